Context: an optimization exercise on an open-source flow, tuned for small area, a short achievable clock period and few clock cycles. The choices shown serve that exercise and are no tape-out recipe. The RTL was checked by simulation tests, not by an equivalence proof against the original design. Runs are listed by start time; runs that overlapped did not see each other's results, and the first one shown may already differ from the original design. Some runs may be left out. An edit can pass the tests and still lose a function that they never use. Power is estimated from default activity; no workload was simulated.

### design.v
module ALU(clk, resetn, srcA, srcB, ALUControl, Zero, ALUResult);
input clk, resetn;
input [31:0] srcA, srcB;
input [9:0] ALUControl;
output reg Zero;
output reg [31:0] ALUResult;
localparam ADD               = 10'b0000000000;
localparam SUB               = 10'b0100000000;
localparam SLL               = 10'b0000000001;
localparam SLT               = 10'b0000000010;
localparam SLTU              = 10'b0000000011;
localparam XOR               = 10'b0000000100;
localparam SRL               = 10'b0000000101;
localparam SRA               = 10'b0100000101;
localparam OR                = 10'b0000000110;
localparam AND               = 10'b0000000111;
localparam BEQ               = 10'b0000001000;
localparam BNE               = 10'b0000001001;
localparam BLT               = 10'b0000001010;
localparam BGE               = 10'b0000001011;
localparam BLTU              = 10'b0000001100;
localparam BGEU              = 10'b0000001101;
localparam LUI               = 10'b0000001110;
always @ (*)
begin
	case(ALUControl)
		ADD : ALUResult = srcA + srcB;
		SUB : ALUResult = srcA - srcB;
		SLL : ALUResult = srcA << srcB[4:0];
		SLT : ALUResult = ($signed(srcA) < $signed(srcB))?32'b1:32'b0;
		SLTU: ALUResult = (srcA < srcB)?32'b1:32'b0;
		XOR : ALUResult = srcA ^ srcB;
		SRL : ALUResult = srcA >> srcB[4:0];
		SRA : ALUResult = $signed(srcA) >>> srcB[4:0];
		OR  : ALUResult = srcA | srcB;
		AND : ALUResult = srcA & srcB;
		BEQ :begin
			ALUResult = srcA - srcB;
		end
		BNE :begin
			ALUResult = srcA - srcB;
		end
		BLT :begin
			ALUResult = srcA - srcB;
		end
		BGE :begin
			ALUResult = srcA - srcB;
		end
		BLTU:begin
			ALUResult = srcA - srcB;
		end
		BGEU:begin
			ALUResult = srcA - srcB;
		end
		LUI:ALUResult = srcB;
		default : ALUResult = 32'h0;
	endcase
end
always @ (*)
begin
	case(ALUControl)
		BEQ : Zero = (srcA == srcB);
		BNE : Zero = (srcA != srcB);
		BLT : Zero = ($signed(srcA) < $signed(srcB));
		BGE : Zero = ($signed(srcA) >= $signed(srcB));
		BLTU: Zero = (srcA < srcB);
		BGEU: Zero = (srcA >= srcB);
		default : Zero = 1'b0;
	endcase
end
endmodule
module Controller(clk, resetn, opcode, func3, func7, Zero, IRWrite, MemWrite, AdrSrc, PCWrite, RegWrite, ResultSrc, ALUSrcB, ALUSrcA, ImmSrc, ALUControl);
input clk, resetn, Zero;
input [2:0] func3;  
input [6:0] opcode, func7;  
output reg IRWrite, MemWrite, AdrSrc, PCWrite, RegWrite;  
output reg [1:0] ResultSrc, ALUSrcB, ALUSrcA;  
output reg [2:0] ImmSrc;
output reg [9:0] ALUControl;
reg [4:0] state, next_state;
localparam Fetch             = 5'b00000;
localparam Decode            = 5'b00001;
localparam MemAdr            = 5'b00010;
localparam MemRead           = 5'b00110;
localparam MemWB             = 5'b00111;
localparam MemWrite_state    = 5'b01100;
localparam ExecuteR          = 5'b01010;
localparam ExecuteL          = 5'b01110;
localparam ALUWB             = 5'b01000;
localparam BEQ               = 5'b01001;
localparam JAL               = 5'b01011;
localparam AUIPC             = 5'b10000;
localparam LUI               = 5'b01101;
localparam JALR              = 5'b10001;
always @ (posedge clk)
begin
    if (~resetn)
        state <= Fetch;
    else
        state <= next_state;
end
always @ (*)
begin
	case(opcode)
		7'b0000011: ImmSrc = 3'b000;
		7'b0010011: begin
			if(func3 != 3'b101)
				ImmSrc = 3'b000;
			else
				ImmSrc = 3'b101;
		end
		7'b0100011: ImmSrc = 3'b001;
		7'b1100011: ImmSrc = 3'b010;
		7'b1101111: ImmSrc = 3'b011;
		7'b0110111: ImmSrc = 3'b100;
		7'b0010111: ImmSrc = 3'b100;
		default: ImmSrc = 3'b000;
	endcase
end
always @ (*)
begin
	next_state = Fetch;
	AdrSrc = 0;
	IRWrite = 0;
	ALUSrcA = 2'b00;
	ALUSrcB = 2'b00;
	ALUControl = 0;
	ResultSrc = 0;
	RegWrite = 0;
	MemWrite = 0;
	PCWrite = 0;
	if(resetn) begin
		case(state)
			Fetch:begin
				AdrSrc = 0;
				IRWrite = 1;
				ALUSrcA = 2'b00;
				ALUSrcB = 2'b10;
				ALUControl = 10'b0000000000;
				ResultSrc = 2'b10;
				PCWrite = 1;
				next_state = Decode;
			end
			Decode:begin
				ALUSrcA = 2'b01;
				ALUSrcB = 2'b01;
				case(opcode)
					7'b0000011: next_state = MemAdr;
					7'b0100011: next_state = MemAdr;
					7'b0110011: next_state = ExecuteR;
					7'b0010011: next_state = ExecuteL;
					7'b1101111: next_state = JAL;
					7'b1100111: next_state = JALR;
					7'b1100011: next_state = BEQ;
					7'b0010111: next_state = AUIPC;
					7'b0110111: next_state = LUI;
					default: next_state = Fetch;
				endcase
			end
			MemAdr:begin
				ALUSrcA = 2'b10;
				ALUSrcB = 2'b01;
				ALUControl = 10'b0000000000;
				case(opcode)
					7'b0000011: next_state = MemRead;
					7'b0100011: next_state = MemWrite_state;
					default: next_state = Fetch;
				endcase
			end
			MemRead:begin
				AdrSrc = 1;
				ALUSrcA = 2'b10;
				ALUSrcB = 2'b01;
				ALUControl = 10'b0000000000;
				ResultSrc = 2'b00;
				next_state = MemWB;
			end
			MemWB:begin
				AdrSrc = 1;
				ResultSrc = 2'b01;
				RegWrite = 1;
				next_state = Fetch;
			end
			MemWrite_state:begin
				AdrSrc = 1;
				ResultSrc = 2'b00;
				MemWrite = 1;
				next_state = Fetch;
			end
			ExecuteR:begin
				ALUSrcA = 2'b10;
				ALUSrcB = 2'b00;
				ALUControl = {func7,func3};
				next_state = ALUWB;
			end
			ExecuteL:begin
				ALUSrcA = 2'b10;
				ALUSrcB = 2'b01;
				ALUControl = {7'b0,func3};
				if ({func7,func3} == 10'b0100000101)
				   ALUControl = 10'b0100000101;
				next_state = ALUWB;
			end
			ALUWB:begin
				ResultSrc = 2'b00;
				RegWrite = 1;
				next_state = Fetch;
			end
			BEQ:begin
				ALUSrcA = 2'b10;
				ALUSrcB = 2'b00;
				case(func3)
					3'b000:ALUControl = 10'b0000001000;
					3'b001:ALUControl = 10'b0000001001;
					3'b100:ALUControl = 10'b0000001010;
					3'b101:ALUControl = 10'b0000001011;
					3'b110:ALUControl = 10'b0000001100;
					3'b111:ALUControl = 10'b0000001101;
					default:ALUControl = 10'b0000000000;
				endcase
				ResultSrc = 2'b00;
				PCWrite = Zero;
				next_state = Fetch;
			end
			JAL:begin
				ALUSrcA = 2'b01;
				ALUSrcB = 2'b10;
				ALUControl = 10'b0000000000;
				ResultSrc = 2'b00;
				PCWrite = 1;
				next_state = ALUWB;
			end
			JALR:begin
				ALUSrcA = 2'b10;
				ALUSrcB = 2'b01;
				ALUControl = 10'b0000000000;
				next_state = JAL;
			end
			AUIPC:begin
				ALUSrcA = 2'b01;
				ALUSrcB = 2'b01;
				ALUControl = 10'b0000000000;
				next_state = ALUWB;
			end
			LUI:begin
				ALUSrcA = 2'b10;
				ALUSrcB = 2'b01;
				ALUControl = 10'b0000001110;
				next_state = ALUWB;
			end
			default:begin
				next_state = Fetch;
			end
		endcase
	end
end
endmodule
module Extend(clk, resetn, immValue, immSrc, immExt);
input clk, resetn;
input [2:0] immSrc;
input [24:0] immValue;
output reg [31:0] immExt;
always @ (*)
begin
	case(immSrc)
		3'b000 : immExt = {{20{immValue[24]}},immValue[24:13]};  
		3'b001 : immExt = {{20{immValue[24]}},immValue[24:18],immValue[4:0]};  
		3'b010 : immExt = {{20{immValue[24]}},immValue[0],immValue[23:18],immValue[4:1],1'b0};  
		3'b011 : immExt = {{12{immValue[24]}},immValue[12:5],immValue[13],immValue[23:14],1'b0};  
		3'b100 : immExt = {immValue[24:5],12'b0};  
		3'b101 : immExt = {27'b0,immValue[17:13]};  
		default : immExt = 32'b0;  
	endcase
end
endmodule
module InstructionFetch(clk, resetn, IRWrite, PC, RD, OldPC, Instruction_rs1, Instruction_rs2, Instruction_rd, Instruction_extend, Instruction_op, Instruction_func3, Instruction_func7);
input clk, resetn, IRWrite;
input [31:0] PC, RD;
output reg [31:0] OldPC;
output [4:0] Instruction_rs1, Instruction_rs2, Instruction_rd;
output [24:0] Instruction_extend;
output [6:0] Instruction_op;
output [2:0] Instruction_func3;
output [6:0] Instruction_func7;
reg [31:0] InstructionRegister;
always @ (posedge clk)
begin
	if(IRWrite == 1'b1) begin
		InstructionRegister <= RD;
		OldPC <= PC;
	end
end
assign Instruction_op = InstructionRegister[6:0];
assign Instruction_rd = InstructionRegister[11:7];
assign Instruction_rs1 = InstructionRegister[19:15];
assign Instruction_rs2 = InstructionRegister[24:20];
assign Instruction_extend = InstructionRegister[31:7];
assign Instruction_func3 = InstructionRegister[14:12];
assign Instruction_func7 = InstructionRegister[31:25];
endmodule
module Multiplex(clk, resetn, ALUSrc, opt1, opt2, opt3, result);
input clk, resetn;
input [1:0] ALUSrc;
input [31:0] opt1, opt2, opt3;
output reg [31:0] result;
always @ (*)
begin
	case(ALUSrc)
	     2'b00 : result = opt1;
	     2'b01 : result = opt2;
	     2'b10 : result = opt3;
	     default : result = 32'h0;
	endcase
end
endmodule
module Multiplex_address(clk, resetn, PC, ALUResult, AdrSrc, address);
input clk, resetn;
input AdrSrc;
input [31:0] PC, ALUResult;
output reg [31:0] address;
always @ (*)
begin
	if(AdrSrc) begin
	   address = ALUResult;
	end
	else begin
	   address = PC;
	end
end
endmodule
module RegisterFile(clk,resetn,A1,A2,A3,WD3,WE3,RD1,RD2);
input clk,resetn,WE3;
input [4:0] A1;
input [4:0] A2;
input [4:0] A3;
input [31:0] WD3;
output [31:0] RD1;
output [31:0] RD2;
reg [31:0] Registers[31:1];
assign RD1 = (A1 == 5'd0) ? 32'h0 : Registers[A1];
assign RD2 = (A2 == 5'd0) ? 32'h0 : Registers[A2];
always @ (posedge clk)
begin
	if(WE3 == 1'b1 && A3 != 5'd0)
	begin
		Registers[A3] <= WD3;
	end
end
endmodule
module loadRegs_ALUOut(clk, resetn, ALUResult, ALUOut);
input clk, resetn;
input [31:0] ALUResult;
output reg [31:0] ALUOut;
always @ (posedge clk)
begin
	ALUOut <= ALUResult;
end
endmodule
module ProgramCounter(clk, resetn, PCWrite, PCNext, PC);
input clk, resetn, PCWrite;
input [31:0] PCNext;
output reg [31:0] PC;
always @ (posedge clk)
begin
	if(resetn == 1'b0) begin
		PC <= 32'h00000000;
	end else if(PCWrite == 1'b1) begin
		PC <= {PCNext[31:1], 1'b0};
	end
end
endmodule
module core(  
  input clk,  
  input resetn,  
  output [31:0] address,  
  output [31:0] data_out,  
  input [31:0] data_in,  
  output we  
);
wire [2:0] func3;  
wire [6:0] opcode, func7;  
wire IRWrite, MemWrite, AdrSrc, PCWrite, RegWrite;  
wire [1:0] ResultSrc, ALUSrcB, ALUSrcA;  
wire [2:0] ImmSrc;
wire [9:0] ALUControl; 
reg [31:0] PCNext;
wire [31:0] PC;
wire [31:0] ReadData;  
wire [4:0] Rs1, Rs2, Rd;  
wire [24:0] extend;  
wire [31:0] OldPC;
wire [31:0] RD1, RD2;  
wire [31:0] ImmExt;
wire Zero;
wire [31:0] ALUResult, ALUOut;
wire [31:0] multiplex_alu;
wire [31:0] multiplex_srcA;
wire [31:0] multiplex_srcB;
wire [31:0] multiplex_adr;
Controller cont(
	.clk(clk),
	.resetn(resetn), 
	.opcode(opcode), 
	.func3(func3), 
	.func7(func7), 
	.Zero(Zero), 
	.IRWrite(IRWrite), 
	.MemWrite(MemWrite), 
	.AdrSrc(AdrSrc), 
	.PCWrite(PCWrite), 
	.RegWrite(RegWrite), 
	.ResultSrc(ResultSrc), 
	.ALUSrcB(ALUSrcB), 
	.ALUSrcA(ALUSrcA), 
	.ImmSrc(ImmSrc), 
	.ALUControl(ALUControl)
);
ProgramCounter Prog_count(
	.clk(clk), 
	.resetn(resetn),
	.PCWrite(PCWrite), 
	.PCNext(multiplex_alu), 
	.PC(PC)
);
Multiplex_address Mult_adr(
	.clk(clk),
	.resetn(resetn),
	.PC(PC),
	.ALUResult(ALUOut), 
	.AdrSrc(AdrSrc), 
	.address(multiplex_adr)
);
InstructionFetch Inst_fetch(
	.clk(clk), 
	.resetn(resetn), 
	.IRWrite(IRWrite), 
	.PC(PC), 
	.RD(data_in), 
	.OldPC(OldPC), 
	.Instruction_rs1(Rs1), 
	.Instruction_rs2(Rs2), 
	.Instruction_rd(Rd), 
	.Instruction_extend(extend), 
	.Instruction_op(opcode), 
	.Instruction_func3(func3), 
	.Instruction_func7(func7)
);
RegisterFile Reg_file(
	.clk(clk),
	.resetn(resetn),
	.A1(Rs1),
	.A2(Rs2),
	.A3(Rd),
	.WD3(multiplex_alu),
	.WE3(RegWrite),
	.RD1(RD1),
	.RD2(RD2)
);
Extend Ext(
	.clk(clk),
	.resetn(resetn), 
	.immValue(extend), 
	.immSrc(ImmSrc), 
	.immExt(ImmExt)
);
Multiplex Multiplex_instance_SrcA (
	.clk(clk),
	.resetn(resetn),
	.ALUSrc(ALUSrcA),
	.opt1(PC),
	.opt2(OldPC),
	.opt3(RD1),
	.result(multiplex_srcA)
);
Multiplex Multiplex_instance_SrcB (
	.clk(clk),
	.resetn(resetn),
	.ALUSrc(ALUSrcB),
	.opt1(RD2),
	.opt2(ImmExt),
	.opt3(32'd4),
	.result(multiplex_srcB)
);
ALU Alu(
	.clk(clk),
 	.resetn(resetn), 
 	.srcA(multiplex_srcA), 
 	.srcB(multiplex_srcB), 
 	.ALUControl(ALUControl), 
 	.Zero(Zero), 
 	.ALUResult(ALUResult)
);
loadRegs_ALUOut loadReg(
	.clk(clk),
	.resetn(resetn),
	.ALUResult(ALUResult),
	.ALUOut(ALUOut)
);
Multiplex Multiplex_instance_ALU(
	.clk(clk),
	.resetn(resetn),
	.ALUSrc(ResultSrc),
	.opt1(ALUOut),
	.opt2(data_in),
	.opt3(ALUResult),
	.result(multiplex_alu)
);
assign data_out = RD2;
assign address = multiplex_adr;
assign we = MemWrite;
endmodule
### run.sh
#!/bin/bash
# synth_recipe.tcl (not shown) runs the flow's synth.tcl, then flattens the netlist and writes it again
# the make line also repeats each setting of config.mk as NAME=value (left out here)
make -C /OpenROAD-flow-scripts/flow DESIGN_CONFIG=/design/flow/config.mk WORK_HOME=/design/flow/orfs CLKGATE_MAP_FILE= SYNTH_SCRIPT=/design/flow/synth_recipe.tcl finish
### config.mk
export PLATFORM = sky130hd
export DESIGN_NAME = core
export DESIGN_NICKNAME = core
export VERILOG_FILES = /design/flow/design.v
export SDC_FILE = /design/flow/constraint.sdc
export NUM_CORES = 4
export LEC_CHECK = 0
export CAP_MARGIN = 20
export CORE_MARGIN = 2
export CORE_UTILIZATION = 45
export PLACE_DENSITY = 0.6
export SLEW_MARGIN = 20
### constraint.sdc
create_clock -name core_clock -period 10.0 [get_ports {clk}]
set_input_delay 2.0000 -clock core_clock [delete_from_list [all_inputs] [get_ports {clk}]]
set_output_delay 2.0000 -clock core_clock [all_outputs]
set_load 0.01 [all_outputs]
==> impl_results.html, run 1 <==
<table>
<tr><th>Metric</th><th>Value</th></tr>
<tr><th colspan="2">Route</th></tr>
<tr><td>Post-route antenna net violation count</td><td>0</td></tr>
<tr><td>Violation count after the first detailed-routing iteration</td><td>approximately 7500</td></tr>
<tr><td>First-pass iteration count of the detailed router</td><td>6</td></tr>
<tr><td>Wire length per cell after detailed routing</td><td>about 45 µm</td></tr>
<tr><td>Total number of vias</td><td>just under 50000</td></tr>
<tr><td>Residual DRC count</td><td>0</td></tr>
<tr><td>Wire length reported by the detailed router</td><td>between 300 and 400 mm</td></tr>
<tr><td>Via/cell ratio</td><td>a little over 7</td></tr>
<tr><th colspan="2">Logic synthesis</th></tr>
<tr><td>Post-Synthesis Net Count</td><td>roughly 4700</td></tr>
<tr><td>Number of cells produced by synthesis</td><td>between 4000 and 5000</td></tr>
<tr><td>Synthesized area</td><td>about 63000 µm²</td></tr>
<tr><td>Fraction of registers with async set or reset after synthesis</td><td>0%</td></tr>
<tr><td>Syn Area/Cell</td><td>roughly 14 µm²</td></tr>
<tr><td>Predominant post-synthesis flop cell</td><td>sky130_fd_sc_hd__edfxtp_1</td></tr>
<tr><td>Number of register bits inferred by synthesis</td><td>1133</td></tr>
<tr><td>EDFF count, synth</td><td>about 1100</td></tr>
<tr><td>Share of the yosys chip area belonging to registers</td><td>a little over half</td></tr>
<tr><td>Count of yosys warnings during synthesis</td><td>9</td></tr>
<tr><td>Number of distinct library cells after synthesis</td><td>about 110</td></tr>
<tr><th colspan="2">Hold path</th></tr>
<tr><td>Path class of the lowest-slack min-delay path</td><td>flop to flop</td></tr>
<tr><th colspan="2">Setup path</th></tr>
<tr><td>Worst Setup End Kind</td><td>flop</td></tr>
<tr><td>Type of origin of the critical path</td><td>flop</td></tr>
<tr><td>Critical path's most frequent cell</td><td>sky130_fd_sc_hd__buf_4</td></tr>
<tr><td>Critical path's top delay family</td><td>compound AO/OA/AOI/OAI gates</td></tr>
<tr><td>CP required</td><td>about 10000 ps</td></tr>
<tr><td>Worst-path cell chain</td><td>buf_4 -&gt; buf_4 -&gt; mux4_2 -&gt; a22oi_1 -&gt; o2111ai_1 -&gt; a311oi_2 -&gt; inv_1 -&gt; ha_1 -&gt; nand2_1 -&gt; nor4_1 -&gt; a221oi_1 -&gt; nand2_1 -&gt; a31oi_1 -&gt; a2bb2oi_1 -&gt; a21oi_1 -&gt; nor3_1 -&gt; o21ai_0 -&gt; a211oi_1 -&gt; buf_4 -&gt; o21ai_2 -&gt; buf_4</td></tr>
<tr><td>Crit Path Max Fanout</td><td>31</td></tr>
<tr><td>Number of buffers and inverters on the critical path</td><td>5</td></tr>
<tr><td>Worst endpoint data arrival time</td><td>~9800 ps</td></tr>
<tr><td>Largest incremental delay on the critical path</td><td>approximately 960 ps</td></tr>
<tr><td>Worst path slowest cell</td><td>sky130_fd_sc_hd__a311oi_2</td></tr>
<tr><td>Worst Path Class, Setup</td><td>flop to flop</td></tr>
<tr><th colspan="2">Global routing</th></tr>
<tr><td>Total overflow reported by the global router</td><td>0</td></tr>
<tr><td>Global-route wire length before repair</td><td>403 mm</td></tr>
<tr><td>Overall Global Routing Usage</td><td>a little over two fifths</td></tr>
<tr><td>Vias in the first global route</td><td>between 40000 and 50000</td></tr>
<tr><td>Maximum number of pins on one net before global-route repair</td><td>99</td></tr>
<tr><td>Antenna violations before repair</td><td>21</td></tr>
<tr><th colspan="2">Clock network</th></tr>
<tr><td>Clock slew at reported path FFs</td><td>approximately 60 ps</td></tr>
<tr><td>Clock tree from TritonCTS</td><td>built</td></tr>
<tr><td>Count of cells resized by post-cts repair</td><td>0</td></tr>
<tr><td>H-Tree Level Count</td><td>3</td></tr>
<tr><td>Setup Buffers After CTS</td><td>0</td></tr>
<tr><td>Cts bufs inserted</td><td>120</td></tr>
<tr><td>Cell at the root of the clock tree</td><td>sky130_fd_sc_hd__clkbuf_16</td></tr>
<tr><td>Count of clock tree sinks</td><td>roughly 1100</td></tr>
<tr><td>Worst-case clock buffer depth</td><td>3</td></tr>
<tr><td>Clock network latency to the later pin of the worst-skew pair</td><td>~800 ps</td></tr>
<tr><td>Cts hold-fix bufs</td><td>0</td></tr>
<tr><th colspan="2">Place</th></tr>
<tr><td>Global placer's final weighted congestion</td><td>~1.1</td></tr>
<tr><td>Worst slack at placement</td><td>just over 500 ps</td></tr>
<tr><td>Total of buffers placed on input and output ports</td><td>between 90 and 100</td></tr>
<tr><td>Number of cells after detailed placement</td><td>6467</td></tr>
<tr><td>Post-DP HPWL</td><td>approximately 210 mm</td></tr>
<tr><th colspan="2">Timing</th></tr>
<tr><td>Number of hold violations in the final report</td><td>0</td></tr>
<tr><td>Final number of max-transition violations</td><td>0</td></tr>
<tr><td>Max Clock Skew</td><td>between 80 and 90 ps</td></tr>
<tr><td>Final Cycle Share</td><td>a little over 90%</td></tr>
<tr><td>Pin slew with the least headroom to its limit</td><td>1300 ps</td></tr>
<tr><td>Setup repair after global routing missed its margin</td><td>no</td></tr>
<tr><td>Max-slew headroom at the worst pin</td><td>13.5%</td></tr>
<tr><td>Worst hold margin</td><td>about 450 ps</td></tr>
<tr><td>Fin Setup TNS</td><td>0 ps</td></tr>
<tr><td>Max Fclk</td><td>~110 MHz</td></tr>
<tr><td>Final setup violating endpoints</td><td>0</td></tr>
<tr><td>Crit path time final</td><td>around 9300 ps</td></tr>
<tr><td>Worst-case setup margin in the final layout</td><td>695 ps</td></tr>
<tr><th colspan="2">Floorplanning</th></tr>
<tr><td>Die Y-Extent</td><td>379 µm</td></tr>
<tr><td>Overall die width</td><td>379 µm</td></tr>
<tr><td>Effective utilization at floorplan</td><td>45.3%</td></tr>
<tr><td>Number of I/O pins</td><td>slightly below 100</td></tr>
<tr><td>Full die area</td><td>roughly 140000 µm²</td></tr>
<tr><td>Num rows</td><td>roughly 140</td></tr>
<tr><td>Core outline area</td><td>140000 µm²</td></tr>
<tr><th colspan="2">Run status</th></tr>
<tr><td>Run status</td><td>timing/DRC/antenna clean</td></tr>
<tr><th colspan="2">Final layout</th></tr>
<tr><td>Area growth syn-to-layout</td><td>13.1%</td></tr>
<tr><td>Nets</td><td>about 4800</td></tr>
<tr><td>Share of layout cells above drive strength 1</td><td>about 24%</td></tr>
<tr><td>Layout Cells excl Fill</td><td>between 6000 and 7000</td></tr>
<tr><th colspan="2">Power</th></tr>
<tr><td>Power density of the placed cells</td><td>roughly 210 nW/µm²</td></tr>
<tr><td>Leakage</td><td>roughly 24 nW</td></tr>
<tr><td>Worst vdd ir</td><td>0.162 mV</td></tr>
<tr><td>Total power</td><td>approximately 15 mW</td></tr>
<tr><th colspan="2">Run</th></tr>
<tr><td>Max-cap violation count</td><td>0</td></tr>
</table>
==> cell families after synthesis <==
logic type                 after synthesis  synth area share [%]
DFF                                   1133                  52.6
xor gates and xnor gates                20                 0.277
and+or+nand+nor                        953                  7.42
adders and majority gates              101                  2.02
muxes                                  771                  21.3
buffers and inverters                  474                  3.64
AOI/OAI and AO/OA                     1120                  12.8
==> flip-flops by register name, indices dropped and copies added (netlist names), named ones only <==
name,flops
Inst_fetch.InstructionRegister,32
Prog_count.PC,31
Reg_file.Registers,992
Inst_fetch.OldPC,31
loadReg.ALUOut,32
cont.state,5
==> worst register-to-register path: stages, from the launching register on <==
cell and delay [ps]:
sky130_fd_sc_hd__dfxtp_4 790, sky130_fd_sc_hd__buf_4 450, sky130_fd_sc_hd__buf_4 470, sky130_fd_sc_hd__mux4_2 580, sky130_fd_sc_hd__a22oi_1 200, sky130_fd_sc_hd__o2111ai_1 180
sky130_fd_sc_hd__a311oi_2 960, sky130_fd_sc_hd__inv_1 190, sky130_fd_sc_hd__ha_1 560, sky130_fd_sc_hd__nand2_1 160, sky130_fd_sc_hd__nor4_1 960, sky130_fd_sc_hd__a221oi_1 480
sky130_fd_sc_hd__nand2_1 300, sky130_fd_sc_hd__a31oi_1 220, sky130_fd_sc_hd__a2bb2oi_1 200, sky130_fd_sc_hd__a21oi_1 120, sky130_fd_sc_hd__nor3_1 770, sky130_fd_sc_hd__o21ai_0 290
sky130_fd_sc_hd__a211oi_1 640, sky130_fd_sc_hd__buf_4 250, sky130_fd_sc_hd__o21ai_2 50, sky130_fd_sc_hd__buf_4 240
==> metrics by stage <==
stage	cell area (µm²)	util, %
finish	71500	51.3
global route	71500	51.2
CTS	71500	51.2
detailed placement	67500	48.4
global placement	67500	48.3
floorplan	63200	-
==> cell usage after synthesis (33+ instances only) <==
| master | count | share of area [%] |
|---|---|---|
| sky130_fd_sc_hd__edfxtp_1 | 1055 | 50 |
| sky130_fd_sc_hd__a21oi_1 | 193 | 1.5 |
| sky130_fd_sc_hd__ha_1 | 99 | 2.0 |
| sky130_fd_sc_hd__dfxtp_1 | 78 | 2.5 |
| sky130_fd_sc_hd__mux2_2 | 86 | 1.5 |
| sky130_fd_sc_hd__buf_2 | 102 | 0.81 |
| sky130_fd_sc_hd__nand2_1 | 267 | 1.6 |
| sky130_fd_sc_hd__mux2i_1 | 233 | 3.7 |
| sky130_fd_sc_hd__inv_1 | 103 | 0.61 |
| sky130_fd_sc_hd__nand3_1 | 69 | 0.55 |
| sky130_fd_sc_hd__a22oi_1 | 116 | 1.4 |
| sky130_fd_sc_hd__nand2b_1 | 33 | 0.33 |
| sky130_fd_sc_hd__a211oi_1 | 55 | 0.65 |
| sky130_fd_sc_hd__a31oi_1 | 46 | 0.46 |
| sky130_fd_sc_hd__mux4_2 | 450 | 16 |
| sky130_fd_sc_hd__o21ai_0 | 126 | 1.0 |
| sky130_fd_sc_hd__nor2_1 | 262 | 1.6 |
| sky130_fd_sc_hd__buf_4 | 40 | 0.47 |
| sky130_fd_sc_hd__o211ai_1 | 50 | 0.59 |
| sky130_fd_sc_hd__clkbuf_1 | 154 | 0.91 |
| sky130_fd_sc_hd__o22ai_1 | 76 | 0.75 |
| sky130_fd_sc_hd__nor3_1 | 65 | 0.51 |
==> path summary, 6_finish.rpt <==
path | start | end | slack [ps] | cells past startpoint
max | flop | Reg_file.Registers[31][19] | 690 | 21
min | Prog_count.PC[13] | Inst_fetch.OldPC[13] | 450 | 0
max reg2reg | flop | Reg_file.Registers[31][19] | 690 | 21
min reg2reg | Prog_count.PC[13] | Inst_fetch.OldPC[13] | 450 | 0
==> placed cells by master (no fill, tap or decap), types with 50 or more instances in the layout <==
master and n:
sky130_fd_sc_hd__buf_4 263, sky130_fd_sc_hd__nor2_1 224, sky130_fd_sc_hd__nand2_1 266, sky130_fd_sc_hd__inv_1 100, sky130_fd_sc_hd__ha_1 99, sky130_fd_sc_hd__clkdlybuf4s50_1 97, sky130_fd_sc_hd__mux2i_1 228, sky130_fd_sc_hd__edfxtp_1 1055
sky130_fd_sc_hd__o22ai_1 76, sky130_fd_sc_hd__nand3_1 69, sky130_fd_sc_hd__nor3_1 61, sky130_fd_sc_hd__dfxtp_1 70, sky130_fd_sc_hd__a211oi_1 53, sky130_fd_sc_hd__mux2_2 86, sky130_fd_sc_hd__o21ai_0 121, sky130_fd_sc_hd__clkbuf_16 121
sky130_fd_sc_hd__a22oi_1 116, sky130_fd_sc_hd__a21oi_1 193, sky130_fd_sc_hd__mux4_2 450, sky130_fd_sc_hd__o211ai_1 50
==> where the power goes <==
part           internal [mW]  switching (mW)
clock network           2.59            1.99
registers               5.78           0.131
logic                   1.40            3.11
total                   9.76            5.23
==> area by class of cell <==
cell class                      instances  area (µm²)
Antenna cell                            7        17.5
Sequential cell                      1133       33300
Timing Repair Buffer                  378        3280
Clock buffer                          153        3170
Tap cell                             1876        2350
Clock inverter                         69         823
Fill cell                           11900       68000
Multi-Input combinational cell       2965       28200
Inverter                              116         445
==> layer usage <==
layer  global-route usage (%)  wire (µm)
met1                     56.2     115000
met2                     61.1     130000
met3                     9.67      34200
met4                     25.7      22300
met5                        0        201
Testbench counts, summed over its fixed seeds: cycles 255,244.
==> run 2: changes to the inputs <==
==> design.v (replaced) <==
module ALU(a, b, c, sub, sel_add, sel_slt, sel_xor, sel_or, sel_and, sel_sh, sel_c,
           uns, sh_right, sh_arith, sum, eq, lt, result);
input [31:0] a, b, c;
input sub, sel_add, sel_slt, sel_xor, sel_or, sel_and, sel_sh, sel_c;
input uns, sh_right, sh_arith;
output [31:0] sum;
output eq, lt;
output [31:0] result;
wire [32:0] s = {1'b0, a} + {1'b0, b ^ {32{sub}}} + {32'b0, sub};
assign sum = s[31:0];
wire ltu = ~s[32];
wire lts = (a[31] ^ b[31]) ? a[31] : s[31];
assign lt = uns ? ltu : lts;
assign eq = (a == b);
wire [31:0] ar;
genvar i;
generate for (i = 0; i < 32; i = i + 1) begin : rev
	assign ar[i] = a[31 - i];
end endgenerate
wire [31:0] sin = sh_right ? a : ar;
wire [32:0] sx = {sh_arith & a[31], sin};
wire [32:0] sr = $signed(sx) >>> b[4:0];
wire [31:0] srr;
generate for (i = 0; i < 32; i = i + 1) begin : rev2
	assign srr[i] = sr[31 - i];
end endgenerate
wire [31:0] shres = sh_right ? sr[31:0] : srr;
assign result = ({32{sel_add}} & sum)
              | {31'b0, sel_slt & lt}
              | ({32{sel_xor}} & (a ^ b))
              | ({32{sel_or}}  & (a | b))
              | ({32{sel_and}} & (a & b))
              | ({32{sel_sh}}  & shres)
              | ({32{sel_c}}   & c);
endmodule
module RegisterFile(clk, A1, A2, A3, WD3, WE3, RD1, RD2);
input clk, WE3;
input [4:0] A1, A2, A3;
input [31:0] WD3;
output [31:0] RD1, RD2;
reg [31:0] Registers[31:1];
assign RD1 = (A1 == 5'd0) ? 32'h0 : Registers[A1];
assign RD2 = (A2 == 5'd0) ? 32'h0 : Registers[A2];
always @ (posedge clk)
begin
	if (WE3 && A3 != 5'd0)
		Registers[A3] <= WD3;
end
endmodule
module core(
  input clk,
  input resetn,
  output [31:0] address,
  output [31:0] data_out,
  input [31:0] data_in,
  output we
);
reg [31:0] addr_q;    
reg [31:0] fpc_q;     
reg        st_q;      
reg        ld_q;      
reg [4:0]  mrd_q;     
reg [31:0] dout_q;    
wire mem = st_q | ld_q;
assign address  = addr_q;
assign data_out = dout_q;
assign we       = st_q;
reg        dv_q;
reg [31:0] ir_q;
reg [31:0] pcd_q;
reg        ev_q;
reg [31:0] a_q, b_q, c_q;
reg [4:0]  rd_q;      
reg        e_ld, e_st, e_br, e_jalr, e_pred;
reg [2:0]  e_f3;
reg        e_sub, e_add, e_slt, e_xor, e_or, e_and, e_sh, e_c;
reg        e_uns, e_shr, e_sha;
reg        m1_q, m2_q, mc_q;  
wire [6:0] op  = ir_q[6:0];
wire [2:0] f3  = ir_q[14:12];
wire [4:0] rs1 = ir_q[19:15];
wire [4:0] rs2 = ir_q[24:20];
wire [4:0] rd  = ir_q[11:7];
wire d_load  = (op[6:4] == 3'b000);
wire d_store = (op[6:4] == 3'b010);
wire d_opimm = (op[6:4] == 3'b001) & ~op[2];
wire d_op    = (op[6:4] == 3'b011) & ~op[2];
wire d_lui   = (op[6:4] == 3'b011) &  op[2];
wire d_auipc = (op[6:4] == 3'b001) &  op[2];
wire d_br    = op[6] & ~op[2];
wire d_jalr  = op[6] & op[2] & ~op[3];
wire d_jal   = op[6] & op[3];
wire [31:0] imm_i = {{20{ir_q[31]}}, ir_q[31:20]};
wire [31:0] imm_s = {{20{ir_q[31]}}, ir_q[31:25], ir_q[11:7]};
wire [31:0] imm_b = {{20{ir_q[31]}}, ir_q[7], ir_q[30:25], ir_q[11:8], 1'b0};
wire [31:0] imm_u = {ir_q[31:12], 12'b0};
wire [31:0] imm_j = {{12{ir_q[31]}}, ir_q[19:12], ir_q[20], ir_q[30:21], 1'b0};
wire [31:0] dimm = d_jal ? imm_j : d_br ? imm_b : imm_u;
wire [31:0] dsum = pcd_q + dimm;
wire [31:0] pc4  = pcd_q + 32'd4;
wire d_wr   = d_load | d_opimm | d_op | d_lui | d_auipc | d_jal | d_jalr;
wire d_pred = d_br & ir_q[31];
wire [31:0] r1, r2;
wire        rf_we;
wire [4:0]  rf_wa;
wire [31:0] rf_wd;
RegisterFile Reg_file(
	.clk(clk), .A1(rs1), .A2(rs2), .A3(rf_wa), .WD3(rf_wd), .WE3(rf_we),
	.RD1(r1), .RD2(r2)
);
wire [31:0] sum, res;
wire eq, lt;
ALU Alu(
	.a(a_q), .b(b_q), .c(c_q), .sub(e_sub),
	.sel_add(e_add), .sel_slt(e_slt), .sel_xor(e_xor), .sel_or(e_or), .sel_and(e_and),
	.sel_sh(e_sh), .sel_c(e_c), .uns(e_uns), .sh_right(e_shr), .sh_arith(e_sha),
	.sum(sum), .eq(eq), .lt(lt), .result(res)
);
wire taken   = (e_f3[2] ? lt : eq) ^ e_f3[0];
wire ex_go   = ev_q & ~mem;
wire ex_redir = ex_go & ((e_br & (taken ^ e_pred)) | e_jalr);
wire [31:0] ex_target = e_jalr ? {sum[31:1], 1'b0} : c_q;
wire ex_mem  = ex_go & (e_ld | e_st);
wire ex_wr   = ex_go & ~e_ld & (rd_q != 5'd0);
wire d_redir = dv_q & ~mem & ~ex_redir & (d_jal | d_pred);
assign rf_we = mem ? (ld_q & (mrd_q != 5'd0)) : ex_wr;
assign rf_wa = mem ? mrd_q : rd_q;
assign rf_wd = mem ? data_in : res;
wire fw1 = ex_wr & (rd_q == rs1);
wire fw2 = ex_wr & (rd_q == rs2);
wire [31:0] rs1v = fw1 ? res : r1;
wire [31:0] rs2v = fw2 ? res : r2;
wire lu1 = ex_mem & e_ld & (rd_q != 5'd0) & (rd_q == rs1);
wire lu2 = ex_mem & e_ld & (rd_q != 5'd0) & (rd_q == rs2);
wire [31:0] nf = mem ? fpc_q : ex_redir ? ex_target : d_redir ? dsum : addr_q + 32'd4;
always @ (posedge clk)
begin
	if (~resetn) begin
		addr_q <= 32'h0;
		st_q <= 1'b0;
		ld_q <= 1'b0;
		dv_q <= 1'b0;
		ev_q <= 1'b0;
	end else begin
		if (ex_mem) begin
			addr_q <= sum;
			fpc_q <= nf;
		end else
			addr_q <= nf;
		st_q <= ex_mem & e_st;
		ld_q <= ex_mem & e_ld;
		if (~mem)
			dv_q <= ~(ex_redir | d_redir);
		if (~mem)
			ev_q <= dv_q & ~ex_redir;
	end
end
always @ (posedge clk)
begin
	if (~mem) begin
		ir_q <= data_in;
		pcd_q <= addr_q;
	end
	if (ex_mem) begin
		mrd_q <= rd_q;
		dout_q <= c_q;
	end
end
always @ (posedge clk)
begin
	if (~mem) begin
		a_q <= rs1v;
		b_q <= (d_op | d_br) ? rs2v : (d_store ? imm_s : imm_i);
		c_q <= d_store ? rs2v : d_lui ? imm_u : (d_auipc | (d_br & ~ir_q[31])) ? dsum : pc4;
		m1_q <= lu1;
		m2_q <= lu2 & (d_op | d_br);
		mc_q <= lu2 & d_store;
		rd_q <= d_wr ? rd : 5'd0;
		e_ld <= d_load;
		e_st <= d_store;
		e_br <= d_br;
		e_jalr <= d_jalr;
		e_pred <= d_pred;
		e_f3 <= f3;
		e_sub <= d_br | ((d_op | d_opimm) & (f3 == 3'b010 || f3 == 3'b011)) | (d_op & f3 == 3'b000 & ir_q[30]);
		e_add <= ((d_op | d_opimm) & f3 == 3'b000);
		e_slt <= (d_op | d_opimm) & (f3 == 3'b010 || f3 == 3'b011);
		e_xor <= (d_op | d_opimm) & f3 == 3'b100;
		e_or  <= (d_op | d_opimm) & f3 == 3'b110;
		e_and <= (d_op | d_opimm) & f3 == 3'b111;
		e_sh  <= (d_op | d_opimm) & f3[1:0] == 2'b01;
		e_c   <= d_lui | d_auipc | d_jal | d_jalr;
		e_uns <= d_br ? f3[1] : f3[0];
		e_shr <= f3[2];
		e_sha <= ir_q[30] & f3[2];
	end else begin
		if (m1_q) a_q <= data_in;
		if (m2_q) b_q <= data_in;
		if (mc_q) c_q <= data_in;
	end
end
endmodule
==> run 2 against run 1 <==
Hold slack better by 16 ps. Maximum frequency increased by 76%. Die area rose by 9.1%. Clock power is 18% higher. Critical path type unchanged. Final cell count up 1.7%. Largest cell class unchanged. Global-route usage shrank 10 points. Largest power group unchanged. Utilization is 0.29 points lower. Non-clock buffer count fell by 144.
==> impl_results.html, run 2 <==
<table>
<tr><th>Metric</th><th>Value</th></tr>
<tr><th colspan="2">Timing</th></tr>
<tr><td>Max Fclk</td><td>189 MHz</td></tr>
<tr><td>Max Clock Skew</td><td>about 67 ps</td></tr>
<tr><td>Max-slew headroom at the worst pin</td><td>17.3%</td></tr>
<tr><td>Fin Setup TNS</td><td>0 ps</td></tr>
<tr><td>Number of hold violations in the final report</td><td>0</td></tr>
<tr><td>Final setup violating endpoints</td><td>0</td></tr>
<tr><td>Final Cycle Share</td><td>~53%</td></tr>
<tr><td>Final number of max-transition violations</td><td>0</td></tr>
<tr><td>Crit path time final</td><td>between 5000 and 6000 ps</td></tr>
<tr><td>Setup repair after global routing missed its margin</td><td>no</td></tr>
<tr><td>Pin slew with the least headroom to its limit</td><td>1230 ps</td></tr>
<tr><th colspan="2">Floorplanning</th></tr>
<tr><td>Core outline area</td><td>between 150000 and 200000 µm²</td></tr>
<tr><td>Die Y-Extent</td><td>slightly below 400 µm</td></tr>
<tr><td>Num rows</td><td>~140</td></tr>
<tr><td>Effective utilization at floorplan</td><td>~45%</td></tr>
<tr><td>Overall die width</td><td>slightly below 400 µm</td></tr>
<tr><td>Full die area</td><td>roughly 160000 µm²</td></tr>
<tr><td>Number of I/O pins</td><td>99</td></tr>
<tr><th colspan="2">Setup path</th></tr>
<tr><td>Crit Reg-Reg Startpoint</td><td>b_q[0]</td></tr>
<tr><td>CP required</td><td>10480 ps</td></tr>
<tr><td>Worst endpoint data arrival time</td><td>a little under 6000 ps</td></tr>
<tr><td>Slack of the worst reg-to-reg path</td><td>around 4700 ps</td></tr>
<tr><td>Crit Path Max Fanout</td><td>38</td></tr>
<tr><td>Worst reg2reg endpoint</td><td>Reg_file.Registers[9][28]</td></tr>
<tr><td>Worst Setup End Kind</td><td>flop</td></tr>
<tr><td>R2r worst-path depth</td><td>11</td></tr>
<tr><td>Type of origin of the critical path</td><td>flop</td></tr>
<tr><td>Worst Path Class, Setup</td><td>flop to flop</td></tr>
<tr><th colspan="2">Power</th></tr>
<tr><td>Internal Dissipation</td><td>~11 mW</td></tr>
<tr><td>Power density of the placed cells</td><td>~220 nW/µm²</td></tr>
<tr><td>Switching power</td><td>roughly 5.9 mW</td></tr>
<tr><td>Seq pwr share</td><td>a little over two fifths</td></tr>
<tr><td>Share of total power in the clock network</td><td>31.4%</td></tr>
<tr><td>Worst vdd ir</td><td>0.187 mV</td></tr>
<tr><td>Net switching fraction of the power</td><td>roughly a third</td></tr>
<tr><td>Leakage</td><td>between 20 and 30 nW</td></tr>
<tr><td>Combinational group share of total power</td><td>between 20% and 30%</td></tr>
<tr><th colspan="2">Run status</th></tr>
<tr><td>Run status</td><td>timing/DRC/antenna clean</td></tr>
<tr><th colspan="2">Logic synthesis</th></tr>
<tr><td>Combinational family with the most area after synthesis</td><td>multiplexers</td></tr>
<tr><td>Synthesized area</td><td>between 60000 and 70000 µm²</td></tr>
<tr><td>Syn Area/Cell</td><td>around 15 µm²</td></tr>
<tr><td>Post-synthesis adder-cell area fraction</td><td>2.36%</td></tr>
<tr><td>Most instantiated library cell after synthesis</td><td>sky130_fd_sc_hd__edfxtp_1</td></tr>
<tr><td>Synth area leaders</td><td>sky130_fd_sc_hd__edfxtp_1, sky130_fd_sc_hd__mux4_2, sky130_fd_sc_hd__mux2i_1, sky130_fd_sc_hd__ha_1, sky130_fd_sc_hd__nand2_1</td></tr>
<tr><td>Post-Synthesis Net Count</td><td>around 4800</td></tr>
<tr><td>Predominant post-synthesis flop cell</td><td>sky130_fd_sc_hd__edfxtp_1</td></tr>
<tr><td>Number of cells produced by synthesis</td><td>approximately 4600</td></tr>
<tr><td>Count of yosys warnings during synthesis</td><td>2</td></tr>
<tr><td>EDFF count, synth</td><td>roughly 1200</td></tr>
<tr><td>Share of the yosys chip area belonging to registers</td><td>a little under three fifths</td></tr>
<tr><td>Fraction of registers with async set or reset after synthesis</td><td>0%</td></tr>
<tr><td>Number of distinct library cells after synthesis</td><td>slightly below 100</td></tr>
<tr><td>Synth Area in Simple Gates</td><td>5.55%</td></tr>
<tr><td>Number of register bits inferred by synthesis</td><td>between 1000 and 1500</td></tr>
<tr><td>Leading area contributor after synthesis</td><td>sky130_fd_sc_hd__edfxtp_1</td></tr>
<tr><td>Top cells by instance count after synthesis</td><td>sky130_fd_sc_hd__edfxtp_1, sky130_fd_sc_hd__mux4_2, sky130_fd_sc_hd__nand2_1, sky130_fd_sc_hd__nor2_1, sky130_fd_sc_hd__clkbuf_1</td></tr>
<tr><td>Fraction of synthesized cell area taken by the top area cell type</td><td>54.1%</td></tr>
<tr><td>XOR/XNOR Fraction of Synth Area</td><td>under 10%</td></tr>
<tr><td>Proportion of synthesized area in mux cells</td><td>between 20 and 25%</td></tr>
<tr><td>Post-synthesis compound-gate area fraction</td><td>a little over 9%</td></tr>
<tr><th colspan="2">Final layout</th></tr>
<tr><td>Register name with the most flops</td><td>Reg_file.Registers</td></tr>
<tr><td>Flip-flop count of the largest register after layout</td><td>just under 1000</td></tr>
<tr><td>Area growth syn-to-layout</td><td>12.3%</td></tr>
<tr><td>Sequential cell area</td><td>between 30000 and 40000 µm²</td></tr>
<tr><td>Nets</td><td>a little under 5000</td></tr>
<tr><td>Multi-input combinational cell area</td><td>~30000 µm²</td></tr>
<tr><td>Filler cells</td><td>12600</td></tr>
<tr><td>Layout Cells excl Fill</td><td>roughly 7000</td></tr>
<tr><td>Commonest cells after routing, fill and taps aside</td><td>sky130_fd_sc_hd__edfxtp_1, sky130_fd_sc_hd__mux4_2, sky130_fd_sc_hd__nand2_1, sky130_fd_sc_hd__nor2_1, sky130_fd_sc_hd__a21oi_1</td></tr>
<tr><td>Utilization after layout</td><td>51.0%</td></tr>
<tr><td>Share of layout cells above drive strength 1</td><td>~23%</td></tr>
<tr><td>Most common library cell in the layout ignoring fill and taps</td><td>sky130_fd_sc_hd__edfxtp_1</td></tr>
<tr><th colspan="2">Hold path</th></tr>
<tr><td>Path class of the lowest-slack min-delay path</td><td>flop to flop</td></tr>
<tr><td>Worst hold path depth</td><td>0</td></tr>
<tr><td>Hold path startpoint</td><td>addr_q[1]</td></tr>
<tr><td>Endpoint with the worst hold slack</td><td>pcd_q[1]</td></tr>
<tr><th colspan="2">Global routing</th></tr>
<tr><td>Global-route wire length before repair</td><td>between 300 and 400 mm</td></tr>
<tr><td>Antenna violations before repair</td><td>12</td></tr>
<tr><td>Maximum number of pins on one net before global-route repair</td><td>roughly 120</td></tr>
<tr><td>Vias in the first global route</td><td>roughly 45000</td></tr>
<tr><td>Total overflow reported by the global router</td><td>0</td></tr>
<tr><td>Overall Global Routing Usage</td><td>a little under a third</td></tr>
<tr><th colspan="2">Place</th></tr>
<tr><td>Number of cells after detailed placement</td><td>6545</td></tr>
<tr><td>Post-DP HPWL</td><td>roughly 160 mm</td></tr>
<tr><td>Global placer's final weighted congestion</td><td>approximately 1.0</td></tr>
<tr><td>Total of buffers placed on input and output ports</td><td>between 90 and 100</td></tr>
<tr><th colspan="2">Clock network</th></tr>
<tr><td>H-Tree Level Count</td><td>4</td></tr>
<tr><td>Cts bufs inserted</td><td>about 140</td></tr>
<tr><td>Count of clock tree sinks</td><td>around 1300</td></tr>
<tr><td>Count of cells resized by post-cts repair</td><td>0</td></tr>
<tr><td>Setup Buffers After CTS</td><td>0</td></tr>
<tr><td>Clock slew at reported path FFs</td><td>60 ps</td></tr>
<tr><td>Worst-case clock buffer depth</td><td>3</td></tr>
<tr><td>Cell at the root of the clock tree</td><td>sky130_fd_sc_hd__clkbuf_16</td></tr>
<tr><td>Clock network latency to the later pin of the worst-skew pair</td><td>around 820 ps</td></tr>
<tr><td>Clock tree from TritonCTS</td><td>built</td></tr>
<tr><td>Cts hold-fix bufs</td><td>0</td></tr>
<tr><th colspan="2">Route</th></tr>
<tr><td>Total number of vias</td><td>46700</td></tr>
<tr><td>Post-route antenna net violation count</td><td>0</td></tr>
<tr><td>Via/cell ratio</td><td>about 6.9</td></tr>
<tr><td>Wire length reported by the detailed router</td><td>around 250 mm</td></tr>
<tr><td>Violation count after the first detailed-routing iteration</td><td>roughly 6700</td></tr>
<tr><td>Wire length per cell after detailed routing</td><td>between 30 and 40 µm</td></tr>
<tr><td>First-pass iteration count of the detailed router</td><td>7</td></tr>
<tr><td>Residual DRC count</td><td>0</td></tr>
<tr><th colspan="2">Run</th></tr>
<tr><td>Max-cap violation count</td><td>0</td></tr>
</table>
run 2: cell count changes in the layout (fill, tap and decap cells not counted), sizes merged, moves of 31 or more:
| cell | previous run | this run |
|---|---|---|
| nand2 | 268 | 329 |
| a211oi | 55 | 118 |
| a22oi | 117 | 20 |
| a21o | 23 | 54 |
| dfxtp | 78 | 46 |
| xnor2 | 13 | 68 |
| mux2 | 88 | 17 |
| mux2i | 233 | 179 |
| edfxtp | 1055 | 1244 |
| buf | 281 | 136 |
| mux4 | 450 | 609 |
| o22ai | 76 | 26 |
| xor2 | 7 | 84 |
run 2: worst max path at each step:
stage,startpoint,depth (start not counted),end
after floorplan,st_q,7,Reg_file.Registers[10][10]
after global placement,b_q[0],11,Reg_file.Registers[6][28]
after detailed placement,b_q[0],11,Reg_file.Registers[19][28]
after CTS,b_q[0],11,Reg_file.Registers[9][28]
after global routing,b_q[0],11,Reg_file.Registers[25][28]
final,b_q[0],11,Reg_file.Registers[9][28]
run 2: kinds of logic (layout without fill, tap and decap cells):
group,Yosys count,in the layout
flops,1290,1290
compound gates,923,923
simple gates,863,863
mux,805,805
buf+inv,458,617
xor+xnor,152,152
fa+ha+maj,129,129
other cells,0,2
run 2: worst max-delay path, cell delays in order (launching register included):
cell                       delay, ps
sky130_fd_sc_hd__edfxtp_1        320
sky130_fd_sc_hd__buf_4           510
sky130_fd_sc_hd__mux2_4          370
sky130_fd_sc_hd__fa_1            460
sky130_fd_sc_hd__a211oi_1        240
sky130_fd_sc_hd__o21ai_1         160
sky130_fd_sc_hd__o21ai_1         370
sky130_fd_sc_hd__a211o_1         280
sky130_fd_sc_hd__nand2_1         100
sky130_fd_sc_hd__a311oi_1       1010
sky130_fd_sc_hd__a221oi_1        420
sky130_fd_sc_hd__o21ai_4         700
run 2: through the flow:
stage,instance area (µm²),power (mW),hold slack (ps),setup WS (ps)
after floorplan,69000,9.70,424,4140
after global placement,72600,11.7,458,4590
after detailed placement,72700,11.7,459,4440
after CTS,77400,17.1,473,4470
after global routing,77500,17.7,503,4500
final,77500,17.2,467,4710
run 2: area by class of cell:
cell class | instances | share of cell area (%)
Clock inverter | 99 | 1.32
Sequential cell | 1290 | 49.4
Timing Repair Buffer | 234 | 2.68
Clock buffer | 165 | 4.83
Antenna cell | 2 | 0.00646
Tap cell | 2030 | 3.28
Inverter | 119 | 0.586
Multi-Input combinational cell | 2872 | 37.9
run 2: power groups by stage:
| stage | registers [mW] | logic (mW) | clock network (mW) |
|---|---|---|---|
| 5_1_grt | 7.21 | 4.80 | 5.66 |
| 2_1_floorplan | 6.96 | 2.74 | 0 |
| 3_3_place_gp | 7.29 | 4.45 | 0 |
| 4_1_cts | 7.18 | 4.47 | 5.44 |
| 3_5_place_dp | 7.29 | 4.45 | 0 |
| 6_report | 7.22 | 4.60 | 5.40 |
run 2: routing by layer:
layer / vias up / global-route usage, % / wire, µm
met3: 573 / 6.32 / 26600
met5: - / 0 / 22
li1: 18900 / - / -
met1: 24200 / 43.7 / 95500
met2: 3016 / 47.6 / 112000
met4: 4 / 15.7 / 14100
Testbench counts for the RTL of run 2, summed over its fixed seeds: cycles 96,309.
==> run 3: changes to the inputs <==
--- a/design.v
+++ b/design.v
@@ -37,10 +37,18 @@
 input clk, WE3;
 input [4:0] A1, A2, A3;
 input [31:0] WD3;
-output [31:0] RD1, RD2;
+output reg [31:0] RD1, RD2;
 reg [31:0] Registers[31:1];
-assign RD1 = (A1 == 5'd0) ? 32'h0 : Registers[A1];
-assign RD2 = (A2 == 5'd0) ? 32'h0 : Registers[A2];
+integer k;
+always @ (*)
+begin
+	RD1 = 32'h0;
+	RD2 = 32'h0;
+	for (k = 1; k < 32; k = k + 1) begin
+		RD1 = RD1 | ({32{A1 == k}} & Registers[k]);
+		RD2 = RD2 | ({32{A2 == k}} & Registers[k]);
+	end
+end
 always @ (posedge clk)
 begin
 	if (WE3 && A3 != 5'd0)
@@ -142,11 +150,7 @@
 		dv_q <= 1'b0;
 		ev_q <= 1'b0;
 	end else begin
-		if (ex_mem) begin
-			addr_q <= sum;
-			fpc_q <= nf;
-		end else
-			addr_q <= nf;
+		addr_q <= ex_mem ? sum : nf;
 		st_q <= ex_mem & e_st;
 		ld_q <= ex_mem & e_ld;
 		if (~mem)
@@ -161,10 +165,9 @@
 		ir_q <= data_in;
 		pcd_q <= addr_q;
 	end
-	if (ex_mem) begin
-		mrd_q <= rd_q;
-		dout_q <= c_q;
-	end
+	fpc_q <= nf;
+	mrd_q <= rd_q;
+	dout_q <= c_q;
 end
 always @ (posedge clk)
 begin
--- a/config.mk
+++ b/config.mk
@@ -9,4 +9,5 @@
 export CORE_MARGIN = 2
 export CORE_UTILIZATION = 45
 export PLACE_DENSITY = 0.6
+export SETUP_SLACK_MARGIN = 5
 export SLEW_MARGIN = 20
==> run 3 against run 2 <==
Wire length grew 29%. First-iteration DRC count is 84% higher. Clock power shrank 5.6%. Cell area fell by 6.9%. Clock-buffer cell count is 3 lower. Power decreased by 6.0%. Clock skew shrank 15 ps. Die area decreased by 8.6%. Final cell count rose by 5.4%. Via count grew 21%. Critical endpoint is now c_q[9]. Combinational power shrank 12%. Register-to-register slack gained 200 ps.
==> impl_results.html, run 3 <==
<table>
<tr><th>Metric</th><th>Value</th></tr>
<tr><th colspan="2">Logic synthesis</th></tr>
<tr><td>EDFF count, synth</td><td>1175</td></tr>
<tr><td>Fraction of synthesized cell area taken by the top area cell type</td><td>55.9%</td></tr>
<tr><td>Number of register bits inferred by synthesis</td><td>roughly 1300</td></tr>
<tr><td>Synthesized area</td><td>63100 µm²</td></tr>
<tr><td>Post-Synthesis Net Count</td><td>5254</td></tr>
<tr><td>Top cells by instance count after synthesis</td><td>sky130_fd_sc_hd__edfxtp_1, sky130_fd_sc_hd__a22oi_1, sky130_fd_sc_hd__nor2_1, sky130_fd_sc_hd__clkbuf_1, sky130_fd_sc_hd__nand2_1</td></tr>
<tr><td>Synth area leaders</td><td>sky130_fd_sc_hd__edfxtp_1, sky130_fd_sc_hd__a22oi_1, sky130_fd_sc_hd__a221oi_1, sky130_fd_sc_hd__a22o_1, sky130_fd_sc_hd__dfxtp_1</td></tr>
<tr><td>Number of cells produced by synthesis</td><td>between 5000 and 6000</td></tr>
<tr><td>Number of distinct library cells after synthesis</td><td>95</td></tr>
<tr><td>Most instantiated library cell after synthesis</td><td>sky130_fd_sc_hd__edfxtp_1</td></tr>
<tr><td>Count of yosys warnings during synthesis</td><td>2</td></tr>
<tr><td>Syn Area/Cell</td><td>between 10 and 15 µm²</td></tr>
<tr><td>Predominant post-synthesis flop cell</td><td>sky130_fd_sc_hd__edfxtp_1</td></tr>
<tr><td>Leading area contributor after synthesis</td><td>sky130_fd_sc_hd__edfxtp_1</td></tr>
<tr><td>Fraction of registers with async set or reset after synthesis</td><td>0%</td></tr>
<tr><td>Share of the yosys chip area belonging to registers</td><td>about 59%</td></tr>
<tr><th colspan="2">Setup path</th></tr>
<tr><td>Worst path slowest cell</td><td>sky130_fd_sc_hd__nor3_1</td></tr>
<tr><td>Largest incremental delay on the critical path</td><td>850 ps</td></tr>
<tr><td>CP required</td><td>10470 ps</td></tr>
<tr><td>Critical path's top delay family</td><td>simple AND/OR/NAND/NOR gates</td></tr>
<tr><td>Worst Setup End Kind</td><td>flop</td></tr>
<tr><td>Number of buffers and inverters on the critical path</td><td>1</td></tr>
<tr><td>Slack of the worst reg-to-reg path</td><td>around 5000 ps</td></tr>
<tr><td>Worst-path cell chain</td><td>nand2b_1 -&gt; nor2_4 -&gt; buf_4 -&gt; a22o_1 -&gt; a221oi_1 -&gt; nand3_1 -&gt; nor3_1 -&gt; nand2_1 -&gt; o21ai_0 -&gt; nor2_1 -&gt; a21oi_1 -&gt; a21oi_1</td></tr>
<tr><td>Critical Path Stages</td><td>12</td></tr>
<tr><td>R2r worst-path depth</td><td>12</td></tr>
<tr><td>Crit Path Max Fanout</td><td>18</td></tr>
<tr><td>Worst endpoint data arrival time</td><td>between 5000 and 6000 ps</td></tr>
<tr><td>Critical path origin</td><td>ir_q[20]</td></tr>
<tr><td>Worst reg2reg endpoint</td><td>c_q[9]</td></tr>
<tr><td>Crit Reg-Reg Startpoint</td><td>ir_q[20]</td></tr>
<tr><td>Type of origin of the critical path</td><td>flop</td></tr>
<tr><td>Critical path's most frequent cell</td><td>sky130_fd_sc_hd__a21oi_1</td></tr>
<tr><td>Worst Path Class, Setup</td><td>flop to flop</td></tr>
<tr><td>Critical Path Sink</td><td>c_q[9]</td></tr>
<tr><th colspan="2">Power</th></tr>
<tr><td>Total power</td><td>16.2 mW</td></tr>
<tr><td>Worst vdd ir</td><td>around 0.15 mV</td></tr>
<tr><td>Leakage</td><td>~25 nW</td></tr>
<tr><td>Power density of the placed cells</td><td>224 nW/µm²</td></tr>
<tr><th colspan="2">Global routing</th></tr>
<tr><td>Vias in the first global route</td><td>between 50000 and 60000</td></tr>
<tr><td>Maximum number of pins on one net before global-route repair</td><td>86</td></tr>
<tr><td>Global-route wire length before repair</td><td>427 mm</td></tr>
<tr><td>Antenna violations before repair</td><td>27</td></tr>
<tr><td>Total overflow reported by the global router</td><td>0</td></tr>
<tr><td>Overall Global Routing Usage</td><td>43.6%</td></tr>
<tr><th colspan="2">Final layout</th></tr>
<tr><td>Multi-input combinational cell area</td><td>between 20000 and 30000 µm²</td></tr>
<tr><td>Commonest cells after routing, fill and taps aside</td><td>sky130_fd_sc_hd__edfxtp_1, sky130_fd_sc_hd__a22oi_1, sky130_fd_sc_hd__nand2_1, sky130_fd_sc_hd__a221oi_1, sky130_fd_sc_hd__a22o_1</td></tr>
<tr><td>Most common library cell in the layout ignoring fill and taps</td><td>sky130_fd_sc_hd__edfxtp_1</td></tr>
<tr><td>Register name with the most flops</td><td>Reg_file.Registers</td></tr>
<tr><td>Layout Cells excl Fill</td><td>a little over 7000</td></tr>
<tr><td>Filler cells</td><td>approximately 12000</td></tr>
<tr><td>Nets</td><td>about 5300</td></tr>
<tr><td>Share of layout cells above drive strength 1</td><td>a little over an eighth</td></tr>
<tr><td>Final design area excluding fillers</td><td>72200 µm²</td></tr>
<tr><td>Flip-flop count of the largest register after layout</td><td>992</td></tr>
<tr><td>Sequential cell area</td><td>37400 µm²</td></tr>
<tr><td>Area growth syn-to-layout</td><td>14.4%</td></tr>
<tr><th colspan="2">Clock network</th></tr>
<tr><td>Clock slew at reported path FFs</td><td>about 60 ps</td></tr>
<tr><td>Cts bufs inserted</td><td>138</td></tr>
<tr><td>Clock network latency to the later pin of the worst-skew pair</td><td>810 ps</td></tr>
<tr><td>Clock tree from TritonCTS</td><td>built</td></tr>
<tr><td>H-Tree Level Count</td><td>4</td></tr>
<tr><td>Count of clock tree sinks</td><td>~1300</td></tr>
<tr><td>Cell at the root of the clock tree</td><td>sky130_fd_sc_hd__clkbuf_16</td></tr>
<tr><td>Worst-case clock buffer depth</td><td>3</td></tr>
<tr><th colspan="2">Place</th></tr>
<tr><td>Post-DP HPWL</td><td>between 150 and 200 mm</td></tr>
<tr><td>Number of cells after detailed placement</td><td>slightly below 7000</td></tr>
<tr><td>Total of buffers placed on input and output ports</td><td>98</td></tr>
<tr><td>Area post-placement</td><td>~67000 µm²</td></tr>
<tr><td>Global placer's final weighted congestion</td><td>roughly 1.0</td></tr>
<tr><th colspan="2">Route</th></tr>
<tr><td>Post-route antenna net violation count</td><td>0</td></tr>
<tr><td>Wire length per cell after detailed routing</td><td>roughly 44 µm</td></tr>
<tr><td>First-pass iteration count of the detailed router</td><td>14</td></tr>
<tr><td>Wire length reported by the detailed router</td><td>approximately 320 mm</td></tr>
<tr><td>Via/cell ratio</td><td>slightly below 8</td></tr>
<tr><td>Violation count after the first detailed-routing iteration</td><td>12300</td></tr>
<tr><td>Total number of vias</td><td>around 56000</td></tr>
<tr><td>Residual DRC count</td><td>0</td></tr>
<tr><th colspan="2">Timing</th></tr>
<tr><td>Fin Setup TNS</td><td>0 ps</td></tr>
<tr><td>Final setup violating endpoints</td><td>0</td></tr>
<tr><td>Max-slew headroom at the worst pin</td><td>around a tenth</td></tr>
<tr><td>Pin slew with the least headroom to its limit</td><td>between 1000 and 1500 ps</td></tr>
<tr><td>Max Clock Skew</td><td>between 50 and 60 ps</td></tr>
<tr><td>Number of hold violations in the final report</td><td>0</td></tr>
<tr><td>Worst hold margin</td><td>approximately 450 ps</td></tr>
<tr><td>Crit path time final</td><td>approximately 5100 ps</td></tr>
<tr><td>Final Cycle Share</td><td>around half</td></tr>
<tr><td>Setup repair after global routing missed its margin</td><td>no</td></tr>
<tr><td>Final number of max-transition violations</td><td>0</td></tr>
<tr><td>Max Fclk</td><td>196 MHz</td></tr>
<tr><th colspan="2">Hold path</th></tr>
<tr><td>Worst hold path depth</td><td>2</td></tr>
<tr><td>Path class of the lowest-slack min-delay path</td><td>flop to flop</td></tr>
<tr><th colspan="2">Run status</th></tr>
<tr><td>Run status</td><td>timing/DRC/antenna clean</td></tr>
<tr><th colspan="2">Floorplanning</th></tr>
<tr><td>Core outline area</td><td>139000 µm²</td></tr>
<tr><td>Num rows</td><td>about 140</td></tr>
<tr><td>Full die area</td><td>143000 µm²</td></tr>
<tr><td>Overall die width</td><td>approximately 380 µm</td></tr>
<tr><td>Die Y-Extent</td><td>378 µm</td></tr>
<tr><td>Effective utilization at floorplan</td><td>a little under half</td></tr>
<tr><td>Number of I/O pins</td><td>99</td></tr>
<tr><th colspan="2">Run</th></tr>
<tr><td>Max-cap violation count</td><td>0</td></tr>
</table>
==> run 3: repair_timing <==
action	4_1_cts	5_1_grt
buffers inserted	2	20
cloned	1	0
hold buffers	0	0
pin swaps	0	3
resized for setup	14	24
setup endpoints to repair	105	258
==> run 3: layer usage <==
metal	wire length, µm	vias to the layer above	track usage, %
met1	104000	27000	52.7
met2	128000	6401	61.4
met3	54100	1969	18.2
met4	33600	18	33.3
li1	-	21000	-
met5	203	-	0.583
==> run 3: power breakdown <==
group / switching [mW] / internal [mW] / leakage (nW)
clock: 2.31 / 2.79 / 2.13
combinational: 2.82 / 1.24 / 10.4
sequential: 0.507 / 6.51 / 12.0
total: 5.64 / 10.5 / 24.5
==> run 3: worst min-delay path, stage by stage (launching register included) <==
cell and delay (ps):
sky130_fd_sc_hd__dfxtp_1 310, sky130_fd_sc_hd__nand2_1 50, sky130_fd_sc_hd__o21ai_1 60
==> run 3: through the flow <==
stage | utilization (%) | worst slack (ps)
2_1_floorplan | - | 5630
3_3_place_gp | 48.2 | 4580
3_5_place_dp | 48.2 | 4590
4_1_cts | 51.4 | 5010
5_1_grt | 51.7 | 4990
6_report | 51.8 | 4910
==> run 3: logic make-up after synthesis <==
| kind of cell | Yosys count | share of synthesized area, % |
|---|---|---|
| fa+ha+maj | 129 | 2.58 |
| flops | 1280 | 59.3 |
| buf+inv | 463 | 2.82 |
| simple gates | 1165 | 8.73 |
| xor+xnor | 153 | 2.12 |
| compound gates | 1746 | 21.1 |
| mux | 155 | 3.41 |
==> run 3: worst min path at each step <==
| stage | startpoint | endpoint | slack [ps] |
|---|---|---|---|
| after floorplan | rd_q[4] | mrd_q[4] | 350 |
| after global placement | fpc_q[27] | fpc_q[27] | 430 |
| after detailed placement | fpc_q[23] | fpc_q[23] | 440 |
| after CTS | fpc_q[23] | fpc_q[23] | 450 |
| after global routing | fpc_q[31] | fpc_q[31] | 470 |
| final | fpc_q[23] | fpc_q[23] | 450 |
==> run 3: cell type report <==
cell class	instances	share of cell area [%]
diodes	23	0.0798
clock buffers	162	5.04
clock inverters	86	1.05
inverters	103	0.567
multi-input cells	3348	34.7
flip-flops and latches	1280	51.8
well taps	1876	3.25
repair buffers	301	3.52
repair inverters	1	0.00694
Testbench counts for the RTL of run 3, summed over its fixed seeds: cycles 96,309.
==> run 4: changes to the inputs <==
--- a/design.v
+++ b/design.v
@@ -6,14 +6,28 @@
 output [31:0] sum;
 output eq, lt;
 output [31:0] result;
-wire [32:0] s = {1'b0, a} + {1'b0, b ^ {32{sub}}} + {32'b0, sub};
-assign sum = s[31:0];
-wire ltu = ~s[32];
-wire lts = (a[31] ^ b[31]) ? a[31] : s[31];
-assign lt = uns ? ltu : lts;
-assign eq = (a == b);
+wire cout;
+Adder32 add(.a(a), .b(b ^ {32{sub}}), .cin(sub), .sum(sum), .cout(cout));
+wire [31:0] x = {a[31] ^ ~uns, a[30:0]};
+wire [31:0] y = {b[31] ^ ~uns, b[30:0]};
+wire [31:0] l [0:5];
+wire [31:0] e [0:5];
+assign l[0] = ~x & y;
+assign e[0] = ~(x ^ y);
+genvar i, k;
+generate for (k = 0; k < 5; k = k + 1) begin : lv
+	for (i = 0; i < (32 >> (k + 1)); i = i + 1) begin : nd
+		assign l[k+1][i] = l[k][2*i+1] | (e[k][2*i+1] & l[k][2*i]);
+		assign e[k+1][i] = e[k][2*i+1] & e[k][2*i];
+	end
+	for (i = (32 >> (k + 1)); i < 32; i = i + 1) begin : unused
+		assign l[k+1][i] = 1'b0;
+		assign e[k+1][i] = 1'b0;
+	end
+end endgenerate
+assign lt = l[5][0];
+assign eq = e[5][0];
 wire [31:0] ar;
-genvar i;
 generate for (i = 0; i < 32; i = i + 1) begin : rev
 	assign ar[i] = a[31 - i];
 end endgenerate
@@ -32,6 +46,30 @@
               | ({32{sel_and}} & (a & b))
               | ({32{sel_sh}}  & shres)
               | ({32{sel_c}}   & c);
+endmodule
+module Adder32(a, b, cin, sum, cout);
+input [31:0] a, b;
+input cin;
+output [31:0] sum;
+output cout;
+wire [32:0] g [0:6];
+wire [32:0] p [0:6];
+assign g[0] = {a & b, cin};
+assign p[0] = {a ^ b, 1'b0};
+genvar l, i;
+generate for (l = 0; l < 6; l = l + 1) begin : lvl
+	for (i = 0; i < 33; i = i + 1) begin : pos
+		if (i >= (1 << l)) begin : op
+			assign g[l+1][i] = g[l][i] | (p[l][i] & g[l][i - (1 << l)]);
+			assign p[l+1][i] = p[l][i] & p[l][i - (1 << l)];
+		end else begin : pass
+			assign g[l+1][i] = g[l][i];
+			assign p[l+1][i] = p[l][i];
+		end
+	end
+end endgenerate
+assign sum = p[0][32:1] ^ g[6][31:0];
+assign cout = g[6][32];
 endmodule
 module RegisterFile(clk, A1, A2, A3, WD3, WE3, RD1, RD2);
 input clk, WE3;
@@ -75,7 +113,8 @@
 assign we       = st_q;
 reg        dv_q;
 reg [31:0] ir_q;
-reg [31:0] pcd_q;
+reg [31:0] tgt_q;     
+reg [31:0] pcn_q;     
 reg        ev_q;
 reg [31:0] a_q, b_q, c_q;
 reg [4:0]  rd_q;      
@@ -84,6 +123,15 @@
 reg        e_sub, e_add, e_slt, e_xor, e_or, e_and, e_sh, e_c;
 reg        e_uns, e_shr, e_sha;
 reg        m1_q, m2_q, mc_q;  
+wire [31:0] f_ib = {{20{data_in[31]}}, data_in[7], data_in[30:25], data_in[11:8], 1'b0};
+wire [31:0] f_ij = {{12{data_in[31]}}, data_in[19:12], data_in[20], data_in[30:21], 1'b0};
+wire [31:0] f_iu = {data_in[31:12], 12'b0};
+wire [31:0] f_imm = data_in[2] ? (data_in[3] ? f_ij : f_iu) : f_ib;
+wire [31:0] f_tgt;
+wire        f_tgt_co;
+Adder32 fadd(.a(addr_q), .b(f_imm), .cin(1'b0), .sum(f_tgt), .cout(f_tgt_co));
+wire [31:0] f_pcn = addr_q + 32'd4;
+wire f_jump = data_in[6] & data_in[5] & ~data_in[4] & (data_in[3] | (~data_in[2] & data_in[31]));
 wire [6:0] op  = ir_q[6:0];
 wire [2:0] f3  = ir_q[14:12];
 wire [4:0] rs1 = ir_q[19:15];
@@ -100,12 +148,7 @@
 wire d_jal   = op[6] & op[3];
 wire [31:0] imm_i = {{20{ir_q[31]}}, ir_q[31:20]};
 wire [31:0] imm_s = {{20{ir_q[31]}}, ir_q[31:25], ir_q[11:7]};
-wire [31:0] imm_b = {{20{ir_q[31]}}, ir_q[7], ir_q[30:25], ir_q[11:8], 1'b0};
 wire [31:0] imm_u = {ir_q[31:12], 12'b0};
-wire [31:0] imm_j = {{12{ir_q[31]}}, ir_q[19:12], ir_q[20], ir_q[30:21], 1'b0};
-wire [31:0] dimm = d_jal ? imm_j : d_br ? imm_b : imm_u;
-wire [31:0] dsum = pcd_q + dimm;
-wire [31:0] pc4  = pcd_q + 32'd4;
 wire d_wr   = d_load | d_opimm | d_op | d_lui | d_auipc | d_jal | d_jalr;
 wire d_pred = d_br & ir_q[31];
 wire [31:0] r1, r2;
@@ -130,7 +173,7 @@
 wire [31:0] ex_target = e_jalr ? {sum[31:1], 1'b0} : c_q;
 wire ex_mem  = ex_go & (e_ld | e_st);
 wire ex_wr   = ex_go & ~e_ld & (rd_q != 5'd0);
-wire d_redir = dv_q & ~mem & ~ex_redir & (d_jal | d_pred);
+wire f_redir = ~mem & ~ex_redir & f_jump;
 assign rf_we = mem ? (ld_q & (mrd_q != 5'd0)) : ex_wr;
 assign rf_wa = mem ? mrd_q : rd_q;
 assign rf_wd = mem ? data_in : res;
@@ -140,7 +183,7 @@
 wire [31:0] rs2v = fw2 ? res : r2;
 wire lu1 = ex_mem & e_ld & (rd_q != 5'd0) & (rd_q == rs1);
 wire lu2 = ex_mem & e_ld & (rd_q != 5'd0) & (rd_q == rs2);
-wire [31:0] nf = mem ? fpc_q : ex_redir ? ex_target : d_redir ? dsum : addr_q + 32'd4;
+wire [31:0] nf = mem ? fpc_q : ex_redir ? ex_target : f_redir ? f_tgt : f_pcn;
 always @ (posedge clk)
 begin
 	if (~resetn) begin
@@ -154,7 +197,7 @@
 		st_q <= ex_mem & e_st;
 		ld_q <= ex_mem & e_ld;
 		if (~mem)
-			dv_q <= ~(ex_redir | d_redir);
+			dv_q <= ~ex_redir;
 		if (~mem)
 			ev_q <= dv_q & ~ex_redir;
 	end
@@ -163,7 +206,8 @@
 begin
 	if (~mem) begin
 		ir_q <= data_in;
-		pcd_q <= addr_q;
+		tgt_q <= f_tgt;
+		pcn_q <= f_pcn;
 	end
 	fpc_q <= nf;
 	mrd_q <= rd_q;
@@ -174,7 +218,7 @@
 	if (~mem) begin
 		a_q <= rs1v;
 		b_q <= (d_op | d_br) ? rs2v : (d_store ? imm_s : imm_i);
-		c_q <= d_store ? rs2v : d_lui ? imm_u : (d_auipc | (d_br & ~ir_q[31])) ? dsum : pc4;
+		c_q <= d_store ? rs2v : d_lui ? imm_u : (d_auipc | (d_br & ~ir_q[31])) ? tgt_q : pcn_q;
 		m1_q <= lu1;
 		m2_q <= lu2 & (d_op | d_br);
 		mc_q <= lu2 & d_store;
@@ -185,8 +229,8 @@
 		e_jalr <= d_jalr;
 		e_pred <= d_pred;
 		e_f3 <= f3;
-		e_sub <= d_br | ((d_op | d_opimm) & (f3 == 3'b010 || f3 == 3'b011)) | (d_op & f3 == 3'b000 & ir_q[30]);
-		e_add <= ((d_op | d_opimm) & f3 == 3'b000);
+		e_sub <= d_op & f3 == 3'b000 & ir_q[30];
+		e_add <= (d_op | d_opimm) & f3 == 3'b000;
 		e_slt <= (d_op | d_opimm) & (f3 == 3'b010 || f3 == 3'b011);
 		e_xor <= (d_op | d_opimm) & f3 == 3'b100;
 		e_or  <= (d_op | d_opimm) & f3 == 3'b110;
==> flow/run.sh (new file) <==
#!/bin/bash
set -o pipefail
bash standard.sh SETUP_SLACK_MARGIN=7 TNS_END_PERCENT=0 finish > standard.log 2>&1
==> standard.sh (new file) <==
#!/bin/bash
# synth_recipe.tcl (not shown) runs the flow's synth.tcl, then flattens the netlist and writes it again
# the make line also repeats each setting of config.mk as NAME=value (left out here)
make -C /OpenROAD-flow-scripts/flow DESIGN_CONFIG=/design/flow/config.mk WORK_HOME=/design/flow/orfs CLKGATE_MAP_FILE= SYNTH_SCRIPT=/design/flow/synth_recipe.tcl "${@:-finish}"
--- a/config.mk
+++ b/config.mk
@@ -8,6 +8,7 @@
 export CAP_MARGIN = 20
 export CORE_MARGIN = 2
 export CORE_UTILIZATION = 45
+export CTS_BUF_LIST = sky130_fd_sc_hd__clkbuf_8
+export CTS_CLUSTER_SIZE = 40
 export PLACE_DENSITY = 0.6
-export SETUP_SLACK_MARGIN = 5
 export SLEW_MARGIN = 20
removed: run.sh
==> run 4 against run 3 <==
Still clean on timing, DRC and antenna. Setup slack better by 730 ps. Via count is 2.8% higher. Clock-buffer cell count is 55 higher. Clock power is 7.5% lower. Maximum frequency is 17% higher. Largest cell class unchanged. Largest power group unchanged.
==> impl_results.html, run 4 <==
<table>
<tr><th>Metric</th><th>Value</th></tr>
<tr><th colspan="2">Clock network</th></tr>
<tr><td>H-Tree Level Count</td><td>4</td></tr>
<tr><td>Count of clock tree sinks</td><td>between 1000 and 1500</td></tr>
<tr><td>Clock network latency to the later pin of the worst-skew pair</td><td>a little under 1000 ps</td></tr>
<tr><td>Cell at the root of the clock tree</td><td>sky130_fd_sc_hd__clkbuf_8</td></tr>
<tr><td>Clock slew at reported path FFs</td><td>~70 ps</td></tr>
<tr><td>Cts bufs inserted</td><td>about 210</td></tr>
<tr><td>Worst-case clock buffer depth</td><td>3</td></tr>
<tr><td>Clock tree from TritonCTS</td><td>built</td></tr>
<tr><th colspan="2">Setup path</th></tr>
<tr><td>Largest incremental delay on the critical path</td><td>slightly below 1000 ps</td></tr>
<tr><td>Worst path slowest cell</td><td>sky130_fd_sc_hd__o31ai_1</td></tr>
<tr><td>Worst reg2reg endpoint</td><td>a_q[11]</td></tr>
<tr><td>Slack of the worst reg-to-reg path</td><td>between 5000 and 6000 ps</td></tr>
<tr><td>Critical path's most frequent cell</td><td>sky130_fd_sc_hd__buf_4</td></tr>
<tr><td>CP required</td><td>10510 ps</td></tr>
<tr><td>Crit Path Max Fanout</td><td>22</td></tr>
<tr><td>Worst Setup End Kind</td><td>flop</td></tr>
<tr><td>Number of buffers and inverters on the critical path</td><td>2</td></tr>
<tr><td>Worst Path Class, Setup</td><td>flop to flop</td></tr>
<tr><td>Critical Path Sink</td><td>a_q[11]</td></tr>
<tr><td>Worst-path cell chain</td><td>nand2b_2 -&gt; nor2_4 -&gt; buf_4 -&gt; buf_4 -&gt; a222oi_1 -&gt; nand4_1 -&gt; o31ai_1 -&gt; o22ai_1</td></tr>
<tr><td>Critical path's top delay family</td><td>compound AO/OA/AOI/OAI gates</td></tr>
<tr><td>Crit Reg-Reg Startpoint</td><td>ir_q[16]</td></tr>
<tr><td>Critical Path Stages</td><td>8</td></tr>
<tr><td>Worst endpoint data arrival time</td><td>around 5000 ps</td></tr>
<tr><td>R2r worst-path depth</td><td>8</td></tr>
<tr><td>Type of origin of the critical path</td><td>flop</td></tr>
<tr><td>Critical path origin</td><td>ir_q[16]</td></tr>
<tr><th colspan="2">Timing</th></tr>
<tr><td>Worst hold margin</td><td>439 ps</td></tr>
<tr><td>Max Clock Skew</td><td>72.1 ps</td></tr>
<tr><td>Pin slew with the least headroom to its limit</td><td>1250 ps</td></tr>
<tr><td>Number of hold violations in the final report</td><td>0</td></tr>
<tr><td>Final setup violating endpoints</td><td>0</td></tr>
<tr><td>Setup repair after global routing missed its margin</td><td>yes</td></tr>
<tr><td>Crit path time final</td><td>4360 ps</td></tr>
<tr><td>Final number of max-transition violations</td><td>0</td></tr>
<tr><td>Max-slew headroom at the worst pin</td><td>15.7%</td></tr>
<tr><td>Fin Setup TNS</td><td>0 ps</td></tr>
<tr><td>Max Fclk</td><td>229 MHz</td></tr>
<tr><td>Final Cycle Share</td><td>about 44%</td></tr>
<tr><th colspan="2">Final layout</th></tr>
<tr><td>Register name with the most flops</td><td>Reg_file.Registers</td></tr>
<tr><td>Flip-flop count of the largest register after layout</td><td>a little under 1000</td></tr>
<tr><td>Most common library cell in the layout ignoring fill and taps</td><td>sky130_fd_sc_hd__edfxtp_1</td></tr>
<tr><td>Area growth syn-to-layout</td><td>16.5%</td></tr>
<tr><td>Filler cells</td><td>around 12000</td></tr>
<tr><td>Commonest cells after routing, fill and taps aside</td><td>sky130_fd_sc_hd__edfxtp_1, sky130_fd_sc_hd__a22oi_1, sky130_fd_sc_hd__nand2_1, sky130_fd_sc_hd__buf_4, sky130_fd_sc_hd__clkbuf_8</td></tr>
<tr><td>Nets</td><td>~5700</td></tr>
<tr><td>Share of layout cells above drive strength 1</td><td>about 18%</td></tr>
<tr><th colspan="2">Logic synthesis</th></tr>
<tr><td>Fraction of synthesized cell area taken by the top area cell type</td><td>55.9%</td></tr>
<tr><td>EDFF count, synth</td><td>roughly 1200</td></tr>
<tr><td>Number of distinct library cells after synthesis</td><td>93</td></tr>
<tr><td>Post-synthesis adder-cell area fraction</td><td>under 10%</td></tr>
<tr><td>Syn Area/Cell</td><td>between 10 and 15 µm²</td></tr>
<tr><td>Combinational family with the most area after synthesis</td><td>compound AO/OA/AOI/OAI gates</td></tr>
<tr><td>Post-synthesis compound-gate area fraction</td><td>20.3%</td></tr>
<tr><td>Count of yosys warnings during synthesis</td><td>4</td></tr>
<tr><td>Number of cells produced by synthesis</td><td>approximately 5200</td></tr>
<tr><td>Fraction of registers with async set or reset after synthesis</td><td>0%</td></tr>
<tr><td>Share of the yosys chip area belonging to registers</td><td>about 60%</td></tr>
<tr><td>Most instantiated library cell after synthesis</td><td>sky130_fd_sc_hd__edfxtp_1</td></tr>
<tr><td>Leading area contributor after synthesis</td><td>sky130_fd_sc_hd__edfxtp_1</td></tr>
<tr><td>Predominant post-synthesis flop cell</td><td>sky130_fd_sc_hd__edfxtp_1</td></tr>
<tr><td>Synth Area in Simple Gates</td><td>9.23%</td></tr>
<tr><td>Synth area leaders</td><td>sky130_fd_sc_hd__edfxtp_1, sky130_fd_sc_hd__a22oi_1, sky130_fd_sc_hd__dfxtp_1, sky130_fd_sc_hd__ha_1, sky130_fd_sc_hd__a221oi_1</td></tr>
<tr><td>Number of register bits inferred by synthesis</td><td>~1300</td></tr>
<tr><td>XOR/XNOR Fraction of Synth Area</td><td>1.72%</td></tr>
<tr><td>Synthesized area</td><td>between 60000 and 70000 µm²</td></tr>
<tr><td>Proportion of synthesized area in mux cells</td><td>3.71%</td></tr>
<tr><td>Top cells by instance count after synthesis</td><td>sky130_fd_sc_hd__edfxtp_1, sky130_fd_sc_hd__a22oi_1, sky130_fd_sc_hd__nand2_1, sky130_fd_sc_hd__nor2_1, sky130_fd_sc_hd__clkbuf_1</td></tr>
<tr><td>Post-Synthesis Net Count</td><td>5439</td></tr>
<tr><th colspan="2">Route</th></tr>
<tr><td>Violation count after the first detailed-routing iteration</td><td>roughly 12000</td></tr>
<tr><td>Residual DRC count</td><td>0</td></tr>
<tr><td>Met3 wire length</td><td>roughly 57 mm</td></tr>
<tr><td>Via/cell ratio</td><td>around 7.6</td></tr>
<tr><td>Routed metal-1 wire length</td><td>around 110 mm</td></tr>
<tr><td>Post-route antenna net violation count</td><td>0</td></tr>
<tr><td>Total number of vias</td><td>~58000</td></tr>
<tr><td>Max Used Layer</td><td>met5</td></tr>
<tr><td>Wire length per cell after detailed routing</td><td>44.0 µm</td></tr>
<tr><td>Amount of wire on met2 after detailed routing</td><td>roughly 130 mm</td></tr>
<tr><td>First-pass iteration count of the detailed router</td><td>10</td></tr>
<tr><td>Wire length reported by the detailed router</td><td>approximately 330 mm</td></tr>
<tr><th colspan="2">Global routing</th></tr>
<tr><td>Maximum number of pins on one net before global-route repair</td><td>67</td></tr>
<tr><td>Vias in the first global route</td><td>between 50000 and 60000</td></tr>
<tr><td>Overall Global Routing Usage</td><td>around 44%</td></tr>
<tr><td>Antenna violations before repair</td><td>21</td></tr>
<tr><td>Global-route wire length before repair</td><td>around 440 mm</td></tr>
<tr><td>Total overflow reported by the global router</td><td>0</td></tr>
<tr><th colspan="2">Run</th></tr>
<tr><td>Max-cap violation count</td><td>0</td></tr>
<tr><th colspan="2">Floorplanning</th></tr>
<tr><td>Effective utilization at floorplan</td><td>a little under half</td></tr>
<tr><td>Full die area</td><td>around 150000 µm²</td></tr>
<tr><td>Core outline area</td><td>143000 µm²</td></tr>
<tr><td>Die Y-Extent</td><td>about 380 µm</td></tr>
<tr><td>Overall die width</td><td>between 300 and 400 µm</td></tr>
<tr><td>Num rows</td><td>139</td></tr>
<tr><td>Number of I/O pins</td><td>slightly below 100</td></tr>
<tr><th colspan="2">Hold path</th></tr>
<tr><td>Hold path startpoint</td><td>fpc_q[7]</td></tr>
<tr><td>Worst hold path depth</td><td>2</td></tr>
<tr><td>Path class of the lowest-slack min-delay path</td><td>flop to flop</td></tr>
<tr><th colspan="2">Place</th></tr>
<tr><td>Post-DP HPWL</td><td>197 mm</td></tr>
<tr><td>Total of buffers placed on input and output ports</td><td>98</td></tr>
<tr><td>Global placer's final weighted congestion</td><td>between 1 and 1.5</td></tr>
<tr><th colspan="2">Power</th></tr>
<tr><td>Leakage</td><td>26.8 nW</td></tr>
<tr><td>Power density of the placed cells</td><td>between 200 and 250 nW/µm²</td></tr>
<tr><td>Worst vdd ir</td><td>approximately 0.15 mV</td></tr>
<tr><th colspan="2">Run status</th></tr>
<tr><td>Run status</td><td>timing/DRC/antenna clean</td></tr>
</table>
-- run 4: changes by cell type after synthesis, sizes merged, moves of 30 or more --
cell | before | now
nand2 | 293 | 375
ha | 127 | 157
nand4 | 156 | 110
edfxtp | 1175 | 1206
nor3 | 94 | 125
o21ai | 232 | 159
a22o | 272 | 201
a22oi | 379 | 524
a221oi | 293 | 210
-- run 4: cells by family after synthesis --
logic type	count (synthesis)
adders and majority gates	158
AOI/OAI and AO/OA	1739
DFF	1311
muxes	172
and+or+nand+nor	1257
xor gates and xnor gates	127
buffers and inverters	483
-- run 4: tightest hold or removal path, delay by kind of cell, from the launching register on --
family / cells / cell delay, ps
DFF: 1 / 310
and+or+nand+nor: 2 / 100
-- run 4: worst min path at each step --
stage,endpoint,slack (ps)
finish,fpc_q[7],440
global route,fpc_q[11],460
CTS,fpc_q[7],440
detailed placement,fpc_q[7],420
global placement,fpc_q[7],410
floorplan,mrd_q[1],350
-- run 4: cell type report --
| class | instances | area [µm²] | area share (%) |
|---|---|---|---|
| inverters | 121 | 482 | 0.638 |
| multi-input cells | 3459 | 26500 | 35.1 |
| clock inverters | 171 | 1160 | 1.54 |
| clock buffers | 217 | 2990 | 3.96 |
| well taps | 1903 | 2380 | 3.15 |
| repair buffers | 409 | 3610 | 4.78 |
| flip-flops and latches | 1311 | 38400 | 50.8 |
| diodes | 12 | 30.0 | 0.0398 |
-- run 4: power by group --
group,switching (mW),internal [mW]
Combinational,2.94,1.41
Clock,2.37,2.36
Sequential,0.396,6.70
-- run 4: through the flow --
stage	worst slack (ps)	instance area [µm²]	cells	utilization, %	power, mW
after floorplan	5140	64800	5247	-	9.03
after global placement	3210	69200	7089	48.3	10.8
after detailed placement	3170	69200	7089	48.3	10.9
after CTS	5940	75000	7570	52.3	15.7
after global routing	5780	75500	7594	52.7	16.5
final	5640	75500	7603	52.7	16.2
-- run 4: per-layer routing --
| metal | up-vias | track usage, % |
|---|---|---|
| met5 | - | 0.195 |
| met4 | 14 | 34.7 |
| met3 | 1908 | 19.6 |
| met2 | 6238 | 61.8 |
| met1 | 27900 | 52.8 |
| li1 | 21800 | - |
-- run 4: what timing repair did --
item                                    CTS  global route
gates resized for setup                 284            63
gates cloned                              5             4
endpoints found under the hold margin     0             0
setup endpoints to repair              2273          2301
hold buffers                              0             0
pin swaps                                52            26
setup buffers                            88            16
Testbench counts for the RTL of run 4, summed over its fixed seeds: cycles 91,144.
==> run 5: changes to the inputs <==
--- a/design.v
+++ b/design.v
@@ -8,6 +8,32 @@
 output [31:0] result;
 wire cout;
 Adder32 add(.a(a), .b(b ^ {32{sub}}), .cin(sub), .sum(sum), .cout(cout));
+Compare32 cmp(.a(a), .b(b), .uns(uns), .lt(lt), .eq(eq));
+genvar i;
+wire [31:0] ar;
+generate for (i = 0; i < 32; i = i + 1) begin : rev
+	assign ar[i] = a[31 - i];
+end endgenerate
+wire [31:0] sin = sh_right ? a : ar;
+wire [32:0] sx = {sh_arith & a[31], sin};
+wire [32:0] sr = $signed(sx) >>> b[4:0];
+wire [31:0] srr;
+generate for (i = 0; i < 32; i = i + 1) begin : rev2
+	assign srr[i] = sr[31 - i];
+end endgenerate
+wire [31:0] shres = sh_right ? sr[31:0] : srr;
+assign result = ({32{sel_add}} & sum)
+              | {31'b0, sel_slt & lt}
+              | ({32{sel_xor}} & (a ^ b))
+              | ({32{sel_or}}  & (a | b))
+              | ({32{sel_and}} & (a & b))
+              | ({32{sel_sh}}  & shres)
+              | ({32{sel_c}}   & c);
+endmodule
+module Compare32(a, b, uns, lt, eq);
+input [31:0] a, b;
+input uns;
+output lt, eq;
 wire [31:0] x = {a[31] ^ ~uns, a[30:0]};
 wire [31:0] y = {b[31] ^ ~uns, b[30:0]};
 wire [31:0] l [0:5];
@@ -27,25 +53,6 @@
 end endgenerate
 assign lt = l[5][0];
 assign eq = e[5][0];
-wire [31:0] ar;
-generate for (i = 0; i < 32; i = i + 1) begin : rev
-	assign ar[i] = a[31 - i];
-end endgenerate
-wire [31:0] sin = sh_right ? a : ar;
-wire [32:0] sx = {sh_arith & a[31], sin};
-wire [32:0] sr = $signed(sx) >>> b[4:0];
-wire [31:0] srr;
-generate for (i = 0; i < 32; i = i + 1) begin : rev2
-	assign srr[i] = sr[31 - i];
-end endgenerate
-wire [31:0] shres = sh_right ? sr[31:0] : srr;
-assign result = ({32{sel_add}} & sum)
-              | {31'b0, sel_slt & lt}
-              | ({32{sel_xor}} & (a ^ b))
-              | ({32{sel_or}}  & (a | b))
-              | ({32{sel_and}} & (a & b))
-              | ({32{sel_sh}}  & shres)
-              | ({32{sel_c}}   & c);
 endmodule
 module Adder32(a, b, cin, sum, cout);
 input [31:0] a, b;
@@ -112,9 +119,10 @@
 assign data_out = dout_q;
 assign we       = st_q;
 reg        dv_q;
+reg        fr_q;      
+reg        fx_q;      
 reg [31:0] ir_q;
-reg [31:0] tgt_q;     
-reg [31:0] pcn_q;     
+reg [31:0] pcd_q;
 reg        ev_q;
 reg [31:0] a_q, b_q, c_q;
 reg [4:0]  rd_q;      
@@ -123,15 +131,6 @@
 reg        e_sub, e_add, e_slt, e_xor, e_or, e_and, e_sh, e_c;
 reg        e_uns, e_shr, e_sha;
 reg        m1_q, m2_q, mc_q;  
-wire [31:0] f_ib = {{20{data_in[31]}}, data_in[7], data_in[30:25], data_in[11:8], 1'b0};
-wire [31:0] f_ij = {{12{data_in[31]}}, data_in[19:12], data_in[20], data_in[30:21], 1'b0};
-wire [31:0] f_iu = {data_in[31:12], 12'b0};
-wire [31:0] f_imm = data_in[2] ? (data_in[3] ? f_ij : f_iu) : f_ib;
-wire [31:0] f_tgt;
-wire        f_tgt_co;
-Adder32 fadd(.a(addr_q), .b(f_imm), .cin(1'b0), .sum(f_tgt), .cout(f_tgt_co));
-wire [31:0] f_pcn = addr_q + 32'd4;
-wire f_jump = data_in[6] & data_in[5] & ~data_in[4] & (data_in[3] | (~data_in[2] & data_in[31]));
 wire [6:0] op  = ir_q[6:0];
 wire [2:0] f3  = ir_q[14:12];
 wire [4:0] rs1 = ir_q[19:15];
@@ -148,9 +147,15 @@
 wire d_jal   = op[6] & op[3];
 wire [31:0] imm_i = {{20{ir_q[31]}}, ir_q[31:20]};
 wire [31:0] imm_s = {{20{ir_q[31]}}, ir_q[31:25], ir_q[11:7]};
+wire [31:0] imm_b = {{20{ir_q[31]}}, ir_q[7], ir_q[30:25], ir_q[11:8], 1'b0};
 wire [31:0] imm_u = {ir_q[31:12], 12'b0};
+wire [31:0] imm_j = {{12{ir_q[31]}}, ir_q[19:12], ir_q[20], ir_q[30:21], 1'b0};
+wire [31:0] dimm = d_jal ? imm_j : d_br ? imm_b : imm_u;
+wire [31:0] dsum;
+wire dsum_co;
+Adder32 dadd(.a(pcd_q), .b(dimm), .cin(1'b0), .sum(dsum), .cout(dsum_co));
+wire [31:0] pc4  = pcd_q + 32'd4;
 wire d_wr   = d_load | d_opimm | d_op | d_lui | d_auipc | d_jal | d_jalr;
-wire d_pred = d_br & ir_q[31];
 wire [31:0] r1, r2;
 wire        rf_we;
 wire [4:0]  rf_wa;
@@ -173,7 +178,17 @@
 wire [31:0] ex_target = e_jalr ? {sum[31:1], 1'b0} : c_q;
 wire ex_mem  = ex_go & (e_ld | e_st);
 wire ex_wr   = ex_go & ~e_ld & (rd_q != 5'd0);
-wire f_redir = ~mem & ~ex_redir & f_jump;
+wire d_pred = ir_q[31];
+wire d_redir = dv_q & ~mem & ~ex_redir & (fr_q ? fx_q : (d_jal | (d_br & d_pred)));
+wire [31:0] f_ib = {{20{data_in[31]}}, data_in[7], data_in[30:25], data_in[11:8], 1'b0};
+wire [31:0] f_ij = {{12{data_in[31]}}, data_in[19:12], data_in[20], data_in[30:21], 1'b0};
+wire [10:0] f_off = data_in[3] ? f_ij[10:0] : f_ib[10:0];
+wire f_small = data_in[3] ? (f_ij[31:11] == {21{data_in[31]}}) : (data_in[7] == data_in[31]);
+wire f_jump = data_in[6] & data_in[5] & ~data_in[4] & (data_in[3] | (~data_in[2] & data_in[31]));
+wire [11:0] f_low = {1'b0, addr_q[10:0]} + {1'b0, f_off};
+wire f_cross = (f_low[11] ^ data_in[31]) | ~f_small;
+wire [31:0] f_tgt = {addr_q[31:11], f_low[10:0]};
+wire f_redir = ~mem & ~ex_redir & ~d_redir & f_jump;
 assign rf_we = mem ? (ld_q & (mrd_q != 5'd0)) : ex_wr;
 assign rf_wa = mem ? mrd_q : rd_q;
 assign rf_wd = mem ? data_in : res;
@@ -183,7 +198,8 @@
 wire [31:0] rs2v = fw2 ? res : r2;
 wire lu1 = ex_mem & e_ld & (rd_q != 5'd0) & (rd_q == rs1);
 wire lu2 = ex_mem & e_ld & (rd_q != 5'd0) & (rd_q == rs2);
-wire [31:0] nf = mem ? fpc_q : ex_redir ? ex_target : f_redir ? f_tgt : f_pcn;
+wire d_redir0 = dv_q & (fr_q ? fx_q : (d_jal | (d_br & d_pred)));
+wire [31:0] nf = ex_redir ? ex_target : mem ? fpc_q : d_redir0 ? dsum : f_jump ? f_tgt : addr_q + 32'd4;
 always @ (posedge clk)
 begin
 	if (~resetn) begin
@@ -197,7 +213,11 @@
 		st_q <= ex_mem & e_st;
 		ld_q <= ex_mem & e_ld;
 		if (~mem)
-			dv_q <= ~ex_redir;
+			dv_q <= ~(ex_redir | d_redir);
+		if (~mem)
+			fr_q <= f_redir;
+		if (~mem)
+			fx_q <= f_cross;
 		if (~mem)
 			ev_q <= dv_q & ~ex_redir;
 	end
@@ -206,8 +226,7 @@
 begin
 	if (~mem) begin
 		ir_q <= data_in;
-		tgt_q <= f_tgt;
-		pcn_q <= f_pcn;
+		pcd_q <= addr_q;
 	end
 	fpc_q <= nf;
 	mrd_q <= rd_q;
@@ -218,7 +237,7 @@
 	if (~mem) begin
 		a_q <= rs1v;
 		b_q <= (d_op | d_br) ? rs2v : (d_store ? imm_s : imm_i);
-		c_q <= d_store ? rs2v : d_lui ? imm_u : (d_auipc | (d_br & ~ir_q[31])) ? tgt_q : pcn_q;
+		c_q <= d_store ? rs2v : d_lui ? imm_u : (d_auipc | (d_br & ~d_pred)) ? dsum : pc4;
 		m1_q <= lu1;
 		m2_q <= lu2 & (d_op | d_br);
 		mc_q <= lu2 & d_store;
@@ -230,7 +249,7 @@
 		e_pred <= d_pred;
 		e_f3 <= f3;
 		e_sub <= d_op & f3 == 3'b000 & ir_q[30];
-		e_add <= (d_op | d_opimm) & f3 == 3'b000;
+		e_add <= ((d_op | d_opimm) & f3 == 3'b000);
 		e_slt <= (d_op | d_opimm) & (f3 == 3'b010 || f3 == 3'b011);
 		e_xor <= (d_op | d_opimm) & f3 == 3'b100;
 		e_or  <= (d_op | d_opimm) & f3 == 3'b110;
==> flow/run.sh (replaced) <==
#!/bin/bash
set -o pipefail
bash standard.sh SETUP_SLACK_MARGIN=7 "BUFFER_PORTS_ARGS=-buffer_cell sky130_fd_sc_hd__buf_4" finish > standard.log 2>&1
--- a/config.mk
+++ b/config.mk
@@ -8,7 +8,9 @@
 export CAP_MARGIN = 20
 export CORE_MARGIN = 2
 export CORE_UTILIZATION = 45
-export CTS_BUF_LIST = sky130_fd_sc_hd__clkbuf_8
-export CTS_CLUSTER_SIZE = 40
+export CTS_BUF_LIST = sky130_fd_sc_hd__clkbuf_16
+export CTS_CLUSTER_DIAMETER = 150
+export CTS_CLUSTER_SIZE = 20
 export PLACE_DENSITY = 0.6
 export SLEW_MARGIN = 20
+export TNS_END_PERCENT = 0
==> run 5 against run 4 <==
Still clean on timing, DRC and antenna. Non-clock buffer count decreased by 29. Maximum frequency is 0.91% higher. Area after synthesis about the same. Clock skew down 33 ps. Synthesized cell count is 3.1% higher. Setup slack better by 40 ps. Power fell by 9.4%.
==> impl_results.html, run 5 <==
<table>
<tr><th>Metric</th><th>Value</th></tr>
<tr><th colspan="2">Run status</th></tr>
<tr><td>Run status</td><td>timing/DRC/antenna clean</td></tr>
<tr><th colspan="2">Timing</th></tr>
<tr><td>Final setup violating endpoints</td><td>0</td></tr>
<tr><td>Pin slew with the least headroom to its limit</td><td>1290 ps</td></tr>
<tr><td>Setup repair after global routing missed its margin</td><td>yes</td></tr>
<tr><td>Max-slew headroom at the worst pin</td><td>between 10% and 20%</td></tr>
<tr><td>Max Clock Skew</td><td>39.0 ps</td></tr>
<tr><td>Final Cycle Share</td><td>~43%</td></tr>
<tr><td>Crit path time final</td><td>around 4300 ps</td></tr>
<tr><td>Max Fclk</td><td>around 230 MHz</td></tr>
<tr><td>Fin Setup TNS</td><td>0 ps</td></tr>
<tr><td>Number of hold violations in the final report</td><td>0</td></tr>
<tr><td>Worst-case setup margin in the final layout</td><td>5680 ps</td></tr>
<tr><td>Final number of max-transition violations</td><td>0</td></tr>
<tr><th colspan="2">Global routing</th></tr>
<tr><td>Total overflow reported by the global router</td><td>0</td></tr>
<tr><td>Global-route wire length before repair</td><td>approximately 450 mm</td></tr>
<tr><td>Overall Global Routing Usage</td><td>between 40 and 50%</td></tr>
<tr><td>Vias in the first global route</td><td>between 50000 and 60000</td></tr>
<tr><td>Maximum number of pins on one net before global-route repair</td><td>75</td></tr>
<tr><td>Antenna violations before repair</td><td>24</td></tr>
<tr><th colspan="2">Logic synthesis</th></tr>
<tr><td>Number of register bits inferred by synthesis</td><td>roughly 1300</td></tr>
<tr><td>Syn Area/Cell</td><td>12.0 µm²</td></tr>
<tr><td>Synth area leaders</td><td>sky130_fd_sc_hd__edfxtp_1, sky130_fd_sc_hd__a22oi_1, sky130_fd_sc_hd__dfxtp_1, sky130_fd_sc_hd__ha_1, sky130_fd_sc_hd__nand2_1</td></tr>
<tr><td>Synthesized area</td><td>~65000 µm²</td></tr>
<tr><td>EDFF count, synth</td><td>~1200</td></tr>
<tr><td>Predominant post-synthesis flop cell</td><td>sky130_fd_sc_hd__edfxtp_1</td></tr>
<tr><td>Post-Synthesis Net Count</td><td>~5600</td></tr>
<tr><td>Most instantiated library cell after synthesis</td><td>sky130_fd_sc_hd__edfxtp_1</td></tr>
<tr><td>Fraction of registers with async set or reset after synthesis</td><td>0%</td></tr>
<tr><td>Share of the yosys chip area belonging to registers</td><td>between 50% and 60%</td></tr>
<tr><td>Fraction of synthesized cell area taken by the top area cell type</td><td>around 55%</td></tr>
<tr><td>Leading area contributor after synthesis</td><td>sky130_fd_sc_hd__edfxtp_1</td></tr>
<tr><td>Number of cells produced by synthesis</td><td>approximately 5400</td></tr>
<tr><td>Top cells by instance count after synthesis</td><td>sky130_fd_sc_hd__edfxtp_1, sky130_fd_sc_hd__a22oi_1, sky130_fd_sc_hd__nand2_1, sky130_fd_sc_hd__nor2_1, sky130_fd_sc_hd__clkbuf_1</td></tr>
<tr><td>Count of yosys warnings during synthesis</td><td>4</td></tr>
<tr><td>Number of distinct library cells after synthesis</td><td>96</td></tr>
<tr><th colspan="2">Final layout</th></tr>
<tr><td>Share of layout cells above drive strength 1</td><td>approximately 16%</td></tr>
<tr><td>Area growth syn-to-layout</td><td>12.9%</td></tr>
<tr><td>Most common library cell in the layout ignoring fill and taps</td><td>sky130_fd_sc_hd__edfxtp_1</td></tr>
<tr><td>Nets</td><td>around 5700</td></tr>
<tr><td>Filler cells</td><td>approximately 12000</td></tr>
<tr><td>Commonest cells after routing, fill and taps aside</td><td>sky130_fd_sc_hd__edfxtp_1, sky130_fd_sc_hd__a22oi_1, sky130_fd_sc_hd__nand2_1, sky130_fd_sc_hd__buf_4, sky130_fd_sc_hd__nor2_1</td></tr>
<tr><td>Register name with the most flops</td><td>Reg_file.Registers</td></tr>
<tr><td>Flip-flop count of the largest register after layout</td><td>around 990</td></tr>
<tr><th colspan="2">Run</th></tr>
<tr><td>Max-cap violation count</td><td>0</td></tr>
<tr><th colspan="2">Floorplanning</th></tr>
<tr><td>Overall die width</td><td>approximately 380 µm</td></tr>
<tr><td>Die Y-Extent</td><td>~380 µm</td></tr>
<tr><td>Core outline area</td><td>143000 µm²</td></tr>
<tr><td>Effective utilization at floorplan</td><td>a little under half</td></tr>
<tr><td>Full die area</td><td>between 100000 and 150000 µm²</td></tr>
<tr><td>Number of I/O pins</td><td>99</td></tr>
<tr><td>Num rows</td><td>139</td></tr>
<tr><th colspan="2">Setup path</th></tr>
<tr><td>Critical path's top delay family</td><td>simple AND/OR/NAND/NOR gates</td></tr>
<tr><td>Largest incremental delay on the critical path</td><td>600 ps</td></tr>
<tr><td>Crit Reg-Reg Startpoint</td><td>ir_q[22]</td></tr>
<tr><td>Worst Setup End Kind</td><td>flop</td></tr>
<tr><td>Worst reg2reg endpoint</td><td>b_q[2]</td></tr>
<tr><td>Crit Path Max Fanout</td><td>16</td></tr>
<tr><td>CP required</td><td>between 10000 and 15000 ps</td></tr>
<tr><td>Type of origin of the critical path</td><td>flop</td></tr>
<tr><td>Slack of the worst reg-to-reg path</td><td>between 5000 and 6000 ps</td></tr>
<tr><td>Worst endpoint data arrival time</td><td>4830 ps</td></tr>
<tr><td>Worst path slowest cell</td><td>sky130_fd_sc_hd__or3b_2</td></tr>
<tr><td>Number of buffers and inverters on the critical path</td><td>2</td></tr>
<tr><td>Worst-path cell chain</td><td>buf_4 -&gt; or3b_2 -&gt; nor2_4 -&gt; buf_4 -&gt; a22oi_1 -&gt; nand2_1 -&gt; nor3_1 -&gt; nand3_1 -&gt; o21ai_1 -&gt; nor2_1 -&gt; nor3_1 -&gt; nor2_2</td></tr>
<tr><td>R2r worst-path depth</td><td>12</td></tr>
<tr><td>Worst Path Class, Setup</td><td>flop to flop</td></tr>
<tr><th colspan="2">Route</th></tr>
<tr><td>Wire length per cell after detailed routing</td><td>approximately 45 µm</td></tr>
<tr><td>Residual DRC count</td><td>0</td></tr>
<tr><td>Violation count after the first detailed-routing iteration</td><td>about 12000</td></tr>
<tr><td>First-pass iteration count of the detailed router</td><td>10</td></tr>
<tr><td>Total number of vias</td><td>between 50000 and 60000</td></tr>
<tr><td>Wire length reported by the detailed router</td><td>roughly 340 mm</td></tr>
<tr><td>Via/cell ratio</td><td>slightly below 8</td></tr>
<tr><td>Post-route antenna net violation count</td><td>0</td></tr>
<tr><th colspan="2">Power</th></tr>
<tr><td>Internal Dissipation</td><td>a little over 9 mW</td></tr>
<tr><td>Net switching fraction of the power</td><td>36.6%</td></tr>
<tr><td>Combinational group share of total power</td><td>a little under a third</td></tr>
<tr><td>Worst vdd ir</td><td>about 0.17 mV</td></tr>
<tr><td>Power density of the placed cells</td><td>about 200 nW/µm²</td></tr>
<tr><td>Share of total power in the clock network</td><td>between 20 and 25%</td></tr>
<tr><td>Leakage</td><td>around 25 nW</td></tr>
<tr><td>Switching power</td><td>about 5.4 mW</td></tr>
<tr><td>Seq pwr share</td><td>about 48%</td></tr>
<tr><th colspan="2">Clock network</th></tr>
<tr><td>Clock network latency to the later pin of the worst-skew pair</td><td>around 750 ps</td></tr>
<tr><td>Worst-case clock buffer depth</td><td>3</td></tr>
<tr><td>Cts bufs inserted</td><td>75</td></tr>
<tr><td>Clock tree from TritonCTS</td><td>built</td></tr>
<tr><td>H-Tree Level Count</td><td>3</td></tr>
<tr><td>Cell at the root of the clock tree</td><td>sky130_fd_sc_hd__clkbuf_16</td></tr>
<tr><td>Count of clock tree sinks</td><td>between 1000 and 1500</td></tr>
<tr><td>Cts hold-fix bufs</td><td>0</td></tr>
<tr><td>Clock slew at reported path FFs</td><td>between 100 and 150 ps</td></tr>
<tr><th colspan="2">Place</th></tr>
<tr><td>Post-DP HPWL</td><td>roughly 200 mm</td></tr>
<tr><td>Worst slack at placement</td><td>~4700 ps</td></tr>
<tr><td>Total of buffers placed on input and output ports</td><td>98</td></tr>
<tr><td>Global placer's final weighted congestion</td><td>about 1.0</td></tr>
<tr><th colspan="2">Hold path</th></tr>
<tr><td>Worst hold path depth</td><td>2</td></tr>
<tr><td>Endpoint with the worst hold slack</td><td>ev_q</td></tr>
<tr><td>Hold path startpoint</td><td>ev_q</td></tr>
<tr><td>Path class of the lowest-slack min-delay path</td><td>flop to flop</td></tr>
</table>
-- run 5: worst min-delay path, cell delays in order (launching register included) --
cell,delay (ps)
sky130_fd_sc_hd__dfxtp_1,350
sky130_fd_sc_hd__nand2_1,60
sky130_fd_sc_hd__a21boi_1,50
-- run 5: power by group through the flow --
stage               registers [mW]  logic, mW  clock network (mW)
finish                        6.98       4.39                3.28
global route                  6.97       4.49                3.42
CTS                           6.94       4.13                3.25
detailed placement            7.10       3.72                   0
global placement              7.10       3.71                   0
floorplan                     6.81       2.12                   0
-- run 5: kinds of logic (layout without fill, tap and decap cells) --
group / Yosys count / count (layout) / synth area share [%]
compound gates: 1816 / 1821 / 20.8
mux: 134 / 134 / 3.14
xor+xnor: 162 / 162 / 2.20
simple gates: 1362 / 1369 / 9.84
buf+inv: 486 / 590 / 2.95
other cells: 0 / 19 / 0
flops: 1282 / 1282 / 57.8
fa+ha+maj: 170 / 170 / 3.30
-- run 5: worst max path at each step --
stage	start	endpoint	slack, ps	cells past startpoint
global route	data_in[3]	addr_q[10]	5810	13
global placement	ir_q[6]	c_q[31]	4190	15
detailed placement	e_sub	Reg_file.Registers[23][19]	4710	13
CTS	ir_q[3]	c_q[31]	6010	15
finish	ir_q[22]	b_q[2]	5680	12
floorplan	data_in[3]	addr_q[10]	5670	13
-- run 5: layout make-up --
class | count | area (µm²) | share of cell area [%]
tap | 1903 | 2380 | 3.25
clock buffer | 76 | 1900 | 2.60
clock inverter | 18 | 185 | 0.253
antenna | 19 | 47.5 | 0.0650
sequential | 1282 | 37400 | 51.2
inverter | 116 | 458 | 0.626
timing repair buffer | 380 | 3140 | 4.29
multi-input combinational | 3656 | 27600 | 37.7
-- run 5: repair_timing --
action,4_1_cts,5_1_grt
gates resized for setup,222,17
endpoints found under the setup margin,2213,2213
pin swaps,70,10
gates cloned,12,2
buffers inserted,90,4
-- run 5: routing by layer --
layer | part of all wire [%] | track usage, % | vias to the layer above
met5 | 0.16 | 1.59 | -
met4 | 9.6 | 31.4 | 33
met3 | 17 | 19.6 | 1896
met2 | 41 | 63.7 | 6218
met1 | 33 | 53.8 | 28300
li1 | - | - | 21900
-- run 5: through the flow --
step / instances / area [µm²] / hold WS [ps] / utilization, % / total power [mW]
detailed placement: 7229 / 68800 / 469 / 48.0 / 10.8
CTS: 7425 / 72900 / 485 / 50.9 / 14.3
global placement: 7229 / 68700 / 459 / 48.0 / 10.8
floorplan: 5412 / 64900 / 346 / - / 8.94
global route: 7433 / 73100 / 509 / 51.0 / 14.9
finish: 7450 / 73200 / 484 / 51.0 / 14.7
Testbench counts for the RTL of run 5, summed over its fixed seeds: cycles 91,144.
==> run 6: changes to the inputs <==
--- a/design.v
+++ b/design.v
@@ -66,9 +66,9 @@
 genvar l, i;
 generate for (l = 0; l < 6; l = l + 1) begin : lvl
 	for (i = 0; i < 33; i = i + 1) begin : pos
-		if (i >= (1 << l)) begin : op
-			assign g[l+1][i] = g[l][i] | (p[l][i] & g[l][i - (1 << l)]);
-			assign p[l+1][i] = p[l][i] & p[l][i - (1 << l)];
+		if ((i >> l) & 1) begin : op
+			assign g[l+1][i] = g[l][i] | (p[l][i] & g[l][((i >> l) << l) - 1]);
+			assign p[l+1][i] = p[l][i] & p[l][((i >> l) << l) - 1];
 		end else begin : pass
 			assign g[l+1][i] = g[l][i];
 			assign p[l+1][i] = p[l][i];
@@ -150,10 +150,11 @@
 wire [31:0] imm_b = {{20{ir_q[31]}}, ir_q[7], ir_q[30:25], ir_q[11:8], 1'b0};
 wire [31:0] imm_u = {ir_q[31:12], 12'b0};
 wire [31:0] imm_j = {{12{ir_q[31]}}, ir_q[19:12], ir_q[20], ir_q[30:21], 1'b0};
-wire [31:0] dimm = d_jal ? imm_j : d_br ? imm_b : imm_u;
+wire d_jalr_fast = d_jalr & ev_q & e_c & (rd_q != 5'd0) & (rd_q == rs1);
+wire [31:0] dimm = d_jalr ? imm_i : d_jal ? imm_j : d_br ? imm_b : imm_u;
 wire [31:0] dsum;
 wire dsum_co;
-Adder32 dadd(.a(pcd_q), .b(dimm), .cin(1'b0), .sum(dsum), .cout(dsum_co));
+Adder32 dadd(.a(d_jalr_fast ? c_q : pcd_q), .b(dimm), .cin(1'b0), .sum(dsum), .cout(dsum_co));
 wire [31:0] pc4  = pcd_q + 32'd4;
 wire d_wr   = d_load | d_opimm | d_op | d_lui | d_auipc | d_jal | d_jalr;
 wire [31:0] r1, r2;
@@ -179,7 +180,7 @@
 wire ex_mem  = ex_go & (e_ld | e_st);
 wire ex_wr   = ex_go & ~e_ld & (rd_q != 5'd0);
 wire d_pred = ir_q[31];
-wire d_redir = dv_q & ~mem & ~ex_redir & (fr_q ? fx_q : (d_jal | (d_br & d_pred)));
+wire d_redir = dv_q & ~mem & ~ex_redir & (fr_q ? fx_q : (d_jal | (d_br & d_pred) | d_jalr_fast));
 wire [31:0] f_ib = {{20{data_in[31]}}, data_in[7], data_in[30:25], data_in[11:8], 1'b0};
 wire [31:0] f_ij = {{12{data_in[31]}}, data_in[19:12], data_in[20], data_in[30:21], 1'b0};
 wire [10:0] f_off = data_in[3] ? f_ij[10:0] : f_ib[10:0];
@@ -198,8 +199,8 @@
 wire [31:0] rs2v = fw2 ? res : r2;
 wire lu1 = ex_mem & e_ld & (rd_q != 5'd0) & (rd_q == rs1);
 wire lu2 = ex_mem & e_ld & (rd_q != 5'd0) & (rd_q == rs2);
-wire d_redir0 = dv_q & (fr_q ? fx_q : (d_jal | (d_br & d_pred)));
-wire [31:0] nf = ex_redir ? ex_target : mem ? fpc_q : d_redir0 ? dsum : f_jump ? f_tgt : addr_q + 32'd4;
+wire d_redir0 = dv_q & (fr_q ? fx_q : (d_jal | (d_br & d_pred) | d_jalr_fast));
+wire [31:0] nf = ex_redir ? ex_target : mem ? fpc_q : d_redir0 ? {dsum[31:1], 1'b0} : f_jump ? f_tgt : addr_q + 32'd4;
 always @ (posedge clk)
 begin
 	if (~resetn) begin
@@ -245,7 +246,7 @@
 		e_ld <= d_load;
 		e_st <= d_store;
 		e_br <= d_br;
-		e_jalr <= d_jalr;
+		e_jalr <= d_jalr & ~d_jalr_fast;
 		e_pred <= d_pred;
 		e_f3 <= f3;
 		e_sub <= d_op & f3 == 3'b000 & ir_q[30];
==> run 6 against run 5 <==
Still clean on timing, DRC and antenna. Clock skew fell by 3.4 ps. Synthesized cell count fell by 1.5%. Sequential share of layout area rose by 0.15 points. Global-route usage rose by 0.24 points. Final cell count fell by 0.90%. First-iteration DRC count rose by 2.2%. Sequential power barely moved. Maximum frequency fell by 8.5%. Non-clock buffer count rose by 3. Clock power barely moved. Die area rose by 0.27%. Largest cell class unchanged. Largest power group unchanged.
==> impl_results.html, run 6 <==
<table>
<tr><th>Metric</th><th>Value</th></tr>
<tr><th colspan="2">Logic synthesis</th></tr>
<tr><td>Predominant post-synthesis flop cell</td><td>sky130_fd_sc_hd__edfxtp_1</td></tr>
<tr><td>Synth Area in Simple Gates</td><td>a little under a tenth</td></tr>
<tr><td>Syn Area/Cell</td><td>~12 µm²</td></tr>
<tr><td>Post-synthesis adder-cell area fraction</td><td>under 10%</td></tr>
<tr><td>XOR/XNOR Fraction of Synth Area</td><td>approximately 2.0%</td></tr>
<tr><td>Number of cells produced by synthesis</td><td>5332</td></tr>
<tr><td>Share of the yosys chip area belonging to registers</td><td>slightly below 60%</td></tr>
<tr><td>Combinational family with the most area after synthesis</td><td>compound AO/OA/AOI/OAI gates</td></tr>
<tr><td>Top cells by instance count after synthesis</td><td>sky130_fd_sc_hd__edfxtp_1, sky130_fd_sc_hd__a22oi_1, sky130_fd_sc_hd__nand2_1, sky130_fd_sc_hd__nor2_1, sky130_fd_sc_hd__clkbuf_1</td></tr>
<tr><td>Post-Synthesis Net Count</td><td>~5500</td></tr>
<tr><td>Synthesized area</td><td>~65000 µm²</td></tr>
<tr><td>Number of distinct library cells after synthesis</td><td>97</td></tr>
<tr><td>Most instantiated library cell after synthesis</td><td>sky130_fd_sc_hd__edfxtp_1</td></tr>
<tr><td>Count of yosys warnings during synthesis</td><td>4</td></tr>
<tr><td>Post-synthesis compound-gate area fraction</td><td>~20%</td></tr>
<tr><td>EDFF count, synth</td><td>1177</td></tr>
<tr><td>Number of register bits inferred by synthesis</td><td>roughly 1300</td></tr>
<tr><td>Fraction of registers with async set or reset after synthesis</td><td>0%</td></tr>
<tr><td>Proportion of synthesized area in mux cells</td><td>3.98%</td></tr>
<tr><td>Synth area leaders</td><td>sky130_fd_sc_hd__edfxtp_1, sky130_fd_sc_hd__a22oi_1, sky130_fd_sc_hd__dfxtp_1, sky130_fd_sc_hd__ha_1, sky130_fd_sc_hd__a221oi_1</td></tr>
<tr><td>Fraction of synthesized cell area taken by the top area cell type</td><td>around 54%</td></tr>
<tr><td>Leading area contributor after synthesis</td><td>sky130_fd_sc_hd__edfxtp_1</td></tr>
<tr><th colspan="2">Route</th></tr>
<tr><td>Via/cell ratio</td><td>7.91</td></tr>
<tr><td>Residual DRC count</td><td>0</td></tr>
<tr><td>Violation count after the first detailed-routing iteration</td><td>12500</td></tr>
<tr><td>Wire length per cell after detailed routing</td><td>roughly 46 µm</td></tr>
<tr><td>Post-route antenna net violation count</td><td>0</td></tr>
<tr><td>Wire length reported by the detailed router</td><td>342 mm</td></tr>
<tr><td>Total number of vias</td><td>58400</td></tr>
<tr><td>First-pass iteration count of the detailed router</td><td>10</td></tr>
<tr><th colspan="2">Timing</th></tr>
<tr><td>Max Clock Skew</td><td>about 36 ps</td></tr>
<tr><td>Max Fclk</td><td>approximately 210 MHz</td></tr>
<tr><td>Final number of max-transition violations</td><td>0</td></tr>
<tr><td>Fin Setup TNS</td><td>0 ps</td></tr>
<tr><td>Crit path time final</td><td>between 4000 and 5000 ps</td></tr>
<tr><td>Max-slew headroom at the worst pin</td><td>approximately an eighth</td></tr>
<tr><td>Pin slew with the least headroom to its limit</td><td>roughly 1300 ps</td></tr>
<tr><td>Setup repair after global routing missed its margin</td><td>yes</td></tr>
<tr><td>Final setup violating endpoints</td><td>0</td></tr>
<tr><td>Number of hold violations in the final report</td><td>0</td></tr>
<tr><td>Final Cycle Share</td><td>between 40% and 50%</td></tr>
<tr><th colspan="2">Clock network</th></tr>
<tr><td>Clock network latency to the later pin of the worst-skew pair</td><td>about 760 ps</td></tr>
<tr><td>Clock slew at reported path FFs</td><td>between 100 and 150 ps</td></tr>
<tr><td>Cts bufs inserted</td><td>74</td></tr>
<tr><td>Cell at the root of the clock tree</td><td>sky130_fd_sc_hd__clkbuf_16</td></tr>
<tr><td>Worst-case clock buffer depth</td><td>3</td></tr>
<tr><td>Count of clock tree sinks</td><td>around 1300</td></tr>
<tr><td>H-Tree Level Count</td><td>3</td></tr>
<tr><td>Clock tree from TritonCTS</td><td>built</td></tr>
<tr><th colspan="2">Global routing</th></tr>
<tr><td>Maximum number of pins on one net before global-route repair</td><td>56</td></tr>
<tr><td>Overall Global Routing Usage</td><td>44.9%</td></tr>
<tr><td>Total overflow reported by the global router</td><td>0</td></tr>
<tr><td>Antenna violations before repair</td><td>28</td></tr>
<tr><td>Vias in the first global route</td><td>53000</td></tr>
<tr><td>Global-route wire length before repair</td><td>about 450 mm</td></tr>
<tr><th colspan="2">Place</th></tr>
<tr><td>Global placer's final weighted congestion</td><td>just over 1</td></tr>
<tr><td>Total of buffers placed on input and output ports</td><td>approximately 100</td></tr>
<tr><td>Post-DP HPWL</td><td>~210 mm</td></tr>
<tr><th colspan="2">Setup path</th></tr>
<tr><td>Critical Path Stages</td><td>10</td></tr>
<tr><td>Critical Path Sink</td><td>b_q[18]</td></tr>
<tr><td>R2r worst-path depth</td><td>10</td></tr>
<tr><td>Crit Path Max Fanout</td><td>20</td></tr>
<tr><td>Worst Setup End Kind</td><td>flop</td></tr>
<tr><td>Worst reg2reg endpoint</td><td>b_q[18]</td></tr>
<tr><td>Number of buffers and inverters on the critical path</td><td>1</td></tr>
<tr><td>Worst path slowest cell</td><td>sky130_fd_sc_hd__edfxtp_1</td></tr>
<tr><td>Worst endpoint data arrival time</td><td>approximately 5300 ps</td></tr>
<tr><td>Critical path's top delay family</td><td>simple AND/OR/NAND/NOR gates</td></tr>
<tr><td>Critical path's most frequent cell</td><td>sky130_fd_sc_hd__nand3_1</td></tr>
<tr><td>Crit Reg-Reg Startpoint</td><td>ir_q[24]</td></tr>
<tr><td>Worst Path Class, Setup</td><td>flop to flop</td></tr>
<tr><td>Slack of the worst reg-to-reg path</td><td>~5300 ps</td></tr>
<tr><td>Critical path origin</td><td>ir_q[24]</td></tr>
<tr><td>Worst-path cell chain</td><td>nand3b_1 -&gt; nor2_4 -&gt; buf_4 -&gt; a22oi_1 -&gt; nand3_1 -&gt; nor3_1 -&gt; nand3_1 -&gt; o21ai_1 -&gt; o21a_1 -&gt; nor2_1</td></tr>
<tr><td>Largest incremental delay on the critical path</td><td>roughly 950 ps</td></tr>
<tr><td>Type of origin of the critical path</td><td>flop</td></tr>
<tr><td>CP required</td><td>roughly 11000 ps</td></tr>
<tr><th colspan="2">Floorplanning</th></tr>
<tr><td>Die Y-Extent</td><td>a little under 400 µm</td></tr>
<tr><td>Number of I/O pins</td><td>99</td></tr>
<tr><td>Core outline area</td><td>143000 µm²</td></tr>
<tr><td>Overall die width</td><td>between 300 and 400 µm</td></tr>
<tr><td>Num rows</td><td>about 140</td></tr>
<tr><td>Effective utilization at floorplan</td><td>45.3%</td></tr>
<tr><td>Full die area</td><td>~150000 µm²</td></tr>
<tr><th colspan="2">Final layout</th></tr>
<tr><td>Most common library cell in the layout ignoring fill and taps</td><td>sky130_fd_sc_hd__edfxtp_1</td></tr>
<tr><td>Area growth syn-to-layout</td><td>12.2%</td></tr>
<tr><td>Register name with the most flops</td><td>Reg_file.Registers</td></tr>
<tr><td>Filler cells</td><td>roughly 12000</td></tr>
<tr><td>Multi-input combinational cell area</td><td>27400 µm²</td></tr>
<tr><td>Commonest cells after routing, fill and taps aside</td><td>sky130_fd_sc_hd__edfxtp_1, sky130_fd_sc_hd__a22oi_1, sky130_fd_sc_hd__buf_4, sky130_fd_sc_hd__nand2_1, sky130_fd_sc_hd__nor2_1</td></tr>
<tr><td>Nets</td><td>5646</td></tr>
<tr><td>Flip-flop count of the largest register after layout</td><td>992</td></tr>
<tr><td>Share of layout cells above drive strength 1</td><td>between 10% and 20%</td></tr>
<tr><td>Sequential cell area</td><td>around 37000 µm²</td></tr>
<tr><th colspan="2">Power</th></tr>
<tr><td>Switching power</td><td>a little over 5 mW</td></tr>
<tr><td>Share of total power in the clock network</td><td>between 20% and 30%</td></tr>
<tr><td>Power density of the placed cells</td><td>just under 200 nW/µm²</td></tr>
<tr><td>Total power</td><td>14.4 mW</td></tr>
<tr><td>Worst vdd ir</td><td>a little over 0.2 mV</td></tr>
<tr><td>Internal Dissipation</td><td>a little over 9 mW</td></tr>
<tr><td>Net switching fraction of the power</td><td>36.1%</td></tr>
<tr><td>Leakage</td><td>around 25 nW</td></tr>
<tr><td>Seq pwr share</td><td>approximately half</td></tr>
<tr><td>Combinational group share of total power</td><td>28.8%</td></tr>
<tr><th colspan="2">Run status</th></tr>
<tr><td>Run status</td><td>timing/DRC/antenna clean</td></tr>
<tr><th colspan="2">Hold path</th></tr>
<tr><td>Path class of the lowest-slack min-delay path</td><td>flop to flop</td></tr>
<tr><th colspan="2">Run</th></tr>
<tr><td>Max-cap violation count</td><td>0</td></tr>
</table>
## run 6: power groups by stage
stage	clock (mW)	sequential, mW	combinational, mW
final	3.25	6.97	4.14
after global routing	3.38	6.95	4.24
after CTS	3.20	6.93	3.85
after detailed placement	0	7.09	3.63
after floorplan	0	6.82	2.03
after global placement	0	7.10	3.61
## run 6: kinds of logic after synthesis
logic type	count (synthesis)
compound gates	1756
simple gates	1299
flops	1282
buf+inv	491
mux	178
fa+ha+maj	177
xor+xnor	149
## run 6: what timing repair did
item | 4_1_cts | 5_1_grt
hold buffers | 0 | 0
pin swaps | 29 | 32
endpoints found under the setup margin | 2213 | 2225
setup buffers | 49 | 24
gates resized for setup | 97 | 45
cloned | 6 | 1
## run 6: routing by layer
layer  global-route usage, %  vias to the layer above  routed length [µm]
met3                    19.5                     2017               57800
met2                    62.3                     6498              135000
met1                    54.3                    28200              111000
met4                    35.2                       33               36600
met5                    1.43                        -                 569
li1                        -                    21700                   -
## run 6: worst min path at each step
stage / from / to / cells past startpoint
final: fpc_q[0] / fpc_q[0] / 2
after global placement: fpc_q[0] / fpc_q[0] / 2
after global routing: fpc_q[0] / fpc_q[0] / 2
after floorplan: rd_q[4] / mrd_q[4] / 0
after detailed placement: fpc_q[0] / fpc_q[0] / 2
after CTS: fpc_q[0] / fpc_q[0] / 2
## run 6: area by class of cell
cell class	instances	share of cell area, %
clock inverters	21	0.264
inverters	130	0.688
multi-input cells	3563	37.6
repair inverters	1	0.00686
flip-flops and latches	1282	51.3
clock buffers	75	2.57
well taps	1903	3.26
diodes	25	0.0858
repair buffers	383	4.15
## run 6: stage by stage
step	utilization [%]	instance area [µm²]	setup slack, ps	cells	hold slack (ps)
finish	50.8	72900	5280	7383	471
global route	50.8	72900	5370	7362	499
CTS	50.4	72300	5570	7330	470
detailed placement	48.3	69300	4120	7179	445
global placement	48.3	69300	4280	7179	438
floorplan	-	65200	5550	5332	343
## run 6: worst reg2reg max path, delay by kind of cell, from the launching register on
kind	cells	cell delay, ps
AO/OA/AOI/OAI	3	810
buffers and inverters	1	690
flip-flops	1	950
AND/OR/NAND/NOR	6	2080
Testbench counts for the RTL of run 6, summed over its fixed seeds: cycles 89,602.
==> run 7: changes to the inputs <==
--- a/design.v
+++ b/design.v
@@ -150,11 +150,10 @@
 wire [31:0] imm_b = {{20{ir_q[31]}}, ir_q[7], ir_q[30:25], ir_q[11:8], 1'b0};
 wire [31:0] imm_u = {ir_q[31:12], 12'b0};
 wire [31:0] imm_j = {{12{ir_q[31]}}, ir_q[19:12], ir_q[20], ir_q[30:21], 1'b0};
-wire d_jalr_fast = d_jalr & ev_q & e_c & (rd_q != 5'd0) & (rd_q == rs1);
-wire [31:0] dimm = d_jalr ? imm_i : d_jal ? imm_j : d_br ? imm_b : imm_u;
+wire [31:0] dimm = d_jal ? imm_j : d_br ? imm_b : imm_u;
 wire [31:0] dsum;
 wire dsum_co;
-Adder32 dadd(.a(d_jalr_fast ? c_q : pcd_q), .b(dimm), .cin(1'b0), .sum(dsum), .cout(dsum_co));
+Adder32 dadd(.a(pcd_q), .b(dimm), .cin(1'b0), .sum(dsum), .cout(dsum_co));
 wire [31:0] pc4  = pcd_q + 32'd4;
 wire d_wr   = d_load | d_opimm | d_op | d_lui | d_auipc | d_jal | d_jalr;
 wire [31:0] r1, r2;
@@ -180,7 +179,7 @@
 wire ex_mem  = ex_go & (e_ld | e_st);
 wire ex_wr   = ex_go & ~e_ld & (rd_q != 5'd0);
 wire d_pred = ir_q[31];
-wire d_redir = dv_q & ~mem & ~ex_redir & (fr_q ? fx_q : (d_jal | (d_br & d_pred) | d_jalr_fast));
+wire d_redir = dv_q & ~mem & ~ex_redir & (fr_q ? fx_q : (d_jal | (d_br & d_pred)));
 wire [31:0] f_ib = {{20{data_in[31]}}, data_in[7], data_in[30:25], data_in[11:8], 1'b0};
 wire [31:0] f_ij = {{12{data_in[31]}}, data_in[19:12], data_in[20], data_in[30:21], 1'b0};
 wire [10:0] f_off = data_in[3] ? f_ij[10:0] : f_ib[10:0];
@@ -199,8 +198,8 @@
 wire [31:0] rs2v = fw2 ? res : r2;
 wire lu1 = ex_mem & e_ld & (rd_q != 5'd0) & (rd_q == rs1);
 wire lu2 = ex_mem & e_ld & (rd_q != 5'd0) & (rd_q == rs2);
-wire d_redir0 = dv_q & (fr_q ? fx_q : (d_jal | (d_br & d_pred) | d_jalr_fast));
-wire [31:0] nf = ex_redir ? ex_target : mem ? fpc_q : d_redir0 ? {dsum[31:1], 1'b0} : f_jump ? f_tgt : addr_q + 32'd4;
+wire d_redir0 = dv_q & (fr_q ? fx_q : (d_jal | (d_br & d_pred)));
+wire [31:0] nf = ex_redir ? ex_target : mem ? fpc_q : d_redir0 ? dsum : f_jump ? f_tgt : addr_q + 32'd4;
 always @ (posedge clk)
 begin
 	if (~resetn) begin
@@ -246,7 +245,7 @@
 		e_ld <= d_load;
 		e_st <= d_store;
 		e_br <= d_br;
-		e_jalr <= d_jalr & ~d_jalr_fast;
+		e_jalr <= d_jalr;
 		e_pred <= d_pred;
 		e_f3 <= f3;
 		e_sub <= d_op & f3 == 3'b000 & ir_q[30];
==> run 7 against run 6 <==
Still clean. Power up 0.49%. Cell area down 0.74%. Critical path depth up 1. Combinational power up 2%. Die area down 1.2%. Sequential share of layout area up 0.39 points. Area after synthesis down 1.3%. First-iteration DRC count up 0.50%. Clock skew up 26 ps. Hold slack better by 32 ps. Non-clock buffer count up 9. Critical path type unchanged. Largest power group unchanged.
==> impl_results.html, run 7 <==
<table>
<tr><th>Metric</th><th>Value</th></tr>
<tr><th colspan="2">Run status</th></tr>
<tr><td>Run status</td><td>timing/DRC/antenna clean</td></tr>
<tr><th colspan="2">Global routing</th></tr>
<tr><td>Antenna violations before repair</td><td>20</td></tr>
<tr><td>Maximum number of pins on one net before global-route repair</td><td>79</td></tr>
<tr><td>Total overflow reported by the global router</td><td>0</td></tr>
<tr><td>Global-route wire length before repair</td><td>around 450 mm</td></tr>
<tr><td>Overall Global Routing Usage</td><td>about 45%</td></tr>
<tr><td>Vias in the first global route</td><td>between 50000 and 60000</td></tr>
<tr><th colspan="2">Clock network</th></tr>
<tr><td>Clock slew at reported path FFs</td><td>about 100 ps</td></tr>
<tr><td>H-Tree Level Count</td><td>3</td></tr>
<tr><td>Clock network latency to the later pin of the worst-skew pair</td><td>slightly below 800 ps</td></tr>
<tr><td>Cts bufs inserted</td><td>74</td></tr>
<tr><td>Count of clock tree sinks</td><td>1282</td></tr>
<tr><td>Cts hold-fix bufs</td><td>0</td></tr>
<tr><td>Cell at the root of the clock tree</td><td>sky130_fd_sc_hd__clkbuf_16</td></tr>
<tr><td>Worst-case clock buffer depth</td><td>3</td></tr>
<tr><td>Clock tree from TritonCTS</td><td>built</td></tr>
<tr><th colspan="2">Logic synthesis</th></tr>
<tr><td>Top cells by instance count after synthesis</td><td>sky130_fd_sc_hd__edfxtp_1, sky130_fd_sc_hd__a22oi_1, sky130_fd_sc_hd__nand2_1, sky130_fd_sc_hd__nor2_1, sky130_fd_sc_hd__clkbuf_1</td></tr>
<tr><td>Fraction of registers with async set or reset after synthesis</td><td>0%</td></tr>
<tr><td>Share of the yosys chip area belonging to registers</td><td>58.4%</td></tr>
<tr><td>Post-Synthesis Net Count</td><td>approximately 5500</td></tr>
<tr><td>Predominant post-synthesis flop cell</td><td>sky130_fd_sc_hd__edfxtp_1</td></tr>
<tr><td>Leading area contributor after synthesis</td><td>sky130_fd_sc_hd__edfxtp_1</td></tr>
<tr><td>Most instantiated library cell after synthesis</td><td>sky130_fd_sc_hd__edfxtp_1</td></tr>
<tr><td>Synth area leaders</td><td>sky130_fd_sc_hd__edfxtp_1, sky130_fd_sc_hd__a22oi_1, sky130_fd_sc_hd__dfxtp_1, sky130_fd_sc_hd__ha_1, sky130_fd_sc_hd__a221oi_1</td></tr>
<tr><td>Number of cells produced by synthesis</td><td>around 5300</td></tr>
<tr><td>EDFF count, synth</td><td>between 1000 and 1500</td></tr>
<tr><td>Fraction of synthesized cell area taken by the top area cell type</td><td>a little under three fifths</td></tr>
<tr><td>Syn Area/Cell</td><td>approximately 12 µm²</td></tr>
<tr><td>Number of distinct library cells after synthesis</td><td>92</td></tr>
<tr><td>Count of yosys warnings during synthesis</td><td>4</td></tr>
<tr><td>Number of register bits inferred by synthesis</td><td>1282</td></tr>
<tr><td>Synthesized area</td><td>about 64000 µm²</td></tr>
<tr><th colspan="2">Setup path</th></tr>
<tr><td>Critical path's top delay family</td><td>simple AND/OR/NAND/NOR gates</td></tr>
<tr><td>Critical Path Stages</td><td>11</td></tr>
<tr><td>R2r worst-path depth</td><td>11</td></tr>
<tr><td>Number of buffers and inverters on the critical path</td><td>2</td></tr>
<tr><td>Type of origin of the critical path</td><td>flop</td></tr>
<tr><td>Worst Setup End Kind</td><td>flop</td></tr>
<tr><td>Crit Path Max Fanout</td><td>21</td></tr>
<tr><td>CP required</td><td>10590 ps</td></tr>
<tr><td>Worst-path cell chain</td><td>buf_4 -&gt; or3b_2 -&gt; nor2_4 -&gt; buf_4 -&gt; a22oi_1 -&gt; nand4_1 -&gt; nor3_1 -&gt; and3_1 -&gt; a21oi_1 -&gt; a221oi_1 -&gt; nor2_1</td></tr>
<tr><td>Worst path slowest cell</td><td>sky130_fd_sc_hd__buf_4</td></tr>
<tr><td>Largest incremental delay on the critical path</td><td>around 700 ps</td></tr>
<tr><td>Worst Path Class, Setup</td><td>flop to flop</td></tr>
<tr><td>Critical path's most frequent cell</td><td>sky130_fd_sc_hd__buf_4</td></tr>
<tr><td>Worst endpoint data arrival time</td><td>a little under 5000 ps</td></tr>
<tr><th colspan="2">Final layout</th></tr>
<tr><td>Area growth syn-to-layout</td><td>12.8%</td></tr>
<tr><td>Register name with the most flops</td><td>Reg_file.Registers</td></tr>
<tr><td>Commonest cells after routing, fill and taps aside</td><td>sky130_fd_sc_hd__edfxtp_1, sky130_fd_sc_hd__a22oi_1, sky130_fd_sc_hd__nand2_1, sky130_fd_sc_hd__buf_4, sky130_fd_sc_hd__nor2_1</td></tr>
<tr><td>Share of layout cells above drive strength 1</td><td>16.1%</td></tr>
<tr><td>Flip-flop count of the largest register after layout</td><td>992</td></tr>
<tr><td>Most common library cell in the layout ignoring fill and taps</td><td>sky130_fd_sc_hd__edfxtp_1</td></tr>
<tr><td>Nets</td><td>approximately 5600</td></tr>
<tr><th colspan="2">Run</th></tr>
<tr><td>Max-cap violation count</td><td>0</td></tr>
<tr><th colspan="2">Timing</th></tr>
<tr><td>Setup repair after global routing missed its margin</td><td>yes</td></tr>
<tr><td>Pin slew with the least headroom to its limit</td><td>around 1300 ps</td></tr>
<tr><td>Final number of max-transition violations</td><td>0</td></tr>
<tr><td>Crit path time final</td><td>~4300 ps</td></tr>
<tr><td>Max Fclk</td><td>between 200 and 250 MHz</td></tr>
<tr><td>Final setup violating endpoints</td><td>0</td></tr>
<tr><td>Max Clock Skew</td><td>between 60 and 70 ps</td></tr>
<tr><td>Max-slew headroom at the worst pin</td><td>12.0%</td></tr>
<tr><td>Final Cycle Share</td><td>between 40% and 50%</td></tr>
<tr><td>Fin Setup TNS</td><td>0 ps</td></tr>
<tr><td>Worst hold margin</td><td>503 ps</td></tr>
<tr><td>Number of hold violations in the final report</td><td>0</td></tr>
<tr><th colspan="2">Route</th></tr>
<tr><td>Wire length reported by the detailed router</td><td>approximately 330 mm</td></tr>
<tr><td>Residual DRC count</td><td>0</td></tr>
<tr><td>Wire length per cell after detailed routing</td><td>roughly 46 µm</td></tr>
<tr><td>Violation count after the first detailed-routing iteration</td><td>around 13000</td></tr>
<tr><td>First-pass iteration count of the detailed router</td><td>10</td></tr>
<tr><td>Total number of vias</td><td>about 57000</td></tr>
<tr><td>Via/cell ratio</td><td>approximately 8</td></tr>
<tr><td>Post-route antenna net violation count</td><td>0</td></tr>
<tr><th colspan="2">Floorplanning</th></tr>
<tr><td>Core outline area</td><td>142000 µm²</td></tr>
<tr><td>Die Y-Extent</td><td>between 300 and 400 µm</td></tr>
<tr><td>Overall die width</td><td>about 380 µm</td></tr>
<tr><td>Number of I/O pins</td><td>99</td></tr>
<tr><td>Effective utilization at floorplan</td><td>a little under half</td></tr>
<tr><td>Full die area</td><td>146000 µm²</td></tr>
<tr><td>Num rows</td><td>about 140</td></tr>
<tr><th colspan="2">Power</th></tr>
<tr><td>Power density of the placed cells</td><td>roughly 200 nW/µm²</td></tr>
<tr><td>Worst vdd ir</td><td>around 0.14 mV</td></tr>
<tr><td>Leakage</td><td>about 25 nW</td></tr>
<tr><th colspan="2">Place</th></tr>
<tr><td>Global placer's final weighted congestion</td><td>roughly 1.1</td></tr>
<tr><td>Total of buffers placed on input and output ports</td><td>98</td></tr>
<tr><td>Post-DP HPWL</td><td>199 mm</td></tr>
<tr><th colspan="2">Hold path</th></tr>
<tr><td>Path class of the lowest-slack min-delay path</td><td>flop to flop</td></tr>
<tr><td>Worst hold path depth</td><td>2</td></tr>
</table>
## run 7: final timing paths
path	from	endpoint	slack, ps
min	fpc_q[11]	fpc_q[11]	500
min reg2reg	fpc_q[11]	fpc_q[11]	500
max reg2reg	ir_q[22]	c_q[10]	5670
max	ir_q[22]	c_q[10]	5670
## run 7: final cells by class
| class | instances | area, µm² |
|---|---|---|
| clock inverters | 20 | 260 |
| inverters | 128 | 499 |
| clock buffers | 74 | 1850 |
| well taps | 1890 | 2360 |
| repair buffers | 392 | 3180 |
| diodes | 18 | 45.0 |
| multi-input cells | 3501 | 26700 |
| flip-flops and latches | 1282 | 37400 |
| fillers | 12300 | 69200 |
## run 7: worst min-delay path: cells and delay by family (launching register included)
| kind | cells | cell delay [ps] |
|---|---|---|
| flops | 1 | 310 |
| compound gates | 1 | 90 |
| simple gates | 1 | 50 |
## run 7: what timing repair did
| action | CTS | global route |
|---|---|---|
| setup buffers | 79 | 22 |
| pin swaps | 61 | 32 |
| setup endpoints to repair | 2215 | 2222 |
| resized for setup | 189 | 44 |
| gates cloned | 6 | 0 |
## run 7: routing by layer
| metal | up-vias | GRT usage, % | wire (µm) |
|---|---|---|---|
| li1 | 21300 | - | - |
| met1 | 27700 | 54.4 | 109000 |
| met2 | 6367 | 63.3 | 136000 |
| met3 | 1905 | 18.5 | 57000 |
| met4 | 12 | 32.5 | 33200 |
| met5 | - | 0.198 | 68 |
## run 7: cells by family after synthesis
group | after synthesis | synth area share [%]
muxes | 153 | 3.63
DFF | 1282 | 58.4
and+or+nand+nor | 1298 | 9.49
buffers and inverters | 482 | 2.95
xor gates and xnor gates | 147 | 2.01
adders and majority gates | 175 | 3.52
AOI/OAI and AO/OA | 1725 | 20.1
## run 7: through the flow
step	utilization, %	cell area [µm²]	setup WS [ps]	total power [mW]	instances
after global routing	51.1	72300	5770	14.7	7287
after CTS	50.8	71900	5940	14.1	7265
after detailed placement	48.2	68200	4460	10.6	7086
after global placement	48.1	68200	4490	10.6	7085
after floorplan	-	64200	5690	8.81	5262
final	51.1	72400	5670	14.4	7305
## run 7: power breakdown
group	switching (mW)	internal, mW
Combinational	2.82	1.40
Clock	1.90	1.37
Sequential	0.461	6.49
Total	5.18	9.25
Testbench counts for the RTL of run 7, summed over its fixed seeds: cycles 91,144.
==> run 8: changes to the inputs <==
--- a/design.v
+++ b/design.v
@@ -78,9 +78,11 @@
 assign sum = p[0][32:1] ^ g[6][31:0];
 assign cout = g[6][32];
 endmodule
-module RegisterFile(clk, A1, A2, A3, WD3, WE3, RD1, RD2);
+module RegisterFile(clk, S1H, S1L, S2H, S2L, A3, WD3, WE3, RD1, RD2);
 input clk, WE3;
-input [4:0] A1, A2, A3;
+input [3:0] S1H, S2H;
+input [7:0] S1L, S2L;
+input [4:0] A3;
 input [31:0] WD3;
 output reg [31:0] RD1, RD2;
 reg [31:0] Registers[31:1];
@@ -90,8 +92,8 @@
 	RD1 = 32'h0;
 	RD2 = 32'h0;
 	for (k = 1; k < 32; k = k + 1) begin
-		RD1 = RD1 | ({32{A1 == k}} & Registers[k]);
-		RD2 = RD2 | ({32{A2 == k}} & Registers[k]);
+		RD1 = RD1 | ({32{S1H[k >> 3] & S1L[k & 7]}} & Registers[k]);
+		RD2 = RD2 | ({32{S2H[k >> 3] & S2L[k & 7]}} & Registers[k]);
 	end
 end
 always @ (posedge clk)
@@ -119,6 +121,8 @@
 assign data_out = dout_q;
 assign we       = st_q;
 reg        dv_q;
+reg [3:0]  s1h_q, s2h_q;  
+reg [7:0]  s1l_q, s2l_q;  
 reg        fr_q;      
 reg        fx_q;      
 reg [31:0] ir_q;
@@ -161,8 +165,8 @@
 wire [4:0]  rf_wa;
 wire [31:0] rf_wd;
 RegisterFile Reg_file(
-	.clk(clk), .A1(rs1), .A2(rs2), .A3(rf_wa), .WD3(rf_wd), .WE3(rf_we),
-	.RD1(r1), .RD2(r2)
+	.clk(clk), .S1H(s1h_q), .S1L(s1l_q), .S2H(s2h_q), .S2L(s2l_q),
+	.A3(rf_wa), .WD3(rf_wd), .WE3(rf_we), .RD1(r1), .RD2(r2)
 );
 wire [31:0] sum, res;
 wire eq, lt;
@@ -227,6 +231,10 @@
 	if (~mem) begin
 		ir_q <= data_in;
 		pcd_q <= addr_q;
+		s1h_q <= 4'b1 << data_in[19:18];
+		s1l_q <= 8'b1 << data_in[17:15];
+		s2h_q <= 4'b1 << data_in[24:23];
+		s2l_q <= 8'b1 << data_in[22:20];
 	end
 	fpc_q <= nf;
 	mrd_q <= rd_q;
==> run 8 against run 7 <==
Final cell count fell by 2.9%. Sequential share of layout area is 1.1 points higher. Via count shrank 1.5%. Hold slack improved by 7.2 ps. Flip-flop and latch count increased by 24. Power is 2.8% higher. Register-to-register slack better by 120 ps. Die area increased by 0.81%. Non-clock buffer count down 40. Wire length is 2.1% lower. Critical path type unchanged. Largest power group unchanged. Highest routed layer unchanged.
==> impl_results.html, run 8 <==
<table>
<tr><th>Metric</th><th>Value</th></tr>
<tr><th colspan="2">Timing</th></tr>
<tr><td>Final Cycle Share</td><td>roughly 42%</td></tr>
<tr><td>Pin slew with the least headroom to its limit</td><td>1360 ps</td></tr>
<tr><td>Crit path time final</td><td>~4200 ps</td></tr>
<tr><td>Max-slew headroom at the worst pin</td><td>under 10%</td></tr>
<tr><td>Number of hold violations in the final report</td><td>0</td></tr>
<tr><td>Max Fclk</td><td>about 240 MHz</td></tr>
<tr><td>Setup repair after global routing missed its margin</td><td>yes</td></tr>
<tr><td>Final setup violating endpoints</td><td>0</td></tr>
<tr><td>Final number of max-transition violations</td><td>0</td></tr>
<tr><td>Worst hold margin</td><td>about 510 ps</td></tr>
<tr><td>Max Clock Skew</td><td>slightly above 80 ps</td></tr>
<tr><td>Fin Setup TNS</td><td>0 ps</td></tr>
<tr><th colspan="2">Route</th></tr>
<tr><td>Violation count after the first detailed-routing iteration</td><td>12600</td></tr>
<tr><td>Post-route antenna net violation count</td><td>0</td></tr>
<tr><td>Total number of vias</td><td>around 56000</td></tr>
<tr><td>Via/cell ratio</td><td>7.97</td></tr>
<tr><td>Wire length per cell after detailed routing</td><td>roughly 46 µm</td></tr>
<tr><td>Wire length reported by the detailed router</td><td>roughly 330 mm</td></tr>
<tr><td>Residual DRC count</td><td>0</td></tr>
<tr><td>First-pass iteration count of the detailed router</td><td>13</td></tr>
<tr><th colspan="2">Run status</th></tr>
<tr><td>Run status</td><td>timing/DRC/antenna clean</td></tr>
<tr><th colspan="2">Global routing</th></tr>
<tr><td>Antenna violations before repair</td><td>21</td></tr>
<tr><td>Overall Global Routing Usage</td><td>43.2%</td></tr>
<tr><td>Maximum number of pins on one net before global-route repair</td><td>137</td></tr>
<tr><td>Global-route wire length before repair</td><td>roughly 440 mm</td></tr>
<tr><td>Total overflow reported by the global router</td><td>0</td></tr>
<tr><td>Vias in the first global route</td><td>51900</td></tr>
<tr><th colspan="2">Power</th></tr>
<tr><td>Leakage</td><td>24.9 nW</td></tr>
<tr><td>Switching power</td><td>roughly 5.4 mW</td></tr>
<tr><td>Internal Dissipation</td><td>approximately 9.5 mW</td></tr>
<tr><td>Power density of the placed cells</td><td>~200 nW/µm²</td></tr>
<tr><td>Total power</td><td>about 15 mW</td></tr>
<tr><td>Share of total power in the clock network</td><td>22.6%</td></tr>
<tr><td>Combinational group share of total power</td><td>approximately 30%</td></tr>
<tr><td>Seq pwr share</td><td>between 40% and 50%</td></tr>
<tr><td>Net switching fraction of the power</td><td>a little over a third</td></tr>
<tr><td>Worst vdd ir</td><td>about 0.16 mV</td></tr>
<tr><th colspan="2">Place</th></tr>
<tr><td>Area post-placement</td><td>68200 µm²</td></tr>
<tr><td>Total of buffers placed on input and output ports</td><td>98</td></tr>
<tr><td>Post-DP HPWL</td><td>just under 200 mm</td></tr>
<tr><td>Number of cells after detailed placement</td><td>just under 7000</td></tr>
<tr><td>Global placer's final weighted congestion</td><td>approximately 1.1</td></tr>
<tr><th colspan="2">Floorplanning</th></tr>
<tr><td>Die Y-Extent</td><td>between 300 and 400 µm</td></tr>
<tr><td>Number of I/O pins</td><td>about 100</td></tr>
<tr><td>Core outline area</td><td>roughly 140000 µm²</td></tr>
<tr><td>Overall die width</td><td>between 300 and 400 µm</td></tr>
<tr><td>Num rows</td><td>around 140</td></tr>
<tr><td>Effective utilization at floorplan</td><td>between 40% and 50%</td></tr>
<tr><td>Full die area</td><td>roughly 150000 µm²</td></tr>
<tr><th colspan="2">Logic synthesis</th></tr>
<tr><td>Leading area contributor after synthesis</td><td>sky130_fd_sc_hd__edfxtp_1</td></tr>
<tr><td>Predominant post-synthesis flop cell</td><td>sky130_fd_sc_hd__edfxtp_1</td></tr>
<tr><td>Count of yosys warnings during synthesis</td><td>4</td></tr>
<tr><td>Syn Area/Cell</td><td>roughly 13 µm²</td></tr>
<tr><td>Post-Synthesis Net Count</td><td>around 5300</td></tr>
<tr><td>EDFF count, synth</td><td>roughly 1200</td></tr>
<tr><td>Number of distinct library cells after synthesis</td><td>93</td></tr>
<tr><td>Share of the yosys chip area belonging to registers</td><td>59.0%</td></tr>
<tr><td>Number of register bits inferred by synthesis</td><td>around 1300</td></tr>
<tr><td>Synthesized area</td><td>between 60000 and 70000 µm²</td></tr>
<tr><td>Number of cells produced by synthesis</td><td>slightly above 5000</td></tr>
<tr><td>Synth area leaders</td><td>sky130_fd_sc_hd__edfxtp_1, sky130_fd_sc_hd__a221oi_1, sky130_fd_sc_hd__a22o_1, sky130_fd_sc_hd__dfxtp_1, sky130_fd_sc_hd__ha_1</td></tr>
<tr><td>Most instantiated library cell after synthesis</td><td>sky130_fd_sc_hd__edfxtp_1</td></tr>
<tr><td>Fraction of synthesized cell area taken by the top area cell type</td><td>a little under three fifths</td></tr>
<tr><td>Fraction of registers with async set or reset after synthesis</td><td>0%</td></tr>
<tr><td>Top cells by instance count after synthesis</td><td>sky130_fd_sc_hd__edfxtp_1, sky130_fd_sc_hd__a221oi_1, sky130_fd_sc_hd__a22o_1, sky130_fd_sc_hd__clkbuf_1, sky130_fd_sc_hd__nand2_1</td></tr>
<tr><th colspan="2">Setup path</th></tr>
<tr><td>Crit Path Max Fanout</td><td>14</td></tr>
<tr><td>Type of origin of the critical path</td><td>flop</td></tr>
<tr><td>Worst Path Class, Setup</td><td>flop to flop</td></tr>
<tr><td>Worst Setup End Kind</td><td>flop</td></tr>
<tr><td>CP required</td><td>approximately 11000 ps</td></tr>
<tr><td>Worst endpoint data arrival time</td><td>4720 ps</td></tr>
<tr><th colspan="2">Final layout</th></tr>
<tr><td>Multi-input combinational cell area</td><td>between 20000 and 30000 µm²</td></tr>
<tr><td>Flip-flop count of the largest register after layout</td><td>~1000</td></tr>
<tr><td>Filler cells</td><td>12300</td></tr>
<tr><td>Share of layout cells above drive strength 1</td><td>around 16%</td></tr>
<tr><td>Final design area excluding fillers</td><td>72200 µm²</td></tr>
<tr><td>Register name with the most flops</td><td>Reg_file.Registers</td></tr>
<tr><td>Nets</td><td>5367</td></tr>
<tr><td>Layout Cells excl Fill</td><td>between 7000 and 8000</td></tr>
<tr><td>Most common library cell in the layout ignoring fill and taps</td><td>sky130_fd_sc_hd__edfxtp_1</td></tr>
<tr><td>Sequential cell area</td><td>~38000 µm²</td></tr>
<tr><td>Area growth syn-to-layout</td><td>11.6%</td></tr>
<tr><td>Commonest cells after routing, fill and taps aside</td><td>sky130_fd_sc_hd__edfxtp_1, sky130_fd_sc_hd__a221oi_1, sky130_fd_sc_hd__a22o_1, sky130_fd_sc_hd__buf_4, sky130_fd_sc_hd__nand2_1</td></tr>
<tr><th colspan="2">Clock network</th></tr>
<tr><td>Clock tree from TritonCTS</td><td>built</td></tr>
<tr><td>Clock network latency to the later pin of the worst-skew pair</td><td>800 ps</td></tr>
<tr><td>Cts bufs inserted</td><td>76</td></tr>
<tr><td>Clock slew at reported path FFs</td><td>approximately 110 ps</td></tr>
<tr><td>Cts hold-fix bufs</td><td>0</td></tr>
<tr><td>Count of clock tree sinks</td><td>about 1300</td></tr>
<tr><td>H-Tree Level Count</td><td>3</td></tr>
<tr><td>Cell at the root of the clock tree</td><td>sky130_fd_sc_hd__clkbuf_16</td></tr>
<tr><td>Worst-case clock buffer depth</td><td>3</td></tr>
<tr><th colspan="2">Run</th></tr>
<tr><td>Max-cap violation count</td><td>0</td></tr>
<tr><th colspan="2">Hold path</th></tr>
<tr><td>Path class of the lowest-slack min-delay path</td><td>flop to flop</td></tr>
</table>
run 8: cell types whose count changed after synthesis, sizes merged, moves of 24 or more:
cell / previous run / this run
nand3: 130 / 88
nor3: 112 / 78
a221oi: 186 / 416
nand4: 120 / 146
nand2: 411 / 297
and2: 16 / 83
nor2: 314 / 236
clkbuf: 290 / 344
a22o: 168 / 400
a22oi: 608 / 142
edfxtp: 1177 / 1201
run 8: power groups by stage:
stage,Combinational [mW],Sequential [mW],Clock (mW)
floorplan,2.11,6.97,0
global placement,3.66,7.22,0
detailed placement,3.69,7.21,0
CTS,3.92,7.07,3.31
global route,4.48,7.09,3.49
finish,4.39,7.09,3.36
run 8: area by class of cell:
| class | instances | share of cell area (%) |
|---|---|---|
| Clock inverter | 18 | 0.295 |
| Timing Repair Buffer | 352 | 4.08 |
| Multi-Input combinational cell | 3294 | 36.1 |
| Sequential cell | 1306 | 52.9 |
| Inverter | 128 | 0.695 |
| Antenna cell | 12 | 0.0416 |
| Tap cell | 1903 | 3.30 |
| Clock buffer | 77 | 2.67 |
run 8: stage by stage:
stage,utilization [%],setup WS [ps]
global route,50.4,5830
CTS,49.9,5930
finish,50.4,5780
detailed placement,47.6,4750
global placement,47.6,4740
floorplan,-,5750
run 8: critical path: stages, from the launching register on:
cell and delay (ps):
sky130_fd_sc_hd__edfxtp_1 500, sky130_fd_sc_hd__and2_2 410, sky130_fd_sc_hd__buf_4 320, sky130_fd_sc_hd__buf_4 320, sky130_fd_sc_hd__a222oi_1 380, sky130_fd_sc_hd__nand3_1 140, sky130_fd_sc_hd__nor4_1 960, sky130_fd_sc_hd__nand2_1 380
sky130_fd_sc_hd__a21oi_4 390, sky130_fd_sc_hd__nor3_2 80
run 8: metal layers:
metal	part of all wire, %	GRT usage, %
met1	32	51.7
met2	40	60.6
met3	17	19.4
met4	11	32.7
met5	0.090	0.992
run 8: cell families after synthesis:
logic type	share of synthesized area, %
AOI/OAI and AO/OA	20.7
xor gates and xnor gates	2.02
adders and majority gates	3.49
buffers and inverters	3.12
DFF	59.0
muxes	3.10
and+or+nand+nor	8.60
run 8: worst paths after layout:
check | start | endpoint | slack, ps | depth (start not counted)
max | s2h_q[1] | c_q[15] | 5780 | 9
min | fpc_q[27] | fpc_q[27] | 510 | 2
max reg2reg | s2h_q[1] | c_q[15] | 5780 | 9
min reg2reg | fpc_q[27] | fpc_q[27] | 510 | 2
run 8: repair_timing:
action                                  in CTS  in global routing
gates cloned                                 5                  5
buffers inserted                            38                 28
resized for setup                          140                 93
endpoints found under the setup margin    2213               2229
pin swaps                                   31                 43
Testbench counts for the RTL of run 8, summed over its fixed seeds: cycles 91,144.
==> run 9: changes to the inputs <==
--- a/design.v
+++ b/design.v
@@ -7,7 +7,7 @@
 output eq, lt;
 output [31:0] result;
 wire cout;
-Adder32 add(.a(a), .b(b ^ {32{sub}}), .cin(sub), .sum(sum), .cout(cout));
+Adder32 add(.a(a), .b(b), .cin(sub), .sum(sum), .cout(cout));
 Compare32 cmp(.a(a), .b(b), .uns(uns), .lt(lt), .eq(eq));
 genvar i;
 wire [31:0] ar;
@@ -159,6 +159,7 @@
 wire dsum_co;
 Adder32 dadd(.a(pcd_q), .b(dimm), .cin(1'b0), .sum(dsum), .cout(dsum_co));
 wire [31:0] pc4  = pcd_q + 32'd4;
+wire d_sub  = d_op & (f3 == 3'b000) & ir_q[30];
 wire d_wr   = d_load | d_opimm | d_op | d_lui | d_auipc | d_jal | d_jalr;
 wire [31:0] r1, r2;
 wire        rf_we;
@@ -244,7 +245,7 @@
 begin
 	if (~mem) begin
 		a_q <= rs1v;
-		b_q <= (d_op | d_br) ? rs2v : (d_store ? imm_s : imm_i);
+		b_q <= d_sub ? ~rs2v : (d_op | d_br) ? rs2v : (d_store ? imm_s : imm_i);
 		c_q <= d_store ? rs2v : d_lui ? imm_u : (d_auipc | (d_br & ~d_pred)) ? dsum : pc4;
 		m1_q <= lu1;
 		m2_q <= lu2 & (d_op | d_br);
@@ -256,7 +257,7 @@
 		e_jalr <= d_jalr;
 		e_pred <= d_pred;
 		e_f3 <= f3;
-		e_sub <= d_op & f3 == 3'b000 & ir_q[30];
+		e_sub <= d_sub;
 		e_add <= ((d_op | d_opimm) & f3 == 3'b000);
 		e_slt <= (d_op | d_opimm) & (f3 == 3'b010 || f3 == 3'b011);
 		e_xor <= (d_op | d_opimm) & f3 == 3'b100;
@@ -269,7 +270,7 @@
 		e_sha <= ir_q[30] & f3[2];
 	end else begin
 		if (m1_q) a_q <= data_in;
-		if (m2_q) b_q <= data_in;
+		if (m2_q) b_q <= e_sub ? ~data_in : data_in;
 		if (mc_q) c_q <= data_in;
 	end
 end
==> run 9 against run 8 <==
Combinational power is about 10% higher. Die area is 1.5% higher. Utilization is 0.22 points higher. Clock power hardly changed. Cell area is 1.9% higher. Non-clock buffer count is 29 higher. Power is 3.0% higher. Largest power group unchanged. Setup slack worse by 6.8 ps.
==> impl_results.html, run 9 <==
<table>
<tr><th>Metric</th><th>Value</th></tr>
<tr><th colspan="2">Run status</th></tr>
<tr><td>Run status</td><td>timing/DRC/antenna clean</td></tr>
<tr><th colspan="2">Logic synthesis</th></tr>
<tr><td>Syn Area/Cell</td><td>~12 µm²</td></tr>
<tr><td>Fraction of synthesized cell area taken by the top area cell type</td><td>a little over half</td></tr>
<tr><td>EDFF count, synth</td><td>1201</td></tr>
<tr><td>Synth area leaders</td><td>sky130_fd_sc_hd__edfxtp_1, sky130_fd_sc_hd__a221oi_1, sky130_fd_sc_hd__a22o_1, sky130_fd_sc_hd__dfxtp_1, sky130_fd_sc_hd__ha_1</td></tr>
<tr><td>Number of cells produced by synthesis</td><td>around 5300</td></tr>
<tr><td>Fraction of registers with async set or reset after synthesis</td><td>0%</td></tr>
<tr><td>Number of register bits inferred by synthesis</td><td>roughly 1300</td></tr>
<tr><td>Share of the yosys chip area belonging to registers</td><td>between 50% and 60%</td></tr>
<tr><td>Count of yosys warnings during synthesis</td><td>4</td></tr>
<tr><td>Most instantiated library cell after synthesis</td><td>sky130_fd_sc_hd__edfxtp_1</td></tr>
<tr><td>Predominant post-synthesis flop cell</td><td>sky130_fd_sc_hd__edfxtp_1</td></tr>
<tr><td>Synthesized area</td><td>about 66000 µm²</td></tr>
<tr><td>Number of distinct library cells after synthesis</td><td>93</td></tr>
<tr><td>Post-Synthesis Net Count</td><td>5447</td></tr>
<tr><td>Top cells by instance count after synthesis</td><td>sky130_fd_sc_hd__edfxtp_1, sky130_fd_sc_hd__a221oi_1, sky130_fd_sc_hd__clkbuf_1, sky130_fd_sc_hd__a22o_1</td></tr>
<tr><td>Leading area contributor after synthesis</td><td>sky130_fd_sc_hd__edfxtp_1</td></tr>
<tr><th colspan="2">Power</th></tr>
<tr><td>Seq pwr share</td><td>46.4%</td></tr>
<tr><td>Power density of the placed cells</td><td>approximately 210 nW/µm²</td></tr>
<tr><td>Worst vdd ir</td><td>0.158 mV</td></tr>
<tr><td>Switching power</td><td>5.57 mW</td></tr>
<tr><td>Net switching fraction of the power</td><td>roughly 36%</td></tr>
<tr><td>Leakage</td><td>25.2 nW</td></tr>
<tr><td>Share of total power in the clock network</td><td>21.9%</td></tr>
<tr><td>Total power</td><td>between 15 and 20 mW</td></tr>
<tr><td>Internal Dissipation</td><td>approximately 10 mW</td></tr>
<tr><td>Combinational group share of total power</td><td>31.7%</td></tr>
<tr><th colspan="2">Setup path</th></tr>
<tr><td>Type of origin of the critical path</td><td>flop</td></tr>
<tr><td>Worst reg2reg endpoint</td><td>c_q[14]</td></tr>
<tr><td>Worst endpoint data arrival time</td><td>4710 ps</td></tr>
<tr><td>Worst Setup End Kind</td><td>flop</td></tr>
<tr><td>Worst Path Class, Setup</td><td>flop to flop</td></tr>
<tr><td>CP required</td><td>10490 ps</td></tr>
<tr><td>Crit Path Max Fanout</td><td>19</td></tr>
<tr><td>Crit Reg-Reg Startpoint</td><td>s2h_q[3]</td></tr>
<tr><td>R2r worst-path depth</td><td>10</td></tr>
<tr><td>Slack of the worst reg-to-reg path</td><td>5780 ps</td></tr>
<tr><th colspan="2">Place</th></tr>
<tr><td>Area post-placement</td><td>around 69000 µm²</td></tr>
<tr><td>Total of buffers placed on input and output ports</td><td>just under 100</td></tr>
<tr><td>Post-DP HPWL</td><td>about 200 mm</td></tr>
<tr><td>Global placer's final weighted congestion</td><td>1.07</td></tr>
<tr><th colspan="2">Timing</th></tr>
<tr><td>Crit path time final</td><td>between 4000 and 5000 ps</td></tr>
<tr><td>Final Cycle Share</td><td>42.2%</td></tr>
<tr><td>Worst hold margin</td><td>512 ps</td></tr>
<tr><td>Max Fclk</td><td>237 MHz</td></tr>
<tr><td>Max Clock Skew</td><td>64.0 ps</td></tr>
<tr><td>Final setup violating endpoints</td><td>0</td></tr>
<tr><td>Final number of max-transition violations</td><td>0</td></tr>
<tr><td>Max-slew headroom at the worst pin</td><td>between 10% and 20%</td></tr>
<tr><td>Fin Setup TNS</td><td>0 ps</td></tr>
<tr><td>Setup repair after global routing missed its margin</td><td>yes</td></tr>
<tr><td>Number of hold violations in the final report</td><td>0</td></tr>
<tr><td>Pin slew with the least headroom to its limit</td><td>roughly 1300 ps</td></tr>
<tr><th colspan="2">Route</th></tr>
<tr><td>Wire length per cell after detailed routing</td><td>~46 µm</td></tr>
<tr><td>First-pass iteration count of the detailed router</td><td>9</td></tr>
<tr><td>Residual DRC count</td><td>0</td></tr>
<tr><td>Post-route antenna net violation count</td><td>0</td></tr>
<tr><td>Violation count after the first detailed-routing iteration</td><td>~13000</td></tr>
<tr><td>Total number of vias</td><td>between 50000 and 60000</td></tr>
<tr><td>Wire length reported by the detailed router</td><td>335 mm</td></tr>
<tr><td>Via/cell ratio</td><td>just under 8</td></tr>
<tr><th colspan="2">Clock network</th></tr>
<tr><td>Clock network latency to the later pin of the worst-skew pair</td><td>approximately 750 ps</td></tr>
<tr><td>Clock tree from TritonCTS</td><td>built</td></tr>
<tr><td>Worst-case clock buffer depth</td><td>3</td></tr>
<tr><td>Cts bufs inserted</td><td>76</td></tr>
<tr><td>Cts hold-fix bufs</td><td>0</td></tr>
<tr><td>Clock slew at reported path FFs</td><td>100 ps</td></tr>
<tr><td>Cell at the root of the clock tree</td><td>sky130_fd_sc_hd__clkbuf_16</td></tr>
<tr><td>H-Tree Level Count</td><td>3</td></tr>
<tr><td>Count of clock tree sinks</td><td>~1300</td></tr>
<tr><th colspan="2">Floorplanning</th></tr>
<tr><td>Overall die width</td><td>between 300 and 400 µm</td></tr>
<tr><td>Number of I/O pins</td><td>99</td></tr>
<tr><td>Die Y-Extent</td><td>386 µm</td></tr>
<tr><td>Full die area</td><td>approximately 150000 µm²</td></tr>
<tr><td>Core outline area</td><td>between 100000 and 150000 µm²</td></tr>
<tr><td>Num rows</td><td>between 100 and 150</td></tr>
<tr><td>Effective utilization at floorplan</td><td>a little under half</td></tr>
<tr><th colspan="2">Hold path</th></tr>
<tr><td>Path class of the lowest-slack min-delay path</td><td>flop to flop</td></tr>
<tr><td>Endpoint with the worst hold slack</td><td>fpc_q[6]</td></tr>
<tr><td>Hold path startpoint</td><td>fpc_q[6]</td></tr>
<tr><td>Worst hold path depth</td><td>2</td></tr>
<tr><th colspan="2">Final layout</th></tr>
<tr><td>Multi-input combinational cell area</td><td>around 27000 µm²</td></tr>
<tr><td>Most common library cell in the layout ignoring fill and taps</td><td>sky130_fd_sc_hd__edfxtp_1</td></tr>
<tr><td>Commonest cells after routing, fill and taps aside</td><td>sky130_fd_sc_hd__edfxtp_1, sky130_fd_sc_hd__a221oi_1, sky130_fd_sc_hd__a22o_1, sky130_fd_sc_hd__buf_4, sky130_fd_sc_hd__nand2_1</td></tr>
<tr><td>Final design area excluding fillers</td><td>73600 µm²</td></tr>
<tr><td>Area growth syn-to-layout</td><td>12.0%</td></tr>
<tr><td>Utilization after layout</td><td>~51%</td></tr>
<tr><td>Register name with the most flops</td><td>Reg_file.Registers</td></tr>
<tr><td>Nets</td><td>~5500</td></tr>
<tr><td>Share of layout cells above drive strength 1</td><td>approximately 17%</td></tr>
<tr><td>Flip-flop count of the largest register after layout</td><td>992</td></tr>
<tr><td>Sequential cell area</td><td>approximately 38000 µm²</td></tr>
<tr><td>Filler cells</td><td>between 10000 and 15000</td></tr>
<tr><th colspan="2">Global routing</th></tr>
<tr><td>Total overflow reported by the global router</td><td>0</td></tr>
<tr><td>Antenna violations before repair</td><td>23</td></tr>
<tr><td>Maximum number of pins on one net before global-route repair</td><td>73</td></tr>
<tr><td>Overall Global Routing Usage</td><td>a little over two fifths</td></tr>
<tr><td>Global-route wire length before repair</td><td>446 mm</td></tr>
<tr><td>Vias in the first global route</td><td>52900</td></tr>
<tr><th colspan="2">Run</th></tr>
<tr><td>Max-cap violation count</td><td>0</td></tr>
</table>
[run 9: cell families (layout without fill, tap and decap cells)]
group | after synthesis | in the layout | synth area share [%]
muxes | 195 | 195 | 4.28
DFF | 1306 | 1306 | 58.1
AOI/OAI and AO/OA | 1773 | 1779 | 20.9
other | 0 | 15 | 0
buffers and inverters | 554 | 604 | 3.31
adders and majority gates | 146 | 146 | 2.90
xor gates and xnor gates | 152 | 152 | 2.03
and+or+nand+nor | 1141 | 1144 | 8.50
[run 9: routing by layer]
layer	vias up	GRT usage (%)	share of wire [%]
met5	-	0.357	0.13
met4	26	30.2	9.9
met3	1898	18.2	17
met2	6294	62.1	40
met1	27800	54.0	33
li1	21400	-	-
[run 9: power by group through the flow]
stage               Combinational (mW)  Clock [mW]  Sequential (mW)
floorplan                         2.35           0             7.02
global placement                  3.99           0             7.28
detailed placement                4.01           0             7.28
CTS                               4.57        3.32             7.07
global route                      4.94        3.49             7.10
finish                            4.84        3.35             7.10
[run 9: area by class of cell]
cell class,instances,area share (%)
flip-flops and latches,1306,51.9
multi-input cells,3416,36.6
repair buffers,381,4.54
well taps,1917,3.26
clock buffers,77,2.62
inverters,121,0.667
clock inverters,25,0.338
diodes,15,0.0510
[run 9: worst max-delay path by stage]
| stage | start | endpoint |
|---|---|---|
| after global routing | ir_q[2] | c_q[15] |
| after detailed placement | b_q[2] | Reg_file.Registers[8][30] |
| after floorplan | data_in[3] | addr_q[7] |
| after global placement | b_q[2] | Reg_file.Registers[30][30] |
| final | s2h_q[3] | c_q[14] |
| after CTS | b_q[0] | a_q[15] |
[run 9: critical path, stage by stage (launching register included)]
cell	delay, ps
sky130_fd_sc_hd__edfxtp_1	560
sky130_fd_sc_hd__and2_2	560
sky130_fd_sc_hd__buf_4	450
sky130_fd_sc_hd__a22o_1	270
sky130_fd_sc_hd__a221oi_1	220
sky130_fd_sc_hd__nand4_1	130
sky130_fd_sc_hd__nor3_1	970
sky130_fd_sc_hd__nand2_1	140
sky130_fd_sc_hd__o21ai_1	310
sky130_fd_sc_hd__a22o_1	290
sky130_fd_sc_hd__nor2_1	50
[run 9: stage by stage]
step | setup WS [ps] | cells
2_1_floorplan | 5660 | 5267
4_1_cts | 6090 | 7241
5_1_grt | 5780 | 7244
3_3_place_gp | 4380 | 7027
3_5_place_dp | 4280 | 7028
6_report | 5780 | 7258
[run 9: repair_timing]
action                      CTS  global route
cloned                       16             1
resized for setup           257            20
setup endpoints to repair  2221          2245
buffers inserted             95             1
pin swaps                    63             7
Testbench counts for the RTL of run 9, summed over its fixed seeds: cycles 91,144.
==> run 10: changes to the inputs <==
--- a/design.v
+++ b/design.v
@@ -66,9 +66,9 @@
 genvar l, i;
 generate for (l = 0; l < 6; l = l + 1) begin : lvl
 	for (i = 0; i < 33; i = i + 1) begin : pos
-		if ((i >> l) & 1) begin : op
-			assign g[l+1][i] = g[l][i] | (p[l][i] & g[l][((i >> l) << l) - 1]);
-			assign p[l+1][i] = p[l][i] & p[l][((i >> l) << l) - 1];
+		if (i >= (1 << l)) begin : op
+			assign g[l+1][i] = g[l][i] | (p[l][i] & g[l][i - (1 << l)]);
+			assign p[l+1][i] = p[l][i] & p[l][i - (1 << l)];
 		end else begin : pass
 			assign g[l+1][i] = g[l][i];
 			assign p[l+1][i] = p[l][i];
==> run 10 against run 9 <==
Synthesized cell count up 2.4%. First-iteration DRC count about the same. Final cell count up 1.9%. Hold slack worse by 22 ps. Flip-flop and latch count unchanged. Critical path depth unchanged. Non-clock buffer count up 15. Maximum frequency down 2.1%. Register-to-register slack worse by 90 ps. Clock power about the same. Critical path type unchanged. Critical endpoint is now b_q[15]. Highest routed layer unchanged.
==> impl_results.html, run 10 <==
<table>
<tr><th>Metric</th><th>Value</th></tr>
<tr><th colspan="2">Place</th></tr>
<tr><td>Total of buffers placed on input and output ports</td><td>between 90 and 100</td></tr>
<tr><td>Global placer's final weighted congestion</td><td>roughly 1.0</td></tr>
<tr><td>Post-DP HPWL</td><td>~210 mm</td></tr>
<tr><td>Worst slack at placement</td><td>between 4000 and 5000 ps</td></tr>
<tr><td>Number of cells after detailed placement</td><td>approximately 7100</td></tr>
<tr><td>Area post-placement</td><td>69800 µm²</td></tr>
<tr><th colspan="2">Global routing</th></tr>
<tr><td>Global-route wire length before repair</td><td>roughly 470 mm</td></tr>
<tr><td>Maximum number of pins on one net before global-route repair</td><td>between 100 and 150</td></tr>
<tr><td>Total overflow reported by the global router</td><td>0</td></tr>
<tr><td>Vias in the first global route</td><td>54800</td></tr>
<tr><td>Antenna violations before repair</td><td>34</td></tr>
<tr><td>Overall Global Routing Usage</td><td>between 40 and 50%</td></tr>
<tr><th colspan="2">Route</th></tr>
<tr><td>Residual DRC count</td><td>0</td></tr>
<tr><td>First-pass iteration count of the detailed router</td><td>13</td></tr>
<tr><td>Via/cell ratio</td><td>8.05</td></tr>
<tr><td>Wire length per cell after detailed routing</td><td>around 47 µm</td></tr>
<tr><td>Wire length reported by the detailed router</td><td>350 mm</td></tr>
<tr><td>Post-route antenna net violation count</td><td>0</td></tr>
<tr><td>Violation count after the first detailed-routing iteration</td><td>12600</td></tr>
<tr><td>Total number of vias</td><td>59600</td></tr>
<tr><th colspan="2">Clock network</th></tr>
<tr><td>Worst-case clock buffer depth</td><td>3</td></tr>
<tr><td>Clock tree from TritonCTS</td><td>built</td></tr>
<tr><td>Count of clock tree sinks</td><td>1306</td></tr>
<tr><td>Cell at the root of the clock tree</td><td>sky130_fd_sc_hd__clkbuf_16</td></tr>
<tr><td>Clock network latency to the later pin of the worst-skew pair</td><td>~760 ps</td></tr>
<tr><td>H-Tree Level Count</td><td>3</td></tr>
<tr><td>Clock slew at reported path FFs</td><td>roughly 90 ps</td></tr>
<tr><td>Cts bufs inserted</td><td>76</td></tr>
<tr><td>Cts hold-fix bufs</td><td>0</td></tr>
<tr><th colspan="2">Floorplanning</th></tr>
<tr><td>Num rows</td><td>141</td></tr>
<tr><td>Die Y-Extent</td><td>roughly 390 µm</td></tr>
<tr><td>Number of I/O pins</td><td>99</td></tr>
<tr><td>Full die area</td><td>about 150000 µm²</td></tr>
<tr><td>Core outline area</td><td>about 150000 µm²</td></tr>
<tr><td>Overall die width</td><td>388 µm</td></tr>
<tr><td>Effective utilization at floorplan</td><td>45.2%</td></tr>
<tr><th colspan="2">Timing</th></tr>
<tr><td>Fin Setup TNS</td><td>0 ps</td></tr>
<tr><td>Final number of max-transition violations</td><td>0</td></tr>
<tr><td>Max Fclk</td><td>around 230 MHz</td></tr>
<tr><td>Final setup violating endpoints</td><td>0</td></tr>
<tr><td>Setup repair after global routing missed its margin</td><td>yes</td></tr>
<tr><td>Number of hold violations in the final report</td><td>0</td></tr>
<tr><td>Crit path time final</td><td>around 4300 ps</td></tr>
<tr><td>Final Cycle Share</td><td>between 40% and 50%</td></tr>
<tr><td>Worst-case setup margin in the final layout</td><td>around 5700 ps</td></tr>
<tr><td>Max Clock Skew</td><td>approximately 47 ps</td></tr>
<tr><td>Pin slew with the least headroom to its limit</td><td>1410 ps</td></tr>
<tr><td>Max-slew headroom at the worst pin</td><td>5.19%</td></tr>
<tr><th colspan="2">Power</th></tr>
<tr><td>Total power</td><td>between 15 and 20 mW</td></tr>
<tr><td>Switching power</td><td>6.04 mW</td></tr>
<tr><td>Worst vdd ir</td><td>between 0.15 and 0.2 mV</td></tr>
<tr><td>Leakage</td><td>between 20 and 30 nW</td></tr>
<tr><td>Seq pwr share</td><td>44.9%</td></tr>
<tr><td>Combinational group share of total power</td><td>between 30% and 40%</td></tr>
<tr><td>Internal Dissipation</td><td>between 9 and 10 mW</td></tr>
<tr><td>Net switching fraction of the power</td><td>a little under two fifths</td></tr>
<tr><td>Share of total power in the clock network</td><td>roughly a fifth</td></tr>
<tr><td>Power density of the placed cells</td><td>~210 nW/µm²</td></tr>
<tr><th colspan="2">Final layout</th></tr>
<tr><td>Share of layout cells above drive strength 1</td><td>between 10% and 20%</td></tr>
<tr><td>Layout Cells excl Fill</td><td>7399</td></tr>
<tr><td>Flip-flop count of the largest register after layout</td><td>between 900 and 1000</td></tr>
<tr><td>Area growth syn-to-layout</td><td>12.9%</td></tr>
<tr><td>Nets</td><td>5605</td></tr>
<tr><td>Most common library cell in the layout ignoring fill and taps</td><td>sky130_fd_sc_hd__edfxtp_1</td></tr>
<tr><td>Filler cells</td><td>between 10000 and 15000</td></tr>
<tr><td>Commonest cells after routing, fill and taps aside</td><td>sky130_fd_sc_hd__edfxtp_1, sky130_fd_sc_hd__a221oi_1, sky130_fd_sc_hd__a22o_1, sky130_fd_sc_hd__buf_4, sky130_fd_sc_hd__nand2_1</td></tr>
<tr><td>Final design area excluding fillers</td><td>75000 µm²</td></tr>
<tr><td>Register name with the most flops</td><td>Reg_file.Registers</td></tr>
<tr><th colspan="2">Logic synthesis</th></tr>
<tr><td>Most instantiated library cell after synthesis</td><td>sky130_fd_sc_hd__edfxtp_1</td></tr>
<tr><td>Number of distinct library cells after synthesis</td><td>between 90 and 100</td></tr>
<tr><td>Top cells by instance count after synthesis</td><td>sky130_fd_sc_hd__edfxtp_1, sky130_fd_sc_hd__clkbuf_1, sky130_fd_sc_hd__a221oi_1, sky130_fd_sc_hd__a22o_1, sky130_fd_sc_hd__nand2_1</td></tr>
<tr><td>Syn Area/Cell</td><td>12.3 µm²</td></tr>
<tr><td>Synth area leaders</td><td>sky130_fd_sc_hd__edfxtp_1, sky130_fd_sc_hd__a221oi_1, sky130_fd_sc_hd__a22o_1, sky130_fd_sc_hd__dfxtp_1, sky130_fd_sc_hd__a22oi_1</td></tr>
<tr><td>XOR/XNOR Fraction of Synth Area</td><td>just over 2%</td></tr>
<tr><td>Count of yosys warnings during synthesis</td><td>4</td></tr>
<tr><td>Share of the yosys chip area belonging to registers</td><td>57.4%</td></tr>
<tr><td>EDFF count, synth</td><td>about 1200</td></tr>
<tr><td>Predominant post-synthesis flop cell</td><td>sky130_fd_sc_hd__edfxtp_1</td></tr>
<tr><td>Combinational family with the most area after synthesis</td><td>compound AO/OA/AOI/OAI gates</td></tr>
<tr><td>Fraction of registers with async set or reset after synthesis</td><td>0%</td></tr>
<tr><td>Post-synthesis adder-cell area fraction</td><td>2.67%</td></tr>
<tr><td>Post-Synthesis Net Count</td><td>between 5000 and 6000</td></tr>
<tr><td>Number of cells produced by synthesis</td><td>about 5400</td></tr>
<tr><td>Number of register bits inferred by synthesis</td><td>1306</td></tr>
<tr><td>Fraction of synthesized cell area taken by the top area cell type</td><td>around 54%</td></tr>
<tr><td>Post-synthesis compound-gate area fraction</td><td>a little over a fifth</td></tr>
<tr><td>Synthesized area</td><td>between 60000 and 70000 µm²</td></tr>
<tr><td>Synth Area in Simple Gates</td><td>~8.4%</td></tr>
<tr><td>Leading area contributor after synthesis</td><td>sky130_fd_sc_hd__edfxtp_1</td></tr>
<tr><td>Proportion of synthesized area in mux cells</td><td>approximately 4.6%</td></tr>
<tr><th colspan="2">Setup path</th></tr>
<tr><td>Type of origin of the critical path</td><td>flop</td></tr>
<tr><td>Worst Setup End Kind</td><td>flop</td></tr>
<tr><td>Critical path origin</td><td>s2h_q[1]</td></tr>
<tr><td>Slack of the worst reg-to-reg path</td><td>5690 ps</td></tr>
<tr><td>Worst reg2reg endpoint</td><td>b_q[15]</td></tr>
<tr><td>Crit Reg-Reg Startpoint</td><td>s2h_q[1]</td></tr>
<tr><td>Crit Path Max Fanout</td><td>24</td></tr>
<tr><td>Critical Path Sink</td><td>b_q[15]</td></tr>
<tr><td>CP required</td><td>around 10000 ps</td></tr>
<tr><td>R2r worst-path depth</td><td>10</td></tr>
<tr><td>Worst endpoint data arrival time</td><td>around 4800 ps</td></tr>
<tr><td>Worst Path Class, Setup</td><td>flop to flop</td></tr>
<tr><th colspan="2">Run</th></tr>
<tr><td>Max-cap violation count</td><td>0</td></tr>
<tr><th colspan="2">Hold path</th></tr>
<tr><td>Path class of the lowest-slack min-delay path</td><td>flop to flop</td></tr>
<tr><th colspan="2">Run status</th></tr>
<tr><td>Run status</td><td>timing/DRC/antenna clean</td></tr>
</table>
-- run 10: cell type report --
cell class	instances	area, µm²	area share (%)
Antenna cell	20	50.0	0.0667
Clock buffer	77	1930	2.57
Clock inverter	19	234	0.312
Inverter	136	562	0.749
Multi-Input combinational cell	3514	27900	37.2
Sequential cell	1306	38200	50.9
Tap cell	1930	2410	3.22
Timing Repair Buffer	396	3770	5.02
Timing Repair inverter	1	5.00	0.00667
-- run 10: kinds of logic after synthesis --
logic type / count (synthesis)
multiplexers: 214
AND/OR/NAND/NOR: 1130
AO/OA/AOI/OAI: 1865
adder cells (fa/ha/maj): 140
flip-flops: 1306
buffers and inverters: 581
XOR/XNOR: 156
-- run 10: timing repair --
action | in CTS | in global routing
cloned | 17 | 1
pin swaps | 62 | 17
setup buffers | 103 | 11
endpoints found under the setup margin | 2213 | 2213
gates resized for setup | 305 | 51
-- run 10: metal layers --
layer | vias up | wire, µm | track usage (%)
met2 | 6642 | 140000 | 63.5
met3 | 2034 | 59400 | 20.2
met1 | 29000 | 115000 | 54.1
met4 | 32 | 34800 | 32.6
li1 | 21900 | - | -
met5 | - | 264 | 0.223
-- run 10: per-stage QoR --
stage                     utilization [%]  hold WS, ps
after floorplan                         -          346
after global placement               47.4          461
after detailed placement             47.4          477
after CTS                            50.7          490
after global routing                 51.0          505
final                                51.0          489
-- run 10: worst max-delay path: stages, from the launching register on --
cell and delay [ps]:
sky130_fd_sc_hd__edfxtp_1 590, sky130_fd_sc_hd__and2_2 470, sky130_fd_sc_hd__buf_4 420, sky130_fd_sc_hd__a22o_1 280, sky130_fd_sc_hd__a221oi_1 270, sky130_fd_sc_hd__nand4_1 150, sky130_fd_sc_hd__nor3_1 880, sky130_fd_sc_hd__nand2_1 310
sky130_fd_sc_hd__o21ai_4 200, sky130_fd_sc_hd__nor2_1 80, sky130_fd_sc_hd__a221oi_2 370
-- run 10: worst min path at each step --
stage	startpoint	end	slack (ps)	cells after the start
6_report	addr_q[31]	pcd_q[31]	490	0
3_3_place_gp	c_q[18]	dout_q[18]	460	0
2_1_floorplan	rd_q[0]	mrd_q[0]	350	0
5_1_grt	c_q[18]	dout_q[18]	500	0
3_5_place_dp	c_q[18]	dout_q[18]	480	0
4_1_cts	addr_q[31]	pcd_q[31]	490	0
-- run 10: power by group through the flow --
stage / sequential (mW) / clock [mW] / combinational [mW]
2_1_floorplan: 7.05 / 0 / 2.52
6_report: 7.15 / 3.35 / 5.44
5_1_grt: 7.15 / 3.48 / 5.51
3_3_place_gp: 7.33 / 0 / 4.41
3_5_place_dp: 7.33 / 0 / 4.41
4_1_cts: 7.13 / 3.31 / 5.05
Testbench counts for the RTL of run 10, summed over its fixed seeds: cycles 91,144.

## re-timing with driven ports
How much do the figures lean on ideal ports? The routed layouts below were timed once more, with nothing changed but the port constraints. Step 1: set_driving_cell puts a clkbuf_16 on clk and a buf_2 on each other input, an assumption about the parent block. Step 2 also shifts input and output timing later by t, the mid clock arrival at the registers, as if the neighbouring blocks saw the same clock. Slacks: ideal / step 1 / step 2; pairs: ideal / step 1.
| run | t (ns) | setup WS [ns] | worst setup path after step 2 | worst data-port slew with drivers (ns) | pins driven straight from the clock port |
|---|---|---|---|---|---|
| run 1 | 0.825 | 0.695 / 0.695 / 0.040 | input to register | 0.08 | 1 |
| run 2 | 0.873 | 4.712 / 4.712 / 4.712 | register to register | 0.09 | 1 |
| run 3 | 0.863 | 4.908 / 4.908 / 4.908 | register to register | 0.04 | 1 |
| run 4 | 1.027 | 5.642 / 5.642 / 4.811 | input to register | 0.17 | 1 |
| run 5 | 0.808 | 5.682 / 5.682 / 5.176 | input to register | 0.15 | 1 |
| run 6 | 0.811 | 5.281 / 5.281 / 4.866 | input to register | 0.13 | 1 |
| run 7 | 0.822 | 5.668 / 5.668 / 5.107 | input to register | 0.12 | 1 |
| run 8 | 0.843 | 5.784 / 5.784 / 5.147 | input to register | 0.16 | 1 |
| run 9 | 0.799 | 5.778 / 5.778 / 5.264 | input to register | 0.16 | 1 |
| run 10 | 0.818 | 5.686 / 5.686 / 5.124 | input to register | 0.14 | 1 |
After both steps every run listed still meets setup and hold. For run 4, which loses most, drivers alone change the setup slack by 0.000 ns; drivers and shift together by -0.831 ns.
